Source: an optimization exercise on an open RTL-to-GDS flow (aim: small area). Production flows keep margins and buffers that such runs may drop. In this exercise RTL edits were held to simulation tests only and were not proved equivalent to the original. Runs are listed by start time; runs that overlapped did not see each other's results, and the first one shown may already differ from the original design. The series may have gaps, and a smaller design here may also do less where the tests do not look. Power is estimated from default activity; no workload was simulated.

<file path="config.mk">
export PLATFORM = sky130hd
export DESIGN_NAME = fpga_bridge
export DESIGN_NICKNAME = fpga_bridge
export VERILOG_FILES = /design/flow/design.v
export SDC_FILE = /design/flow/constraint.sdc
export NUM_CORES = 4
export LEC_CHECK = 0
export CAP_MARGIN = 20
export CORE_MARGIN = 2
export CORE_UTILIZATION = 40
export SLEW_MARGIN = 20
</file>
<file path="constraint.sdc">
create_clock -name core_clock -period 10.0 [get_ports {sys_clk}]
set_input_delay 2.0000 -clock core_clock [delete_from_list [all_inputs] [get_ports {sys_clk}]]
set_output_delay 2.0000 -clock core_clock [all_outputs]
set_load 0.01 [all_outputs]
</file>
<file path="design.v">
`default_nettype none
module sr_ff
(
    input wire clk,
    input wire reset,
    input wire set,
    input wire rst,
    output logic state
);
logic r_state;
always_ff @(posedge clk)
if(reset)
    r_state <= 1'b0;
else
    r_state <= (r_state && rst) || (!r_state && !set) ? 1'b0 : ((r_state && !rst) || (!r_state && set) ? 1'b1 : r_state); 
assign state = r_state;
endmodule
`default_nettype wire
module sync_fifo #(
    parameter WIDTH        = 8,
    parameter DEPTH        = 8,
    parameter ALMOST_EMPTY = 1,
    parameter ALMOST_FULL  = DEPTH-1
)
(
  input         clk,
  input         reset,
  input  [WIDTH-1:0]  wdata,
  input         write,
  input         read,      
  output [WIDTH-1:0]  rdata,
  output        empty,
  output        full,
  output        almost_full,
  output        almost_empty
  );
  localparam AWIDTH = $clog2(DEPTH);
  reg                full_in;
  reg               empty_in;
  reg   [AWIDTH-1:0]  rd_ptr;
  reg   [AWIDTH-1:0]  wr_ptr;
  reg   [AWIDTH-1:0]  usedw_in;
  reg   [WIDTH-1:0]  mem[DEPTH-1:0];
  always @(posedge clk)
  if(reset)
  begin
      wr_ptr      <= '0;
      mem[wr_ptr] <= '0;
  end
  else if(write && ~full_in)
  begin
      wr_ptr      <= wr_ptr + 1'b1;
      mem[wr_ptr] <= wdata;
  end
  always @(posedge clk or posedge reset)
  if(reset)
      rd_ptr <= '0;
  else if(read && ~empty_in)
      rd_ptr <= rd_ptr + 1'b1;
  always @(posedge clk or posedge reset)
  if(reset)
      full_in <= 1'b0;
  else if((~read&&write) && ((wr_ptr==rd_ptr-1'b1) || (rd_ptr=='0 && wr_ptr=='1)))
      full_in <= 1'b1;
  else if(full_in && read)
    full_in <= 1'b0;
  always @(posedge clk or posedge reset)
  if(reset)
      empty_in <= 1'b1;
  else if((read&&~write) && ((rd_ptr==wr_ptr-1'b1) || (rd_ptr=='1 && wr_ptr=='0)))
      empty_in <= 1'b1;
  else if(empty_in && write)
      empty_in <= 1'b0;
  always @(posedge clk or posedge reset)
  if(reset)
      usedw_in <= '0;
  else if(write && ~read)
      usedw_in <= wr_ptr + 1'b1;
  else if(write && read)
      usedw_in <= wr_ptr - rd_ptr + 1'b1;
  else if(~write && read)
      usedw_in <= usedw_in - 1'b1;
  else
      usedw_in <= '0;
  assign full  = full_in;
  assign empty = empty_in;
  assign rdata = mem[rd_ptr];
  assign almost_full  = (usedw_in == ALMOST_FULL); 
  assign almost_empty = (usedw_in == ALMOST_EMPTY); 
endmodule
`default_nettype none
module avlst2wshb 
#(
    parameter ADDR_WIDTH   = 32,
    parameter DATA_WIDTH   = 32
)
(
    input  wire                  clk,
    input  wire                  rst,
    input  wire                  st_valid,
    output wire                  st_ready,
    input  wire [DATA_WIDTH-1:0] st_data,
    input  wire                  st_startofpacket,
    input  wire                  st_endofpacket,
    output wire                  m_cyc,
    output wire                  m_stb,
    output wire [ADDR_WIDTH-1:0] m_adr,
    output wire                  m_we,
    output wire [DATA_WIDTH-1:0] m_dat_ms,
    output wire [DATA_WIDTH/8-1:0] m_sel,
    output wire [2:0]            m_cti,
    output wire [1:0]            m_bte,
    input  wire                  m_ack
);
localparam  WB_MAX_TRANS_NB = 16;  
typedef enum {
               WAIT_ID_CTL_DATA, 
               RD_CTL_DATA, 
               WAIT_START_VIDEO_DATA, 
               RD_VIDEO_DATA,
               RD_VIDEO_DATA_1
             } avl_fsm;
avl_fsm r_state;
logic fifo_full;
logic fifo_alfull;
logic fifo_empty;
logic fifo_alempty;
logic fifo_write;
logic [DATA_WIDTH:0] wdata_eop;
logic [DATA_WIDTH:0] rdata_eop;
always_ff @(posedge clk)
if(rst)
begin
    r_state <= WAIT_ID_CTL_DATA;
end
else
    case (r_state)
        WAIT_ID_CTL_DATA:
            if(st_valid && st_startofpacket && st_data[3:0] == 4'hf)
            begin
                r_state   <= RD_CTL_DATA;
            end
        RD_CTL_DATA:
            if(st_valid && st_endofpacket)
                r_state <= WAIT_START_VIDEO_DATA;
        WAIT_START_VIDEO_DATA:
            if(st_valid && st_startofpacket && st_data[3:0] == 4'h0)
                r_state <= RD_VIDEO_DATA;
        RD_VIDEO_DATA:
            if(fifo_alfull && st_valid && !st_endofpacket)
                r_state <= RD_VIDEO_DATA_1;
            else if(!fifo_full && st_valid && st_endofpacket)
                    r_state <= WAIT_ID_CTL_DATA;
        RD_VIDEO_DATA_1:
            if(m_ack) 
                r_state <= RD_VIDEO_DATA;
        default:
            r_state <= WAIT_ID_CTL_DATA;
    endcase
logic [ADDR_WIDTH-1:0] r_pix_adr;
logic r_stall;
always_ff @(posedge clk)
if(rst)
begin
    r_stall   <= '1;
    r_pix_adr <= '0;
end
else
begin
    r_stall <= 1'b0;
    if(m_ack)
    begin
        r_stall   <= (r_pix_adr[ADDR_WIDTH-1:2] % WB_MAX_TRANS_NB) == WB_MAX_TRANS_NB - 1;
        r_pix_adr <= r_pix_adr + 4'h4;
        if(rdata_eop[DATA_WIDTH])  
            r_pix_adr <= '0;
    end
end
assign fifo_write = (r_state == RD_VIDEO_DATA) && st_valid;
assign wdata_eop = {st_endofpacket, st_data};
assign st_ready    = !((r_state == RD_VIDEO_DATA) || (r_state == RD_VIDEO_DATA_1)) ||
                           ((r_state == RD_VIDEO_DATA) && !fifo_alfull) ||
                           ((r_state == RD_VIDEO_DATA_1) && m_ack);
assign m_cyc     = !r_stall;
assign m_stb     = !fifo_empty && !r_stall;
assign m_adr     = r_pix_adr;
assign m_we      = 1'b1;
assign m_sel     = 4'hf;
assign m_dat_ms  = rdata_eop[DATA_WIDTH-1:0];
assign m_cti     = '0;
assign m_bte     = '0;
sync_fifo
#(
    .WIDTH(DATA_WIDTH+1),
    .DEPTH(4)
)
sync_fifo_i
(
    .clk(clk),
    .reset(rst),
    .write(fifo_write),
    .wdata(wdata_eop),
    .read(m_ack),
    .rdata(rdata_eop),
    .empty(fifo_empty),
    .full (fifo_full),
    .almost_full (fifo_alfull),
    .almost_empty(fifo_alempty)
);
endmodule
`default_nettype wire
`default_nettype none
module wshb2avl 
#(
    parameter ADDR_WIDTH   = 32,
    parameter DATA_WIDTH   = 32,
    parameter AVL_BURST_LENGTH = 8
)
(
    input  wire                  clk,
    input  wire                  rst,
    input  wire                  s_cyc,
    input  wire                  s_stb,
    input  wire [ADDR_WIDTH-1:0] s_adr,
    input  wire                  s_we,
    input  wire [DATA_WIDTH-1:0] s_dat_ms,
    output wire                  s_ack,
    output wire [DATA_WIDTH-1:0] s_dat_sm,
    output wire                  s_err,
    output wire                  s_rty,
    input  wire                  avl_waitrequest,
    output wire [ADDR_WIDTH-1:0] avl_address,
    output wire                  avl_read,
    output wire                  avl_write,
    output wire [DATA_WIDTH-1:0] avl_writedata,
    output wire [DATA_WIDTH/8-1:0] avl_byteenable,
    output wire [7:0]            avl_burstcount,
    input  wire                  avl_readdatavalid,
    input  wire [DATA_WIDTH-1:0] avl_readdata,
    input wire [31:0] img_addr
);
wire  [ADDR_WIDTH+DATA_WIDTH-1:0] wr_fifo_rdata;
wire  [ADDR_WIDTH+DATA_WIDTH-1:0] wr_fifo_wdata;
logic wr_fifo_write;
wire  wr_fifo_read;
wire  wr_fifo_full;
wire  wr_fifo_alfull;
wire  wr_fifo_empty;
wire  wr_fifo_alempty;
wire  [ADDR_WIDTH+DATA_WIDTH-1:0] read_fifo_rdata;
wire  [ADDR_WIDTH+DATA_WIDTH-1:0] read_fifo_wdata;
logic read_fifo_write;
wire  read_fifo_read;
wire  read_fifo_full;
wire  read_fifo_alfull;
wire  read_fifo_empty;
wire  read_fifo_alempty;
wire valid_read_req  = s_cyc && s_stb && !s_we;
wire valid_write_req = s_cyc && s_stb &&  s_we;
logic [ADDR_WIDTH-1:0] r_addr;
logic [ADDR_WIDTH-1:0] r_waddr;
logic [7:0] r_burst_count;
logic [7:0] r_wb_wr_burst_count;
logic [7:0] r_wb_rd_burst_count;
logic [7:0] r_burst_avl_wr;
logic wb_write_set, avl_write_rst, wb_avail_write;
logic avl_read_set, wb_read_rst  , avl_avail_read;
sr_ff
sr_ff_wr
(
    .clk(clk),
    .reset(rst),
    .set(wb_write_set),
    .rst(avl_write_rst),
    .state(wb_avail_write)
);
sr_ff
sr_ff_rd
(
    .clk(clk),
    .reset(rst),
    .set(avl_read_set),
    .rst(wb_read_rst),
    .state(avl_avail_read)
);
typedef enum logic [1:0] {AVL_IDLE, RD_BURST, WR_BURST} avl_fsm;
avl_fsm r_avl_state;
wire wb_pending_write;
wire match_write_addr = s_adr == r_waddr;
assign avl_write_rst = (r_avl_state == WR_BURST) && !avl_waitrequest && (r_burst_count == '0);
assign avl_read_set = (r_avl_state == RD_BURST) && avl_readdatavalid && (r_burst_count == '0);
wire avl_pending_read = (r_avl_state == RD_BURST);
always_ff @(posedge clk)
    if(rst) 
    begin
        r_avl_state   <= AVL_IDLE;
        r_addr        <= '0;
        r_burst_count <= '0;
    end
    else
        case (r_avl_state)
            AVL_IDLE:
                if(wb_avail_write)
                begin
                    r_burst_count <= r_burst_avl_wr - 1'b1;
                    r_avl_state   <= WR_BURST;
                end
                else if(valid_read_req && !avl_waitrequest && !avl_avail_read && !wb_pending_write)
                begin
                    r_addr        <= s_adr;
                    r_burst_count <= '0;
                    r_avl_state   <= RD_BURST;
                end
            WR_BURST:
                if(!avl_waitrequest)
                begin
                    if(!wr_fifo_empty)
                    begin
                        if(r_burst_count == '0)
                            r_avl_state <= AVL_IDLE;
                        else
                        begin
                            r_burst_count <= r_burst_count - 1'b1;
                        end
                    end
                end
            RD_BURST:
                if(avl_readdatavalid) 
                begin
                    if(r_burst_count == AVL_BURST_LENGTH - 1)  
                        r_avl_state <= AVL_IDLE;
                    else
                    begin
                        r_addr        <= r_addr + 4'h4;
                        r_burst_count <= r_burst_count + 1'b1;
                    end
                end
            default:
                r_avl_state <= AVL_IDLE;
        endcase
assign read_fifo_write  = (r_avl_state == RD_BURST) && avl_readdatavalid;
assign read_fifo_wdata  = {r_addr, avl_readdata};
assign wr_fifo_read     = (r_avl_state == WR_BURST) && !avl_waitrequest;
assign avl_address    = img_addr + ((r_avl_state == WR_BURST) ? wr_fifo_rdata[ADDR_WIDTH+DATA_WIDTH-1:DATA_WIDTH] : s_adr);
assign avl_read       = (r_avl_state == AVL_IDLE) && valid_read_req && !avl_avail_read && !(wb_pending_write || wb_avail_write);
assign avl_write      = (r_avl_state == WR_BURST) && !wr_fifo_empty;
assign avl_writedata  = wr_fifo_rdata[DATA_WIDTH-1:0];
assign avl_byteenable = '1;
assign avl_burstcount = (r_avl_state == WR_BURST) ? r_burst_avl_wr : AVL_BURST_LENGTH;
typedef enum logic [1:0] {WB_IDLE, WB_FIFO_WRITE, WB_FIFO_READ, WB_FIFO_FLUSH} wb_fsm;
wb_fsm r_wb_state;
assign wb_pending_write = (r_wb_state == WB_FIFO_WRITE);
wire match_read_addr = s_adr == read_fifo_rdata[ADDR_WIDTH+DATA_WIDTH-1:DATA_WIDTH];
always_ff @(posedge clk)
    if(rst)
    begin
        r_wb_state          <= WB_IDLE;
        r_waddr             <= '0;
        r_wb_wr_burst_count <= '0;
        r_wb_rd_burst_count <= '0;
        r_burst_avl_wr      <= '0;
    end
    else
        case (r_wb_state)
            WB_IDLE:
                if(valid_write_req)
                begin
                    r_waddr             <= s_adr;
                    r_wb_wr_burst_count <= '0;
                    r_wb_state     <= WB_FIFO_WRITE;
                end
                else if(valid_read_req) 
                begin
                    r_wb_state <= WB_FIFO_READ;
                    r_wb_rd_burst_count <= '0;
                end
            WB_FIFO_WRITE:
                if(!wr_fifo_full)
                begin
                    if (valid_write_req && match_write_addr)
                    begin
                        r_waddr        <= r_waddr + 4'h4;
                        r_wb_wr_burst_count <= r_wb_wr_burst_count + 1'b1;
                    end
                    else if ((valid_write_req && !match_write_addr) || valid_read_req)
                         begin
                             if(!wb_avail_write)
                             begin
                                 r_burst_avl_wr <= r_wb_wr_burst_count;
                                 r_wb_state     <= WB_IDLE;
                             end
                         end
                end
                else if(!wb_avail_write)  
                begin
                     r_burst_avl_wr <= r_wb_wr_burst_count;
                     r_wb_state     <= WB_IDLE;
                end
            WB_FIFO_READ:
            if(avl_avail_read)
            begin
                    if(read_fifo_empty)
                    begin
                        if(!avl_pending_read)
                        begin
                            r_wb_state <= WB_IDLE;
                        end
                    end
                    else if ((valid_read_req && !match_read_addr) || valid_write_req)
                         begin
                            r_wb_state <= WB_FIFO_FLUSH;
                         end
            end
            WB_FIFO_FLUSH:
                if(read_fifo_empty && !avl_pending_read) 
                    r_wb_state <= WB_IDLE;
            default:
                r_wb_state <= WB_IDLE;
        endcase
 logic wb_read_ack;
 logic wb_write_ack;
assign wb_write_set = (r_wb_state == WB_FIFO_WRITE) && (wr_fifo_full || (valid_write_req && !match_write_addr) || valid_read_req);
 assign wb_read_rst  = ((r_wb_state == WB_FIFO_READ) && avl_avail_read && read_fifo_empty && !avl_pending_read) || 
                        (r_wb_state == WB_FIFO_FLUSH && !avl_pending_read);
 assign wr_fifo_write = (r_wb_state == WB_FIFO_WRITE) && valid_write_req && match_write_addr;
 assign wr_fifo_wdata = {s_adr, s_dat_ms};
 assign wb_write_ack  = (r_wb_state == WB_FIFO_WRITE) && valid_write_req && match_write_addr && !wr_fifo_full;
 assign read_fifo_read = (r_wb_state == WB_FIFO_READ) && avl_avail_read && valid_read_req && match_read_addr; 
 assign wb_read_ack   = read_fifo_read && !read_fifo_empty;
 assign s_ack = wb_read_ack || wb_write_ack;
 assign s_dat_sm = read_fifo_rdata[DATA_WIDTH-1:0];
 assign s_err = 1'b0;
 assign s_rty = 1'b0;
wire read_fifo_rst = rst || (r_wb_state == WB_FIFO_FLUSH && !avl_pending_read);
sync_fifo
#(
    .WIDTH(ADDR_WIDTH+DATA_WIDTH),
    .DEPTH(8)
)
wr_fifo_i
(
    .clk(clk),
    .reset(rst),
    .write(wr_fifo_write),
    .wdata(wr_fifo_wdata),
    .read(wr_fifo_read ),
    .rdata(wr_fifo_rdata),
    .empty(wr_fifo_empty),
    .full (wr_fifo_full),
    .almost_full (wr_fifo_alfull),
    .almost_empty(wr_fifo_alempty)
);
sync_fifo
#(
    .WIDTH(ADDR_WIDTH+DATA_WIDTH),
    .DEPTH(AVL_BURST_LENGTH)
)
read_fifo_i
(
    .clk(clk),
    .reset(read_fifo_rst),
    .write(read_fifo_write),
    .wdata(read_fifo_wdata),
    .read(read_fifo_read ),
    .rdata(read_fifo_rdata),
    .empty(read_fifo_empty),
    .full (read_fifo_full),
    .almost_full (read_fifo_alfull),
    .almost_empty(read_fifo_alempty)
);
endmodule
`default_nettype wire
`default_nettype none
module fpga_bridge
(
    input  wire        sys_clk,
    input  wire        sys_rst,
    input  wire        avl_waitrequest,
    output wire [31:0] avl_address,
    output wire        avl_read,
    output wire        avl_write,
    output wire [31:0] avl_writedata,
    output wire [3:0]  avl_byteenable,
    output wire [7:0]  avl_burstcount,
    input  wire        avl_readdatavalid,
    input  wire [31:0] avl_readdata,
    input  wire        st_valid,
    output wire        st_ready,
    input  wire [31:0] st_data,
    input  wire        st_startofpacket,
    input  wire        st_endofpacket,
    input  wire        s_cyc,
    input  wire        s_stb,
    input  wire [31:0] s_adr,
    input  wire        s_we,
    input  wire [31:0] s_dat_ms,
    input  wire [3:0]  s_sel,
    input  wire [2:0]  s_cti,
    input  wire [1:0]  s_bte,
    output wire        s_ack,
    output wire [31:0] s_dat_sm,
    output wire        s_err,
    output wire        s_rty,
    output wire        m_cyc,
    output wire        m_stb,
    output wire [31:0] m_adr,
    output wire        m_we,
    output wire [31:0] m_dat_ms,
    output wire [3:0]  m_sel,
    output wire [2:0]  m_cti,
    output wire [1:0]  m_bte,
    input  wire        m_ack,
    input  wire [31:0] m_dat_sm,
    input  wire        m_err,
    input  wire        m_rty,
    input  wire [31:0] img_addr
);
avlst2wshb 
avlst2wshb_inst 
(
    .clk(sys_clk),
    .rst(sys_rst),
    .st_valid(st_valid),
    .st_ready(st_ready),
    .st_data(st_data),
    .st_startofpacket(st_startofpacket),
    .st_endofpacket(st_endofpacket),
    .m_cyc(m_cyc),
    .m_stb(m_stb),
    .m_adr(m_adr),
    .m_we(m_we),
    .m_dat_ms(m_dat_ms),
    .m_sel(m_sel),
    .m_cti(m_cti),
    .m_bte(m_bte),
    .m_ack(m_ack)
);
wshb2avl 
#(
    .ADDR_WIDTH(32),
    .DATA_WIDTH(32),
    .AVL_BURST_LENGTH(32)
)
wshb2avl_i 
(
    .clk(sys_clk),
    .rst(sys_rst),
    .s_cyc(s_cyc),
    .s_stb(s_stb),
    .s_adr(s_adr),
    .s_we(s_we),
    .s_dat_ms(s_dat_ms),
    .s_ack(s_ack),
    .s_dat_sm(s_dat_sm),
    .s_err(s_err),
    .s_rty(s_rty),
    .avl_waitrequest(avl_waitrequest),
    .avl_address(avl_address),
    .avl_read(avl_read),
    .avl_write(avl_write),
    .avl_writedata(avl_writedata),
    .avl_byteenable(avl_byteenable),
    .avl_burstcount(avl_burstcount),
    .avl_readdatavalid(avl_readdatavalid),
    .avl_readdata(avl_readdata),
    .img_addr(img_addr)
);
endmodule
`default_nettype wire
</file>
<file path="run.sh">
#!/bin/bash
# synth_recipe.tcl (not shown) runs the flow's synth.tcl, then flattens the netlist and writes it again
# the make line also repeats each setting of config.mk as NAME=value (left out here)
make -C /OpenROAD-flow-scripts/flow DESIGN_CONFIG=/design/flow/config.mk WORK_HOME=/design/flow/orfs CLKGATE_MAP_FILE= SYNTH_SCRIPT=/design/flow/synth_recipe.tcl finish
</file>
==> results of run 1 <==
-- per-stage QoR --
step	hold WS [ps]	std cells	power, mW	area, sq um
floorplan	452	5936	14.7	114000
global placement	485	9845	15.5	123000
detailed placement	501	9850	15.6	123000
CTS	511	10400	26.1	132000
global route	534	10400	26.7	132000
finish	515	10400	25.9	132000
-- worst max-delay path: cells and delay by family, from the launching register on --
| family | cells | cell delay, ps |
|---|---|---|
| and+or+nand+nor | 3 | 360 |
| buffers and inverters | 2 | 1020 |
| adders and majority gates | 1 | 370 |
| DFF | 1 | 1040 |
| AOI/OAI and AO/OA | 7 | 1850 |
| xor gates and xnor gates | 1 | 150 |
| muxes | 2 | 1050 |
-- logic make-up after synthesis --
| logic type | Yosys count |
|---|---|
| and+or+nand+nor | 1010 |
| xor gates and xnor gates | 163 |
| other | 2 |
| adders and majority gates | 77 |
| DFF | 2848 |
| buffers and inverters | 394 |
| muxes | 906 |
| AOI/OAI and AO/OA | 520 |
-- worst max path at each step --
stage / start / to / depth (start not counted) / slack (ps)
global route: wshb2avl_i.wr_fifo_i.rd_ptr[0]$_DFFE_PP0P_ / avl_address[28] / 16 / 740
floorplan: s_adr[22] / wshb2avl_i.wr_fifo_i.mem[0][0]$_DFFE_PP_ / 10 / 1130
global placement: s_adr[0] / avl_address[28] / 17 / 1520
CTS: wshb2avl_i.wr_fifo_i.rd_ptr[0]$_DFFE_PP0P_ / avl_address[28] / 16 / 1200
detailed placement: s_adr[0] / avl_address[28] / 17 / 1590
finish: wshb2avl_i.wr_fifo_i.rd_ptr[0]$_DFFE_PP0P_ / avl_address[28] / 16 / 1270
-- state kept, by name (all words and copies together), names as in the netlist, 2 cells and up --
register,flops
wshb2avl_i.wr_fifo_i.mem,512
wshb2avl_i.r_addr,32
wshb2avl_i.r_wb_wr_burst_count,8
wshb2avl_i.r_wb_state,2
avlst2wshb_inst.sync_fifo_i.usedw_in,2
avlst2wshb_inst.sync_fifo_i.wr_ptr,2
wshb2avl_i.read_fifo_i.mem,2048
avlst2wshb_inst.r_pix_adr,30
wshb2avl_i.r_avl_state,2
wshb2avl_i.read_fifo_i.rd_ptr,5
wshb2avl_i.r_burst_avl_wr,8
avlst2wshb_inst.r_state,3
avlst2wshb_inst.sync_fifo_i.rd_ptr,2
wshb2avl_i.r_burst_count,8
wshb2avl_i.wr_fifo_i.wr_ptr,3
wshb2avl_i.wr_fifo_i.rd_ptr,3
wshb2avl_i.read_fifo_i.wr_ptr,5
avlst2wshb_inst.sync_fifo_i.mem,132
wshb2avl_i.r_waddr,32
-- cell usage in the layout (no fill, tap or decap), drive strengths merged, types with 12 or more instances in the layout --
cell and count:
nor2 252, nor2b 27, dfrtp 15, and2 57, conb 18, nor3 39
mux2i 165, nand3 56, or3 14, buf 156, nand4 31, edfxtp 2692
ha 75, a22oi 55, xnor2 75, clkbuf 383, bufinv 20, a31oi 12
inv 61, mux4 700, a211oi 34, mux2 41, a21oi 141, xor2 88
o21ai 78, o22ai 61, dfxtp 138, a21o 22, clkinv 92, nand2 306
nor4 23, clkdlybuf4s50 341, and3 156, a221oi 14
-- report_power, final --
part	switching (mW)	leakage, nW	internal (mW)
Sequential	0.195	27.5	13.1
Clock	4.50	4.49	6.13
Combinational	1.09	11.4	0.926
-- per-layer routing --
metal / track usage / part of all wire / vias to the layer above
li1: - / - / 25000
met1: 0.292 / 0.43 / 32200
met2: 0.315 / 0.47 / 2524
met3: 0.0349 / 0.079 / 400
met4: 0.0450 / 0.021 / 14
met5: 0 / 0.00030 / -
-- area by class of cell --
class	instances	area [sq um]
diodes	6	15.0
clock buffers	383	7930
clock inverters	130	1280
fillers	23700	152000
inverters	51	194
multi-input cells	2694	29000
flip-flops and latches	2848	84100
well taps	3762	4710
repair buffers	497	5030
==> metrics.md, run 1 <==
| Metric | Value |
|---|---|
| Hold/Removal Path Class | reg -> reg |
| Slowest CP cell | dfrtp_4 |
| Delay of the slowest critical-path stage | 1040 ps |
| Post-route core utilization | 0.464 |
| Layout cells sized above 1 | 0.210 |
| Clk slew on worst S/H paths | ~60 ps |
| Post-route DRC | 0 |
| Hold Crit Start | wshb2avl_i.r_wb_wr_burst_count[1]$_SDFFE_PP0P_ |
| Grt total ovfl | 0 |
| Fin Setup TNS | 0 ps |
| Post-synthesis cell count | 5920 |
| Worst VDD drop | around 130 uV |
| Area grow syn2layout | 15.6% |
| FF-to-FF Start | wshb2avl_i.r_wb_state[1]$_SDFFE_PP0P_ |
| Post-Synth XOR/XNOR Area | 0.0125 |
| Area leader, netlist | edfxtp_1 |
| Largest net degree at the start of global routing | 94 |
| Clock Sink Count | ~2.8k |
| Vias post-DR | 60.2k |
| Average cell area after synthesis | a little under 20 sq um |
| Die area | about 0.29 sq mm |
| Worst Hold Depth | 2 |
| Endpoint type of the worst setup path | output pin |
| Fin. Hold Viols | 0 |
| DR iter-0 viols | approximately 7k |
| Top cells by count, synth | 2692 x edfxtp_1, 700 x mux4_2, 306 x nand2_1, 252 x nor2_1, 190 x clkbuf_1 |
| Pwr dens | approximately 200 mW/mm^2 |
| Cts hold-fix bufs | 0 |
| Critical path cell sequence | buf_4, mux4_2, mux2i_1, a21oi_1, ha_1, and3_1, nand2_1, nor2_1, o2bb2ai_1, o311ai_0, a21oi_1, o21ai_0, o21bai_1, a21oi_1, xnor2_1, clkdlybuf4s50_1 |
| Die Y | 539 um |
| Lkg Pwr | roughly 43 nW |
| Final #Nets | between 6k and 7k |
| H-tree levels | 5 |
| TritonRoute pass-1 iters | 6 |
| Initial antenna violation count | 16 |
| Clock Root Buffer | clkbuf_16 |
| EDFF count, synth | about 2.7k |
| CTS tree | yes |
| Tot GR Track Use | 0.201 |
| I/O Pins | just over 400 |
| Pre-CTS setup slack | 1590 ps |
| DIE WIDTH | about 540 um |
| #FFs+latches synth | 2848 |
| Port Buf Inserts | 342 |
| Measured slew at the worst slew-check pin | around 1200 ps |
| Reg2reg end | wshb2avl_i.wr_fifo_i.mem[7][10]$_DFFE_PP_ |
| Required time of the critical path | around 8000 ps |
| Max Fclk | between 100 and 150 MHz |
| Routed Antenna Nets | 0 |
| Max-cap viol count | 0 |
| Period minus WS final | ~8700 ps |
| Synth async-reset ratio | 0.00632 |
| WP data arrival | 6730 ps |
| Synth top area share | 0.707 |
| Synth Area in Compound Gates | 0.0296 |
| Worst R2R Setup Slack | ~4400 ps |
| First-pass GRT wire length | 427000 um |
| YS warnings | 6 |
| Status | finished clean |
| Rel. slew slack | 0.197 |
| Seq/Total Area, Yosys | 0.735 |
| CP most frequent cell | a21oi_1 |
| Routed wire length | 297000 um |
| Worst-path maximum fanout | 45 |
| Worst Hold Path EP | wshb2avl_i.r_wb_wr_burst_count[1]$_SDFFE_PP0P_ |
| Setup CP Type | reg -> out |
| Initial core utilization | 0.402 |
| Most common cell in the netlist | edfxtp_1 |
| Final Skew | 55.4 ps |
| Final Max Tran Viols | 0 |
| Cell variety after synth | 77 |
| R2R depth | 9 |
| Routability cong. | roughly 0.84 |
| Fin crit share | 0.873 |
| Crit path launch type | flip-flop |
| Number of global-route vias before repair | roughly 60k |
| Worst-skew pair later-pin latency | approximately 870 ps |
| Inserted Clock Buffers | roughly 300 |
| Final setup viols | 0 |
| Largest family of logic cells by synthesized area | multiplexers |
| Mapped Area | 0.114 sq mm |
| Post-synthesis adder-cell area fraction | 0.00855 |
| DR WL/cell | between 20 and 30 um |
| RSZ-0062 raised after global routing | false |
| Post-CTS setup repair buffer count | 0 |
| HPWL reported at the end of detailed placement | 160000 um |
| Std-Cell Core Area | ~0.28 sq mm |
| Simple-gate share of the synthesized area | 0.0428 |
| Row cnt | 196 |
| Ranking of synthesized cells by area | edfxtp_1 71%, mux4_2 14%, dfxtp_1 2.4% |
| Maximum clock insertion buffer count | 4 |
| Setup ws final | about 1300 ps |
| Post-synthesis mux area share | 0.156 |
| Vias per cell | approximately 5.8 |
| Main synth FF type | edfxtp_1 |
| Post-cts resize count | 0 |
==> inputs of run 2 (changes only) <==
==> design.v (replaced) <==
`default_nettype none
module avlst2wshb
#(
    parameter ADDR_WIDTH   = 32,
    parameter DATA_WIDTH   = 32
)
(
    input  wire                  clk,
    input  wire                  rst,
    input  wire                  st_valid,
    output wire                  st_ready,
    input  wire [DATA_WIDTH-1:0] st_data,
    input  wire                  st_startofpacket,
    input  wire                  st_endofpacket,
    output wire                  m_cyc,
    output wire                  m_stb,
    output wire [ADDR_WIDTH-1:0] m_adr,
    output wire                  m_we,
    output wire [DATA_WIDTH-1:0] m_dat_ms,
    output wire [DATA_WIDTH/8-1:0] m_sel,
    output wire [2:0]            m_cti,
    output wire [1:0]            m_bte,
    input  wire                  m_ack
);
localparam [2:0] WAIT_ID_CTL_DATA      = 3'd0,
                 RD_CTL_DATA           = 3'd1,
                 WAIT_START_VIDEO_DATA = 3'd2,
                 RD_VIDEO_DATA         = 3'd3,
                 RD_VIDEO_DATA_1       = 3'd4;
reg [2:0] r_state;
reg [DATA_WIDTH:0] f_mem [0:3];
reg [1:0] f_wp, f_rp, f_usedw;
reg       f_full, f_empty;
wire f_write  = (r_state == RD_VIDEO_DATA) && st_valid;
wire f_read   = m_ack;
wire f_alfull = (f_usedw == 2'd3);
wire [DATA_WIDTH:0] f_rdata = f_mem[f_rp];
always @(posedge clk)
if (rst)
    r_state <= WAIT_ID_CTL_DATA;
else
    case (r_state)
        WAIT_ID_CTL_DATA:
            if (st_valid && st_startofpacket && st_data[3:0] == 4'hf)
                r_state <= RD_CTL_DATA;
        RD_CTL_DATA:
            if (st_valid && st_endofpacket)
                r_state <= WAIT_START_VIDEO_DATA;
        WAIT_START_VIDEO_DATA:
            if (st_valid && st_startofpacket && st_data[3:0] == 4'h0)
                r_state <= RD_VIDEO_DATA;
        RD_VIDEO_DATA:
            if (f_alfull && st_valid && !st_endofpacket)
                r_state <= RD_VIDEO_DATA_1;
            else if (!f_full && st_valid && st_endofpacket)
                r_state <= WAIT_ID_CTL_DATA;
        RD_VIDEO_DATA_1:
            if (m_ack)
                r_state <= RD_VIDEO_DATA;
        default:
            r_state <= WAIT_ID_CTL_DATA;
    endcase
always @(posedge clk)
if (f_write && !f_full)
    f_mem[f_wp] <= {st_endofpacket, st_data};
always @(posedge clk)
if (rst)
begin
    f_wp    <= 2'd0;
    f_rp    <= 2'd0;
    f_full  <= 1'b0;
    f_empty <= 1'b1;
    f_usedw <= 2'd0;
end
else
begin
    if (f_write && !f_full)
        f_wp <= f_wp + 1'b1;
    if (f_read && !f_empty)
        f_rp <= f_rp + 1'b1;
    if (!f_read && f_write && (f_wp == f_rp - 1'b1))
        f_full <= 1'b1;
    else if (f_full && f_read)
        f_full <= 1'b0;
    if (f_read && !f_write && (f_rp == f_wp - 1'b1))
        f_empty <= 1'b1;
    else if (f_empty && f_write)
        f_empty <= 1'b0;
    if (f_write && !f_read)
        f_usedw <= f_wp + 1'b1;
    else if (f_write && f_read)
        f_usedw <= f_wp - f_rp + 1'b1;
    else if (!f_write && f_read)
        f_usedw <= f_usedw - 1'b1;
    else
        f_usedw <= 2'd0;
end
reg [ADDR_WIDTH-1:2] r_pix_adr;
reg r_stall;
always @(posedge clk)
if (rst)
begin
    r_stall   <= 1'b1;
    r_pix_adr <= '0;
end
else
begin
    r_stall <= 1'b0;
    if (m_ack)
    begin
        r_stall   <= &r_pix_adr[5:2];
        r_pix_adr <= f_rdata[DATA_WIDTH] ? '0 : r_pix_adr + 1'b1;
    end
end
assign st_ready = !((r_state == RD_VIDEO_DATA) || (r_state == RD_VIDEO_DATA_1)) ||
                  ((r_state == RD_VIDEO_DATA) && !f_alfull) ||
                  ((r_state == RD_VIDEO_DATA_1) && m_ack);
assign m_cyc    = !r_stall;
assign m_stb    = !f_empty && !r_stall;
assign m_adr    = {r_pix_adr, 2'b00};
assign m_we     = 1'b1;
assign m_sel    = 4'hf;
assign m_dat_ms = f_rdata[DATA_WIDTH-1:0];
assign m_cti    = 3'd0;
assign m_bte    = 2'd0;
endmodule
`default_nettype wire
`default_nettype none
module wshb2avl
#(
    parameter ADDR_WIDTH   = 32,
    parameter DATA_WIDTH   = 32,
    parameter AVL_BURST_LENGTH = 32
)
(
    input  wire                  clk,
    input  wire                  rst,
    input  wire                  s_cyc,
    input  wire                  s_stb,
    input  wire [ADDR_WIDTH-1:0] s_adr,
    input  wire                  s_we,
    input  wire [DATA_WIDTH-1:0] s_dat_ms,
    output wire                  s_ack,
    output wire [DATA_WIDTH-1:0] s_dat_sm,
    output wire                  s_err,
    output wire                  s_rty,
    input  wire                  avl_waitrequest,
    output wire [ADDR_WIDTH-1:0] avl_address,
    output wire                  avl_read,
    output wire                  avl_write,
    output wire [DATA_WIDTH-1:0] avl_writedata,
    output wire [DATA_WIDTH/8-1:0] avl_byteenable,
    output wire [7:0]            avl_burstcount,
    input  wire                  avl_readdatavalid,
    input  wire [DATA_WIDTH-1:0] avl_readdata,
    input wire [31:0] img_addr
);
wire valid_read_req  = s_cyc && s_stb && !s_we;
wire valid_write_req = s_cyc && s_stb &&  s_we;
localparam [1:0] AVL_IDLE = 2'd0, RD_BURST = 2'd1, WR_BURST = 2'd2;
localparam [1:0] WB_IDLE = 2'd0, WB_FIFO_WRITE = 2'd1, WB_FIFO_READ = 2'd2, WB_FIFO_FLUSH = 2'd3;
reg [1:0] r_avl_state;
reg [1:0] r_wb_state;
reg wb_avail_write;    
reg avl_avail_read;    
reg [ADDR_WIDTH-1:0] r_base;
reg [3:0] r_wcnt;
reg [5:0] r_rcnt;
reg [ADDR_WIDTH-1:0] r_avl_base;
reg [3:0] r_burst_avl_wr;
reg [4:0] r_burst_count;
wire wb_pending_write = (r_wb_state == WB_FIFO_WRITE);
wire avl_pending_read = (r_avl_state == RD_BURST);
wire [4:0] idx = wb_pending_write ? {1'b0, r_wcnt} : r_rcnt[4:0];
wire match_addr = (s_adr == {r_base[ADDR_WIDTH-1:2] + idx, r_base[1:0]});
reg [DATA_WIDTH-1:0] wf_mem [0:7];
reg [2:0] wf_wp, wf_rp;
reg wf_full, wf_empty;
wire wf_write = wb_pending_write && valid_write_req && match_addr;
wire wf_read  = (r_avl_state == WR_BURST) && !avl_waitrequest;
always @(posedge clk)
if (wf_write && !wf_full)
    wf_mem[wf_wp] <= s_dat_ms;
always @(posedge clk)
if (rst)
begin
    wf_wp    <= 3'd0;
    wf_rp    <= 3'd0;
    wf_full  <= 1'b0;
    wf_empty <= 1'b1;
end
else
begin
    if (wf_write && !wf_full)
        wf_wp <= wf_wp + 1'b1;
    if (wf_read && !wf_empty)
        wf_rp <= wf_rp + 1'b1;
    if (!wf_read && wf_write && (wf_wp == wf_rp - 1'b1))
        wf_full <= 1'b1;
    else if (wf_full && wf_read)
        wf_full <= 1'b0;
    if (wf_read && !wf_write && (wf_rp == wf_wp - 1'b1))
        wf_empty <= 1'b1;
    else if (wf_empty && wf_write)
        wf_empty <= 1'b0;
end
reg [DATA_WIDTH-1:0] rf_mem [0:31];
wire rf_empty = (r_rcnt == (avl_pending_read ? {1'b0, r_burst_count} : 6'd32));
wire rf_write = avl_pending_read && avl_readdatavalid;
wire flush_now = (r_wb_state == WB_FIFO_FLUSH) && !avl_pending_read;
wire rf_zero0  = flush_now || (rst && !(avl_pending_read && (r_burst_count != 5'd0)));
always @(posedge clk)
if (rf_zero0)
    rf_mem[0] <= '0;
else if (rf_write && !rst && (r_burst_count == 5'd0))
    rf_mem[0] <= avl_readdata;
genvar gi;
generate
for (gi = 1; gi < 32; gi = gi + 1) begin : g_rf
    always @(posedge clk)
    if (rf_write && (r_burst_count == gi))
        rf_mem[gi] <= avl_readdata;
end
endgenerate
wire avl_write_rst = (r_avl_state == WR_BURST) && !avl_waitrequest &&
                     (r_burst_count[2:0] == r_burst_avl_wr[2:0] - 1'b1);
wire avl_read_set  = avl_pending_read && avl_readdatavalid && (r_burst_count == 5'd0);
wire avl_rd_start  = (r_avl_state == AVL_IDLE) && !wb_avail_write && valid_read_req &&
                     !avl_waitrequest && !avl_avail_read && !wb_pending_write;
always @(posedge clk)
if (rst)
begin
    r_avl_state   <= AVL_IDLE;
    r_burst_count <= 5'd0;
end
else
    case (r_avl_state)
        AVL_IDLE:
            if (wb_avail_write)
            begin
                r_burst_count <= 5'd0;
                r_avl_state   <= WR_BURST;
            end
            else if (avl_rd_start)
            begin
                r_burst_count <= 5'd0;
                r_avl_state   <= RD_BURST;
            end
        WR_BURST:
            if (!avl_waitrequest && !wf_empty)
            begin
                if (r_burst_count[2:0] == r_burst_avl_wr[2:0] - 1'b1)
                    r_avl_state <= AVL_IDLE;
                else
                    r_burst_count <= r_burst_count + 1'b1;
            end
        RD_BURST:
            if (avl_readdatavalid)
            begin
                if (r_burst_count == 5'd31)
                    r_avl_state <= AVL_IDLE;
                else
                    r_burst_count <= r_burst_count + 1'b1;
            end
        default:
            r_avl_state <= AVL_IDLE;
    endcase
wire [ADDR_WIDTH-1:0] wr_addr = {r_avl_base[ADDR_WIDTH-1:2] + r_burst_count[2:0], r_avl_base[1:0]};
assign avl_address    = img_addr + ((r_avl_state == WR_BURST) ? wr_addr : s_adr);
assign avl_read       = (r_avl_state == AVL_IDLE) && valid_read_req && !avl_avail_read &&
                        !(wb_pending_write || wb_avail_write);
assign avl_write      = (r_avl_state == WR_BURST) && !wf_empty;
assign avl_writedata  = wf_mem[wf_rp];
assign avl_byteenable = '1;
assign avl_burstcount = (r_avl_state == WR_BURST) ? {4'd0, r_burst_avl_wr} : AVL_BURST_LENGTH;
wire wr_run_end = wb_pending_write && !wb_avail_write &&
                  (wf_full || (valid_write_req && !match_addr) || valid_read_req);
always @(posedge clk)
if (rst)
    r_wb_state <= WB_IDLE;
else
    case (r_wb_state)
        WB_IDLE:
            if (valid_write_req)
                r_wb_state <= WB_FIFO_WRITE;
            else if (valid_read_req)
                r_wb_state <= WB_FIFO_READ;
        WB_FIFO_WRITE:
            if (wr_run_end)
                r_wb_state <= WB_IDLE;
        WB_FIFO_READ:
            if (avl_avail_read)
            begin
                if (rf_empty)
                begin
                    if (!avl_pending_read)
                        r_wb_state <= WB_IDLE;
                end
                else if ((valid_read_req && !match_addr) || valid_write_req)
                    r_wb_state <= WB_FIFO_FLUSH;
            end
        default:  
            if (!avl_pending_read)
                r_wb_state <= WB_IDLE;
    endcase
always @(posedge clk)
begin
    if ((r_wb_state == WB_IDLE && valid_write_req) || avl_rd_start)
        r_base <= s_adr;
    if (wr_run_end)
    begin
        r_avl_base     <= r_base;
        r_burst_avl_wr <= r_wcnt;
    end
end
wire wb_write_ack = wb_pending_write && valid_write_req && match_addr && !wf_full;
wire wb_read_ack  = (r_wb_state == WB_FIFO_READ) && avl_avail_read && valid_read_req &&
                    match_addr && !rf_empty;
always @(posedge clk)
begin
    if (r_wb_state == WB_IDLE)
        r_wcnt <= 4'd0;
    else if (wb_write_ack)
        r_wcnt <= r_wcnt + 1'b1;
    if (rst || !avl_avail_read)
        r_rcnt <= 6'd0;
    else if (wb_read_ack)
        r_rcnt <= r_rcnt + 1'b1;
end
wire wb_write_set = wb_pending_write && (wf_full || (valid_write_req && !match_addr) || valid_read_req);
wire wb_read_rst  = ((r_wb_state == WB_FIFO_READ) && avl_avail_read && rf_empty && !avl_pending_read) ||
                    flush_now;
always @(posedge clk)
if (rst)
begin
    wb_avail_write <= 1'b0;
    avl_avail_read <= 1'b0;
end
else
begin
    wb_avail_write <= wb_avail_write ? !avl_write_rst : wb_write_set;
    avl_avail_read <= avl_avail_read ? !wb_read_rst   : avl_read_set;
end
assign s_ack    = wb_read_ack || wb_write_ack;
assign s_dat_sm = rf_mem[r_rcnt[4:0]];
assign s_err    = 1'b0;
assign s_rty    = 1'b0;
endmodule
`default_nettype wire
`default_nettype none
module fpga_bridge
(
    input  wire        sys_clk,
    input  wire        sys_rst,
    input  wire        avl_waitrequest,
    output wire [31:0] avl_address,
    output wire        avl_read,
    output wire        avl_write,
    output wire [31:0] avl_writedata,
    output wire [3:0]  avl_byteenable,
    output wire [7:0]  avl_burstcount,
    input  wire        avl_readdatavalid,
    input  wire [31:0] avl_readdata,
    input  wire        st_valid,
    output wire        st_ready,
    input  wire [31:0] st_data,
    input  wire        st_startofpacket,
    input  wire        st_endofpacket,
    input  wire        s_cyc,
    input  wire        s_stb,
    input  wire [31:0] s_adr,
    input  wire        s_we,
    input  wire [31:0] s_dat_ms,
    input  wire [3:0]  s_sel,
    input  wire [2:0]  s_cti,
    input  wire [1:0]  s_bte,
    output wire        s_ack,
    output wire [31:0] s_dat_sm,
    output wire        s_err,
    output wire        s_rty,
    output wire        m_cyc,
    output wire        m_stb,
    output wire [31:0] m_adr,
    output wire        m_we,
    output wire [31:0] m_dat_ms,
    output wire [3:0]  m_sel,
    output wire [2:0]  m_cti,
    output wire [1:0]  m_bte,
    input  wire        m_ack,
    input  wire [31:0] m_dat_sm,
    input  wire        m_err,
    input  wire        m_rty,
    input  wire [31:0] img_addr
);
avlst2wshb 
avlst2wshb_inst 
(
    .clk(sys_clk),
    .rst(sys_rst),
    .st_valid(st_valid),
    .st_ready(st_ready),
    .st_data(st_data),
    .st_startofpacket(st_startofpacket),
    .st_endofpacket(st_endofpacket),
    .m_cyc(m_cyc),
    .m_stb(m_stb),
    .m_adr(m_adr),
    .m_we(m_we),
    .m_dat_ms(m_dat_ms),
    .m_sel(m_sel),
    .m_cti(m_cti),
    .m_bte(m_bte),
    .m_ack(m_ack)
);
wshb2avl 
#(
    .ADDR_WIDTH(32),
    .DATA_WIDTH(32),
    .AVL_BURST_LENGTH(32)
)
wshb2avl_i 
(
    .clk(sys_clk),
    .rst(sys_rst),
    .s_cyc(s_cyc),
    .s_stb(s_stb),
    .s_adr(s_adr),
    .s_we(s_we),
    .s_dat_ms(s_dat_ms),
    .s_ack(s_ack),
    .s_dat_sm(s_dat_sm),
    .s_err(s_err),
    .s_rty(s_rty),
    .avl_waitrequest(avl_waitrequest),
    .avl_address(avl_address),
    .avl_read(avl_read),
    .avl_write(avl_write),
    .avl_writedata(avl_writedata),
    .avl_byteenable(avl_byteenable),
    .avl_burstcount(avl_burstcount),
    .avl_readdatavalid(avl_readdatavalid),
    .avl_readdata(avl_readdata),
    .img_addr(img_addr)
);
endmodule
`default_nettype wire
==> run 2 against run 1 <==
Compared with the run above: still clean; critical path depth up 3; global-route usage up 3.0 points; fmax up 0.45%; total power down 47%; first-iteration DRC count down 41%; via count down 39%; flip-flop and latch count down 1292; synthesized cell count down 38%; sequential share of layout area down 0.83 points; core utilization up 1.5 points; register-to-register slack worse by 410 ps; critical path type unchanged; largest cell class unchanged.
==> metrics.md, run 2 <==
| Metric | Value |
|---|---|
| Cell variety after synth | 86 |
| Fin crit share | 0.869 |
| Clock Root Buffer | clkbuf_16 |
| Clock power frac | 0.432 |
| Area grow syn2layout | 19.1% |
| Std-Cell Core Area | around 0.15 sq mm |
| Max-cap viol count | 0 |
| Period minus WS final | 8690 ps |
| Measured slew at the worst slew-check pin | ~1200 ps |
| Vias post-DR | ~37k |
| Fin Setup TNS | 0 ps |
| Largest net degree at the start of global routing | 65 |
| Synth async-reset ratio | 0 |
| Ranking of synthesized cells by area | edfxtp_1 71%, mux4_2 3.6%, dfxtp_1 3.5% |
| Initial core utilization | 0.402 |
| Row cnt | about 140 |
| DR iter-0 viols | approximately 4.0k |
| Largest regs | wshb2avl_i.rf_mem x1024, wshb2avl_i.wf_mem x256, avlst2wshb_inst.f_mem x132 |
| Mapped Area | a little over 0.06 sq mm |
| Endpoint type of the worst setup path | output pin |
| Crit path launch type | flip-flop |
| Switching Fraction | 0.221 |
| Layout cells sized above 1 | 0.136 |
| Final #Nets | between 4k and 5k |
| Worst-skew pair later-pin latency | 800 ps |
| Worst-path maximum fanout | 7 |
| Die Y | approximately 400 um |
| Wire length on met2 | about 88000 um |
| Commonest non-fill, non-tap cell in the layout | edfxtp_1 |
| #FFs+latches synth | roughly 1.6k |
| Synth top area share | 0.712 |
| Worst VDD drop | 179 uV |
| Lkg Pwr | ~23 nW |
| Seq pwr share | 0.521 |
| Status | finished clean |
| Grt total ovfl | 0 |
| Top cells by count, synth | 1448 x edfxtp_1, 230 x nor2_1, 171 x a22oi_1, 159 x nand2_1, 147 x a21oi_1 |
| CTS tree | yes |
| Rel. slew slack | 0.229 |
| EDFF count, synth | between 1k and 1.5k |
| Post-cts resize count | 0 |
| Post-route cell area | about 0.073 sq mm |
| I/O Pins | about 400 |
| Most frequent cells in the layout | 1448 x edfxtp_1, 334 x clkdlybuf4s50_1, 172 x nor2_1 |
| Area leader, netlist | edfxtp_1 |
| Top layer in use | met5 |
| Port Buf Inserts | between 300 and 400 |
| H-tree levels | 4 |
| Initial antenna violation count | 14 |
| Tot GR Track Use | 0.231 |
| YS warnings | 3 |
| Final Max Tran Viols | 0 |
| Post-CTS setup repair buffer count | 0 |
| WP data arrival | roughly 6700 ps |
| Area post-placement | slightly below 0.07 sq mm |
| DIE WIDTH | slightly below 400 um |
| First-pass GRT wire length | 259000 um |
| DR WL/cell | about 30 um |
| Combinational group share of total power | 0.048 |
| Max Fclk | approximately 120 MHz |
| Clk slew on worst S/H paths | around 60 ps |
| Final Skew | 69.1 ps |
| Average cell area after synthesis | around 17 sq um |
| Main synth FF type | edfxtp_1 |
| Met3 Routed Length | around 17000 um |
| N_diodes | 0 |
| Largest Register | wshb2avl_i.rf_mem |
| Final setup viols | 0 |
| RSZ-0062 raised after global routing | false |
| Cts hold-fix bufs | 0 |
| Routed Antenna Nets | 0 |
| Met1 WL | 72200 um |
| HPWL reported at the end of detailed placement | between 90000 and 100000 um |
| Routability cong. | between 0.8 and 0.9 |
| Number of global-route vias before repair | roughly 35k |
| Fin. Hold Viols | 0 |
| Setup CP Type | reg -> out |
| Inserted Clock Buffers | 163 |
| Maximum clock insertion buffer count | 3 |
| Clock Sink Count | 1556 |
| Largest register FFs | about 1.0k |
| Most common cell in the netlist | edfxtp_1 |
| Die area | approximately 0.16 sq mm |
| P_sw | between 3 and 4 mW |
| Vias per cell | just under 6 |
| Internal power | 10.8 mW |
| Post-route DRC | 0 |
| Seq/Total Area, Yosys | 0.748 |
| Post-synthesis cell count | approximately 3.7k |
| TritonRoute pass-1 iters | 6 |
| Routed wire length | between 150000 and 200000 um |
| Pwr dens | roughly 190 mW/mm^2 |
| Hold/Removal Path Class | reg -> reg |
| Required time of the critical path | ~8000 ps |
==> run 2: cell types whose count changed in the layout (fill, tap and decap cells not counted), moves of 128 or more <==
| cell | change |
|---|---|
| a221oi_1 | +128 |
| a22o_1 | +128 |
| clkbuf_16 | -139 |
| edfxtp_1 | -1244 |
| mux2i_1 | -152 |
| mux4_2 | -603 |
| nand2_1 | -148 |
==> run 2: path summary, 6_finish.rpt <==
path,from,to,slack [ps],depth (start not counted)
max,wshb2avl_i.r_burst_count[0]$_SDFFE_PP0P_,avl_address[31],1310,19
max reg2reg,wshb2avl_i.r_wb_state[1]$_SDFFE_PP0P_,wshb2avl_i.wf_mem[3][5]$_DFFE_PP_,3950,13
min reg2reg,wshb2avl_i.rf_mem[0][21]$_SDFFE_PP0P_,wshb2avl_i.rf_mem[0][21]$_SDFFE_PP0P_,450,2
min,wshb2avl_i.rf_mem[0][21]$_SDFFE_PP0P_,wshb2avl_i.rf_mem[0][21]$_SDFFE_PP0P_,450,2
==> run 2: cell families after synthesis <==
logic type,count (synthesis),share of synthesized area
AO/OA/AOI/OAI,754,0.0937
XOR/XNOR,145,0.0208
adder cells (fa/ha/maj),71,0.0149
buffers and inverters,240,0.0164
flip-flops,1556,0.748
multiplexers,155,0.0463
other,2,0.000123
AND/OR/NAND/NOR,755,0.0603
==> run 2: worst max-delay path: stages (launching register included) <==
cell	delay (ps)
dfxtp_1	590
ha_1	300
fa_1	240
a21oi_1	80
nor2b_1	200
and3_1	300
nand3_1	280
xor2_1	230
a21oi_1	300
ha_1	360
a21oi_1	210
o211ai_1	120
a21oi_1	160
o21ai_1	240
a221oi_1	580
o211ai_1	260
o221ai_1	490
o41ai_1	110
a311oi_1	270
clkdlybuf4s50_1	600
==> run 2: layout make-up <==
cell class                 count  area (sq um)
fill                       12900         79000
sequential                  1556         45700
multi-input combinational   1901         15000
clock buffer                 197          4250
timing repair buffer         427          4030
tap                         2030          2540
clock inverter               105          1100
inverter                      38           143
==> run 2: through the flow <==
step / hold WS, ps / total power [mW] / instances / setup slack [ps] / utilization
2_1_floorplan: 428 / 7.66 / 3697 / 2680 / -
3_3_place_gp: 442 / 7.99 / 5951 / 1570 / 0.444
3_5_place_dp: 448 / 8.00 / 5951 / 1650 / 0.444
4_1_cts: 457 / 13.9 / 6253 / 1310 / 0.479
5_1_grt: 470 / 14.3 / 6254 / 920 / 0.479
6_report: 454 / 13.8 / 6254 / 1310 / 0.479
==> run 2: metal layers <==
metal / track usage / vias up
met5: 0 / -
met4: 0.0725 / 14
met3: 0.0517 / 382
met2: 0.377 / 1912
met1: 0.306 / 19000
li1: - / 15600
==> run 2: power groups by stage <==
stage	registers [mW]	clock network [mW]	logic [mW]
CTS	7.21	6.07	0.661
finish	7.21	5.97	0.661
floorplan	7.32	0	0.343
detailed placement	7.34	0	0.658
global route	7.21	6.32	0.719
global placement	7.34	0	0.650
==> inputs of run 3 (changes only) <==
==> flow/run.sh (new file) <==
#!/bin/bash
# Standard ORFS layout (standard.sh, unchanged synthesis), with:
#  - port buffers made of sky130_fd_sc_hd__buf_1 instead of the default cell,
#  - clock tree built from small clock buffers, without dummy loads.
# Each step's full output goes to a log file in this folder.
set -euo pipefail
export BUFFER_PORTS_ARGS="-buffer_cell sky130_fd_sc_hd__buf_1"
export CTS_ARGS="-sink_clustering_enable -repair_clock_nets -dont_use_dummy_load -buf_list sky130_fd_sc_hd__clkbuf_4"
bash standard.sh synth > synth.log 2>&1
bash standard.sh finish > layout.log 2>&1
==> standard.sh (new file) <==
#!/bin/bash
# synth_recipe.tcl (not shown) runs the flow's synth.tcl, then flattens the netlist and writes it again
# the make line also repeats each setting of config.mk as NAME=value (left out here)
make -C /OpenROAD-flow-scripts/flow DESIGN_CONFIG=/design/flow/config.mk WORK_HOME=/design/flow/orfs CLKGATE_MAP_FILE= SYNTH_SCRIPT=/design/flow/synth_recipe.tcl "${@:-finish}"
removed: run.sh
==> run 3 against run 2 <==
Compared with the run above: register-to-register slack gained 50 ps; final area shrank 5.9%; non-clock buffer count grew 7; largest power group unchanged; critical path type unchanged; cell count grew 1.9%; first-iteration DRC count grew 0.74%; still clean on timing, DRC and antenna; highest routed layer unchanged; wire length shrank 0.31%; fmax grew 2.6%; sequential share of layout area grew 3.9 points; global-route usage shrank 0.091 points; synthesized cell count is the same.
==> metrics.md, run 3 <==
| Metric | Value |
|---|---|
| EDFF count, synth | 1448 |
| DR WL/cell | 28.7 um |
| Cell variety after synth | 86 |
| Post-route core utilization | 0.451 |
| Grt total ovfl | 0 |
| CP most frequent cell | a21oi_1 |
| Commonest non-fill, non-tap cell in the layout | edfxtp_1 |
| Final Skew | about 150 ps |
| Layout cells sized above 1 | 0.179 |
| Tot GR Track Use | 0.230 |
| Row cnt | 143 |
| Largest regs | wshb2avl_i.rf_mem x1024, wshb2avl_i.wf_mem x256, avlst2wshb_inst.f_mem x132 |
| Delay of the slowest critical-path stage | about 700 ps |
| Vias post-DR | 37.8k |
| Post-CTS setup repair buffer count | 0 |
| Final #Nets | 4622 |
| Area grow syn2layout | 12.1% |
| Synth top area share | 0.712 |
| DR iter-0 viols | 4076 |
| I/O Pins | roughly 400 |
| Post-route DRC | 0 |
| Std-Cell Core Area | 0.152 sq mm |
| CP Buf/Inv Count | 1 |
| Clock Root Buffer | clkbuf_4 |
| RSZ-0062 raised after global routing | false |
| H-tree levels | 5 |
| Die area | approximately 0.16 sq mm |
| Port Buf Inserts | 339 |
| First-pass GRT wire length | 258000 um |
| Max Fclk | 118 MHz |
| Max-cap viol count | 0 |
| Clock Sink Count | roughly 1.6k |
| Final setup viols | 0 |
| Maximum clock insertion buffer count | 4 |
| YS warnings | 3 |
| Seq/Total Area, Yosys | 0.748 |
| Post-synthesis cell count | 3678 |
| Slowest CP cell | nor4b_4 |
| HPWL reported at the end of detailed placement | 91800 um |
| Largest net degree at the start of global routing | 65 |
| Inserted Clock Buffers | a little over 400 |
| #FFs+latches synth | 1556 |
| Hold/Removal Path Class | reg -> reg |
| Final Max Tran Viols | 0 |
| Initial antenna violation count | 17 |
| Mapped Area | slightly above 0.06 sq mm |
| CTS tree | yes |
| Rel. slew slack | 0.325 |
| Pwr dens | roughly 170 mW/mm^2 |
| Clk slew on worst S/H paths | roughly 60 ps |
| Routed Antenna Nets | 0 |
| WP data arrival | 6460 ps |
| Top cells by count, synth | 1448 x edfxtp_1, 230 x nor2_1, 171 x a22oi_1, 159 x nand2_1, 147 x a21oi_1 |
| Endpoint type of the worst setup path | output pin |
| Crit path launch type | flip-flop |
| Status | finished clean |
| Routed wire length | 183000 um |
| Cts hold-fix bufs | 0 |
| Ranking of synthesized cells by area | edfxtp_1 71%, mux4_2 3.6%, dfxtp_1 3.5% |
| Die Y | about 390 um |
| Critical path cell sequence | ha_1, a21o_1, a21oi_1, nor4b_4, nand2_1, xor2_1, a21oi_1, ha_1, o2111ai_1, nor3_1, a21oi_1, o21ai_1, a221oi_1, o211ai_1, o221ai_1, o41ai_1, a311oi_1, buf_1 |
| Lkg Pwr | approximately 22 nW |
| DIE WIDTH | 395 um |
| Area leader, netlist | edfxtp_1 |
| Period minus WS final | about 8500 ps |
| Number of global-route vias before repair | around 37k |
| Worst VDD drop | around 100 uV |
| Largest register FFs | around 1.0k |
| Fin crit share | 0.846 |
| Main synth FF type | edfxtp_1 |
| Measured slew at the worst slew-check pin | 1010 ps |
| Routability cong. | 0.806 |
| Top cell family by delay on the critical path | compound AO/OA/AOI/OAI gates |
| Largest Register | wshb2avl_i.rf_mem |
| Setup CP Type | reg -> out |
| Initial core utilization | 0.402 |
| Most common cell in the netlist | edfxtp_1 |
| Worst-skew pair later-pin latency | ~1300 ps |
| Required time of the critical path | about 8000 ps |
| Worst-path maximum fanout | 10 |
| Synth async-reset ratio | 0 |
| Vias per cell | roughly 5.9 |
| Average cell area after synthesis | between 15 and 20 sq um |
| Most frequent cells in the layout | 1448 x edfxtp_1, 406 x clkbuf_4, 313 x buf_1 |
| Fin Setup TNS | 0 ps |
| Fin. Hold Viols | 0 |
| TritonRoute pass-1 iters | 6 |
| Post-cts resize count | 0 |
==> run 3: cell counts after synthesis <==
No cell type changed its count.
==> run 3: metrics by stage <==
step                cell area, sq um  hold slack (ps)  power, mW  instances  worst slack (ps)
floorplan                      61100              428       7.66       3697              2680
global placement               65300              442       7.90       5957              2350
detailed placement             65300              447       7.91       5959              2420
CTS                            68400              455       11.9       6365              1120
global route                   68500              468       12.3       6373               914
finish                         68500              453       11.8       6374              1540
==> run 3: power by group <==
group	switching, mW	total, mW	internal (mW)
clock network	2.19	4.03	1.83
logic	0.395	0.577	0.182
registers	0.0480	7.21	7.16
==> run 3: path summary, 6_finish.rpt <==
kind / startpoint / endpoint / slack, ps / cells past startpoint
worst max-delay path: wshb2avl_i.r_burst_count[0]$_SDFFE_PP0P_ / avl_address[31] / 1540 / 18
worst min-delay path: wshb2avl_i.rf_mem[0][23]$_SDFFE_PP0P_ / wshb2avl_i.rf_mem[0][23]$_SDFFE_PP0P_ / 450 / 2
worst max register to register: wshb2avl_i.r_wb_state[1]$_SDFFE_PP0P_ / wshb2avl_i.wf_mem[5][10]$_DFFE_PP_ / 4000 / 13
worst min register to register: wshb2avl_i.rf_mem[0][23]$_SDFFE_PP0P_ / wshb2avl_i.rf_mem[0][23]$_SDFFE_PP0P_ / 450 / 2
==> run 3: cell type report <==
class | instances | area (sq um)
inverters | 38 | 143
multi-input cells | 1901 | 15000
repair buffers | 434 | 2030
clock buffers | 406 | 3050
fillers | 13400 | 83300
diodes | 9 | 22.5
flip-flops and latches | 1556 | 45700
well taps | 2030 | 2540
==> run 3: worst register-to-register path: cells and delay by family (launching register included) <==
kind                     cells  cell delay (ps)
buffers and inverters        1              540
AO/OA/AOI/OAI                3              880
multiplexers                 1              400
XOR/XNOR                     1              170
adder cells (fa/ha/maj)      1              390
flip-flops                   1              550
AND/OR/NAND/NOR              6             2610
==> run 3: logic make-up after synthesis <==
group | after synthesis | synth area share
compound gates | 754 | 0.0937
buf+inv | 240 | 0.0164
xor+xnor | 145 | 0.0208
mux | 155 | 0.0463
fa+ha+maj | 71 | 0.0149
flops | 1556 | 0.748
other cells | 2 | 0.000123
simple gates | 755 | 0.0603
==> run 3: layer usage <==
| metal | track usage | wire length (um) | part of all wire | up-vias |
|---|---|---|---|---|
| li1 | - | - | - | 16200 |
| met5 | 0 | 118 | 0.00065 | - |
| met4 | 0.0904 | 6160 | 0.034 | 18 |
| met1 | 0.292 | 69000 | 0.38 | 19000 |
| met2 | 0.382 | 89600 | 0.49 | 2128 |
| met3 | 0.0529 | 18100 | 0.099 | 455 |
==> inputs of run 4 (changes only) <==
==> flow/run.sh (replaced) <==
#!/bin/bash
# Standard ORFS layout (standard.sh, unchanged synthesis), with:
#  - port buffers made of sky130_fd_sc_hd__buf_1 instead of the default cell,
#  - a clock tree of small clock buffers, larger sink clusters, no dummy loads,
#  - synthesis buffers removed before placement.
# Each step's full output goes to a log file in this folder.
set -euo pipefail
export BUFFER_PORTS_ARGS="-buffer_cell sky130_fd_sc_hd__buf_1"
export CTS_ARGS="-sink_clustering_enable -repair_clock_nets -dont_use_dummy_load -buf_list sky130_fd_sc_hd__clkbuf_4 -sink_clustering_size 10 -sink_clustering_max_diameter 40"
export REMOVE_ABC_BUFFERS=1
bash standard.sh synth > synth.log 2>&1
bash standard.sh finish > layout.log 2>&1
--- a/config.mk
+++ b/config.mk
@@ -6,6 +6,6 @@
 export NUM_CORES = 4
 export LEC_CHECK = 0
-export CAP_MARGIN = 20
+export CAP_MARGIN = 5
 export CORE_MARGIN = 2
 export CORE_UTILIZATION = 40
-export SLEW_MARGIN = 20
+export SLEW_MARGIN = 5
==> run 4 against run 3 <==
Compared with the run above: largest power group unchanged; die area unchanged; cell count is 3.1% lower; critical endpoint is now s_ack; first-iteration DRC count is 3.3% higher.
==> metrics.md, run 4 <==
| Metric | Value |
|---|---|
| Post-route core utilization | 0.441 |
| Status | finished clean |
| Most common cell in the netlist | edfxtp_1 |
| Top cells by count, synth | 1448 x edfxtp_1, 230 x nor2_1, 171 x a22oi_1, 159 x nand2_1, 147 x a21oi_1 |
| RSZ-0062 raised after global routing | false |
| Final setup viols | 0 |
| Measured slew at the worst slew-check pin | roughly 1300 ps |
| Layout cells sized above 1 | 0.132 |
| Die Y | about 390 um |
| Period minus WS final | between 8000 and 9000 ps |
| Clock Root Buffer | clkbuf_4 |
| Tot GR Track Use | 0.231 |
| Largest Register | wshb2avl_i.rf_mem |
| Worst path depth | 13 |
| HPWL reported at the end of detailed placement | 91100 um |
| Fin Setup TNS | 0 ps |
| Post-route DRC | 0 |
| Finished Layout Cells | 6174 |
| #FFs+latches synth | ~1.6k |
| Cell variety after synth | 86 |
| Rel. slew slack | 0.105 |
| First-pass GRT wire length | around 260000 um |
| Worst Hold Depth | 0 |
| Delay of the slowest critical-path stage | approximately 640 ps |
| Worst VDD drop | around 110 uV |
| CP most frequent cell | nand2_1 |
| Final #Nets | between 4k and 5k |
| Fill count | about 14k |
| Setup ws final | about 1500 ps |
| YS warnings | 3 |
| Synth top area share | 0.712 |
| Post-CTS setup repair buffer count | 0 |
| Largest regs | wshb2avl_i.rf_mem x1024, wshb2avl_i.wf_mem x256, avlst2wshb_inst.f_mem x132 |
| Initial core utilization | 0.402 |
| Post-placement cell count | between 5k and 6k |
| Row cnt | around 140 |
| Worst-skew pair later-pin latency | 1230 ps |
| Die area | between 0.15 and 0.2 sq mm |
| Final Skew | ~150 ps |
| Clock Sink Count | about 1.6k |
| Maximum clock insertion buffer count | 3 |
| Max-cap viol count | 0 |
| Mapped Area | 0.0611 sq mm |
| Area leader, netlist | edfxtp_1 |
| Required time of the critical path | approximately 8000 ps |
| Inserted Clock Buffers | 202 |
| CTS tree | yes |
| Cts hold-fix bufs | 0 |
| Vias per cell | 5.95 |
| H-tree levels | 4 |
| EDFF count, synth | 1448 |
| Slowest CP cell | nor3_4 |
| Commonest non-fill, non-tap cell in the layout | edfxtp_1 |
| Area grow syn2layout | 9.53% |
| Critical path cell sequence | nand2b_1, mux2_2, ha_1, a21o_1, a21oi_2, nand2_1, and4_1, mux2i_1, or4_4, nor3_4, nand2_1, o32ai_1, buf_1 |
| Lkg Pwr | approximately 20 nW |
| Setup CP Type | reg -> out |
| DIE WIDTH | slightly below 400 um |
| Synth async-reset ratio | 0 |
| Top cell family by delay on the critical path | simple AND/OR/NAND/NOR gates |
| TritonRoute pass-1 iters | 8 |
| R2R depth | 13 |
| Std-Cell Core Area | between 0.15 and 0.2 sq mm |
| Crit path launch type | flip-flop |
| Area post-placement | 0.0653 sq mm |
| Largest net degree at the start of global routing | between 60 and 70 |
| Pre-CTS setup slack | 2360 ps |
| Most frequent cells in the layout | 1448 x edfxtp_1, 337 x buf_1, 202 x clkbuf_4 |
| Main synth FF type | edfxtp_1 |
| Routed Antenna Nets | 0 |
| Post-synthesis cell count | roughly 3.7k |
| Clk slew on worst S/H paths | about 80 ps |
| Port Buf Inserts | 339 |
| CP Buf/Inv Count | 1 |
| WP data arrival | approximately 6500 ps |
| Fin. Hold Viols | 0 |
| Max Fclk | 118 MHz |
| Fin crit share | 0.850 |
| Hold/Removal Path Class | reg -> reg |
| Post-route cell area | around 0.067 sq mm |
| Average cell area after synthesis | between 15 and 20 sq um |
| Ranking of synthesized cells by area | edfxtp_1 71%, mux4_2 3.6%, dfxtp_1 3.5% |
| Pwr dens | 159 mW/mm^2 |
| Initial antenna violation count | 17 |
| Grt total ovfl | 0 |
| Largest register FFs | between 1k and 1.5k |
| Number of global-route vias before repair | 35.6k |
| DR iter-0 viols | roughly 4.2k |
| Post-cts resize count | 0 |
| Seq/Total Area, Yosys | 0.748 |
| I/O Pins | 404 |
| Hold_ws | between 400 and 500 ps |
| Routability cong. | between 0.8 and 0.9 |
| Endpoint type of the worst setup path | output pin |
| Final Max Tran Viols | 0 |
| DR WL/cell | between 20 and 30 um |
| Vias post-DR | ~37k |
| Design Power | between 10 and 15 mW |
| Worst-path maximum fanout | 15 |
| Routed wire length | 184000 um |
run 4: cell types whose count changed in the layout (fill, tap and decap cells not counted), sizes merged:
cell,previous run,this run
clkbuf,431,204
buf,409,427
diode,9,18
run 4: worst paths after layout:
kind,startpoint,to,slack [ps]
min,wshb2avl_i.r_base[3]$_DFFE_PP_,wshb2avl_i.r_avl_base[3]$_DFFE_PP_,420
min reg2reg,wshb2avl_i.r_base[3]$_DFFE_PP_,wshb2avl_i.r_avl_base[3]$_DFFE_PP_,420
max,wshb2avl_i.r_wb_state[1]$_SDFFE_PP0P_,s_ack,1500
max reg2reg,wshb2avl_i.r_wb_state[1]$_SDFFE_PP0P_,wshb2avl_i.wf_mem[7][6]$_DFFE_PP_,4060
run 4: worst reg2reg max path: stages (launching register included):
cell and delay (ps):
dfxtp_1 530, nand2b_1 470, mux2_2 420, ha_1 350
a21o_1 210, a21oi_2 360, nand2_1 200, and4_1 250
mux2i_1 130, or4_4 570, nor3_4 640, nand2_1 560
nor4_2 360, buf_4 570
run 4: area by class of cell:
| type | count | area, sq um | area share |
|---|---|---|---|
| sequential | 1556 | 45700 | 0.683 |
| multi-input combinational | 1901 | 15000 | 0.225 |
| tap | 2030 | 2540 | 0.0380 |
| timing repair buffer | 429 | 1960 | 0.0293 |
| clock buffer | 202 | 1520 | 0.0227 |
| inverter | 38 | 143 | 0.00213 |
| antenna | 18 | 45.0 | 0.000674 |
run 4: power breakdown:
part / total [mW] / switching [mW] / internal (mW)
clock network: 2.90 / 1.98 / 0.921
registers: 7.19 / 0.0467 / 7.15
logic: 0.571 / 0.395 / 0.176
run 4: cell families after synthesis:
kind of cell / Yosys count / share of synthesized area
DFF: 1556 / 0.748
and+or+nand+nor: 755 / 0.0603
AOI/OAI and AO/OA: 754 / 0.0937
buffers and inverters: 240 / 0.0164
muxes: 155 / 0.0463
xor gates and xnor gates: 145 / 0.0208
adders and majority gates: 71 / 0.0149
other: 2 / 0.000123
run 4: per-layer routing:
| layer | vias to the layer above | wire length, um | global-route usage |
|---|---|---|---|
| met5 | - | 44 | 0 |
| met4 | 8 | 5820 | 0.0785 |
| met3 | 374 | 17800 | 0.0537 |
| met2 | 1926 | 88700 | 0.378 |
| met1 | 18800 | 71200 | 0.303 |
| li1 | 15700 | - | - |
==> inputs of run 5 (changes only) <==
--- a/config.mk
+++ b/config.mk
@@ -9,3 +9,4 @@
 export CORE_MARGIN = 2
 export CORE_UTILIZATION = 40
+export GPL_TIMING_DRIVEN = 0
 export SLEW_MARGIN = 5
==> run 5 against run 4 <==
Compared with the run above: still clean on timing, DRC and antenna; hold slack improved by 30 ps; sequential power barely moved; critical path depth rose by 4; synthesized area did not move; setup slack got worse by 260 ps; critical path type unchanged.
==> metrics.md, run 5 <==
| Metric | Value |
|---|---|
| WP data arrival | 6760 ps |
| Seq pwr share | 0.671 |
| Most frequent cells in the layout | 1448 x edfxtp_1, 333 x buf_1, 202 x clkbuf_4 |
| Worst-skew pair later-pin latency | 1270 ps |
| Fin. Hold Viols | 0 |
| Final Max Tran Viols | 0 |
| DR WL/cell | roughly 30 um |
| Area leader, netlist | edfxtp_1 |
| Worst path depth | 17 |
| Initial antenna violation count | 13 |
| Clock Sink Count | around 1.6k |
| Critical path cell sequence | ha_1, a21oi_1, nor4b_2, nand2_1, xor2_1, a21oi_1, ha_1, o2111ai_1, nor3_1, a21oi_1, o21ai_1, a221oi_1, o211ai_1, o221ai_1, o41ai_1, a311oi_1, buf_1 |
| Std-Cell Core Area | between 0.15 and 0.2 sq mm |
| Area grow syn2layout | 13.6% |
| Hold/Removal Path Class | reg -> reg |
| Vias per cell | 5.99 |
| Largest regs | wshb2avl_i.rf_mem x1024, wshb2avl_i.wf_mem x256, avlst2wshb_inst.f_mem x132 |
| Post-cts resize count | 0 |
| CP startpoint | wshb2avl_i.r_burst_count[2]$_SDFFE_PP0P_ |
| CP Buf/Inv Count | 1 |
| Initial core utilization | 0.402 |
| Main synth FF type | edfxtp_1 |
| Switching Fraction | 0.229 |
| Combinational group share of total power | 0.056 |
| Post-synthesis adder-cell area fraction | 0.0149 |
| Required time of the critical path | around 8000 ps |
| Met3 Routed Length | ~18000 um |
| Routed Antenna Nets | 0 |
| Post-route DRC | 0 |
| Port Buf Inserts | 339 |
| Top layer in use | met5 |
| DIE WIDTH | 395 um |
| Largest register FFs | 1024 |
| CP most frequent cell | a21oi_1 |
| RSZ-0062 raised after global routing | false |
| Post-synthesis cell count | 3678 |
| Hold_ws | approximately 450 ps |
| #FFs+latches synth | 1556 |
| I/O Pins | a little over 400 |
| Internal power | about 8.3 mW |
| Final #Nets | 4504 |
| R2R depth | 16 |
| Clk slew on worst S/H paths | around 80 ps |
| Period minus WS final | 8760 ps |
| Setup CP Type | reg -> out |
| Grt total ovfl | 0 |
| FF-to-FF Start | wshb2avl_i.r_wb_state[1]$_SDFFE_PP0P_ |
| Measured slew at the worst slew-check pin | around 1300 ps |
| YS warnings | 3 |
| Post-route cell area | 0.0694 sq mm |
| TritonRoute pass-1 iters | 9 |
| Top cells by count, synth | 1448 x edfxtp_1, 230 x nor2_1, 171 x a22oi_1, 159 x nand2_1, 147 x a21oi_1 |
| Post-CTS setup repair buffer count | 0 |
| Status | finished clean |
| Delay of the slowest critical-path stage | ~1000 ps |
| Largest Register | wshb2avl_i.rf_mem |
| Largest net degree at the start of global routing | 56 |
| Reg2reg end | wshb2avl_i.wf_mem[0][11]$_DFFE_PP_ |
| Average cell area after synthesis | ~17 sq um |
| Tot GR Track Use | 0.235 |
| Rel. slew slack | 0.126 |
| Area post-placement | between 0.06 and 0.07 sq mm |
| Cell variety after synth | 86 |
| Fin crit share | 0.876 |
| Seq/Total Area, Yosys | 0.748 |
| H-tree levels | 4 |
| Crit path launch type | flip-flop |
| Worst R2R Setup Slack | roughly 3600 ps |
| EDFF count, synth | around 1.4k |
| Mapped Area | 0.0611 sq mm |
| Largest family of logic cells by synthesized area | compound AO/OA/AOI/OAI gates |
| Met1 WL | a little over 70000 um |
| Routability cong. | about 0.81 |
| End of the critical path | avl_address[31] |
| Max Fclk | 114 MHz |
| Top cell family by delay on the critical path | compound AO/OA/AOI/OAI gates |
| Row cnt | roughly 140 |
| Clock Root Buffer | clkbuf_4 |
| Die Y | about 390 um |
| Post-Synth XOR/XNOR Area | 0.0208 |
| HPWL reported at the end of detailed placement | around 120000 um |
| Final Skew | ~140 ps |
| Post-synthesis mux area share | 0.0463 |
| Synth async-reset ratio | 0 |
| CTS tree | yes |
| Endpoint type of the worst setup path | output pin |
| Inserted Clock Buffers | a little over 200 |
| Slowest CP cell | nor4b_2 |
| Pwr dens | 154 mW/mm^2 |
| Final setup viols | 0 |
| Worst-path maximum fanout | 11 |
| DR iter-0 viols | between 4k and 5k |
| Maximum clock insertion buffer count | 3 |
| Synth top area share | 0.712 |
| P_sw | about 2.5 mW |
| Max-cap viol count | 0 |
| Design Power | around 11 mW |
| Routed wire length | between 150000 and 200000 um |
| Lkg Pwr | approximately 21 nW |
| Cts hold-fix bufs | 0 |
| Ranking of synthesized cells by area | edfxtp_1 71%, mux4_2 3.6%, dfxtp_1 3.5% |
| Most common cell in the netlist | edfxtp_1 |
| Number of global-route vias before repair | 36.4k |
| Clock power frac | 0.273 |
| Vias post-DR | 37.5k |
| Worst VDD drop | about 130 uV |
| Post-route core utilization | 0.457 |
| First-pass GRT wire length | between 200000 and 300000 um |
| Commonest non-fill, non-tap cell in the layout | edfxtp_1 |
| Simple-gate share of the synthesized area | 0.0603 |
| Wire length on met2 | ~91000 um |
| Layout cells sized above 1 | 0.153 |
| Die area | 0.156 sq mm |
| Synth Area in Compound Gates | 0.0937 |
==> run 5: changes by cell type in the layout (fill, tap and decap cells not counted), sizes merged <==
cell	previous run	this run
buf	427	515
clkbuf	204	207
diode	18	14
==> run 5: per-stage QoR <==
step	cells	setup slack (ps)	TNS, ps
after detailed placement	6041	2390	0
after global placement	5864	-2320	-556920
final	6261	1240	0
after CTS	6243	1010	0
after global routing	6261	542	0
after floorplan	3495	2470	0
==> run 5: power groups by stage <==
| stage | logic (mW) | registers (mW) | clock network, mW |
|---|---|---|---|
| after floorplan | 0.319 | 7.33 | 0 |
| final | 0.602 | 7.19 | 2.92 |
| after global placement | 0.551 | 7.34 | 0 |
| after detailed placement | 0.595 | 7.34 | 0 |
| after global routing | 0.657 | 7.20 | 3.24 |
| after CTS | 0.598 | 7.19 | 3.00 |
==> run 5: kinds of logic after synthesis <==
family          after synthesis
xor+xnor                    145
compound gates              754
simple gates                755
buf+inv                     240
fa+ha+maj                    71
mux                         155
other cells                   2
flops                      1556
==> run 5: cell type report <==
| cell class | count | area, sq um |
|---|---|---|
| fill | 13200 | 82300 |
| sequential | 1556 | 45700 |
| multi-input combinational | 1901 | 15000 |
| timing repair buffer | 520 | 4470 |
| tap | 2030 | 2540 |
| clock buffer | 202 | 1520 |
| inverter | 38 | 143 |
| antenna | 14 | 35.0 |
==> run 5: worst min-delay path by stage <==
| stage | start | endpoint | slack [ps] | cells past startpoint |
|---|---|---|---|---|
| 3_3_place_gp | wshb2avl_i.r_base[2]$_DFFE_PP_ | wshb2avl_i.r_avl_base[2]$_DFFE_PP_ | 440 | 0 |
| 2_1_floorplan | wshb2avl_i.r_base[6]$_DFFE_PP_ | wshb2avl_i.r_avl_base[6]$_DFFE_PP_ | 430 | 0 |
| 6_report | wshb2avl_i.r_base[2]$_DFFE_PP_ | wshb2avl_i.r_avl_base[2]$_DFFE_PP_ | 450 | 0 |
| 4_1_cts | wshb2avl_i.r_base[2]$_DFFE_PP_ | wshb2avl_i.r_avl_base[2]$_DFFE_PP_ | 450 | 0 |
| 5_1_grt | wshb2avl_i.r_base[2]$_DFFE_PP_ | wshb2avl_i.r_avl_base[2]$_DFFE_PP_ | 480 | 0 |
| 3_5_place_dp | wshb2avl_i.rf_mem[0][9]$_SDFFE_PP0P_ | wshb2avl_i.rf_mem[0][9]$_SDFFE_PP0P_ | 450 | 2 |
==> run 5: layer usage <==
layer	vias up	track usage
met4	8	0.0869
met3	413	0.0512
li1	15900	-
met2	2130	0.388
met5	-	0
met1	19100	0.303
==> inputs of run 6 (changes only) <==
--- a/flow/run.sh
+++ b/flow/run.sh
@@ -3,5 +3,6 @@
 #  - port buffers made of sky130_fd_sc_hd__buf_1 instead of the default cell,
 #  - a clock tree of small clock buffers, larger sink clusters, no dummy loads,
-#  - synthesis buffers removed before placement.
+#  - synthesis buffers removed before placement,
+#  - gates off the critical paths downsized after global routing (RECOVER_POWER).
 # Each step's full output goes to a log file in this folder.
 set -euo pipefail
@@ -9,4 +10,5 @@
 export CTS_ARGS="-sink_clustering_enable -repair_clock_nets -dont_use_dummy_load -buf_list sky130_fd_sc_hd__clkbuf_4 -sink_clustering_size 10 -sink_clustering_max_diameter 40"
 export REMOVE_ABC_BUFFERS=1
+export RECOVER_POWER=100
 bash standard.sh synth > synth.log 2>&1
 bash standard.sh finish > layout.log 2>&1
--- a/config.mk
+++ b/config.mk
@@ -9,4 +9,3 @@
 export CORE_MARGIN = 2
 export CORE_UTILIZATION = 40
-export GPL_TIMING_DRIVEN = 0
 export SLEW_MARGIN = 5
==> run 6 against run 5 <==
Compared with the run above: synthesized area is the same; final area shrank 4.1%; highest routed layer unchanged; critical endpoint is now s_ack; now fails the layout checks on capacitance limit, slew limit; sequential power is essentially flat; core utilization shrank 1.9 points; combinational power shrank 6.5%.
==> metrics.md, run 6 <==
| Metric | Value |
|---|---|
| Delay of the slowest critical-path stage | 650 ps |
| Die Y | approximately 390 um |
| First-pass GRT wire length | ~260000 um |
| WP data arrival | 6760 ps |
| EDFF count, synth | around 1.4k |
| Initial antenna violation count | 16 |
| Number of global-route vias before repair | between 30k and 40k |
| Slowest CP cell | nor3_4 |
| TritonRoute pass-1 iters | 6 |
| Required time of the critical path | approximately 8000 ps |
| Period minus WS final | just under 9000 ps |
| Main synth FF type | edfxtp_1 |
| DR WL/cell | slightly below 30 um |
| Rel. slew slack | -1.77 |
| Largest net degree at the start of global routing | 65 |
| Post-route cell area | around 0.067 sq mm |
| Average cell area after synthesis | 16.6 sq um |
| Layout cells sized above 1 | 0.112 |
| Clk slew on worst S/H paths | about 80 ps |
| Hold/Removal Path Class | reg -> reg |
| HPWL reported at the end of detailed placement | about 91000 um |
| Synth async-reset ratio | 0 |
| Worst-path maximum fanout | 15 |
| Crit path launch type | flip-flop |
| Largest regs | wshb2avl_i.rf_mem x1024, wshb2avl_i.wf_mem x256, avlst2wshb_inst.f_mem x132 |
| Synth top area share | 0.712 |
| Commonest non-fill, non-tap cell in the layout | edfxtp_1 |
| I/O Pins | between 400 and 500 |
| Post-cts resize count | 0 |
| Largest register FFs | around 1k |
| Clock Root Buffer | clkbuf_4 |
| Final Skew | 159 ps |
| Cell variety after synth | 86 |
| Fin. Hold Viols | 0 |
| Post-CTS setup repair buffer count | 0 |
| Clock Sink Count | ~1.6k |
| Post-route DRC | 0 |
| Largest Register | wshb2avl_i.rf_mem |
| H-tree levels | 4 |
| Worst VDD drop | 107 uV |
| Area grow syn2layout | 8.96% |
| Violated checks | capacitance limit, slew limit |
| Vias per cell | slightly below 6 |
| Inserted Clock Buffers | 202 |
| Area leader, netlist | edfxtp_1 |
| Ranking of synthesized cells by area | edfxtp_1 71%, mux4_2 3.6%, dfxtp_1 3.5% |
| Endpoint type of the worst setup path | output pin |
| Max Fclk | ~110 MHz |
| Fin Setup TNS | 0 ps |
| Maximum clock insertion buffer count | 3 |
| Routed Antenna Nets | 0 |
| Measured slew at the worst slew-check pin | about 4200 ps |
| RSZ-0062 raised after global routing | false |
| Fin crit share | 0.876 |
| Routability cong. | between 0.8 and 0.9 |
| CP most frequent cell | nand2_1 |
| DIE WIDTH | between 300 and 400 um |
| Setup CP Type | reg -> out |
| Post-synthesis cell count | approximately 3.7k |
| Final setup viols | 0 |
| Vias post-DR | between 30k and 40k |
| CTS tree | yes |
| Lkg Pwr | a little over 20 nW |
| #FFs+latches synth | 1556 |
| Top cell family by delay on the critical path | simple AND/OR/NAND/NOR gates |
| Pwr dens | between 150 and 200 mW/mm^2 |
| Top cells by count, synth | 1448 x edfxtp_1, 230 x nor2_1, 171 x a22oi_1, 159 x nand2_1, 147 x a21oi_1 |
| CP Buf/Inv Count | 1 |
| Fill count | approximately 14k |
| Finished Layout Cells | around 6k |
| Tot GR Track Use | 0.231 |
| Status | finished with violations |
| Most frequent cells in the layout | 1448 x edfxtp_1, 262 x buf_1, 202 x clkbuf_4 |
| Initial core utilization | 0.402 |
| Max-cap viol count | 54 |
| Critical path cell sequence | nand2b_1, mux2_1, ha_1, a21o_1, a21oi_1, nand2_1, and4_1, mux2i_1, or4_1, nor3_4, nand2_1, o32ai_1, clkbuf_1 |
| Std-Cell Core Area | around 0.15 sq mm |
| Routed wire length | about 180000 um |
| Most common cell in the netlist | edfxtp_1 |
| Area post-placement | about 0.065 sq mm |
| Seq/Total Area, Yosys | 0.748 |
| YS warnings | 3 |
| Die area | 0.156 sq mm |
| DR iter-0 viols | ~4k |
| Cts hold-fix bufs | 0 |
| Final Max Tran Viols | 1729 |
| Port Buf Inserts | between 300 and 400 |
| Grt total ovfl | 0 |
| Worst-skew pair later-pin latency | ~1200 ps |
| Mapped Area | 0.0611 sq mm |
| Post-placement cell count | about 6k |
| Final #Nets | around 4.4k |
| Row cnt | between 100 and 150 |
-- run 6: cell counts after synthesis --
No cell type changed its count.
-- run 6: report_power, final --
part,leakage (nW),switching (mW),internal [mW]
logic,5.42,0.393,0.170
registers,13.9,0.0468,7.15
clock network,0.929,1.98,0.921
total,20.2,2.42,8.24
-- run 6: logic make-up after synthesis --
| family | after synthesis | share of synthesized area |
|---|---|---|
| AOI/OAI and AO/OA | 754 | 0.0937 |
| xor gates and xnor gates | 145 | 0.0208 |
| adders and majority gates | 71 | 0.0149 |
| buffers and inverters | 240 | 0.0164 |
| DFF | 1556 | 0.748 |
| muxes | 155 | 0.0463 |
| other | 2 | 0.000123 |
| and+or+nand+nor | 755 | 0.0603 |
-- run 6: final timing paths --
path | start | endpoint | slack (ps) | depth (start not counted)
setup reg to reg | wshb2avl_i.r_wb_state[1]$_SDFFE_PP0P_ | wshb2avl_i.wf_mem[3][4]$_DFFE_PP_ | 2330 | 13
hold / removal | wshb2avl_i.r_base[3]$_DFFE_PP_ | wshb2avl_i.r_avl_base[3]$_DFFE_PP_ | 410 | 0
hold reg to reg | wshb2avl_i.r_base[3]$_DFFE_PP_ | wshb2avl_i.r_avl_base[3]$_DFFE_PP_ | 410 | 0
setup / recovery | wshb2avl_i.r_wb_state[1]$_SDFFE_PP0P_ | s_ack | 1240 | 13
-- run 6: metal layers --
| layer | up-vias | global-route usage | wire (um) |
|---|---|---|---|
| met5 | - | 0 | 61 |
| met4 | 10 | 0.0785 | 6230 |
| met3 | 397 | 0.0537 | 18200 |
| met2 | 2012 | 0.378 | 88300 |
| met1 | 18700 | 0.303 | 70900 |
| li1 | 15700 | - | - |
-- run 6: per-stage QoR --
| stage | power (mW) | setup slack (ps) | hold slack [ps] | utilization |
|---|---|---|---|---|
| floorplan | 7.65 | 2470 | 431 | - |
| finish | 10.7 | 1240 | 409 | 0.438 |
| global placement | 7.90 | 2420 | 442 | 0.430 |
| CTS | 10.8 | 1330 | 409 | 0.440 |
| detailed placement | 7.91 | 2360 | 447 | 0.430 |
| global route | 11.0 | 747 | 467 | 0.438 |
-- run 6: final cells by class --
class / instances / area, sq um / area share
Antenna cell: 11 / 27.5 / 0.000414
Clock buffer: 202 / 1520 / 0.0228
Inverter: 38 / 143 / 0.00214
Multi-Input combinational cell: 1901 / 14900 / 0.224
Sequential cell: 1556 / 45700 / 0.686
Tap cell: 2030 / 2540 / 0.0382
Timing Repair Buffer: 429 / 1750 / 0.0263
==> inputs of run 7 (changes only) <==
--- a/design.v
+++ b/design.v
@@ -174,5 +174,4 @@
 wire [4:0] idx = wb_pending_write ? {1'b0, r_wcnt} : r_rcnt[4:0];
 wire match_addr = (s_adr == {r_base[ADDR_WIDTH-1:2] + idx, r_base[1:0]});
-reg [DATA_WIDTH-1:0] wf_mem [0:7];
 reg [2:0] wf_wp, wf_rp;
 reg wf_full, wf_empty;
@@ -180,7 +179,4 @@
 wire wf_read  = (r_avl_state == WR_BURST) && !avl_waitrequest;
 always @(posedge clk)
-if (wf_write && !wf_full)
-    wf_mem[wf_wp] <= s_dat_ms;
-always @(posedge clk)
 if (rst)
 begin
@@ -192,5 +188,5 @@
 else
 begin
-    if (wf_write && !wf_full)
+    if (wf_put)
         wf_wp <= wf_wp + 1'b1;
     if (wf_read && !wf_empty)
@@ -206,4 +202,5 @@
 end
 reg [DATA_WIDTH-1:0] rf_mem [0:31];
+wire wf_put = wf_write && !wf_full;
 wire rf_empty = (r_rcnt == (avl_pending_read ? {1'b0, r_burst_count} : 6'd32));
 wire rf_write = avl_pending_read && avl_readdatavalid;
@@ -218,7 +215,16 @@
 generate
 for (gi = 1; gi < 32; gi = gi + 1) begin : g_rf
-    always @(posedge clk)
-    if (rf_write && (r_burst_count == gi))
-        rf_mem[gi] <= avl_readdata;
+    if (gi >= 8 && gi < 16) begin : g_shared
+        always @(posedge clk)
+        if (rf_write && (r_burst_count == gi))
+            rf_mem[gi] <= avl_readdata;
+        else if (wf_put && (wf_wp == gi - 8))
+            rf_mem[gi] <= s_dat_ms;
+    end
+    else begin : g_rd
+        always @(posedge clk)
+        if (rf_write && (r_burst_count == gi))
+            rf_mem[gi] <= avl_readdata;
+    end
 end
 endgenerate
@@ -271,5 +277,5 @@
                         !(wb_pending_write || wb_avail_write);
 assign avl_write      = (r_avl_state == WR_BURST) && !wf_empty;
-assign avl_writedata  = wf_mem[wf_rp];
+assign avl_writedata  = rf_mem[{2'b01, wf_rp}];
 assign avl_byteenable = '1;
 assign avl_burstcount = (r_avl_state == WR_BURST) ? {4'd0, r_burst_avl_wr} : AVL_BURST_LENGTH;
==> flow/run.sh (replaced) <==
#!/bin/bash
# Standard ORFS layout (standard.sh, unchanged synthesis), with:
#  - port buffers made of sky130_fd_sc_hd__buf_1 instead of the default cell,
#  - a clock tree of small clock buffers, larger sink clusters, no dummy loads,
#  - synthesis buffers removed before placement.
# Each step's full output goes to a log file in this folder.
set -euo pipefail
export BUFFER_PORTS_ARGS="-buffer_cell sky130_fd_sc_hd__buf_1"
export CTS_ARGS="-sink_clustering_enable -repair_clock_nets -dont_use_dummy_load -buf_list sky130_fd_sc_hd__clkbuf_4 -sink_clustering_size 10 -sink_clustering_max_diameter 40"
export REMOVE_ABC_BUFFERS=1
bash standard.sh synth > synth.log 2>&1
bash standard.sh finish > layout.log 2>&1
==> run 7 against run 6 <==
Compared with the run above: the run now finishes clean; critical path depth rose by 7; fmax rose by 4.3%; critical path type unchanged; highest routed layer unchanged; synthesized cell count fell by 0.19%; via count rose by 3.8%; cell count fell by 4.5%.
==> metrics.md, run 7 <==
| Metric | Value |
|---|---|
| Clock Root Buffer | clkbuf_4 |
| WP data arrival | 6400 ps |
| Seq/Total Area, Yosys | 0.684 |
| RSZ-0062 raised after global routing | false |
| Routed Antenna Nets | 0 |
| DIE WIDTH | around 380 um |
| CTS tree | yes |
| Area grow syn2layout | 9.46% |
| Grt total ovfl | 0 |
| Initial core utilization | 0.403 |
| DR iter-0 viols | 6400 |
| Maximum clock insertion buffer count | 3 |
| Top cells by count, synth | 1192 x edfxtp_1, 268 x mux2_2, 205 x nor2_1, 191 x a22oi_1, 160 x a222oi_1 |
| Fin Setup TNS | 0 ps |
| Top cell family by delay on the critical path | compound AO/OA/AOI/OAI gates |
| CP most frequent cell | a21oi_1 |
| YS warnings | 3 |
| Final Max Tran Viols | 0 |
| Endpoint type of the worst setup path | output pin |
| Initial antenna violation count | 17 |
| Post-cts resize count | 0 |
| Ranking of synthesized cells by area | edfxtp_1 65%, mux2_2 5.4%, dfxtp_1 3.8% |
| Largest register FFs | roughly 1.0k |
| Port Buf Inserts | roughly 340 |
| Post-synthesis cell count | ~3.7k |
| Fin. Hold Viols | 0 |
| Die Y | around 380 um |
| Cell variety after synth | 79 |
| Clock Sink Count | between 1k and 1.5k |
| Die area | about 0.14 sq mm |
| Required time of the critical path | approximately 8000 ps |
| Average cell area after synthesis | 15.1 sq um |
| Vias post-DR | between 30k and 40k |
| Inserted Clock Buffers | approximately 180 |
| Final setup viols | 0 |
| Commonest non-fill, non-tap cell in the layout | edfxtp_1 |
| Final #Nets | between 4k and 5k |
| Routability cong. | 0.848 |
| Measured slew at the worst slew-check pin | 1380 ps |
| First-pass GRT wire length | ~270000 um |
| Area leader, netlist | edfxtp_1 |
| Fill count | roughly 12k |
| CP Buf/Inv Count | 1 |
| Fin crit share | 0.840 |
| Max Fclk | approximately 120 MHz |
| Worst-path maximum fanout | 9 |
| EDFF count, synth | around 1.2k |
| Lkg Pwr | around 19 nW |
| Design Power | 8.99 mW |
| Post-CTS setup repair buffer count | 0 |
| Row cnt | about 140 |
| #FFs+latches synth | around 1.3k |
| Layout cells sized above 1 | 0.166 |
| HPWL reported at the end of detailed placement | ~100000 um |
| Most common cell in the netlist | edfxtp_1 |
| Synth async-reset ratio | 0 |
| Largest net degree at the start of global routing | between 60 and 70 |
| Max-cap viol count | 0 |
| Largest regs | wshb2avl_i.rf_mem x1024, avlst2wshb_inst.f_mem x132 |
| Critical path cell sequence | ha_1, a21o_1, a21oi_1, nor4b_1, and2_1, nand2_1, xor2_1, a21oi_1, ha_1, and3_1, a221oi_1, o31a_1, o221ai_1, a21oi_1, o21ai_0, nor3_1, o21bai_1, a21oi_1, xnor2_1, buf_1 |
| Delay of the slowest critical-path stage | between 600 and 700 ps |
| Slowest CP cell | nor4b_1 |
| Hold/Removal Path Class | reg -> reg |
| Number of global-route vias before repair | roughly 37k |
| Pwr dens | approximately 150 mW/mm^2 |
| Final Skew | around 190 ps |
| H-tree levels | 4 |
| Worst-skew pair later-pin latency | about 1300 ps |
| Status | finished clean |
| Vias per cell | ~6.5 |
| Tot GR Track Use | 0.268 |
| Worst VDD drop | around 100 uV |
| Most frequent cells in the layout | 1192 x edfxtp_1, 337 x buf_1, 268 x mux2_2 |
| Std-Cell Core Area | 0.137 sq mm |
| Mapped Area | ~0.055 sq mm |
| DR WL/cell | 33.1 um |
| Largest Register | wshb2avl_i.rf_mem |
| Setup CP Type | reg -> out |
| Post-route DRC | 0 |
| Main synth FF type | edfxtp_1 |
| Cts hold-fix bufs | 0 |
| Crit path launch type | flip-flop |
| TritonRoute pass-1 iters | 17 |
| Synth top area share | 0.646 |
| Routed wire length | between 150000 and 200000 um |
| I/O Pins | about 400 |
| Clk slew on worst S/H paths | around 80 ps |
| Rel. slew slack | 0.0791 |
| Period minus WS final | around 8400 ps |
-- run 7: cell count changes in the layout (fill, tap and decap cells not counted), moves of 58 or more --
cell      previous run  this run
a222oi_1            32       160
mux4_2              97        33
buf_1              262       337
clkbuf_1           130         0
a221oi_1           141        83
mux2_2              34       268
edfxtp_1          1448      1192
-- run 7: cell families (layout without fill, tap and decap cells) --
kind of cell,count (synthesis),after routing,synth area share
compound gates,837,837,0.119
xor+xnor,143,143,0.0226
fa+ha+maj,81,81,0.0187
buf+inv,271,660,0.0199
flops,1297,1297,0.684
mux,342,342,0.0752
other cells,2,38,0.000135
simple gates,698,698,0.0611
-- run 7: worst register-to-register path: cells and delay by family, from the launching register on --
family          cells  cell delay [ps]
simple gates        7             2250
flops               1              570
compound gates      3             1240
mux                 1              390
xor+xnor            1              180
buf+inv             3             1060
fa+ha+maj           2              720
-- run 7: path summary, 6_finish.rpt --
check	from	to	slack (ps)	cells past startpoint
worst min-delay path	wshb2avl_i.r_base[31]$_DFFE_PP_	wshb2avl_i.r_avl_base[31]$_DFFE_PP_	440	0
worst max-delay path	wshb2avl_i.r_burst_count[1]$_SDFFE_PP0P_	avl_address[30]	1600	20
worst max register to register	wshb2avl_i.r_wb_state[1]$_SDFFE_PP0P_	wshb2avl_i.rf_mem[13][9]$_DFFE_PP_	3190	17
worst min register to register	wshb2avl_i.r_base[31]$_DFFE_PP_	wshb2avl_i.r_avl_base[31]$_DFFE_PP_	440	0
-- run 7: cell type report --
cell class              instances  area, sq um  area share
diodes                         17         42.5    0.000701
clock buffers                 183         1370      0.0226
inverters                      45          169     0.00278
multi-input cells            2122        17000       0.280
flip-flops and latches       1297        37900       0.625
well taps                    1794         2240      0.0370
repair buffers                432         1990      0.0328
-- run 7: power by group --
group,leakage (nW),switching (mW),total (mW),internal (mW)
combinational,6.72,0.303,0.464,0.161
sequential,11.6,0.0172,5.94,5.92
clock,0.842,1.75,2.58,0.834
-- run 7: routing by layer --
metal  global-route usage  vias up  part of all wire
li1                     -    15700                 -
met1                0.352    19100              0.37
met2                0.423     2770              0.46
met3               0.0744      502              0.13
met4                0.103       18             0.039
met5                    0        -           0.00052
-- run 7: through the flow --
| step | setup WS, ps | std cells | hold slack, ps | util | cell area (sq um) |
|---|---|---|---|---|---|
| after global placement | 2410 | 5687 | 442 | 0.431 | 59200 |
| after CTS | 1440 | 5870 | 433 | 0.441 | 60600 |
| after detailed placement | 2370 | 5687 | 447 | 0.431 | 59200 |
| final | 1600 | 5890 | 439 | 0.441 | 60700 |
| after global routing | 1030 | 5886 | 476 | 0.441 | 60700 |
| after floorplan | 3240 | 3464 | 433 | - | 54600 |
==> inputs of run 8 (changes only) <==
--- a/design.v
+++ b/design.v
@@ -167,5 +167,4 @@
 reg [3:0] r_wcnt;
 reg [5:0] r_rcnt;
-reg [ADDR_WIDTH-1:0] r_avl_base;
 reg [3:0] r_burst_avl_wr;
 reg [4:0] r_burst_count;
@@ -201,6 +200,9 @@
         wf_empty <= 1'b0;
 end
+wire wr_run_end = wb_pending_write && !wb_avail_write &&
+                  (wf_full || (valid_write_req && !match_addr) || valid_read_req);
 reg [DATA_WIDTH-1:0] rf_mem [0:31];
 wire wf_put = wf_write && !wf_full;
+wire [DATA_WIDTH-1:0] rf_wdata = avl_pending_read ? avl_readdata : s_dat_ms;
 wire rf_empty = (r_rcnt == (avl_pending_read ? {1'b0, r_burst_count} : 6'd32));
 wire rf_write = avl_pending_read && avl_readdatavalid;
@@ -217,8 +219,13 @@
     if (gi >= 8 && gi < 16) begin : g_shared
         always @(posedge clk)
-        if (rf_write && (r_burst_count == gi))
+        if ((rf_write && (r_burst_count == gi)) || (wf_put && (wf_wp == gi - 8)))
+            rf_mem[gi] <= rf_wdata;
+    end
+    else if (gi == 16) begin : g_base
+        always @(posedge clk)
+        if (wr_run_end)
+            rf_mem[gi] <= r_base;
+        else if (rf_write && (r_burst_count == gi))
             rf_mem[gi] <= avl_readdata;
-        else if (wf_put && (wf_wp == gi - 8))
-            rf_mem[gi] <= s_dat_ms;
     end
     else begin : g_rd
@@ -272,4 +279,5 @@
             r_avl_state <= AVL_IDLE;
     endcase
+wire [ADDR_WIDTH-1:0] r_avl_base = rf_mem[16];
 wire [ADDR_WIDTH-1:0] wr_addr = {r_avl_base[ADDR_WIDTH-1:2] + r_burst_count[2:0], r_avl_base[1:0]};
 assign avl_address    = img_addr + ((r_avl_state == WR_BURST) ? wr_addr : s_adr);
@@ -277,9 +285,9 @@
                         !(wb_pending_write || wb_avail_write);
 assign avl_write      = (r_avl_state == WR_BURST) && !wf_empty;
-assign avl_writedata  = rf_mem[{2'b01, wf_rp}];
+wire [4:0] rf_ridx = (r_avl_state == WR_BURST) ? {2'b01, wf_rp} : r_rcnt[4:0];
+wire [DATA_WIDTH-1:0] rf_rdata = rf_mem[rf_ridx];
+assign avl_writedata  = rf_rdata;
 assign avl_byteenable = '1;
 assign avl_burstcount = (r_avl_state == WR_BURST) ? {4'd0, r_burst_avl_wr} : AVL_BURST_LENGTH;
-wire wr_run_end = wb_pending_write && !wb_avail_write &&
-                  (wf_full || (valid_write_req && !match_addr) || valid_read_req);
 always @(posedge clk)
 if (rst)
@@ -316,5 +324,4 @@
     if (wr_run_end)
     begin
-        r_avl_base     <= r_base;
         r_burst_avl_wr <= r_wcnt;
     end
@@ -349,5 +356,5 @@
 end
 assign s_ack    = wb_read_ack || wb_write_ack;
-assign s_dat_sm = rf_mem[r_rcnt[4:0]];
+assign s_dat_sm = wb_pending_write ? rf_mem[0] : rf_rdata;
 assign s_err    = 1'b0;
 assign s_rty    = 1'b0;
==> run 8 against run 7 <==
Compared with the run above: combinational power grew 42%; first-iteration DRC count decreased by 29%; wire length shrank 12%; count of clock-buffer cells in the layout down 16; clock skew is 24 ps lower; sequential power down 1%; still clean; cell count decreased by 5.7%; sequential share of layout area increased by 2.4 points; largest cell class unchanged; global-route usage is 1.3 points lower; total power fell by 0.82%; largest power group unchanged; fmax is 10% lower; register-to-register slack lost 380 ps.
==> metrics.md, run 8 <==
| Metric | Value |
|---|---|
| Most common cell in the netlist | edfxtp_1 |
| Largest regs | wshb2avl_i.rf_mem x1024, avlst2wshb_inst.f_mem x132, wshb2avl_i.r_base x32 |
| Max-cap viol count | 0 |
| DR iter-0 viols | roughly 4.6k |
| Lkg Pwr | approximately 18 nW |
| Main synth FF type | edfxtp_1 |
| Cts hold-fix bufs | 0 |
| Pwr dens | around 160 mW/mm^2 |
| Hold_ws | about 470 ps |
| Clk slew on worst S/H paths | around 100 ps |
| Port Buf Inserts | between 300 and 400 |
| Cell variety after synth | 76 |
| Post-CTS setup repair buffer count | 0 |
| DIE WIDTH | about 360 um |
| #FFs+latches synth | about 1.3k |
| Worst-skew pair later-pin latency | about 1300 ps |
| Crit path launch type | flip-flop |
| Measured slew at the worst slew-check pin | about 1300 ps |
| Synth top area share | 0.672 |
| CTS tree | yes |
| Post-cts resize count | 0 |
| Std-Cell Core Area | 0.129 sq mm |
| Row cnt | ~130 |
| Commonest non-fill, non-tap cell in the layout | edfxtp_1 |
| Hold/Removal Path Class | reg -> reg |
| Ranking of synthesized cells by area | edfxtp_1 67%, dfxtp_1 4.1%, a22oi_1 3.0% |
| Fin Setup TNS | 0 ps |
| Largest net degree at the start of global routing | 63 |
| Max Fclk | about 110 MHz |
| WP data arrival | around 7400 ps |
| TritonRoute pass-1 iters | 7 |
| Vias per cell | 6.04 |
| Rel. slew slack | 0.149 |
| Final setup viols | 0 |
| Routed Antenna Nets | 0 |
| Routed wire length | between 150000 and 200000 um |
| Final Max Tran Viols | 0 |
| RSZ-0062 raised after global routing | false |
| Average cell area after synthesis | between 15 and 20 sq um |
| Period minus WS final | around 9400 ps |
| DR WL/cell | approximately 31 um |
| Routability cong. | just over 0.9 |
| Worst-path maximum fanout | 9 |
| Initial core utilization | 0.402 |
| Largest Register | wshb2avl_i.rf_mem |
| HPWL reported at the end of detailed placement | a little over 100000 um |
| Grt total ovfl | 0 |
| Layout cells sized above 1 | 0.126 |
| Vias post-DR | around 34k |
| YS warnings | 3 |
| Clock Root Buffer | clkbuf_4 |
| Area leader, netlist | edfxtp_1 |
| Inserted Clock Buffers | between 150 and 200 |
| Setup CP Type | reg -> out |
| Area grow syn2layout | 9.82% |
| Post-route DRC | 0 |
| First-pass GRT wire length | 236000 um |
| Fin. Hold Viols | 0 |
| Maximum clock insertion buffer count | 3 |
| Final #Nets | 4082 |
| Multi-input logic area | 0.0145 sq mm |
| Fin crit share | 0.936 |
| H-tree levels | 4 |
| EDFF count, synth | 1160 |
| Largest register FFs | 1024 |
| I/O Pins | just over 400 |
| Top cells by count, synth | 1160 x edfxtp_1, 207 x a22oi_1, 160 x nand2_1, 160 x nor2_1, 147 x clkbuf_1 |
| Number of global-route vias before repair | 31.6k |
| Die area | 0.133 sq mm |
| Clock Sink Count | 1265 |
| Status | finished clean |
| Post-synthesis cell count | between 3k and 4k |
| Seq/Total Area, Yosys | 0.712 |
| Synth async-reset ratio | 0 |
| Register area | 0.0369 sq mm |
| Final Skew | between 150 and 200 ps |
| Worst VDD drop | between 100 and 150 uV |
| Required time of the critical path | around 8000 ps |
| Most frequent cells in the layout | 1160 x edfxtp_1, 338 x buf_1, 207 x a22oi_1 |
| Endpoint type of the worst setup path | output pin |
| Die Y | around 360 um |
| Mapped Area | 0.0519 sq mm |
| Initial antenna violation count | 17 |
| Tot GR Track Use | 0.255 |
| Fill count | around 12k |
[run 8: cell count changes in the layout (fill, tap and decap cells not counted), moves of 31 or more]
cell / before / now
a221oi_1: 83 / 122
nor2_1: 165 / 134
a222oi_1: 160 / 32
edfxtp_1: 1192 / 1160
mux2_2: 268 / 104
a22o_1: 81 / 122
[run 8: cell families (layout without fill, tap and decap cells)]
kind of cell | count (synthesis) | after routing | synth area share
other | 2 | 36 | 0.000145
AOI/OAI and AO/OA | 763 | 763 | 0.110
xor gates and xnor gates | 148 | 148 | 0.0250
DFF | 1265 | 1265 | 0.712
muxes | 178 | 178 | 0.0455
buffers and inverters | 239 | 639 | 0.0195
and+or+nand+nor | 710 | 710 | 0.0702
adders and majority gates | 71 | 71 | 0.0176
[run 8: area by class of cell]
cell class                 instances  area share
timing repair buffer             425      0.0337
inverter                          47     0.00310
multi-input combinational       1891       0.254
clock buffer                     167      0.0220
sequential                      1265       0.648
antenna                           15    0.000659
tap                             1742      0.0383
[run 8: through the flow]
stage	instances	cell area (sq um)	setup slack (ps)	power [mW]	util
after floorplan	3203	51100	1080	6.33	-
after global placement	5370	55700	1830	6.63	0.431
after detailed placement	5370	55700	1850	6.64	0.431
after CTS	5537	56900	935	8.95	0.441
after global routing	5548	57000	454	9.22	0.441
final	5552	57000	639	8.91	0.441
[run 8: worst paths after layout]
| kind | slack (ps) | cells after the start | end | startpoint |
|---|---|---|---|---|
| max reg2reg | 2810 | 15 | wshb2avl_i.rf_mem[16][14]$_DFFE_PP_ | wshb2avl_i.r_wb_state[0]$_SDFFE_PP0P_ |
| min reg2reg | 470 | 2 | wshb2avl_i.rf_mem[0][23]$_SDFFE_PP0P_ | wshb2avl_i.rf_mem[0][23]$_SDFFE_PP0P_ |
| min | 470 | 2 | wshb2avl_i.rf_mem[0][23]$_SDFFE_PP0P_ | wshb2avl_i.rf_mem[0][23]$_SDFFE_PP0P_ |
| max | 640 | 19 | avl_address[29] | wshb2avl_i.r_burst_count[1]$_SDFFE_PP0P_ |
[run 8: power breakdown]
group / switching (mW) / leakage (nW) / internal [mW]
Sequential: 0.0274 / 11.3 / 5.85
Combinational: 0.461 / 5.93 / 0.198
Clock: 1.61 / 0.768 / 0.764
[run 8: layer usage]
| metal | GRT usage | routed length, um | up-vias |
|---|---|---|---|
| li1 | - | - | 14300 |
| met1 | 0.343 | 68200 | 16900 |
| met2 | 0.392 | 77700 | 1981 |
| met3 | 0.0859 | 20800 | 311 |
| met4 | 0.0787 | 5430 | 14 |
| met5 | 0.00654 | 192 | - |
[run 8: worst max-delay path, stage by stage, from the launching register on]
cell,delay (ps)
dfxtp_1,690
ha_1,340
a21o_1,160
a21o_1,210
nand4_1,100
buf_4,180
inv_1,140
and3_1,220
xnor2_1,400
a21oi_1,190
ha_1,400
o21a_1,220
a221oi_1,870
o221ai_1,720
o31ai_1,510
a31oi_1,200
a21o_1,220
a21oi_1,170
xnor2_1,130
buf_1,170
==> inputs of run 9 (changes only) <==
--- a/config.mk
+++ b/config.mk
@@ -8,4 +8,4 @@
 export CAP_MARGIN = 5
 export CORE_MARGIN = 2
-export CORE_UTILIZATION = 40
+export CORE_UTILIZATION = 55
 export SLEW_MARGIN = 5
==> run 9 against run 8 <==
Compared with the run above: hold slack improved by 5.0 ps; flip-flop and latch count did not move; setup slack improved by 540 ps; largest power group unchanged; core utilization rose by 16 points; sequential share of layout area rose by 0.68 points; via count rose by 1.2%; cell count fell by 8.7%; total power fell by 0.22%; non-clock buffer count rose by 6; fmax rose by 6.1%; count of clock-buffer cells in the layout rose by 3.
==> metrics.md, run 9 <==
| Metric | Value |
|---|---|
| First-pass GRT wire length | 230000 um |
| Post-synthesis adder-cell area fraction | 0.0176 |
| Final setup viols | 0 |
| Cts hold-fix bufs | 0 |
| Hold Crit Start | wshb2avl_i.rf_mem[0][13]$_SDFFE_PP0P_ |
| Rel. slew slack | 0.0869 |
| Layout cells sized above 1 | 0.127 |
| Finished Layout Cells | 5068 |
| Std-Cell Core Area | a little over 0.09 sq mm |
| Clk slew on worst S/H paths | approximately 80 ps |
| Cell variety after synth | 76 |
| Synth async-reset ratio | 0 |
| Pre-CTS setup slack | 2390 ps |
| Average cell area after synthesis | 15.4 sq um |
| RSZ-0062 raised after global routing | false |
| Number of global-route vias before repair | around 33k |
| FF-to-FF Start | wshb2avl_i.r_wb_state[0]$_SDFFE_PP0P_ |
| Main synth FF type | edfxtp_1 |
| Synth Area in Compound Gates | 0.110 |
| Pwr dens | ~160 mW/mm^2 |
| CP startpoint | wshb2avl_i.r_avl_state[0]$_SDFFE_PP0P_ |
| M3 GR Usage | 0.0751 |
| Seq pwr share | 0.661 |
| Worst VDD drop | 122 uV |
| Fin crit share | 0.882 |
| Area grow syn2layout | 8.68% |
| YS warnings | 3 |
| WP data arrival | roughly 6800 ps |
| Final Max Tran Viols | 0 |
| Area leader, netlist | edfxtp_1 |
| Combinational group share of total power | 0.069 |
| Ranking of synthesized cells by area | edfxtp_1 67%, dfxtp_1 4.1%, a22oi_1 3.0% |
| Status | finished clean |
| Critical path cell sequence | inv_1, ha_4, nor3b_1, a31oi_2, nor2_4, buf_4, or4_1, nor4_1, nand4_1, a21oi_4, buf_4, mux2_2, mux2_2, buf_1 |
| Reg2reg end | wshb2avl_i.rf_mem[16][13]$_DFFE_PP_ |
| Inserted Clock Buffers | 170 |
| Switching Fraction | 0.233 |
| Crit path launch type | flip-flop |
| Grt total ovfl | 0 |
| Lkg Pwr | ~18 nW |
| R2R depth | 13 |
| Synth top area share | 0.672 |
| TritonRoute pass-1 iters | 8 |
| Worst-skew pair later-pin latency | 1140 ps |
| Max-cap viol count | 0 |
| Largest net degree at the start of global routing | 90 |
| Commonest non-fill, non-tap cell in the layout | edfxtp_1 |
| Worst path depth | 14 |
| Post-route DRC | 0 |
| Setup ws final | around 1200 ps |
| Internal power | approximately 6.8 mW |
| Top cells by count, synth | 1160 x edfxtp_1, 207 x a22oi_1, 160 x nand2_1, 160 x nor2_1, 147 x clkbuf_1 |
| Delay of the slowest critical-path stage | roughly 860 ps |
| Routed wire length | approximately 160000 um |
| Required time of the critical path | 8000 ps |
| Initial antenna violation count | 7 |
| Grt met1 use | 0.464 |
| Post-Synth XOR/XNOR Area | 0.0250 |
| Seq/Total Area, Yosys | 0.712 |
| Setup CP Type | reg -> out |
| Post-placement cell count | a little under 5k |
| Top cell family by delay on the critical path | compound AO/OA/AOI/OAI gates |
| Vias per cell | about 6.7 |
| Final Skew | between 100 and 150 ps |
| Max Fclk | 113 MHz |
| Worst-path maximum fanout | 89 |
| P_sw | between 2 and 2.5 mW |
| Row cnt | 112 |
| DR iter-0 viols | around 4.7k |
| Worst R2R Setup Slack | approximately 3400 ps |
| Most common cell in the netlist | edfxtp_1 |
| Simple-gate share of the synthesized area | 0.0702 |
| Met2 usage | 0.513 |
| Routability cong. | approximately 0.86 |
| Maximum clock insertion buffer count | 3 |
| #FFs+latches synth | between 1k and 1.5k |
| CP Buf/Inv Count | 4 |
| Final #Nets | a little over 4k |
| Fin. Hold Viols | 0 |
| Die area | 0.0968 sq mm |
| Mapped Area | 0.0519 sq mm |
| EDFF count, synth | 1160 |
| Clock power frac | 0.270 |
| Vias post-DR | about 34k |
| CTS tree | yes |
| Die Y | 311 um |
| Period minus WS final | approximately 8800 ps |
| Fin Setup TNS | 0 ps |
| Routed Antenna Nets | 0 |
| Largest regs | wshb2avl_i.rf_mem x1024, avlst2wshb_inst.f_mem x132, wshb2avl_i.r_base x32 |
| Largest family of logic cells by synthesized area | compound AO/OA/AOI/OAI gates |
| Worst Hold Depth | 2 |
| Post-CTS setup repair buffer count | 0 |
| Clock Root Buffer | clkbuf_4 |
| Endpoint type of the worst setup path | output pin |
| I/O Pins | ~400 |
| Post-route core utilization | 0.604 |
| Post-synthesis mux area share | 0.0455 |
| HPWL reported at the end of detailed placement | around 92000 um |
| End of the critical path | s_dat_sm[2] |
| Hold/Removal Path Class | reg -> reg |
| Post-cts resize count | 0 |
| Port Buf Inserts | about 340 |
| H-tree levels | 4 |
| Measured slew at the worst slew-check pin | 1370 ps |
| GR peak layer | met2 |
| Initial core utilization | 0.556 |
| Clock Sink Count | between 1k and 1.5k |
| DR WL/cell | between 30 and 40 um |
| Slowest CP cell | a31oi_2 |
| Largest Register | wshb2avl_i.rf_mem |
| Most frequent cells in the layout | 1160 x edfxtp_1, 338 x buf_1, 207 x a22oi_1 |
| DIE WIDTH | approximately 310 um |
| Largest register FFs | between 1k and 1.5k |
| Post-synthesis cell count | 3376 |
| Tot GR Track Use | 0.333 |
## run 9: cell counts after synthesis
No cell type changed its count.
## run 9: metal layers
metal,wire length [um],share of wire
met2,74600,0.46
met3,17600,0.11
met4,6190,0.038
met1,65000,0.40
met5,14,0.000086
## run 9: power groups by stage
stage | combinational (mW) | clock [mW] | sequential [mW]
4_1_cts | 0.608 | 2.43 | 5.88
6_report | 0.618 | 2.40 | 5.88
3_3_place_gp | 0.584 | 0 | 5.99
5_1_grt | 0.666 | 2.63 | 5.88
2_1_floorplan | 0.345 | 0 | 5.99
3_5_place_dp | 0.606 | 0 | 6.00
## run 9: cell type report
cell class	instances	area [sq um]
antenna	10	25.0
clock buffer	170	1280
fill	7205	37000
inverter	47	176
multi-input combinational	1891	14400
sequential	1265	36900
tap	1254	1570
timing repair buffer	431	1970
## run 9: how the worst min path moves through the flow
stage / end / slack [ps]
floorplan: wshb2avl_i.r_burst_avl_wr[3]$_DFFE_PN_ / 440
global placement: wshb2avl_i.rf_mem[0][4]$_SDFFE_PP0P_ / 450
detailed placement: wshb2avl_i.rf_mem[0][1]$_SDFFE_PP0P_ / 460
CTS: wshb2avl_i.rf_mem[0][1]$_SDFFE_PP0P_ / 470
global route: wshb2avl_i.rf_mem[0][13]$_SDFFE_PP0P_ / 490
finish: wshb2avl_i.rf_mem[0][13]$_SDFFE_PP0P_ / 470
## run 9: kinds of logic (layout without fill, tap and decap cells)
logic type | after synthesis | in the layout
multiplexers | 178 | 178
AND/OR/NAND/NOR | 710 | 710
buffers and inverters | 239 | 648
flip-flops | 1265 | 1265
other | 2 | 31
adder cells (fa/ha/maj) | 71 | 71
XOR/XNOR | 148 | 148
AO/OA/AOI/OAI | 763 | 763
## run 9: worst min-delay path, cell delays in order (launching register included)
cell     delay [ps]
dfxtp_1         320
nand2_1          50
a21oi_1          50
## run 9: stage by stage
step	hold WS, ps	power (mW)	cell area [sq um]
detailed placement	459	6.60	55000
global placement	449	6.58	55000
finish	472	8.89	56400
CTS	474	8.92	56300
floorplan	439	6.33	51100
global route	491	9.18	56400
==> inputs of run 10 (changes only) <==
--- a/flow/run.sh
+++ b/flow/run.sh
@@ -7,5 +7,5 @@
 set -euo pipefail
 export BUFFER_PORTS_ARGS="-buffer_cell sky130_fd_sc_hd__buf_1"
-export CTS_ARGS="-sink_clustering_enable -repair_clock_nets -dont_use_dummy_load -buf_list sky130_fd_sc_hd__clkbuf_4 -sink_clustering_size 10 -sink_clustering_max_diameter 40"
+export CTS_ARGS="-sink_clustering_enable -repair_clock_nets -dont_use_dummy_load -buf_list sky130_fd_sc_hd__clkbuf_8 -sink_clustering_size 18 -sink_clustering_max_diameter 40"
 export REMOVE_ABC_BUFFERS=1
 bash standard.sh synth > synth.log 2>&1
--- a/config.mk
+++ b/config.mk
@@ -6,6 +6,6 @@
 export NUM_CORES = 4
 export LEC_CHECK = 0
-export CAP_MARGIN = 5
+export CAP_MARGIN = 10
 export CORE_MARGIN = 2
-export CORE_UTILIZATION = 55
-export SLEW_MARGIN = 5
+export CORE_UTILIZATION = 40
+export SLEW_MARGIN = 10
==> run 10 against run 9 <==
Compared with the run above: non-clock buffer count is 5 lower; final area grew 2.7%; hold slack lost 7.2 ps; sequential share of layout area shrank 1.7 points; cell count is 9.2% higher; synthesized cell count unchanged.
==> metrics.md, run 10 <==
| Metric | Value |
|---|---|
| Worst R2R Setup Slack | 2840 ps |
| Max-cap viol count | 0 |
| Post-CTS setup repair buffer count | 0 |
| Port Buf Inserts | about 340 |
| Largest Register | wshb2avl_i.rf_mem |
| Grt met1 use | 0.343 |
| Worst-skew pair later-pin latency | 940 ps |
| DR WL/cell | approximately 31 um |
| Final setup viols | 0 |
| Die area | about 0.13 sq mm |
| Post-route DRC | 0 |
| FF-to-FF Start | wshb2avl_i.r_wb_state[0]$_SDFFE_PP0P_ |
| Met2 usage | 0.391 |
| Final Max Tran Viols | 0 |
| Pwr dens | about 170 mW/mm^2 |
| CTS tree | yes |
| Tot GR Track Use | 0.255 |
| Fin crit share | 0.909 |
| Post-route core utilization | 0.448 |
| Row cnt | roughly 130 |
| Largest net degree at the start of global routing | between 60 and 70 |
| Fin. Hold Viols | 0 |
| Grt total ovfl | 0 |
| Clock Sink Count | ~1.3k |
| M3 GR Usage | 0.0811 |
| Initial antenna violation count | 16 |
| Maximum clock insertion buffer count | 3 |
| I/O Pins | between 400 and 500 |
| DIE WIDTH | roughly 360 um |
| TritonRoute pass-1 iters | 6 |
| Design Power | ~9.6 mW |
| Clk slew on worst S/H paths | 60 ps |
| Setup CP Type | reg -> out |
| RSZ-0062 raised after global routing | false |
| Worst-path maximum fanout | 9 |
| Main synth FF type | edfxtp_1 |
| Inserted Clock Buffers | around 160 |
| Routed wire length | around 170000 um |
| Number of global-route vias before repair | 31.5k |
| Initial core utilization | 0.402 |
| Hold_ws | between 400 and 500 ps |
| Ranking of synthesized cells by area | edfxtp_1 67%, dfxtp_1 4.1%, a22oi_1 3.0% |
| Area leader, netlist | edfxtp_1 |
| Largest register FFs | 1024 |
| Commonest non-fill, non-tap cell in the layout | edfxtp_1 |
| Most frequent cells in the layout | 1160 x edfxtp_1, 338 x buf_1, 207 x a22oi_1 |
| Vias per cell | 6.04 |
| Vias post-DR | between 30k and 40k |
| Fin Setup TNS | 0 ps |
| EDFF count, synth | ~1.2k |
| Cell variety after synth | 76 |
| H-tree levels | 4 |
| Status | finished clean |
| Clock Root Buffer | clkbuf_8 |
| DR iter-0 viols | 4524 |
| Rel. slew slack | 0.177 |
| Std-Cell Core Area | approximately 0.13 sq mm |
| Hold/Removal Path Class | reg -> reg |
| Final Skew | 147 ps |
| Routability cong. | between 0.9 and 1 |
| HPWL reported at the end of detailed placement | ~100000 um |
| Routed Antenna Nets | 0 |
| Most common cell in the netlist | edfxtp_1 |
| Endpoint type of the worst setup path | output pin |
| YS warnings | 3 |
| Period minus WS final | between 9000 and 10000 ps |
| Final #Nets | slightly above 4k |
| #FFs+latches synth | 1265 |
| Worst VDD drop | between 100 and 150 uV |
| Average cell area after synthesis | between 15 and 20 sq um |
| Cts hold-fix bufs | 0 |
| Measured slew at the worst slew-check pin | ~1200 ps |
| CP startpoint | wshb2avl_i.r_burst_count[1]$_SDFFE_PP0P_ |
| First-pass GRT wire length | 236000 um |
| Largest regs | wshb2avl_i.rf_mem x1024, avlst2wshb_inst.f_mem x132, wshb2avl_i.r_base x32 |
| WP data arrival | 7090 ps |
| Area grow syn2layout | 11.6% |
| Lkg Pwr | ~18 nW |
| Mapped Area | ~0.052 sq mm |
| Hold Crit Start | wshb2avl_i.rf_mem[0][23]$_SDFFE_PP0P_ |
| Post-cts resize count | 0 |
| Seq/Total Area, Yosys | 0.712 |
| Die Y | between 300 and 400 um |
| Crit path launch type | flip-flop |
| Max Fclk | between 100 and 150 MHz |
| Required time of the critical path | 8000 ps |
| GR peak layer | met2 |
| Layout cells sized above 1 | 0.124 |
| Post-synthesis cell count | roughly 3.4k |
| Synth async-reset ratio | 0 |
| Top cells by count, synth | 1160 x edfxtp_1, 207 x a22oi_1, 160 x nand2_1, 160 x nor2_1, 147 x clkbuf_1 |
| Synth top area share | 0.672 |
-- run 10: cell counts after synthesis --
Identical to the previous run, type by type.
-- run 10: final cells by class --
| class | count | area [sq um] |
|---|---|---|
| clock buffer | 158 | 2170 |
| sequential | 1265 | 36900 |
| fill | 11500 | 71300 |
| tap | 1742 | 2180 |
| multi-input combinational | 1891 | 14500 |
| inverter | 47 | 176 |
| timing repair buffer | 426 | 1930 |
| antenna | 5 | 12.5 |
-- run 10: final timing paths --
check | cells after the start | end
setup / recovery | 19 | avl_address[29]
hold / removal | 2 | wshb2avl_i.rf_mem[0][23]$_SDFFE_PP0P_
setup reg to reg | 15 | wshb2avl_i.rf_mem[16][30]$_DFFE_PP_
hold reg to reg | 2 | wshb2avl_i.rf_mem[0][23]$_SDFFE_PP0P_
-- run 10: layer usage --
metal / routed length (um) / up-vias / share of wire
li1: - / 14200 / -
met1: 69100 / 17000 / 0.40
met4: 5920 / 18 / 0.034
met2: 77600 / 1873 / 0.45
met3: 19900 / 315 / 0.12
met5: 112 / - / 0.00065
-- run 10: stage by stage --
stage | instance area [sq um] | worst slack, ps | cells
floorplan | 51100 | 1080 | 3203
global placement | 55700 | 1830 | 5370
detailed placement | 55700 | 1850 | 5370
CTS | 57900 | 1280 | 5528
global route | 57900 | 854 | 5531
finish | 57900 | 911 | 5534
-- run 10: cell families after synthesis --
family | share of synthesized area
simple gates | 0.0702
buf+inv | 0.0195
other cells | 0.000145
xor+xnor | 0.0250
compound gates | 0.110
mux | 0.0455
fa+ha+maj | 0.0176
flops | 0.712
-- run 10: power breakdown --
group	switching, mW	internal (mW)	leakage (nW)	total [mW]
logic	0.462	0.198	5.93	0.660
clock network	1.71	1.39	1.14	3.10
registers	0.0275	5.86	11.3	5.88
total	2.20	7.44	18.3	9.64
-- run 10: critical path, stage by stage, from the launching register on --
cell      delay, ps
dfxtp_1         680
ha_1            340
a21o_1          160
a21o_1          210
nand4_1         100
buf_4           180
inv_1           150
and3_1          230
xnor2_1         400
a21oi_1         180
ha_1            400
o21a_1          220
a221oi_1        920
o221ai_1        710
o31ai_1         510
a31oi_1         200
a21o_1          210
a21oi_1         170
xnor2_1         130
buf_1           170
==> inputs of run 11 (changes only) <==
--- a/flow/run.sh
+++ b/flow/run.sh
@@ -7,5 +7,5 @@
 set -euo pipefail
 export BUFFER_PORTS_ARGS="-buffer_cell sky130_fd_sc_hd__buf_1"
-export CTS_ARGS="-sink_clustering_enable -repair_clock_nets -dont_use_dummy_load -buf_list sky130_fd_sc_hd__clkbuf_8 -sink_clustering_size 18 -sink_clustering_max_diameter 40"
+export CTS_ARGS="-sink_clustering_enable -repair_clock_nets -dont_use_dummy_load -buf_list sky130_fd_sc_hd__clkbuf_2 -sink_clustering_size 6 -sink_clustering_max_diameter 30"
 export REMOVE_ABC_BUFFERS=1
 bash standard.sh synth > synth.log 2>&1
--- a/config.mk
+++ b/config.mk
@@ -6,6 +6,6 @@
 export NUM_CORES = 4
 export LEC_CHECK = 0
-export CAP_MARGIN = 10
+export CAP_MARGIN = 5
 export CORE_MARGIN = 2
 export CORE_UTILIZATION = 40
-export SLEW_MARGIN = 10
+export SLEW_MARGIN = 5
==> run 11 against run 10 <==
Compared with the run above: final area decreased by 1.2%; total power decreased by 5.7%; hold slack got worse by 20 ps; via count increased by 2.7%; critical path depth unchanged; non-clock buffer count decreased by 1; clock skew increased by 150 ps; sequential power about the same; synthesized area unchanged; combinational power about the same; synthesized cell count unchanged; sequential share of layout area increased by 0.76 points.
==> metrics.md, run 11 <==
| Metric | Value |
|---|---|
| Seq pwr share | 0.646 |
| Fill count | 11.7k |
| Area leader, netlist | edfxtp_1 |
| YS warnings | 3 |
| TritonRoute pass-1 iters | 8 |
| Final Max Tran Viols | 0 |
| Area grow syn2layout | 10.3% |
| P_sw | around 2.3 mW |
| Max Fclk | 103 MHz |
| Vias post-DR | around 34k |
| Status | finished clean |
| Required time of the critical path | 8000 ps |
| Post-route cell area | ~0.057 sq mm |
| Design Power | just over 9 mW |
| Top cells by count, synth | 1160 x edfxtp_1, 207 x a22oi_1, 160 x nand2_1, 160 x nor2_1, 147 x clkbuf_1 |
| Post-cts resize count | 0 |
| Average cell area after synthesis | about 15 sq um |
| Hold_ws | between 400 and 500 ps |
| Largest regs | wshb2avl_i.rf_mem x1024, avlst2wshb_inst.f_mem x132, wshb2avl_i.r_base x32 |
| Final setup viols | 0 |
| Endpoint type of the worst setup path | output pin |
| Period minus WS final | 9750 ps |
| Clock Root Buffer | clkbuf_2 |
| Commonest non-fill, non-tap cell in the layout | edfxtp_1 |
| I/O Pins | approximately 400 |
| Initial antenna violation count | 20 |
| Main synth FF type | edfxtp_1 |
| Initial core utilization | 0.402 |
| Mapped Area | about 0.052 sq mm |
| Pre-CTS setup slack | approximately 1800 ps |
| Post-synthesis cell count | approximately 3.4k |
| Cts hold-fix bufs | 0 |
| Switching Fraction | 0.250 |
| Vias per cell | a little over 6 |
| Measured slew at the worst slew-check pin | between 1000 and 1500 ps |
| Layout cells sized above 1 | 0.155 |
| Rel. slew slack | 0.154 |
| Clk slew on worst S/H paths | roughly 120 ps |
| Hold/Removal Path Class | reg -> reg |
| Clock Sink Count | between 1k and 1.5k |
| Worst-skew pair later-pin latency | approximately 1700 ps |
| WP data arrival | a little under 8000 ps |
| Most common cell in the netlist | edfxtp_1 |
| Final #Nets | between 4k and 5k |
| HPWL reported at the end of detailed placement | about 100000 um |
| Crit path launch type | flip-flop |
| Lkg Pwr | 18.4 nW |
| Setup CP Type | reg -> out |
| DIE WIDTH | approximately 360 um |
| Clock power frac | 0.282 |
| EDFF count, synth | around 1.2k |
| DR iter-0 viols | between 4k and 5k |
| #FFs+latches synth | 1265 |
| Combinational group share of total power | 0.072 |
| Finished Layout Cells | between 5k and 6k |
| Worst VDD drop | between 100 and 150 uV |
| Maximum clock insertion buffer count | 4 |
| Row cnt | 132 |
| Number of global-route vias before repair | roughly 33k |
| Synth async-reset ratio | 0 |
| Ranking of synthesized cells by area | edfxtp_1 67%, dfxtp_1 4.1%, a22oi_1 3.0% |
| Post-placement cell count | ~5.4k |
| Port Buf Inserts | around 340 |
| Cell variety after synth | between 70 and 80 |
| Register area | about 0.037 sq mm |
| Grt total ovfl | 0 |
| Fin crit share | 0.975 |
| Largest net degree at the start of global routing | 63 |
| Largest Register | wshb2avl_i.rf_mem |
| H-tree levels | 5 |
| Worst-path maximum fanout | 9 |
| Largest register FFs | 1024 |
| Die area | around 0.13 sq mm |
| Multi-input logic area | ~0.014 sq mm |
| Std-Cell Core Area | approximately 0.13 sq mm |
| Most frequent cells in the layout | 1160 x edfxtp_1, 338 x buf_1, 299 x clkbuf_2 |
| Inserted Clock Buffers | roughly 300 |
| Setup ws final | between 200 and 250 ps |
| Area post-placement | between 0.05 and 0.06 sq mm |
| Post-CTS setup repair buffer count | 0 |
| Pwr dens | between 150 and 200 mW/mm^2 |
| Worst R2R Setup Slack | around 2800 ps |
| Die Y | 364 um |
| Synth top area share | 0.672 |
| Tot GR Track Use | 0.258 |
| CTS tree | yes |
| Internal power | just under 7 mW |
| Routed wire length | ~170000 um |
| DR WL/cell | between 30 and 40 um |
| Fin. Hold Viols | 0 |
| Post-route DRC | 0 |
| Routability cong. | just over 0.9 |
| Final Skew | 294 ps |
| Seq/Total Area, Yosys | 0.712 |
| Routed Antenna Nets | 0 |
| Max-cap viol count | 0 |
| First-pass GRT wire length | 239000 um |
## run 11: cell counts after synthesis
No cell type changed its count.
## run 11: path summary, 6_finish.rpt
path | cells after the start | endpoint | from
worst max-delay path | 19 | avl_address[29] | wshb2avl_i.r_burst_count[1]$_SDFFE_PP0P_
worst min-delay path | 0 | wshb2avl_i.r_burst_avl_wr[0]$_DFFE_PN_ | wshb2avl_i.r_wcnt[0]$_SDFFE_PP0P_
worst max register to register | 15 | wshb2avl_i.rf_mem[16][24]$_DFFE_PP_ | wshb2avl_i.r_wb_state[0]$_SDFFE_PP0P_
worst min register to register | 0 | wshb2avl_i.r_burst_avl_wr[0]$_DFFE_PN_ | wshb2avl_i.r_wcnt[0]$_SDFFE_PP0P_
## run 11: cell families after synthesis
kind of cell	count (synthesis)	synth area share
and+or+nand+nor	710	0.0702
AOI/OAI and AO/OA	763	0.110
other	2	0.000145
muxes	178	0.0455
xor gates and xnor gates	148	0.0250
DFF	1265	0.712
buffers and inverters	239	0.0195
adders and majority gates	71	0.0176
## run 11: routing by layer
| metal | part of all wire | track usage |
|---|---|---|
| met1 | 0.40 | 0.344 |
| met2 | 0.45 | 0.394 |
| met3 | 0.12 | 0.0845 |
| met4 | 0.030 | 0.0888 |
| met5 | 0.0014 | 0.00944 |
## run 11: through the flow
stage | TNS, ps | utilization
floorplan | 0 | -
global placement | 0 | 0.431
detailed placement | 0 | 0.431
CTS | 0 | 0.443
global route | -1.13 | 0.443
finish | 0 | 0.443
## run 11: critical path: stages, from the launching register on
cell and delay [ps]:
dfxtp_1 700, ha_1 340, a21o_1 160, a21o_1 210
nand4_1 100, buf_4 180, inv_1 140, and3_1 220
xnor2_1 390, a21oi_1 190, ha_1 400, o21a_1 220
a221oi_1 930, o221ai_1 700, o31ai_1 500, a31oi_1 200
a21o_1 220, a21oi_1 170, xnor2_1 130, buf_1 170
## run 11: cell type report
type,instances,share of cell area
repair buffers,425,0.0336
inverters,47,0.00308
multi-input cells,1891,0.253
well taps,1742,0.0381
flip-flops and latches,1265,0.646
diodes,12,0.000525
clock buffers,298,0.0261
## run 11: power by group through the flow
stage | registers [mW] | clock network, mW | logic [mW]
floorplan | 5.99 | 0 | 0.345
finish | 5.88 | 2.56 | 0.658
global route | 5.88 | 2.88 | 0.708
CTS | 5.88 | 2.63 | 0.651
detailed placement | 6.00 | 0 | 0.648
global placement | 5.99 | 0 | 0.639
==> inputs of run 12 (changes only) <==
--- a/flow/run.sh
+++ b/flow/run.sh
@@ -7,5 +7,5 @@
 set -euo pipefail
 export BUFFER_PORTS_ARGS="-buffer_cell sky130_fd_sc_hd__buf_1"
-export CTS_ARGS="-sink_clustering_enable -repair_clock_nets -dont_use_dummy_load -buf_list sky130_fd_sc_hd__clkbuf_2 -sink_clustering_size 6 -sink_clustering_max_diameter 30"
+export CTS_ARGS="-sink_clustering_enable -repair_clock_nets -dont_use_dummy_load -buf_list sky130_fd_sc_hd__clkbuf_4 -sink_clustering_size 10 -sink_clustering_max_diameter 40"
 export REMOVE_ABC_BUFFERS=1
 bash standard.sh synth > synth.log 2>&1
--- a/config.mk
+++ b/config.mk
@@ -6,6 +6,6 @@
 export NUM_CORES = 4
 export LEC_CHECK = 0
-export CAP_MARGIN = 5
+export CAP_MARGIN = 0
 export CORE_MARGIN = 2
 export CORE_UTILIZATION = 40
-export SLEW_MARGIN = 5
+export SLEW_MARGIN = 0
==> run 12 against run 11 <==
Compared with the run above: critical endpoint unchanged; die area unchanged; total power decreased by 2.1%; fmax up 4.2%; register-to-register slack better by 30 ps; critical path depth unchanged; setup slack improved by 390 ps; still clean; non-clock buffer count did not move; cell count fell by 2.3%; global-route usage down 0.22 points; combinational power about the same; highest routed layer unchanged.
==> metrics.md, run 12 <==
| Metric | Value |
|---|---|
| Status | finished clean |
| WP data arrival | roughly 7400 ps |
| Slowest CP cell | a221oi_1 |
| Die area | 0.133 sq mm |
| Largest Register | wshb2avl_i.rf_mem |
| Fin. Hold Viols | 0 |
| Simple-gate share of the synthesized area | 0.0702 |
| Average cell area after synthesis | ~15 sq um |
| EDFF count, synth | 1160 |
| Setup CP Type | reg -> out |
| Post-cts resize count | 0 |
| Worst path depth | 19 |
| Largest family of logic cells by synthesized area | compound AO/OA/AOI/OAI gates |
| Final setup viols | 0 |
| Largest register FFs | approximately 1.0k |
| CTS tree | yes |
| Commonest non-fill, non-tap cell in the layout | edfxtp_1 |
| Routed wire length | 172000 um |
| Initial antenna violation count | 17 |
| R2R depth | 15 |
| Period minus WS final | about 9400 ps |
| Ranking of synthesized cells by area | edfxtp_1 67%, dfxtp_1 4.1%, a22oi_1 3.0% |
| Switching Fraction | 0.236 |
| H-tree levels | 4 |
| Worst R2R Setup Slack | 2810 ps |
| Fin crit share | 0.936 |
| Routed Antenna Nets | 0 |
| Pre-CTS setup slack | ~1800 ps |
| Internal power | ~7 mW |
| Setup ws final | approximately 640 ps |
| #FFs+latches synth | between 1k and 1.5k |
| Port Buf Inserts | 339 |
| Pwr dens | around 160 mW/mm^2 |
| Top cells by count, synth | 1160 x edfxtp_1, 207 x a22oi_1, 160 x nand2_1, 160 x nor2_1, 147 x clkbuf_1 |
| Rel. slew slack | 0.149 |
| Max Fclk | 107 MHz |
| I/O Pins | roughly 400 |
| Routability cong. | ~0.93 |
| Final Max Tran Viols | 0 |
| Vias per cell | ~6 |
| Post-synthesis adder-cell area fraction | 0.0176 |
| Clock power frac | 0.267 |
| Layout cells sized above 1 | 0.126 |
| Clk slew on worst S/H paths | roughly 100 ps |
| Initial core utilization | 0.402 |
| Hold/Removal Path Class | reg -> reg |
| P_sw | 2.10 mW |
| RSZ-0062 raised after global routing | false |
| Worst-path maximum fanout | 9 |
| DR WL/cell | between 30 and 40 um |
| Endpoint type of the worst setup path | output pin |
| YS warnings | 3 |
| Final #Nets | just over 4k |
| Seq/Total Area, Yosys | 0.712 |
| Largest net degree at the start of global routing | 63 |
| Combinational group share of total power | 0.074 |
| CP startpoint | wshb2avl_i.r_burst_count[1]$_SDFFE_PP0P_ |
| TritonRoute pass-1 iters | 7 |
| HPWL reported at the end of detailed placement | slightly above 100000 um |
| Most frequent cells in the layout | 1160 x edfxtp_1, 338 x buf_1, 207 x a22oi_1 |
| Final Skew | 165 ps |
| Measured slew at the worst slew-check pin | 1270 ps |
| DIE WIDTH | roughly 360 um |
| FF-to-FF Start | wshb2avl_i.r_wb_state[0]$_SDFFE_PP0P_ |
| Post-route DRC | 0 |
| Met3 Routed Length | roughly 21000 um |
| Post-synthesis mux area share | 0.0455 |
| Design Power | slightly below 9 mW |
| Inserted Clock Buffers | 167 |
| Required time of the critical path | approximately 8000 ps |
| Most common cell in the netlist | edfxtp_1 |
| Crit path launch type | flip-flop |
| Fin Setup TNS | 0 ps |
| Mapped Area | 0.0519 sq mm |
| Area post-placement | 0.0557 sq mm |
| Grt total ovfl | 0 |
| Wire length on met2 | approximately 78000 um |
| Worst-skew pair later-pin latency | roughly 1300 ps |
| Synth Area in Compound Gates | 0.110 |
| Vias post-DR | 33.5k |
| Row cnt | 132 |
| Synth top area share | 0.672 |
| Cts hold-fix bufs | 0 |
| Clock Sink Count | 1265 |
| DR iter-0 viols | between 4k and 5k |
| Max-cap viol count | 0 |
| Tot GR Track Use | 0.255 |
| Number of global-route vias before repair | around 32k |
| First-pass GRT wire length | 236000 um |
| Cell variety after synth | 76 |
| Maximum clock insertion buffer count | 3 |
| Die Y | 364 um |
| Met1 WL | 68200 um |
| CP most frequent cell | a21o_1 |
| Area grow syn2layout | 9.82% |
| Reg2reg end | wshb2avl_i.rf_mem[16][14]$_DFFE_PP_ |
| Seq pwr share | 0.659 |
| Top cell family by delay on the critical path | compound AO/OA/AOI/OAI gates |
| Std-Cell Core Area | around 0.13 sq mm |
| Post-synthesis cell count | roughly 3.4k |
| Post-route cell area | ~0.057 sq mm |
| Synth async-reset ratio | 0 |
| Hold_ws | 467 ps |
| CP Buf/Inv Count | 3 |
| Worst VDD drop | around 120 uV |
| End of the critical path | avl_address[29] |
| Lkg Pwr | around 18 nW |
| Post-CTS setup repair buffer count | 0 |
| Post-Synth XOR/XNOR Area | 0.0250 |
| Largest regs | wshb2avl_i.rf_mem x1024, avlst2wshb_inst.f_mem x132, wshb2avl_i.r_base x32 |
| Main synth FF type | edfxtp_1 |
| Delay of the slowest critical-path stage | between 800 and 900 ps |
| Clock Root Buffer | clkbuf_4 |
| Top layer in use | met5 |
| Area leader, netlist | edfxtp_1 |
| Critical path cell sequence | ha_1, a21o_1, a21o_1, nand4_1, buf_4, inv_1, and3_1, xnor2_1, a21oi_1, ha_1, o21a_1, a221oi_1, o221ai_1, o31ai_1, a31oi_1, a21o_1, a21oi_1, xnor2_1, buf_1 |
run 12: cell counts after synthesis:
No cell type changed its count.
run 12: power by group through the flow:
stage / registers (mW) / clock network [mW] / logic [mW]
after floorplan: 5.99 / 0 / 0.345
after global placement: 5.99 / 0 / 0.639
after detailed placement: 6.00 / 0 / 0.648
after CTS: 5.88 / 2.43 / 0.651
final: 5.88 / 2.38 / 0.659
after global routing: 5.88 / 2.63 / 0.709
run 12: worst min-delay path by stage:
stage / from / end / slack (ps) / cells past startpoint
5_1_grt: wshb2avl_i.rf_mem[0][20]$_SDFFE_PP0P_ / wshb2avl_i.rf_mem[0][20]$_SDFFE_PP0P_ / 480 / 2
3_3_place_gp: wshb2avl_i.rf_mem[0][23]$_SDFFE_PP0P_ / wshb2avl_i.rf_mem[0][23]$_SDFFE_PP0P_ / 450 / 2
6_report: wshb2avl_i.rf_mem[0][23]$_SDFFE_PP0P_ / wshb2avl_i.rf_mem[0][23]$_SDFFE_PP0P_ / 470 / 2
2_1_floorplan: wshb2avl_i.r_wcnt[3]$_SDFFE_PP0P_ / wshb2avl_i.r_burst_avl_wr[3]$_DFFE_PN_ / 440 / 0
3_5_place_dp: wshb2avl_i.rf_mem[0][15]$_SDFFE_PP0P_ / wshb2avl_i.rf_mem[0][15]$_SDFFE_PP0P_ / 460 / 2
4_1_cts: wshb2avl_i.rf_mem[0][20]$_SDFFE_PP0P_ / wshb2avl_i.rf_mem[0][20]$_SDFFE_PP0P_ / 470 / 2
run 12: worst reg2reg max path, stage by stage (launching register included):
cell and delay [ps]:
dfxtp_1 420, nor2b_4 610, buf_4 630, o21ai_0 270, ha_1 320, a211oi_1 440, o21ai_1 310, and4_1 280
or3_1 370, a211oi_1 430, nand3_2 280, nor4_1 910, or2_2 590, buf_4 430, o31ai_4 310, buf_4 330
run 12: through the flow:
step | std cells | util
after floorplan | 3203 | -
after global placement | 5370 | 0.431
after detailed placement | 5370 | 0.431
after CTS | 5537 | 0.441
after global routing | 5548 | 0.441
final | 5552 | 0.441
run 12: cell type report:
class,count,area [sq um]
Sequential cell,1265,36900
Tap cell,1742,2180
Fill cell,11600,72200
Multi-Input combinational cell,1891,14500
Clock buffer,167,1250
Timing Repair Buffer,425,1920
Inverter,47,176
Antenna cell,15,37.5
run 12: logic make-up (layout without fill, tap and decap cells):
logic type               count (synthesis)  after routing
flip-flops                            1265           1265
AO/OA/AOI/OAI                          763            763
AND/OR/NAND/NOR                        710            710
buffers and inverters                  239            639
multiplexers                           178            178
XOR/XNOR                               148            148
adder cells (fa/ha/maj)                 71             71
other                                    2             36
run 12: layer usage:
layer | vias up | global-route usage
li1 | 14300 | -
met1 | 16900 | 0.343
met2 | 1981 | 0.392
met3 | 311 | 0.0859
met4 | 14 | 0.0787
met5 | - | 0.00654
==> inputs of run 13 (changes only) <==
--- a/design.v
+++ b/design.v
@@ -177,4 +177,5 @@
 wire wf_write = wb_pending_write && valid_write_req && match_addr;
 wire wf_read  = (r_avl_state == WR_BURST) && !avl_waitrequest;
+wire wf_put   = wf_write && !wf_full;
 always @(posedge clk)
 if (rst)
@@ -203,5 +204,4 @@
                   (wf_full || (valid_write_req && !match_addr) || valid_read_req);
 reg [DATA_WIDTH-1:0] rf_mem [0:31];
-wire wf_put = wf_write && !wf_full;
 wire [DATA_WIDTH-1:0] rf_wdata = avl_pending_read ? avl_readdata : s_dat_ms;
 wire rf_empty = (r_rcnt == (avl_pending_read ? {1'b0, r_burst_count} : 6'd32));
--- a/config.mk
+++ b/config.mk
@@ -6,6 +6,6 @@
 export NUM_CORES = 4
 export LEC_CHECK = 0
-export CAP_MARGIN = 0
+export CAP_MARGIN = 5
 export CORE_MARGIN = 2
 export CORE_UTILIZATION = 40
-export SLEW_MARGIN = 0
+export SLEW_MARGIN = 5
==> run 13 against run 12 <==
Compared with the run above: fmax grew 12%; clock power is essentially flat; register-to-register slack gained 500 ps; sequential power grew 1%; critical endpoint is now s_ack; flip-flop and latch count is the same; largest power group unchanged; sequential share of layout area shrank 0.44 points; final area grew 0.69%; via count grew 1.2%; global-route usage shrank 1.6 points; synthesized area grew 0.83%; hold slack gained 7.5 ps.
==> metrics.md, run 13 <==
| Metric | Value |
|---|---|
| TritonRoute pass-1 iters | 9 |
| H-tree levels | 4 |
| Status | finished clean |
| Std-Cell Core Area | between 0.1 and 0.15 sq mm |
| Vias per cell | a little under 6 |
| Worst VDD drop | ~110 uV |
| Area grow syn2layout | 9.67% |
| DIE WIDTH | 366 um |
| Largest Register | wshb2avl_i.rf_mem |
| YS warnings | 3 |
| Synth Area in Compound Gates | 0.111 |
| Final setup viols | 0 |
| Top cells by count, synth | 1160 x edfxtp_1, 258 x a22oi_1, 225 x nand2_1, 221 x nor2_1, 141 x a21oi_1 |
| Ranking of synthesized cells by area | edfxtp_1 67%, dfxtp_1 4.0%, a22oi_1 3.7% |
| Clock Root Buffer | clkbuf_4 |
| Largest regs | wshb2avl_i.rf_mem x1024, avlst2wshb_inst.f_mem x132, wshb2avl_i.r_base x32 |
| Initial core utilization | 0.403 |
| Layout cells sized above 1 | 0.129 |
| Worst-skew pair later-pin latency | between 1000 and 1500 ps |
| Vias post-DR | between 30k and 40k |
| Rel. slew slack | 0.123 |
| Synth top area share | 0.666 |
| Main synth FF type | edfxtp_1 |
| Post-cts resize count | 0 |
| RSZ-0062 raised after global routing | false |
| Crit path launch type | flip-flop |
| Max Fclk | ~120 MHz |
| DR WL/cell | roughly 29 um |
| Post-CTS setup repair buffer count | 0 |
| Die area | about 0.13 sq mm |
| Initial antenna violation count | 12 |
| Largest family of logic cells by synthesized area | compound AO/OA/AOI/OAI gates |
| Setup CP Type | reg -> out |
| Worst-path maximum fanout | 13 |
| Pwr dens | about 160 mW/mm^2 |
| Commonest non-fill, non-tap cell in the layout | edfxtp_1 |
| Tot GR Track Use | 0.240 |
| Most frequent cells in the layout | 1160 x edfxtp_1, 338 x buf_1, 258 x a22oi_1 |
| Routability cong. | about 0.83 |
| Synth async-reset ratio | 0 |
| I/O Pins | 404 |
| Post-synthesis mux area share | 0.0400 |
| HPWL reported at the end of detailed placement | 96500 um |
| Routed wire length | 163000 um |
| Final Skew | between 150 and 200 ps |
| Mapped Area | between 0.05 and 0.06 sq mm |
| Largest net degree at the start of global routing | 71 |
| Maximum clock insertion buffer count | 3 |
| Average cell area after synthesis | 14.9 sq um |
| Port Buf Inserts | between 300 and 400 |
| Hold/Removal Path Class | reg -> reg |
| Die Y | about 370 um |
| Fin. Hold Viols | 0 |
| Most common cell in the netlist | edfxtp_1 |
| Post-synthesis cell count | approximately 3.5k |
| #FFs+latches synth | between 1k and 1.5k |
| Row cnt | 132 |
| Fin crit share | 0.833 |
| Post-route cell area | around 0.057 sq mm |
| Area leader, netlist | edfxtp_1 |
| Max-cap viol count | 0 |
| Fill count | 11.7k |
| Clock Sink Count | approximately 1.3k |
| First-pass GRT wire length | 228000 um |
| Area post-placement | around 0.056 sq mm |
| Cts hold-fix bufs | 0 |
| Required time of the critical path | 8000 ps |
| WP data arrival | about 6300 ps |
| Final Max Tran Viols | 0 |
| Fin Setup TNS | 0 ps |
| Cell variety after synth | 96 |
| Period minus WS final | 8330 ps |
| Clk slew on worst S/H paths | 110 ps |
| Endpoint type of the worst setup path | output pin |
| Lkg Pwr | between 15 and 20 nW |
| Final #Nets | approximately 4.2k |
| DR iter-0 viols | about 4.5k |
| Design Power | approximately 9.2 mW |
| Grt total ovfl | 0 |
| Measured slew at the worst slew-check pin | between 1000 and 1500 ps |
| EDFF count, synth | 1160 |
| Post-Synth XOR/XNOR Area | 0.0233 |
| Post-synthesis adder-cell area fraction | 0.0174 |
| Post-route DRC | 0 |
| Largest register FFs | between 1k and 1.5k |
| Worst R2R Setup Slack | roughly 3300 ps |
| Inserted Clock Buffers | 170 |
| Routed Antenna Nets | 0 |
| Simple-gate share of the synthesized area | 0.0803 |
| Number of global-route vias before repair | approximately 32k |
| Seq/Total Area, Yosys | 0.706 |
| CTS tree | yes |
==> run 13: where the power goes <==
part	internal, mW	leakage [nW]	switching [mW]
logic	0.277	5.86	0.571
registers	5.89	11.3	0.0542
clock network	0.777	0.782	1.63
==> run 13: kinds of logic (layout without fill, tap and decap cells) <==
logic type                 after synthesis  after routing
DFF                                   1265           1265
and+or+nand+nor                        851            851
AOI/OAI and AO/OA                      785            785
buffers and inverters                  259            670
muxes                                  145            145
xor gates and xnor gates               139            139
adders and majority gates               71             71
other                                    2             28
==> run 13: final cells by class <==
| cell class | count | area (sq um) | area share |
|---|---|---|---|
| Sequential cell | 1265 | 36900 | 0.644 |
| Multi-Input combinational cell | 2012 | 14600 | 0.255 |
| Tap cell | 1742 | 2180 | 0.0380 |
| Timing Repair Buffer | 453 | 2130 | 0.0371 |
| Clock buffer | 170 | 1280 | 0.0222 |
| Inverter | 47 | 176 | 0.00308 |
| Antenna cell | 7 | 17.5 | 0.000305 |
==> run 13: per-layer routing <==
| layer | wire (um) | vias up | track usage |
|---|---|---|---|
| li1 | - | 14800 | - |
| met1 | 65500 | 17000 | 0.323 |
| met2 | 74700 | 1859 | 0.374 |
| met3 | 18300 | 271 | 0.0648 |
| met4 | 4690 | 0 | 0.0813 |
| met5 | 0 | - | 0 |
==> run 13: final timing paths <==
kind                                                             end  cells after the start                                  start
worst max-delay path                                           s_ack                     14  wshb2avl_i.r_wb_state[0]$_SDFFE_PP0P_
worst min-delay path            wshb2avl_i.rf_mem[0][0]$_SDFFE_PP0P_                      2   wshb2avl_i.rf_mem[0][0]$_SDFFE_PP0P_
worst max register to register     wshb2avl_i.rf_mem[9][0]$_DFFE_PP_                     13  wshb2avl_i.r_wb_state[0]$_SDFFE_PP0P_
worst min register to register  wshb2avl_i.rf_mem[0][0]$_SDFFE_PP0P_                      2   wshb2avl_i.rf_mem[0][0]$_SDFFE_PP0P_
==> run 13: stage by stage <==
step           instances  worst slack (ps)  hold WS, ps   util
3_5_place_dp        5519              2760          463  0.432
2_1_floorplan       3324               404          438      -
4_1_cts             5689              1530          476  0.442
5_1_grt             5695              1310          496  0.442
3_3_place_gp        5519              2810          456  0.432
6_report            5696              1670          475  0.442
==> run 13: critical path, cell delays in order (launching register included) <==
cell and delay (ps):
dfxtp_1 550, nor2b_1 310, buf_4 280, o21ai_0 220, ha_1 310, fa_1 450
a211o_1 390, a31o_1 390, a211o_1 320, a211oi_2 230, o2111ai_1 200, nor4_4 790
nand2_2 340, o31ai_1 150, buf_1 240

==> re-timing with driven ports <==
The flow's constraints put no driver on any port. The routed layouts listed below were extracted and timed again, unchanged, in two steps. Step 1 sets driving cells, clkbuf_16 on the clock port and buf_2 on the other inputs (assumed; they add their load-dependent delay and slew). Step 2 moves the port delays by t, midway between the first and last clock arrival at a register: inputs arrive t later, outputs are due t later. That takes back most of the time a late clock gives input paths. a / b / c = ideal ports / drivers / drivers and shift; a / b = the first two.
run | shift t [ns] | setup WS [ns] | worst hold slack (ns) | worst setup path after step 2
run 1 | 0.942 | 1.274 / 1.178 / 1.528 | 0.515 / 0.515 / 0.515 | input to output
run 2 | 0.867 | 1.314 / 1.218 / 1.607 | 0.454 / 0.454 / 0.454 | input to output
run 3 | 1.280 | 1.537 / 1.455 / 2.302 | 0.453 / 0.453 / 0.453 | input to output
run 4 | 1.232 | 1.498 / 1.422 / 2.305 | 0.421 / 0.421 / 0.421 | input to output
run 5 | 1.285 | 1.241 / 1.165 / 2.316 | 0.452 / 0.452 / 0.452 | input to output
run 6 | 1.226 | 1.243 / 1.165 / 2.089 | 0.409 / 0.409 / 0.409 | input to output
run 7 | 1.294 | 1.605 / 1.518 / 2.295 | 0.439 / 0.439 / 0.439 | input to output
run 8 | 1.241 | 0.639 / 0.569 / 1.473 | 0.467 / 0.467 / 0.467 | input to output
run 9 | 1.151 | 1.180 / 1.113 / 2.264 | 0.472 / 0.472 / 0.472 | register to output
run 10 | 0.940 | 0.911 / 0.840 / 1.437 | 0.465 / 0.465 / 0.465 | input to output
run 11 | 1.655 | 0.246 / 0.174 / 1.483 | 0.445 / 0.445 / 0.445 | input to output
run 12 | 1.241 | 0.639 / 0.569 / 1.473 | 0.467 / 0.467 / 0.467 | input to output
run 13 | 1.189 | 1.671 / 1.591 / 2.740 | 0.475 / 0.475 / 0.475 | input to output
